Background: an optimization exercise with open tools, aiming at small area, a short achievable clock period and few clock cycles. Do not read the settings as production practice.
The RTL was checked by simulation tests, not by an equivalence proof against the original design.
The runs stand in the order in which they began. Some may have run side by side, so a run need not build on the results above it, and the first need not be the original design.
Some runs may be left out. An edit can pass the tests and still lose a function that they never use.
No activity file was given, so power comes from the tool's default toggle rates.

### flow/design.v
package mult_types;
    typedef struct packed {
        logic reset_n;
        logic start;
        logic [31:0] multiplicand;
		  logic [31:0] multiplier;
    } multi_inputs_t;
    typedef enum bit[1:0] {
        NONE=2'b0,
		  ADD_SHIFT=2'b01,
		  DONE=2'b10
    } op_e;
    typedef struct packed {
        logic ready;
        logic done;
        int iteration;
        op_e op;
        logic[31:0] M;
        logic C;
        logic[31:0] A;
        logic[31:0] Q;
    } mstate_s;
endpackage : mult_types
package div_types;
    parameter int div_width_p = 32;
    typedef bit [div_width_p-1:0] dividend_t;
    typedef bit [div_width_p-1:0] divisor_t;
    typedef bit [div_width_p-1:0] quotient_t;
	 typedef bit [div_width_p*2:0] remainder_t;
endpackage : div_types
module register #(parameter width = 32)
(
    input clk,
    input load,
    input [width-1:0] in,
    output logic [width-1:0] out
);
logic [width-1:0] data;
always_ff @(posedge clk)
begin
    if (load)
    begin
        data <= in;
    end
end
always_comb
begin
    out = data;
end
endmodule
module multiplier
(
    input logic clk_i,
    input logic rst_i,
	 input logic signed1,
	 input logic signed2,
    input logic [31:0] multiplicand_i,
    input logic [31:0] multiplier_i,
    input logic start_i,
    output logic ready_o,
    output logic [63:0] product_o,
    output logic done_o
);
mult_types::mstate_s ms;
mult_types::mstate_s ms_init;
mult_types::mstate_s ms_add_shift;
mult_types::mstate_s inter;
logic update_state;
logic [63:0] unsigned_prod;
assign unsigned_prod = {ms.A, ms.Q};
logic multiplicand_positive;
assign multiplicand_positive = ~multiplicand_i[31];
logic multiplier_positive;
assign multiplier_positive = ~multiplier_i[31];
logic final_sign;
assign final_sign = (signed1 & ~multiplicand_positive) ^ (signed2 & ~multiplier_positive);
assign ready_o = ms.ready;
assign done_o = ms.done;
assign product_o = (final_sign && (signed1 || signed2)) ? (~unsigned_prod + 1'b1) : unsigned_prod;
always_comb begin : init
    ms_init.ready = 1'b0;
    ms_init.done = 1'b0;
    ms_init.iteration = 0;
    ms_init.op = mult_types::ADD_SHIFT;
    ms_init.M = (signed1) ? ((multiplicand_positive) ? multiplicand_i : (~multiplicand_i + 1)) : multiplicand_i; 
    ms_init.C = 1'b0;
    ms_init.A = 0;
    ms_init.Q = (signed2) ? ((multiplier_positive) ? multiplier_i : (~multiplier_i + 1)) : multiplier_i; 
end
always_comb begin : add_shift
		inter = ms;
	   if (ms.Q[0])
	   	  {inter.C, inter.A} = ms.A + ms.M;
	   else
	   	  inter.C = 1'b0;
      ms_add_shift = inter;
      ms_add_shift.op = mult_types::ADD_SHIFT;
      {ms_add_shift.A, ms_add_shift.Q} = {inter.C, inter.A, inter.Q[31:1]};
      ms_add_shift.iteration = inter.iteration + 1;
      if (ms_add_shift.iteration == 32) begin
            ms_add_shift.op = mult_types::DONE;
            ms_add_shift.done = 1'b1;
            ms_add_shift.ready = 1'b1;
      end
end
always_comb begin
    update_state = 1'b0;
    if ((start_i) | (ms.op == mult_types::ADD_SHIFT))
        update_state = 1'b1;
end
always_ff @(posedge clk_i) begin
    if (rst_i) begin
        ms <= '0;
        ms.ready <= 1'b1;
    end
	 else if (update_state) begin
        if (start_i & ready_o) begin
            ms <= ms_init;
        end
        else begin
            case (ms.op)
					 mult_types::ADD_SHIFT: ms <= ms_add_shift;
                default: ms <= ms_init;
            endcase
        end
    end
end
endmodule
module divider_control
(
    input clk,
    input rst,
    input start_i,
	 input div_types::dividend_t dividend,
	 input div_types::divisor_t divisor,
	 input div_types::remainder_t remainder_in,
    input inputs_signed,
	 output logic init,
    output logic load_remainder,
	 output div_types::remainder_t remainder_out,
	 output logic div_zero,
	 output logic sign_overflow,
	 output logic ready,
    output logic done
);
logic [6:0] counter;
logic [6:0] counter_new;
logic reset_counter;
assign div_zero = (divisor == 32'b0);
assign sign_overflow = (inputs_signed && (dividend == 32'h80000000) && (divisor == 32'h1));
function void set_defaults();
	done = 1'b0;
	ready = 1'b0;
	init = 1'b0;
	load_remainder = 1'b0;
	reset_counter = 1'b0;
	remainder_out = remainder_in;
	counter_new = counter;
endfunction
enum int unsigned {
	load,
	start,
	subtract,
	test,
	finish
} state, next_state;
always_ff @(posedge clk) begin
	state <= rst ? load : next_state;
	counter <= reset_counter ? 6'd32 : counter_new;
end
always_comb begin
	unique case(state)
		load: next_state = start_i ? start : load;
		start: next_state = (div_zero || sign_overflow) ? finish : subtract;
		subtract: next_state = test;
		test: if(counter == 6'd1)
					next_state = finish;
				else
					next_state = subtract;
		finish: next_state = load;
		default: next_state = load;
	endcase
end
always_comb begin
	set_defaults();
	unique case(state)
		load: if (start_i) begin
					reset_counter = 1'b1;
					init = 1'b1;
					load_remainder = 1'b1;
				end
				else
					ready = 1'b1;
		start: begin
					 if (~(div_zero || sign_overflow)) begin
						remainder_out = remainder_in << 1;
						load_remainder = 1'b1;
					 end
				 end
		subtract: begin
						 remainder_out = {(remainder_in [64:32] - {1'b0, divisor}), remainder_in[31:0]};
						 load_remainder = 1'b1;
					 end
		test: begin
					counter_new = counter - 1'b1;
					load_remainder = 1'b1;
					if (remainder_in[64]) begin
						remainder_out = {(remainder_in [64:32] + {1'b0, divisor}), remainder_in[31:0]} << 1;
					end
					else begin
						remainder_out = (remainder_in << 1) + 1'b1;
					end
				end
		finish: 	begin
						done = 1'b1;
						ready = 1'b1;
						load_remainder = 1'b1;
						if (~(div_zero || sign_overflow)) begin
							remainder_out = {(remainder_in [64:32] >> 1), remainder_in[31:0]};	
						end
						else begin
							remainder_out = div_zero ? {1'b0, remainder_in[31:0], 32'hFFFFFFFF} : {33'b0, dividend};
						end
					end
	endcase
end
endmodule
module divider
(
    input clk,
    input rst,
	 input start_i,
	 input div_types::dividend_t dividend,
    input div_types::divisor_t divisor,
	 input inputs_signed,
	 output div_types::quotient_t quotient,
    output div_types::quotient_t remainder,
	 output logic ready,
	 output logic done
);
logic load_remainder;
logic dividend_pos;
logic divisor_pos;
div_types::dividend_t dividend_in;
div_types::divisor_t divisor_in;
div_types::dividend_t dividend_out;
div_types::divisor_t divisor_out;
div_types::remainder_t remainder_in;
div_types::remainder_t remainder_mux_out;
div_types::remainder_t remainder_out;
div_types::quotient_t quotient_out;
logic quotient_sign;
logic div_zero;
logic sign_overflow;
logic init;
logic ready_out;
logic done_out;
div_types::dividend_t dividend_og;
assign remainder_mux_out = init ? {33'b0, dividend_og} : remainder_in;
assign dividend_pos = inputs_signed ? ~dividend_out[31] : 1'b1;
assign divisor_pos = inputs_signed ? ~divisor_out[31] : 1'b1;
assign quotient_sign = dividend_pos ^ divisor_pos;
assign quotient_out = remainder_out[31:0];
assign quotient = (quotient_sign && ~(div_zero || sign_overflow)) ? ~quotient_out + 1'b1 : quotient_out;
assign remainder = dividend_pos ? remainder_out[63:32] : ~remainder_out[63:32] + 1'b1;
assign dividend_in = dividend_pos ? dividend_out : (~dividend_out) + 1'b1;
assign divisor_in = divisor_pos ? divisor_out : (~divisor_out) + 1'b1;
assign dividend_og = (inputs_signed && dividend[31]) ? (~dividend) + 1'b1 : dividend;
register #(65) remainder_reg (
    .clk(clk),
    .load(load_remainder),
    .in(remainder_mux_out),
    .out(remainder_out)
);
register #(32) dividend_reg (
    .clk(clk),
    .load(start_i),
    .in(dividend),
    .out(dividend_out)
);
register #(32) divisor_reg (
    .clk(clk),
    .load(start_i),
    .in(divisor),
    .out(divisor_out)
);
divider_control  control (
    .clk (clk),
    .rst (rst),
    .start_i (start_i),
    .dividend (dividend_in),
    .divisor (divisor_in),
	 .remainder_in(remainder_out),
	 .inputs_signed (inputs_signed),
	 .init (init),
    .load_remainder (load_remainder),
	 .remainder_out (remainder_in),
	 .div_zero (div_zero),
	 .sign_overflow (sign_overflow),
	 .ready (ready_out),
    .done (done_out)
);
always_ff @(posedge clk) begin
	if (rst) begin
		done <= 1'b0;
		ready <= 1'b0;
	end
	else begin
		done <= done_out;
		ready <= ready_out;
	end
end
endmodule
module muldiv
(
    input  logic        clk,
    input  logic        rst,
    input  logic        start,
    input  logic [2:0]  funct3,
    input  logic [31:0] rs1,
    input  logic [31:0] rs2,
    output logic        ready,
    output logic        done,
    output logic [31:0] result
);
logic signed1;
logic signed2;
logic half_sel;
logic is_div;
logic mul_rdy;
logic mul_done;
logic [63:0] mul_out;
logic div_rdy;
logic div_done;
logic [31:0] quotient;
logic [31:0] remainder;
assign is_div = funct3[2];
always_comb begin
    unique case (funct3)
        3'b000: {signed1, signed2, half_sel} = 3'b000;  
        3'b001: {signed1, signed2, half_sel} = 3'b111;  
        3'b010: {signed1, signed2, half_sel} = 3'b101;  
        3'b011: {signed1, signed2, half_sel} = 3'b001;  
        3'b100: {signed1, signed2, half_sel} = 3'b110;  
        3'b101: {signed1, signed2, half_sel} = 3'b000;  
        3'b110: {signed1, signed2, half_sel} = 3'b110;  
        3'b111: {signed1, signed2, half_sel} = 3'b000;  
        default: {signed1, signed2, half_sel} = 3'b000;
    endcase
end
assign ready = mul_rdy & div_rdy;
assign done = is_div ? div_done : mul_done;
always_comb begin
    if (is_div)
        result = funct3[1] ? remainder : quotient;
    else
        result = half_sel ? mul_out[63:32] : mul_out[31:0];
end
multiplier MUL(
    .clk_i(clk),
    .rst_i(rst),
    .signed1(signed1),
    .signed2(signed2),
    .multiplicand_i(rs1),
    .multiplier_i(rs2),
    .start_i(start & ready & ~is_div),
    .ready_o(mul_rdy),
    .product_o(mul_out),
    .done_o(mul_done)
);
divider DIV(
    .clk(clk),
    .rst(rst),
    .start_i(start & ready & is_div),
    .dividend(rs1),
    .divisor(rs2),
    .inputs_signed(signed1 || signed2),
    .quotient(quotient),
    .remainder(remainder),
    .ready(div_rdy),
    .done(div_done)
);
endmodule
### flow/run.sh
#!/bin/bash
# synth_recipe.tcl (not shown) runs the flow's synth.tcl, then flattens the netlist and writes it again
# the make line also repeats each setting of config.mk as NAME=value (left out here)
make -C /OpenROAD-flow-scripts/flow DESIGN_CONFIG=/design/flow/config.mk WORK_HOME=/design/flow/orfs CLKGATE_MAP_FILE= SYNTH_SCRIPT=/design/flow/synth_recipe.tcl finish
### flow/config.mk
export PLATFORM = sky130hd
export DESIGN_NAME = muldiv
export DESIGN_NICKNAME = muldiv
export VERILOG_FILES = /design/flow/design.v
export SDC_FILE = /design/flow/constraint.sdc
export NUM_CORES = 4
export LEC_CHECK = 0
export CAP_MARGIN = 20
export CORE_MARGIN = 2
export CORE_UTILIZATION = 40
export SLEW_MARGIN = 20
### flow/constraint.sdc
create_clock -name core_clock -period 9.0 [get_ports {clk}]
set_input_delay 1.8000 -clock core_clock [delete_from_list [all_inputs] [get_ports {clk}]]
set_output_delay 1.8000 -clock core_clock [all_outputs]
set_load 0.01 [all_outputs]
==> results of run 1 <==
-- layout make-up --
type | instances | share of cell area (%)
multi-input cells | 2366 | 59.47
flip-flops and latches | 273 | 25.83
repair buffers | 142 | 5.059
clock inverters | 11 | 0.3682
inverters | 101 | 1.449
clock buffers | 51 | 4.165
well taps | 765 | 3.658
-- registers in the layout, indices dropped and copies added, names as in the netlist --
signal and cells:
DIV.remainder_reg.data 65, DIV.divisor_reg.data 32, DIV.ready 1, DIV.done 1, DIV.control.counter 7, MUL.ms 132, DIV.dividend_reg.data 32, DIV.control.state 3
-- cell families after synthesis --
| logic type | after synthesis | synth area share, % |
|---|---|---|
| AO/OA/AOI/OAI | 843 | 24.16 |
| XOR/XNOR | 343 | 12.91 |
| adder cells (fa/ha/maj) | 121 | 6.585 |
| buffers and inverters | 280 | 4.708 |
| flip-flops | 273 | 28.96 |
| multiplexers | 24 | 1.056 |
| AND/OR/NAND/NOR | 1035 | 21.63 |
-- path summary, 6_finish.rpt --
check / startpoint / to / slack [ns] / cells past startpoint
max: funct3[1] / result[9] / 0.26 / 17
min reg2reg: MUL.ms[65]$_SDFFE_PP0P_ / MUL.ms[65]$_SDFFE_PP0P_ / 0.49 / 2
max reg2reg: DIV.divisor_reg.data[0]$_DFFE_PP_ / DIV.remainder_reg.data[63]$_SDFFCE_PP0P_ / 2.97 / 16
min: MUL.ms[65]$_SDFFE_PP0P_ / MUL.ms[65]$_SDFFE_PP0P_ / 0.49 / 2
-- Yosys cell counts (25+ instances only) --
cell type    n
nor2_1     297
nand2_1    295
a21oi_1    217
xnor2_1    179
xor2_1     163
clkbuf_1   155
o21ai_0    154
dfxtp_1    144
edfxtp_1   129
ha_1       118
inv_1      100
nor3_1      86
a211oi_1    81
or3_1       57
a311oi_1    51
nand3_1     50
o31ai_1     49
a31oi_1     36
nor4_1      36
nand4_1     33
a21o_1      32
or4_1       32
nand2b_1    25
-- where the power goes --
part	total, W	switching (W)	leakage [nW]	internal (W)
sequential	0.00157	0.000164	2.36	0.00140
combinational	0.00141	0.000867	6.48	0.000543
clock	0.00147	0.000593	0.584	0.000874
-- routing by layer --
metal / vias up / track usage (%) / part of all wire [%]
met4: 0 / 12.78 / 4.7
li1: 10750 / - / -
met2: 1103 / 46.36 / 46
met3: 183 / 3.962 / 8.0
met5: - / 0 / 0
met1: 11180 / 38.00 / 42
-- through the flow --
step	cells	area [sq um]	setup WS, ns	power, W	util (%)
final	3709	26170	0.2599	0.004446	45.35
after global routing	3709	26170	0.01312	0.004615	45.35
after CTS	3708	26150	0.2528	0.004421	45.32
after detailed placement	3646	24960	0.2921	0.002952	43.26
after global placement	3646	24960	0.3298	0.002945	43.26
after floorplan	2919	23330	0.1647	0.002444	-
-- worst max-delay path, delay by kind of cell --
kind	cells	cell delay, ns
buf+inv	6	2.01
simple gates	5	1.01
fa+ha+maj	1	0.36
compound gates	4	1.47
xor+xnor	1	0.26
==> key figures, run 1 <==
Floorplan
  – Die W: 245.5 microns
  – Placeable core region: 57700 sq um
  – Starting Density: 40.44%
  – Total number of placement rows: 88
  – Vertical die dimension: 245.5 microns
  – Total die area: 60280 sq um
  – Top Ports: 104

Clock network
  – Clock tree root driver cell: clkbuf_16
  – Num CTS Buffers: 35
  – Post-CTS Setup Bufs: 0
  – CTS sink count: 273
  – Worst skew pair latency: 0.56 ns
  – Hold Buf Count CTS: 0
  – Clock-pin slew on the worst setup and hold paths: 0.07 ns
  – Clock tree from TritonCTS: done
  – Post-cts repair resize count: 0
  – Deepest level of the CTS H-tree: 2
  – Clk buf depth: 3

Final layout
  – Storage cell area: 6758 sq um
  – Filler Cell Count: 5707
  – # nets final: 3110
  – Commonest non-fill, non-tap cell in the layout: nor2_1
  – Antenna fix cells: 0
  – Area of the multi-input gates: 15560 sq um
  – Most frequent cells in the layout: 295 x nor2_1, 294 x nand2_1, 214 x a21oi_1
  – Area growth syn-to-layout: 12.14%
  – Layout cells sized above 1: 5.537%

Synth
  – Fraction of registers with async set or reset after synthesis: 0%
  – Proportion of synthesized chip area in sequential cells: 28.96%
  – EDFF count, synth: 129
  – Net count after synthesis: 3110
  – Synth warn: 6
  – Ys flop type: dfxtp_1
  – Leading area contributor after synthesis: edfxtp_1
  – Number of instances in the synthesized netlist: 2919
  – Top cells by area, synth: edfxtp_1 17%, dfxtp_1 12%, xnor2_1 6.7%, ha_1 6.3%, xor2_1 6.1%
  – Post-synthesis cell type count: 88
  – Mapped cell area: 23330 sq um
  – Post-synth top area share: 16.60%
  – Yosys reg bits: 273
  – Post-synthesis average cell area: 7.993 sq um

Worst setup path
  – CP max stage cell: clkdlybuf4s50_1
  – Stage delay of the slowest cell on the critical path: 0.66 ns
  – Crit-path max FO: 16
  – Type of element capturing the critical path: output port
  – Data arrival, critical path: 6.94 ns
  – Data required time at the worst endpoint: 7.20 ns
  – Startpoint class of the critical path: input port
  – Type of the worst setup path: in2out
  – Cell chain of the critical path: clkdlybuf4s50_1 -> inv_1 -> ha_1 -> nor3_1 -> nor2_2 -> buf_4 -> buf_4 -> o41ai_1 -> xor2_1 -> nand4_1 -> a211oi_1 -> a311oi_4 -> buf_12 -> and3b_1 -> o311ai_1 -> nand2_1 -> clkdlybuf4s50_1

STA
  – Setup clock skew after layout: 0.02870 ns
  – Count of endpoints failing setup in the final report: 0
  – Min Hold Slack: 0.4859 ns
  – Hold Fails Final Rpt: 0
  – Least-Margin Pin Slew: 1.162 ns
  – Setup repair after global routing missed its margin: false
  – Pins Over Slew Limit: 0
  – Relative slew slack: 22.32%
  – Sum of negative setup slack: 0 ns
  – Highest achievable clock rate: 114.4 MHz
  – Ratio of final minimum period to clock period: 97.11%
  – Shortest period the worst path allows: 8.740 ns

Global routing
  – Leftover overflow at the end of global routing: 0
  – Number of antenna violations at the first check in global routing: 0
  – Via count of the first global-routing pass: 21470
  – GRT Resource Usage Total: 28.68%
  – First-pass GRT wire length: 133000 microns
  – Largest net degree at the start of global routing: 99

Routing
  – Drc violations: 0
  – Initial DRC Count: 2566
  – Number of vias per cell: 6.257
  – Routed Wire Length: 89590 microns
  – Routed len/inst: 24.15 microns
  – Via Count: 23210
  – Final antenna-violating net count: 0
  – DRT Pass-1 Iters: 7

Power and ir drop
  – Power Dens Cells: 169.9 nW/um^2
  – Max VDD drop: 0.0001350 V
  – Leak Pwr: 9.425 nW

Run
  – Max-cap violations: 0

Run status
  – Status: complete, no violations

Placed design
  – PortBufs: 103
  – Routability Congestion: 0.9801
  – Half-perimeter wire length after detailed placement: 67160 microns

Worst hold path
  – Worst min-delay path category: reg2reg
Testbench counts, summed over its fixed seeds: cycles 158,424.
==> inputs of run 2 (changes only) <==
==> flow/design.v (replaced) <==
module muldiv
(
    input  logic        clk,
    input  logic        rst,
    input  logic        start,
    input  logic [2:0]  funct3,
    input  logic [31:0] rs1,
    input  logic [31:0] rs2,
    output logic        ready,
    output logic        done,
    output logic [31:0] result
);
logic st_idle, st_mul, st_dneg, st_norm, st_div, st_fix, st_done;
logic [64:0] X;
logic [32:0] Y;        
logic        dneg;     
logic        bprev;
logic [4:0]  cnt;
logic        o_hi;     
logic        o_corr;   
logic        o_rem;    
logic        o_neg;    
logic        f_ah, f_by, f_bh, f_bl, f_inv, f_cin;
wire        p_sgn  = ~funct3[0];                           
wire        p_dneg = funct3[2] & p_sgn & rs2[31];
always_ff @(posedge clk) begin
    if (funct3[2])
        Y <= {1'b0, rs2 ^ {32{p_dneg}}};
    else
        Y <= {((funct3 == 3'b001) | (funct3 == 3'b010)) & rs1[31], rs1};
    dneg <= p_dneg;
end
wire b_one = X[0] ^ bprev;
wire b_two = (X[1] & ~X[0] & ~bprev) | (~X[1] & X[0] & bprev);
wire b_neg = X[1] & ~(X[0] & bprev);
wire sel_ah = st_mul | st_norm | (st_fix & f_ah);
wire sel_ar = st_div;
wire sel_y1 = (st_mul & b_one) | st_div | st_norm | (st_fix & f_by);
wire sel_y2 = st_mul & b_two;
wire sel_bh = st_dneg | (st_fix & f_bh);
wire sel_bl = st_fix & f_bl;
wire inv    = (st_mul & b_neg) | st_div | st_norm | st_dneg | (st_fix & f_inv);
wire cin    = (st_mul & b_neg) | ((st_div | st_norm) & ~dneg) | st_dneg | (st_fix & f_cin);
wire [34:0] ysx = {{2{Y[32]}}, Y};
wire [34:0] aop = ({35{sel_ah}} & {{2{X[64]}}, X[64:32]})
                | ({35{sel_ar}} & {2'b00, X[63:31]});
wire [34:0] bop = ({35{sel_y1}} & ysx)
                | ({35{sel_y2}} & {ysx[33:0], 1'b0})
                | ({35{sel_bh}} & {3'b000, X[63:32]})
                | ({35{sel_bl}} & {3'b000, X[31:0]});
wire [35:0] S36 = {aop, 1'b1} + {bop ^ {35{inv}}, cin};
wire [34:0] S   = S36[35:1];
wire        tneg = S[34];
function automatic logic [2:0] bytelen(input logic [31:0] x);
    if (x[31:24] != 8'd0)      bytelen = 3'd4;
    else if (x[23:16] != 8'd0) bytelen = 3'd3;
    else if (x[15:8] != 8'd0)  bytelen = 3'd2;
    else if (x[7:0] != 8'd0)   bytelen = 3'd1;
    else                       bytelen = 3'd0;
endfunction
wire       dz    = (Y[31:0] == 32'd0) & ~dneg;
wire       early = tneg | dz;                  
wire [2:0] ba    = bytelen(X[63:32]);
wire [2:0] bd    = bytelen(Y[31:0]);
logic [1:0] nbm1;
always_comb begin
    if (early || ba >= bd + 3'd3) nbm1 = 2'd3;
    else if (ba <= bd)            nbm1 = 2'd0;
    else                          nbm1 = 2'(ba - bd);
end
logic [63:0] xn;      
always_comb begin
    case (nbm1)
        2'd0:    xn = {8'd0,  X[63:32], 24'd0};
        2'd1:    xn = {16'd0, X[63:32], 16'd0};
        2'd2:    xn = {24'd0, X[63:32], 8'd0};
        default: xn = {32'd0, X[63:32]};
    endcase
end
always_ff @(posedge clk) begin
    if (st_idle) begin
        X <= {1'b0, rs1 & {32{funct3[2]}}, rs2};
    end else if (st_mul) begin
        X <= {S[34:2], S[1:0], X[31:2]};
    end else if (st_norm) begin
        X <= {1'b0, xn};
    end else if (st_fix) begin
        X[31:0] <= S[31:0];
    end else begin  
        X <= {1'b0, (tneg & ~st_dneg) ? X[62:31] : S[31:0], X[30:0], ~tneg};
    end
    bprev <= st_mul & X[1];
    cnt   <= st_norm ? {nbm1, 3'b111} : (st_idle ? 5'd15 : cnt - 5'd1);
    if (st_idle) begin
        o_hi   <= (funct3 != 3'b000);
        o_corr <= funct3[1] & rs2[31];
        o_rem  <= funct3[1];
        o_neg  <= funct3[1] ? (p_sgn & rs1[31]) : (p_sgn & (rs1[31] ^ rs2[31]));
    end
    if (st_mul) begin
        f_ah <= 1'b1; f_by <= o_corr; f_bh <= 1'b0; f_bl <= 1'b0; f_inv <= 1'b0; f_cin <= 1'b0;
    end else if (st_norm) begin
        f_ah <= 1'b0; f_by <= 1'b0; f_bh <= 1'b0; f_bl <= o_rem;
        f_inv <= o_rem ? o_neg : dz;
        f_cin <= o_rem & o_neg;
    end else begin
        f_ah <= 1'b0; f_by <= 1'b0; f_bh <= o_rem; f_bl <= ~o_rem; f_inv <= o_neg; f_cin <= o_neg;
    end
    if (rst) begin
        {st_idle, st_mul, st_dneg, st_norm, st_div, st_fix, st_done} <= 7'b1000000;
    end else begin
        st_idle <= (st_idle & ~start) | st_done;
        st_mul  <= (st_idle & start & ~funct3[2]) | (st_mul & (cnt != 5'd0));
        st_dneg <= st_idle & start & funct3[2] & p_sgn & rs1[31];
        st_norm <= (st_idle & start & funct3[2] & ~(p_sgn & rs1[31])) | st_dneg;
        st_div  <= (st_norm & ~early) | (st_div & (cnt != 5'd0));
        st_fix  <= (st_mul & (cnt == 5'd0) & o_hi)
                 | (st_norm & early)
                 | (st_div & (cnt == 5'd0) & (o_rem | o_neg));
        st_done <= (st_mul & (cnt == 5'd0) & ~o_hi)
                 | (st_div & (cnt == 5'd0) & ~(o_rem | o_neg))
                 | st_fix;
    end
end
assign ready  = st_idle;
assign done   = st_done;
assign result = X[31:0];
endmodule
--- a/flow/config.mk
+++ b/flow/config.mk
@@ -7,2 +7,3 @@
 export LEC_CHECK = 0
+export ABC_CLOCK_PERIOD_IN_PS = 4000
 export CAP_MARGIN = 20
@@ -10,2 +11,3 @@
 export CORE_UTILIZATION = 40
+export SETUP_SLACK_MARGIN = 4.0
 export SLEW_MARGIN = 20
==> key figures, run 2 <==
Run status
  – Status: complete, no violations

Global routing
  – Via count of the first global-routing pass: 11580 (-46%)
  – GRT Resource Usage Total: 32.88% (+4.2 points)
  – Largest net degree at the start of global routing: 83 (-16%)
  – First-pass GRT wire length: 72160 microns (-46%)
  – Number of antenna violations at the first check in global routing: 0 (unchanged)
  – Leftover overflow at the end of global routing: 0 (unchanged)

Power and ir drop
  – Net Sw Frac: 43.02% (+6.5 points)
  – Power Total: 0.002615 W (-41%)
  – Part of the power in combinational logic: 42.9% (+11 points)
  – Total internal power: 0.001490 W (-47%)
  – Switching power of the nets: 0.001125 W (-31%)
  – Reg power frac: 31.1% (-4.2 points)
  – Max VDD drop: 0.0001308 V (-3.1%)
  – Leak Pwr: 5.318 nW (-44%)
  – Power Dens Cells: 192.6 nW/um^2 (+13%)
  – Clock share of power: 26.1% (-6.9 points)

Clock network
  – Worst skew pair latency: 0.44 ns (-0.12 ns)
  – Deepest level of the CTS H-tree: 4 (+2)
  – CTS sink count: 122 (-55%)
  – Clock-pin slew on the worst setup and hold paths: 0.07 ns (about the same)
  – Clock tree root driver cell: clkbuf_16
  – Num CTS Buffers: 17 (-51%)
  – Clock tree from TritonCTS: done
  – Clk buf depth: 2 (-1)

Synth
  – Most used standard cells in the synthesized netlist: 224 x nand2_1, 131 x a21oi_1, 103 x clkbuf_1
  – Post-synthesis average cell area: 7.589 sq um (-5.1%)
  – Proportion of synthesized chip area in sequential cells: 25.24% (-3.7 points)
  – Number of instances in the synthesized netlist: 1463 (-50%)
  – Mapped cell area: 11100 sq um (-52%)
  – Most frequently used cell type in the post-synthesis netlist: nand2_1
  – Post-synthesis cell type count: 80 (-9.1%)
  – Post-synth top area share: 15.51% (-1.1 points)
  – Top cells by area, synth: dfxtp_1 16%, edfxtp_1 9.7%, nand2_1 7.6%, a21oi_1 5.9%, ha_1 5.0%
  – Synth warn: 1 (-5)
  – Net count after synthesis: 1578 (-49%)
  – Yosys reg bits: 122 (-55%)
  – Leading area contributor after synthesis: dfxtp_1
  – Ys flop type: dfxtp_1
  – Fraction of registers with async set or reset after synthesis: 0% (unchanged)
  – EDFF count, synth: 36 (-72%)

Final layout
  – Antenna fix cells: 0 (unchanged)
  – Post-layout utilization of the core: 50.11% (+4.8 points)
  – Register ranked first by flip-flop count: X
  – Commonest non-fill, non-tap cell in the layout: nand2_1
  – # nets final: 1622 (-48%)
  – Area growth syn-to-layout: 22.30%
  – Most frequent cells in the layout: 221 x nand2_1, 125 x a21oi_1, 102 x clkdlybuf4s50_1
  – Flip-flop count of the largest register, all copies and words added: 65 (-51%)
  – Filler Cell Count: 2653 (-54%)
  – Layout cells sized above 1: 13.55% (+8.0 points)
  – Top flop regs: X (65), Y (33), cnt (5)

STA
  – Hold Fails Final Rpt: 0 (unchanged)
  – Fin worst setup slack: 4.081 ns (+3.821 ns)
  – Setup repair after global routing missed its margin: true
  – Shortest period the worst path allows: 4.919 ns (-3.821 ns)
  – Relative slew slack: 41.30% (+19 points)
  – Sum of negative setup slack: 0 ns (unchanged)
  – Min Hold Slack: 0.4061 ns (-0.07979 ns)
  – Setup clock skew after layout: 0.01130 ns (-0.01740 ns)
  – Highest achievable clock rate: 203.3 MHz (+78%)
  – Count of endpoints failing setup in the final report: 0 (unchanged)
  – Ratio of final minimum period to clock period: 54.66% (-42 points)
  – Pins Over Slew Limit: 0 (unchanged)
  – Least-Margin Pin Slew: 0.8738 ns (-0.2885 ns)

Worst setup path
  – Data required time at the worst endpoint: 9.28 ns (+2.08 ns)
  – Cell chain of the critical path: buf_12 -> a22oi_2 -> buf_6 -> nand2_8 -> clkbuf_16 -> a222oi_1 -> nand2_1 -> xnor2_2 -> ha_4 -> and3_4 -> and4_4 -> o2111ai_4 -> a2111oi_4 -> buf_4 -> o21ai_4 -> buf_6 -> a21oi_4 -> buf_6 -> a32oi_2 -> or3_1 -> a32oi_1
  – Stage delay of the slowest cell on the critical path: 0.42 ns (-0.24 ns)
  – Buffers and inverters on the worst path: 6 (unchanged)
  – Critical path's top delay family: compound AO/OA/AOI/OAI gates
  – Most used cell along the critical path: buf_6
  – Type of the worst setup path: reg2reg
  – CP max stage cell: dfxtp_4
  – Startpoint class of the critical path: register
  – Crit-path max FO: 24 (+8)
  – Data arrival, critical path: 5.20 ns (-1.74 ns)
  – Type of element capturing the critical path: register
  – Worst Setup SP: st_fix$_SDFF_PP0_
  – Source of the worst register-to-register timing path: st_fix$_SDFF_PP0_

Routing
  – Number of vias per cell: 6.652 (+6.3%)
  – Routed Wire Length: 49590 microns (-45%)
  – Routed len/inst: 26.21 microns (+8.5%)
  – Via Count: 12590 (-46%)
  – Drc violations: 0 (unchanged)
  – Final antenna-violating net count: 0 (unchanged)
  – DRT Pass-1 Iters: 8 (+1)
  – Initial DRC Count: 1892 (-26%)

Floorplan
  – Starting Density: 40.97% (+0.53 points)
  – Die W: 170.6 microns (-31%)
  – Total die area: 29110 sq um (-52%)
  – Total number of placement rows: 60 (-32%)
  – Placeable core region: 27100 sq um (-53%)
  – Top Ports: 104 (unchanged)
  – Vertical die dimension: 170.6 microns (-31%)

Run
  – Max-cap violations: 0 (unchanged)

Placed design
  – Worst slack after detailed placement: 2.435 ns (+2.143 ns)
  – Routability Congestion: 0.9511 (-3.0%)
  – PortBufs: 103 (unchanged)
  – Half-perimeter wire length after detailed placement: 32490 microns (-52%)

Worst hold path
  – Start point of the worst min-delay path: cnt[0]$_SDFF_PP1_
  – Worst min-delay path category: reg2reg
## run 2: cell count changes after synthesis, sizes merged, moves of 85 or more
cell / previous run / this run
xnor2: 179 / 60
xor2: 164 / 41
edfxtp: 129 / 36
a21oi: 218 / 133
o21ai: 160 / 61
nor2: 298 / 96
## run 2: repair_timing
item,CTS,global route
resized for setup,36,56
gates cloned,2,4
pin swaps,9,47
endpoints found under the setup margin,68,64
setup buffers,16,43
hold buffers,0,0
## run 2: cell type report
cell class | count | area [sq um] | share of cell area (%)
tap | 372 | 465.4 | 3.428
clock inverter | 15 | 125.1 | 0.9214
sequential | 122 | 2816 | 20.74
clock buffer | 17 | 425.4 | 3.133
timing repair buffer | 189 | 1822 | 13.42
multi-input combinational | 1145 | 7805 | 57.48
inverter | 32 | 120.1 | 0.8845
## run 2: worst reg2reg max path, delay by kind of cell (launching register included)
family	cells	cell delay [ns]
XOR/XNOR	1	0.17
adder cells (fa/ha/maj)	1	0.29
AND/OR/NAND/NOR	5	1.12
AO/OA/AOI/OAI	8	1.66
buffers and inverters	6	1.10
flip-flops	1	0.42
## run 2: power by group through the flow
stage / clock [W] / sequential, W / combinational, W
2_1_floorplan: 0 / 0.000679 / 0.000729
3_3_place_gp: 0 / 0.000811 / 0.000905
3_5_place_dp: 0 / 0.000811 / 0.000906
4_1_cts: 0.000680 / 0.000799 / 0.000958
5_1_grt: 0.000707 / 0.000812 / 0.00119
6_report: 0.000682 / 0.000812 / 0.00112
## run 2: path summary, 6_finish.rpt
check,to,slack [ns],depth (start not counted)
min,cnt[0]$_SDFF_PP1_,0.41,1
max reg2reg,X[39]$_DFFE_PP_,4.08,21
min reg2reg,cnt[0]$_SDFF_PP1_,0.41,1
max,X[39]$_DFFE_PP_,4.08,21
## run 2: per-layer routing
layer	global-route usage [%]	wire length [microns]	vias up
met5	0	0	-
met4	15.05	2532	0
met3	7.194	6046	189
met2	50.17	21390	957
met1	44.26	19620	5933
li1	-	-	5507
## run 2: cell families (layout without fill, tap and decap cells)
kind of cell,Yosys count,in the layout,synth area share (%)
flops,122,122,25.24
compound gates,473,473,30.28
mux,29,29,2.716
buf+inv,199,253,8.170
fa+ha+maj,45,45,5.139
simple gates,494,497,20.49
xor+xnor,101,101,7.967
## run 2: metrics by stage
stage               instance area, sq um  instances
floorplan                          11100       1463
global placement                   12000       1795
detailed placement                 12000       1795
CTS                                12860       1845
finish                             13580       1892
global route                       13580       1892
Testbench counts for the RTL of run 2, summed over its fixed seeds: cycles 47,758.
==> inputs of run 3 (changes only) <==
--- a/flow/design.v
+++ b/flow/design.v
@@ -35,2 +35,5 @@
 wire b_neg = X[1] & ~(X[0] & bprev);
+wire c_one = X[2] ^ X[1];
+wire c_two = (X[3] & ~X[2] & ~X[1]) | (~X[3] & X[2] & X[1]);
+wire c_neg = X[3] & ~(X[2] & X[1]);
 wire sel_ah = st_mul | st_norm | (st_fix & f_ah);
@@ -43,12 +46,19 @@
 wire cin    = (st_mul & b_neg) | ((st_div | st_norm) & ~dneg) | st_dneg | (st_fix & f_cin);
-wire [34:0] ysx = {{2{Y[32]}}, Y};
-wire [34:0] aop = ({35{sel_ah}} & {{2{X[64]}}, X[64:32]})
-                | ({35{sel_ar}} & {2'b00, X[63:31]});
-wire [34:0] bop = ({35{sel_y1}} & ysx)
-                | ({35{sel_y2}} & {ysx[33:0], 1'b0})
-                | ({35{sel_bh}} & {3'b000, X[63:32]})
-                | ({35{sel_bl}} & {3'b000, X[31:0]});
-wire [35:0] S36 = {aop, 1'b1} + {bop ^ {35{inv}}, cin};
-wire [34:0] S   = S36[35:1];
-wire        tneg = S[34];
+wire [36:0] ysx = {{4{Y[32]}}, Y};
+wire [36:0] aop = ({37{sel_ah}} & {{4{X[64]}}, X[64:32]})
+                | ({37{sel_ar}} & {4'b0000, X[63:31]});
+wire [36:0] bop = ({37{sel_y1}} & ysx)
+                | ({37{sel_y2}} & {ysx[35:0], 1'b0})
+                | ({37{sel_bh}} & {5'b00000, X[63:32]})
+                | ({37{sel_bl}} & {5'b00000, X[31:0]});
+wire        cneg  = st_mul & c_neg;
+wire [34:0] cm    = ({35{st_mul & c_one}} & ysx[34:0])
+                  | ({35{st_mul & c_two}} & {ysx[33:0], 1'b0});
+wire [36:0] cop   = {cm ^ {35{cneg}}, {2{cneg}}};
+wire [36:0] bx    = bop ^ {37{inv}};
+wire [36:0] csum  = aop ^ bx ^ cop;
+wire [36:0] ccar  = {(aop[35:0] & bx[35:0]) | (aop[35:0] & cop[35:0]) | (bx[35:0] & cop[35:0]), cneg};
+wire [37:0] S38   = {csum, 1'b1} + {ccar, cin};
+wire [36:0] S     = S38[37:1];
+wire        tneg  = S[36];
 function automatic logic [2:0] bytelen(input logic [31:0] x);
@@ -80,15 +90,22 @@
 always_ff @(posedge clk) begin
-    if (st_idle) begin
-        X <= {1'b0, rs1 & {32{funct3[2]}}, rs2};
-    end else if (st_mul) begin
-        X <= {S[34:2], S[1:0], X[31:2]};
-    end else if (st_norm) begin
-        X <= {1'b0, xn};
-    end else if (st_fix) begin
+    if (st_idle)
+        X[64:32] <= {1'b0, rs1 & {32{funct3[2]}}};
+    else if (st_mul)
+        X[64:32] <= S[36:4];
+    else if (st_norm)
+        X[64:32] <= {1'b0, xn[63:32]};
+    else  
+        X[64:32] <= {1'b0, (tneg & ~st_dneg) ? X[62:31] : S[31:0]};
+    if (st_idle)
+        X[31:0] <= rs2;
+    else if (st_mul)
+        X[31:0] <= {S[3:0], X[31:4]};
+    else if (st_norm)
+        X[31:0] <= xn[31:0];
+    else if (st_fix | st_dneg)
         X[31:0] <= S[31:0];
-    end else begin  
-        X <= {1'b0, (tneg & ~st_dneg) ? X[62:31] : S[31:0], X[30:0], ~tneg};
-    end
-    bprev <= st_mul & X[1];
-    cnt   <= st_norm ? {nbm1, 3'b111} : (st_idle ? 5'd15 : cnt - 5'd1);
+    else  
+        X[31:0] <= {X[30:0], ~tneg};
+    bprev <= st_mul & X[3];
+    cnt   <= st_norm ? {nbm1, 3'b111} : (st_idle ? 5'd7 : cnt - 5'd1);
     if (st_idle) begin
==> key figures, run 3 <==
STA
  – Least-Margin Pin Slew: 1.170 ns (+0.2959 ns)
  – Pins Over Slew Limit: 0 (unchanged)
  – Shortest period the worst path allows: 5.241 ns (+0.3219 ns)
  – Sum of negative setup slack: 0 ns (unchanged)
  – Count of endpoints failing setup in the final report: 0 (unchanged)
  – Ratio of final minimum period to clock period: 58.24% (+3.6 points)
  – Setup clock skew after layout: 0.01486 ns (+0.003557 ns)
  – Highest achievable clock rate: 190.8 MHz (-6.1%)
  – Relative slew slack: 21.73% (-20 points)
  – Hold Fails Final Rpt: 0 (unchanged)
  – Setup repair after global routing missed its margin: true

Worst setup path
  – Startpoint class of the critical path: register
  – Crit-path max FO: 5 (-79%)
  – Stage delay of the slowest cell on the critical path: 0.56 ns (+0.14 ns)
  – Data required time at the worst endpoint: 9.32 ns (+0.04 ns)
  – Type of element capturing the critical path: register
  – Cell chain of the critical path: ha_4 -> a22oi_2 -> nand2_2 -> buf_12 -> buf_16 -> a222oi_1 -> nand2_1 -> xor2_2 -> fa_1 -> inv_2 -> ha_4 -> a21oi_4 -> o211ai_1 -> o311a_4 -> nand2b_4 -> o311ai_4 -> a21boi_4 -> a21oi_4 -> a221o_1 -> o32a_1
  – Data arrival, critical path: 5.56 ns (+0.36 ns)
  – Type of the worst setup path: reg2reg
  – Reg-to-reg setup timing slack: 3.76 ns (-0.32 ns)
  – CP max stage cell: fa_1

Clock network
  – Num CTS Buffers: 17 (unchanged)
  – Clock tree from TritonCTS: done
  – CTS sink count: 122 (unchanged)
  – Clock-pin slew on the worst setup and hold paths: 0.06 ns (about the same)
  – Clk buf depth: 2 (unchanged)
  – Worst skew pair latency: 0.44 ns (about the same)
  – Clock tree root driver cell: clkbuf_16
  – Hold Buf Count CTS: 0 (unchanged)
  – Deepest level of the CTS H-tree: 4 (unchanged)

Synth
  – EDFF count, synth: 4 (-89%)
  – Top cells by area, synth: dfxtp_1 19%, nand2_1 6.0%, fa_1 5.8%, a21oi_1 5.3%, xor2_1 5.0%
  – Post-synth top area share: 18.97% (+3.5 points)
  – Most used standard cells in the synthesized netlist: 198 x nand2_1, 131 x a21oi_1, 118 x dfxtp_1
  – Post-synthesis average cell area: 7.639 sq um (+0.66%)
  – Net count after synthesis: 1784 (+13%)
  – Ys flop type: dfxtp_1
  – Mapped cell area: 12450 sq um (+12%)
  – Yosys reg bits: 122 (unchanged)
  – Number of instances in the synthesized netlist: 1630 (+11%)
  – Fraction of registers with async set or reset after synthesis: 0% (unchanged)
  – Most frequently used cell type in the post-synthesis netlist: nand2_1
  – Leading area contributor after synthesis: dfxtp_1
  – Proportion of synthesized chip area in sequential cells: 19.94% (-5.3 points)
  – Synth warn: 1 (unchanged)
  – Post-synthesis cell type count: 82 (+2.5%)

Routing
  – Routed Wire Length: 57250 microns (+15%)
  – Final antenna-violating net count: 0 (unchanged)
  – Via Count: 13920 (+11%)
  – Initial DRC Count: 2394 (+27%)
  – Drc violations: 0 (unchanged)
  – Routed len/inst: 27.34 microns (+4.3%)
  – Number of vias per cell: 6.646 (about the same)
  – DRT Pass-1 Iters: 13 (+5)

Run
  – Max-cap violations: 0 (unchanged)

Floorplan
  – Top Ports: 104 (unchanged)
  – Starting Density: 40.71% (-0.26 points)
  – Total number of placement rows: 64 (+6.7%)
  – Placeable core region: 30590 sq um (+13%)
  – Vertical die dimension: 180.4 microns (+5.8%)
  – Total die area: 32560 sq um (+12%)
  – Die W: 180.4 microns (+5.8%)

Final layout
  – Flip-flop count of the largest register, all copies and words added: 65 (unchanged)
  – Area of the multi-input gates: 10040 sq um (+29%)
  – Post-route standard cell area excluding fillers: 15960 sq um (+18%)
  – Register ranked first by flip-flop count: X
  – Commonest non-fill, non-tap cell in the layout: nand2_1
  – Layout cells sized above 1: 18.67% (+5.1 points)
  – Antenna fix cells: 0 (unchanged)
  – Most frequent cells in the layout: 190 x nand2_1, 110 x dfxtp_1, 108 x a21oi_1
  – Filler Cell Count: 2944 (+11%)
  – # nets final: 1839 (+13%)
  – Top flop regs: X (65), Y (33), cnt (5)
  – Area growth syn-to-layout: 28.17%
  – Storage cell area: 2500 sq um (-11%)

Global routing
  – Number of antenna violations at the first check in global routing: 0 (unchanged)
  – GRT Resource Usage Total: 33.38% (+0.50 points)
  – First-pass GRT wire length: 83150 microns (+15%)
  – Leftover overflow at the end of global routing: 0 (unchanged)
  – Via count of the first global-routing pass: 13150 (+14%)
  – Largest net degree at the start of global routing: 76 (-8.4%)

Power and ir drop
  – Power Dens Cells: 223.6 nW/um^2 (+16%)
  – Max VDD drop: 0.0001120 V (-14%)
  – Leak Pwr: 6.296 nW (+18%)
  – Power Total: 0.003569 W (+36%)

Placed design
  – Routability Congestion: 1.016 (+6.9%)
  – PortBufs: 103 (unchanged)
  – Area post-placement: 13430 sq um (+12%)
  – Half-perimeter wire length after detailed placement: 40860 microns (+26%)

Worst hold path
  – Worst min-delay path category: reg2reg

Run status
  – Status: complete, no violations
[run 3: changes by cell type in the layout (fill, tap and decap cells not counted), sizes merged, moves of 10 or more]
cell | previous run | this run
inv | 43 | 84
fa | 1 | 36
xor2 | 41 | 71
xnor2 | 60 | 70
edfxtp | 36 | 4
nand3 | 34 | 21
nand2 | 227 | 198
dfxtp | 86 | 118
o21ai | 61 | 73
nor2 | 96 | 107
a22o | 34 | 14
a22oi | 19 | 78
[run 3: kinds of logic (layout without fill, tap and decap cells)]
family          Yosys count  count (layout)  share of synthesized area [%]
compound gates          530             532                          30.22
xor+xnor                141             141                          9.918
fa+ha+maj                84              84                          10.61
buf+inv                 248             314                          8.641
flops                   122             122                          19.94
mux                      37              37                          3.055
simple gates            468             468                          17.62
[run 3: final timing paths]
check,endpoint,startpoint,cells past startpoint
min,cnt[0]$_SDFF_PP1_,cnt[0]$_SDFF_PP1_,1
max reg2reg,X[21]$_DFF_P_,bprev$_DFF_P_,20
min reg2reg,cnt[0]$_SDFF_PP1_,cnt[0]$_SDFF_PP1_,1
max,X[21]$_DFF_P_,bprev$_DFF_P_,20
[run 3: area by class of cell]
type	instances	area share, %
Multi-Input combinational cell	1262	62.90
Clock inverter	13	0.7526
Inverter	83	1.999
Tap cell	396	3.105
Clock buffer	19	2.775
Timing Repair Buffer	199	12.80
Sequential cell	122	15.66
[run 3: metrics by stage]
stage | hold slack (ns) | util [%] | std cells | setup WS, ns
2_1_floorplan | 0.3258 | - | 1630 | 4.018
3_3_place_gp | 0.3845 | 43.89 | 1987 | 3.276
3_5_place_dp | 0.3910 | 43.89 | 1987 | 3.171
4_1_cts | 0.4060 | 49.00 | 2062 | 3.958
5_1_grt | 0.4350 | 52.17 | 2094 | 3.654
6_report | 0.4011 | 52.17 | 2094 | 3.759
[run 3: worst max-delay path, delay by kind of cell (launching register included)]
family,cells,cell delay (ns)
compound gates,10,2.65
fa+ha+maj,3,1.10
simple gates,3,0.47
buf+inv,3,0.35
flops,1,0.35
xor+xnor,1,0.19
[run 3: power by group]
part	total (W)	leakage (nW)	switching (W)	internal (W)
sequential	0.000894	1.03	0.000270	0.000624
combinational	0.00201	5.00	0.00120	0.000804
clock	0.000668	0.270	0.000279	0.000388
[run 3: repair_timing]
action	CTS	global route
gates cloned	4	4
gates resized for setup	132	129
setup endpoints to repair	68	66
pin swaps	33	59
setup buffers	39	28
[run 3: routing by layer]
metal | vias to the layer above | GRT usage (%) | part of all wire, %
met1 | 6548 | 45.08 | 40
met2 | 1065 | 48.12 | 41
met3 | 266 | 10.79 | 13
li1 | 6037 | - | -
met5 | - | 0 | 0
met4 | 0 | 15.39 | 5.8
Testbench counts for the RTL of run 3, summed over its fixed seeds: cycles 35,054.
==> inputs of run 4 (changes only) <==
--- a/flow/design.v
+++ b/flow/design.v
@@ -16,3 +16,2 @@
 logic        dneg;     
-logic        bprev;
 logic [4:0]  cnt;
@@ -32,16 +31,4 @@
 end
-wire b_one = X[0] ^ bprev;
-wire b_two = (X[1] & ~X[0] & ~bprev) | (~X[1] & X[0] & bprev);
-wire b_neg = X[1] & ~(X[0] & bprev);
-wire c_one = X[2] ^ X[1];
-wire c_two = (X[3] & ~X[2] & ~X[1]) | (~X[3] & X[2] & X[1]);
-wire c_neg = X[3] & ~(X[2] & X[1]);
-wire sel_ah = st_mul | st_norm | (st_fix & f_ah);
-wire sel_ar = st_div;
-wire sel_y1 = (st_mul & b_one) | st_div | st_norm | (st_fix & f_by);
-wire sel_y2 = st_mul & b_two;
-wire sel_bh = st_dneg | (st_fix & f_bh);
-wire sel_bl = st_fix & f_bl;
-wire inv    = (st_mul & b_neg) | st_div | st_norm | st_dneg | (st_fix & f_inv);
-wire cin    = (st_mul & b_neg) | ((st_div | st_norm) & ~dneg) | st_dneg | (st_fix & f_cin);
+logic sel_ah, sel_ar, sel_y1, sel_y2, sel_bh, sel_bl, inv, cin;
+logic sel_c1, sel_c2, cneg;
 wire [36:0] ysx = {{4{Y[32]}}, Y};
@@ -53,5 +40,4 @@
                 | ({37{sel_bl}} & {5'b00000, X[31:0]});
-wire        cneg  = st_mul & c_neg;
-wire [34:0] cm    = ({35{st_mul & c_one}} & ysx[34:0])
-                  | ({35{st_mul & c_two}} & {ysx[33:0], 1'b0});
+wire [34:0] cm    = ({35{sel_c1}} & ysx[34:0])
+                  | ({35{sel_c2}} & {ysx[33:0], 1'b0});
 wire [36:0] cop   = {cm ^ {35{cneg}}, {2{cneg}}};
@@ -89,2 +75,34 @@
 end
+wire n_idle = (st_idle & ~start) | st_done;
+wire n_mul  = (st_idle & start & ~funct3[2]) | (st_mul & (cnt != 5'd0));
+wire n_dneg = st_idle & start & funct3[2] & p_sgn & rs1[31];
+wire n_norm = (st_idle & start & funct3[2] & ~(p_sgn & rs1[31])) | st_dneg;
+wire n_div  = (st_norm & ~early) | (st_div & (cnt != 5'd0));
+wire n_fix  = (st_mul & (cnt == 5'd0) & o_hi)
+            | (st_norm & early)
+            | (st_div & (cnt == 5'd0) & (o_rem | o_neg));
+wire n_done = (st_mul & (cnt == 5'd0) & ~o_hi)
+            | (st_div & (cnt == 5'd0) & ~(o_rem | o_neg))
+            | st_fix;
+wire n_dnegv = st_idle ? p_dneg : dneg;
+logic nf_ah, nf_by, nf_bh, nf_bl, nf_inv, nf_cin;
+always_comb begin
+    if (st_mul) begin
+        nf_ah = 1'b1; nf_by = o_corr; nf_bh = 1'b0; nf_bl = 1'b0; nf_inv = 1'b0; nf_cin = 1'b0;
+    end else if (st_norm) begin
+        nf_ah = 1'b0; nf_by = 1'b0; nf_bh = 1'b0; nf_bl = o_rem;
+        nf_inv = o_rem ? o_neg : dz;
+        nf_cin = o_rem & o_neg;
+    end else begin
+        nf_ah = 1'b0; nf_by = 1'b0; nf_bh = o_rem; nf_bl = ~o_rem; nf_inv = o_neg; nf_cin = o_neg;
+    end
+end
+wire [3:0] nx  = st_idle ? rs2[3:0] : X[7:4];
+wire       npv = st_idle ? 1'b0 : X[3];
+wire nb_one = nx[0] ^ npv;
+wire nb_two = (nx[1] & ~nx[0] & ~npv) | (~nx[1] & nx[0] & npv);
+wire nb_neg = nx[1] & ~(nx[0] & npv);
+wire nc_one = nx[2] ^ nx[1];
+wire nc_two = (nx[3] & ~nx[2] & ~nx[1]) | (~nx[3] & nx[2] & nx[1]);
+wire nc_neg = nx[3] & ~(nx[2] & nx[1]);
 always_ff @(posedge clk) begin
@@ -108,3 +126,2 @@
         X[31:0] <= {X[30:0], ~tneg};
-    bprev <= st_mul & X[3];
     cnt   <= st_norm ? {nbm1, 3'b111} : (st_idle ? 5'd7 : cnt - 5'd1);
@@ -116,11 +133,14 @@
     end
-    if (st_mul) begin
-        f_ah <= 1'b1; f_by <= o_corr; f_bh <= 1'b0; f_bl <= 1'b0; f_inv <= 1'b0; f_cin <= 1'b0;
-    end else if (st_norm) begin
-        f_ah <= 1'b0; f_by <= 1'b0; f_bh <= 1'b0; f_bl <= o_rem;
-        f_inv <= o_rem ? o_neg : dz;
-        f_cin <= o_rem & o_neg;
-    end else begin
-        f_ah <= 1'b0; f_by <= 1'b0; f_bh <= o_rem; f_bl <= ~o_rem; f_inv <= o_neg; f_cin <= o_neg;
-    end
+    {f_ah, f_by, f_bh, f_bl, f_inv, f_cin} <= {nf_ah, nf_by, nf_bh, nf_bl, nf_inv, nf_cin};
+    sel_ah <= n_mul | n_norm | (n_fix & nf_ah);
+    sel_ar <= n_div;
+    sel_y1 <= (n_mul & nb_one) | n_div | n_norm | (n_fix & nf_by);
+    sel_y2 <= n_mul & nb_two;
+    sel_bh <= n_dneg | (n_fix & nf_bh);
+    sel_bl <= n_fix & nf_bl;
+    inv    <= (n_mul & nb_neg) | n_div | n_norm | n_dneg | (n_fix & nf_inv);
+    cin    <= (n_mul & nb_neg) | ((n_div | n_norm) & ~n_dnegv) | n_dneg | (n_fix & nf_cin);
+    sel_c1 <= n_mul & nc_one;
+    sel_c2 <= n_mul & nc_two;
+    cneg   <= n_mul & nc_neg;
     if (rst) begin
@@ -128,13 +148,4 @@
     end else begin
-        st_idle <= (st_idle & ~start) | st_done;
-        st_mul  <= (st_idle & start & ~funct3[2]) | (st_mul & (cnt != 5'd0));
-        st_dneg <= st_idle & start & funct3[2] & p_sgn & rs1[31];
-        st_norm <= (st_idle & start & funct3[2] & ~(p_sgn & rs1[31])) | st_dneg;
-        st_div  <= (st_norm & ~early) | (st_div & (cnt != 5'd0));
-        st_fix  <= (st_mul & (cnt == 5'd0) & o_hi)
-                 | (st_norm & early)
-                 | (st_div & (cnt == 5'd0) & (o_rem | o_neg));
-        st_done <= (st_mul & (cnt == 5'd0) & ~o_hi)
-                 | (st_div & (cnt == 5'd0) & ~(o_rem | o_neg))
-                 | st_fix;
+        {st_idle, st_mul, st_dneg, st_norm, st_div, st_fix, st_done}
+            <= {n_idle, n_mul, n_dneg, n_norm, n_div, n_fix, n_done};
     end
==> key figures, run 4 <==
Routing
  – DRT Pass-1 Iters: 6 (-7)
  – Drc violations: 0 (unchanged)
  – Routed len/inst: 25.24 microns (-7.7%)
  – Final antenna-violating net count: 0 (unchanged)
  – Initial DRC Count: 1616 (-32%)
  – Via Count: 12950 (-6.9%)
  – Number of vias per cell: 6.425 (-3.3%)
  – Routed Wire Length: 50880 microns (-11%)

Placed design
  – PortBufs: 103 (unchanged)
  – Worst slack after detailed placement: 3.503 ns (+0.3320 ns)
  – Half-perimeter wire length after detailed placement: 36290 microns (-11%)
  – Routability Congestion: 0.9745 (-4.1%)

Worst setup path
  – CP max stage cell: fa_1
  – Data arrival, critical path: 5.22 ns (-0.34 ns)
  – Cell chain of the critical path: buf_6 -> a22o_1 -> a221oi_1 -> xor2_1 -> fa_1 -> inv_1 -> ha_2 -> and4_2 -> nor4b_2 -> a22oi_2 -> o211ai_1 -> nor2_2 -> o21ba_2 -> mux2i_2 -> buf_12 -> or2_4 -> a211oi_1 -> a21oi_1
  – Type of the worst setup path: reg2reg
  – Stage delay of the slowest cell on the critical path: 0.55 ns (about the same)
  – Data required time at the worst endpoint: 9.30 ns (-0.02 ns)
  – Type of element capturing the critical path: register
  – Startpoint class of the critical path: register
  – Crit-path max FO: 32 (+27)

STA
  – Setup repair after global routing missed its margin: true
  – Count of endpoints failing setup in the final report: 0 (unchanged)
  – Fin worst setup slack: 4.089 ns (+0.3302 ns)
  – Relative slew slack: 33.30% (+12 points)
  – Shortest period the worst path allows: 4.911 ns (-0.3302 ns)
  – Hold Fails Final Rpt: 0 (unchanged)
  – Min Hold Slack: 0.4040 ns (+0.002914 ns)
  – Sum of negative setup slack: 0 ns (unchanged)
  – Highest achievable clock rate: 203.6 MHz (+6.7%)
  – Least-Margin Pin Slew: 1.000 ns (-0.1693 ns)
  – Setup clock skew after layout: 0.01363 ns (-0.001232 ns)
  – Pins Over Slew Limit: 0 (unchanged)
  – Ratio of final minimum period to clock period: 54.57% (-3.7 points)

Floorplan
  – Vertical die dimension: 180.0 microns (-0.23%)
  – Die W: 180.0 microns (-0.23%)
  – Total die area: 32410 sq um (-0.46%)
  – Top Ports: 104 (unchanged)
  – Total number of placement rows: 64 (unchanged)
  – Placeable core region: 30590 sq um (unchanged)
  – Starting Density: 40.51% (-0.19 points)

Final layout
  – # nets final: 1762 (-4.2%)
  – Storage cell area: 2575 sq um (+3.0%)
  – Top flop regs: X (65), Y (33), cnt (5)
  – Antenna fix cells: 0 (unchanged)
  – Most frequent cells in the layout: 194 x nand2_1, 130 x a21oi_1, 117 x nor2_1
  – Area growth syn-to-layout: 14.47%
  – Flip-flop count of the largest register, all copies and words added: 65 (unchanged)
  – Filler Cell Count: 3118 (+5.9%)
  – Commonest non-fill, non-tap cell in the layout: nand2_1
  – Register ranked first by flip-flop count: X
  – Area of the multi-input gates: 8865 sq um (-12%)
  – Layout cells sized above 1: 8.395% (-10 points)

Worst hold path
  – Worst min-delay path category: reg2reg

Clock network
  – CTS sink count: 126 (+3.3%)
  – Clk buf depth: 2 (unchanged)
  – Clock tree from TritonCTS: done
  – Clock tree root driver cell: clkbuf_16
  – Worst skew pair latency: 0.45 ns (about the same)
  – Num CTS Buffers: 17 (unchanged)
  – Deepest level of the CTS H-tree: 4 (unchanged)
  – Hold Buf Count CTS: 0 (unchanged)
  – Clock-pin slew on the worst setup and hold paths: 0.07 ns (about the same)

Synth
  – Ys flop type: dfxtp_1
  – Synth warn: 1 (unchanged)
  – Mapped cell area: 12390 sq um (-0.47%)
  – Yosys reg bits: 126 (+3.3%)
  – Leading area contributor after synthesis: dfxtp_1
  – Net count after synthesis: 1786 (+0.11%)
  – Top cells by area, synth: dfxtp_1 20%, xor2_1 6.5%, nand2_1 5.9%, fa_1 5.8%, a21oi_1 5.4%
  – Most frequently used cell type in the post-synthesis netlist: nand2_1
  – Number of instances in the synthesized netlist: 1631 (+0.061%)
  – Most used standard cells in the synthesized netlist: 194 x nand2_1, 133 x a21oi_1, 122 x dfxtp_1, 122 x nor2_1, 115 x clkbuf_1
  – Post-synthesis cell type count: 82 (unchanged)
  – Proportion of synthesized chip area in sequential cells: 20.68% (+0.74 points)
  – Post-synthesis average cell area: 7.598 sq um (-0.53%)
  – Post-synth top area share: 19.71% (+0.74 points)
  – EDFF count, synth: 4 (unchanged)
  – Fraction of registers with async set or reset after synthesis: 0% (unchanged)

Global routing
  – First-pass GRT wire length: 75770 microns (-8.9%)
  – Leftover overflow at the end of global routing: 0 (unchanged)
  – Number of antenna violations at the first check in global routing: 0 (unchanged)
  – Via count of the first global-routing pass: 12210 (-7.2%)
  – GRT Resource Usage Total: 30.34% (-3.0 points)
  – Largest net degree at the start of global routing: 56 (-26%)

Power and ir drop
  – Power Dens Cells: 353.4 nW/um^2 (+58%)
  – Leak Pwr: 5.706 nW (-9.4%)
  – Max VDD drop: 0.0001339 V (+20%)

Run
  – Max-cap violations: 0 (unchanged)

Run status
  – Status: complete, no violations
## run 4: cell types whose count changed after synthesis, sizes merged, moves of 13 or more
cell and change:
a221oi +37, a222oi -40, a22o +25, a31oi -13, nor2 +16, o21ai -17
xnor2 -24, xor2 +21
## run 4: worst paths after layout
kind                            cells after the start  slack, ns              start           endpoint
worst min-delay path                                1       0.40  cnt[0]$_SDFF_PP1_  cnt[0]$_SDFF_PP1_
worst max-delay path                               18       4.09     sel_bh$_DFF_P_      X[19]$_DFF_P_
worst min register to register                      1       0.40  cnt[0]$_SDFF_PP1_  cnt[0]$_SDFF_PP1_
worst max register to register                     18       4.09     sel_bh$_DFF_P_      X[19]$_DFF_P_
## run 4: report_power, final
part           leakage, nW  total (W)  internal (W)  switching, W
registers             1.06   0.000976      0.000665      0.000311
clock network        0.302   0.000739      0.000401      0.000338
logic                 4.34    0.00330       0.00124       0.00206
total                 5.71    0.00501       0.00231       0.00271
## run 4: critical path, delay by kind of cell (launching register included)
kind	cells	cell delay, ns
adder cells (fa/ha/maj)	2	0.94
AND/OR/NAND/NOR	4	0.91
multiplexers	1	0.18
AO/OA/AOI/OAI	7	1.81
XOR/XNOR	1	0.14
flip-flops	1	0.31
buffers and inverters	3	0.43
## run 4: cells by family (layout without fill, tap and decap cells)
family                     after synthesis  count (layout)  synth area share (%)
buffers and inverters                  266             254                 9.359
AOI/OAI and AO/OA                      529             529                 30.27
xor gates and xnor gates               138             138                 9.753
DFF                                    126             126                 20.68
and+or+nand+nor                        455             456                 16.48
muxes                                   32              32                 2.706
adders and majority gates               85              85                 10.76
## run 4: what timing repair did
action / 4_1_cts / 5_1_grt
pin swaps: 1 / 8
endpoints found under the setup margin: 65 / 70
setup buffers: 3 / 3
resized for setup: 14 / 44
cloned: 0 / 1
## run 4: cell type report
| type | count | share of cell area (%) |
|---|---|---|
| Clock inverter | 15 | 1.358 |
| Multi-Input combinational cell | 1240 | 62.49 |
| Tap cell | 396 | 3.493 |
| Clock buffer | 17 | 2.999 |
| Timing Repair Buffer | 134 | 9.182 |
| Inverter | 88 | 2.328 |
| Sequential cell | 126 | 18.15 |
## run 4: metrics by stage
| stage | cells | utilization (%) | instance area (sq um) | total power (W) |
|---|---|---|---|---|
| floorplan | 1631 | - | 12390 | 0.003090 |
| global placement | 1977 | 43.44 | 13290 | 0.003981 |
| detailed placement | 1977 | 43.44 | 13290 | 0.003985 |
| CTS | 2012 | 45.71 | 13980 | 0.004784 |
| global route | 2016 | 46.38 | 14190 | 0.005294 |
| finish | 2016 | 46.38 | 14190 | 0.005013 |
## run 4: routing by layer
layer	routed length [microns]	GRT usage, %
met5	0	0
met4	2015	11.42
met3	5119	7.336
met2	22410	46.54
met1	21340	41.26
Testbench counts for the RTL of run 4, summed over its fixed seeds: cycles 35,054.
==> inputs of run 5 (changes only) <==
==> flow/design.v (replaced) <==
module muldiv
(
    input  logic        clk,
    input  logic        rst,
    input  logic        start,
    input  logic [2:0]  funct3,
    input  logic [31:0] rs1,
    input  logic [31:0] rs2,
    output logic        ready,
    output logic        done,
    output logic [31:0] result
);
logic st_idle, st_mul, st_dneg, st_norm, st_div, st_corr, st_fix, st_done;
logic [64:0] X;
logic [32:0] Y;        
logic        dneg;     
logic [4:0]  cnt;
logic        o_hi;     
logic        o_corr;   
logic        o_rem;    
logic        o_neg;    
wire        p_sgn  = ~funct3[0];                           
wire        p_dneg = funct3[2] & p_sgn & rs2[31];
always_ff @(posedge clk) begin
    if (funct3[2])
        Y <= {1'b0, rs2 ^ {32{p_dneg}}};
    else
        Y <= {((funct3 == 3'b001) | (funct3 == 3'b010)) & rs1[31], rs1};
    dneg <= p_dneg;
end
logic sel_ah, sel_ar, sel_y1, sel_y2, sel_bh, sel_bl, sel_bm, inv, cin;
logic sel_c1, sel_c2, cneg;
wire [36:0] ysx = {{4{Y[32]}}, Y};
wire [36:0] aop = ({37{sel_ah}} & {{4{X[64]}}, X[64:32]})
                | ({37{sel_ar}} & {{3{X[64]}}, X[64:31]});
wire [36:0] bop = ({37{sel_y1}} & ysx)
                | ({37{sel_y2}} & {ysx[35:0], 1'b0})
                | ({37{sel_bh}} & {5'b00000, X[63:32]})
                | ({37{sel_bl}} & {5'b00000, X[31:0]})
                | ({37{sel_bm}} & {5'b00000, X[59:28]});
wire [34:0] cm    = ({35{sel_c1}} & ysx[34:0])
                  | ({35{sel_c2}} & {ysx[33:0], 1'b0});
wire [36:0] cop   = {cm ^ {35{cneg}}, {2{cneg}}};
wire [36:0] bx    = bop ^ {37{inv}};
wire [36:0] csum  = aop ^ bx ^ cop;
wire [36:0] ccar  = {(aop[35:0] & bx[35:0]) | (aop[35:0] & cop[35:0]) | (bx[35:0] & cop[35:0]), cneg};
wire [37:0] S38   = {csum, 1'b1} + {ccar, cin};
wire [36:0] S     = S38[37:1];
wire        sneg  = S[36];
function automatic logic [3:0] niblen(input logic [31:0] x);
    niblen = 4'd0;
    for (int i = 0; i < 8; i++)
        if (x[4*i +: 4] != 4'd0) niblen = 4'(i + 1);
endfunction
wire       dz    = (Y[31:0] == 32'd0) & ~dneg;
wire       early = sneg | dz;                  
wire [3:0] na    = niblen(X[63:32]);
wire [3:0] nd    = niblen(Y[31:0]);
logic [2:0] nnm1;
always_comb begin
    if (dz || na <= nd)      nnm1 = 3'd0;
    else if (na >= nd + 4'd7) nnm1 = 3'd7;
    else                     nnm1 = 3'(na - nd);
end
wire [63:0] xn = {32'd0, X[63:32]} << {~nnm1, 2'b00};    
wire last   = (cnt == 5'd0);
wire n_idle = (st_idle & ~start) | st_done;
wire n_mul  = (st_idle & start & ~funct3[2]) | (st_mul & ~last);
wire n_dneg = st_idle & start & funct3[2] & p_sgn & rs1[31];
wire n_norm = (st_idle & start & funct3[2] & ~(p_sgn & rs1[31])) | st_dneg;
wire n_div  = (st_norm & ~early) | (st_div & ~last);
wire n_corr = st_div & last & o_rem & sneg;
wire n_fix  = (st_mul & last & o_hi)
            | (st_norm & early)
            | (st_div & last & (o_rem ? ~sneg : o_neg))
            | st_corr;
wire n_done = (st_mul & last & ~o_hi)
            | (st_div & last & ~o_rem & ~o_neg)
            | st_fix;
wire n_sub  = st_norm | ~sneg;
logic nf_ah, nf_by, nf_bh, nf_bl, nf_bm, nf_inv, nf_cin;
always_comb begin
    if (st_mul) begin
        nf_ah = 1'b1; nf_by = o_corr; nf_bh = 1'b0; nf_bl = 1'b0; nf_bm = 1'b0; nf_inv = 1'b0; nf_cin = 1'b0;
    end else if (st_norm) begin
        nf_ah = 1'b0; nf_by = 1'b0; nf_bh = 1'b0; nf_bl = 1'b0; nf_bm = o_rem;
        nf_inv = o_rem ? o_neg : dz;
        nf_cin = o_rem & o_neg;
    end else begin
        nf_ah = 1'b0; nf_by = 1'b0; nf_bh = o_rem; nf_bl = ~o_rem; nf_bm = 1'b0; nf_inv = o_neg; nf_cin = o_neg;
    end
end
wire [3:0] nx  = st_idle ? rs2[3:0] : X[7:4];
wire       npv = st_idle ? 1'b0 : X[3];
wire nb_one = nx[0] ^ npv;
wire nb_two = (nx[1] & ~nx[0] & ~npv) | (~nx[1] & nx[0] & npv);
wire nb_neg = nx[1] & ~(nx[0] & npv);
wire nc_one = nx[2] ^ nx[1];
wire nc_two = (nx[3] & ~nx[2] & ~nx[1]) | (~nx[3] & nx[2] & nx[1]);
wire nc_neg = nx[3] & ~(nx[2] & nx[1]);
always_ff @(posedge clk) begin
    if (st_idle)
        X[64:32] <= {1'b0, rs1 & {32{funct3[2]}}};
    else if (st_mul)
        X[64:32] <= S[36:4];
    else if (st_norm)
        X[64:32] <= {1'b0, xn[63:32]};
    else  
        X[64:32] <= {S[32] & ~st_dneg, S[31:0]};
    if (st_idle)
        X[31:0] <= rs2;
    else if (st_mul)
        X[31:0] <= {S[3:0], X[31:4]};
    else if (st_norm)
        X[31:0] <= xn[31:0];
    else if (st_fix | st_dneg)
        X[31:0] <= S[31:0];
    else  
        X[31:0] <= {X[30:0], ~sneg};
    cnt <= st_norm ? {nnm1, 2'b11} : (st_idle ? 5'd7 : cnt - 5'd1);
    if (st_idle) begin
        o_hi   <= (funct3 != 3'b000);
        o_corr <= funct3[1] & rs2[31];
        o_rem  <= funct3[1];
        o_neg  <= funct3[1] ? (p_sgn & rs1[31]) : (p_sgn & (rs1[31] ^ rs2[31]));
    end
    sel_ah <= n_mul | n_norm | n_corr | (n_fix & nf_ah);
    sel_ar <= n_div;
    sel_y1 <= (n_mul & nb_one) | n_div | n_norm | n_corr | (n_fix & nf_by);
    sel_y2 <= n_mul & nb_two;
    sel_bh <= n_dneg | (n_fix & nf_bh);
    sel_bl <= n_fix & nf_bl;
    sel_bm <= n_fix & nf_bm;
    inv    <= (n_mul & nb_neg) | (n_div & n_sub) | n_norm | n_dneg | (n_fix & nf_inv);
    cin    <= (n_mul & nb_neg) | (n_div & (n_sub ^ p_dneg)) | (n_norm & ~p_dneg)
            | (n_corr & p_dneg) | n_dneg | (n_fix & nf_cin);
    sel_c1 <= n_mul & nc_one;
    sel_c2 <= n_mul & nc_two;
    cneg   <= n_mul & nc_neg;
    if (rst) begin
        {st_idle, st_mul, st_dneg, st_norm, st_div, st_corr, st_fix, st_done} <= 8'b10000000;
    end else begin
        {st_idle, st_mul, st_dneg, st_norm, st_div, st_corr, st_fix, st_done}
            <= {n_idle, n_mul, n_dneg, n_norm, n_div, n_corr, n_fix, n_done};
    end
end
assign ready  = st_idle;
assign done   = st_done;
assign result = X[31:0];
endmodule
==> key figures, run 5 <==
Run status
  – Status: complete, no violations

Global routing
  – First-pass GRT wire length: 89870 microns (+19%)
  – GRT Resource Usage Total: 35.21% (+4.9 points)
  – Via count of the first global-routing pass: 13780 (+13%)
  – Leftover overflow at the end of global routing: 0 (unchanged)
  – Largest net degree at the start of global routing: 53 (-5.4%)
  – Number of antenna violations at the first check in global routing: 2 (+2)

Final layout
  – Top flop regs: X (65), Y (33), cnt (5)
  – Flip-flop count of the largest register, all copies and words added: 65 (unchanged)
  – Area of the multi-input gates: 9693 sq um (+9.3%)
  – Register ranked first by flip-flop count: X
  – Storage cell area: 2611 sq um (+1.4%)
  – Commonest non-fill, non-tap cell in the layout: nand2_1
  – Filler Cell Count: 3285 (+5.4%)
  – Antenna fix cells: 0 (unchanged)
  – Area growth syn-to-layout: 14.23%
  – Layout cells sized above 1: 8.668% (+0.27 points)
  – # nets final: 1863 (+5.7%)
  – Most frequent cells in the layout: 161 x nand2_1, 136 x a21oi_1, 117 x dfxtp_1

STA
  – Setup repair after global routing missed its margin: true
  – Count of endpoints failing setup in the final report: 0 (unchanged)
  – Relative slew slack: 24.45% (-8.9 points)
  – Ratio of final minimum period to clock period: 55.13% (+0.57 points)
  – Shortest period the worst path allows: 4.962 ns (+0.05098 ns)
  – Pins Over Slew Limit: 0 (unchanged)
  – Hold Fails Final Rpt: 0 (unchanged)
  – Fin worst setup slack: 4.038 ns (-0.05098 ns)
  – Least-Margin Pin Slew: 1.132 ns (+0.1316 ns)
  – Setup clock skew after layout: 0.01382 ns (+0.0001870 ns)
  – Highest achievable clock rate: 201.5 MHz (-1.0%)
  – Sum of negative setup slack: 0 ns (unchanged)

Run
  – Max-cap violations: 0 (unchanged)

Clock network
  – Clock-pin slew on the worst setup and hold paths: 0.07 ns (about the same)
  – Deepest level of the CTS H-tree: 4 (unchanged)
  – Clk buf depth: 2 (unchanged)
  – Clock tree from TritonCTS: done
  – CTS sink count: 128 (+1.6%)
  – Clock tree root driver cell: clkbuf_16
  – Num CTS Buffers: 17 (unchanged)
  – Hold Buf Count CTS: 0 (unchanged)
  – Worst skew pair latency: 0.46 ns (about the same)

Routing
  – Routed Wire Length: 61100 microns (+20%)
  – Via Count: 14740 (+14%)
  – Routed len/inst: 28.27 microns (+12%)
  – Initial DRC Count: 2665 (+65%)
  – Drc violations: 0 (unchanged)
  – Number of vias per cell: 6.821 (+6.2%)
  – Final antenna-violating net count: 0 (unchanged)
  – DRT Pass-1 Iters: 10 (+4)

Worst setup path
  – Source of the worst register-to-register timing path: sel_bm$_DFF_P_
  – Worst Setup SP: sel_bm$_DFF_P_
  – Reg-to-reg setup timing slack: 4.04 ns (-0.05 ns)
  – Type of the worst setup path: reg2reg
  – Data required time at the worst endpoint: 9.34 ns (+0.04 ns)
  – CP max stage cell: a21o_1
  – Most used cell along the critical path: a21o_1
  – Startpoint class of the critical path: register
  – Data arrival, critical path: 5.30 ns (+0.08 ns)
  – Depth of the worst register-to-register path: 14 (-4)
  – Cell chain of the critical path: buf_4 -> a22o_1 -> a221oi_1 -> xnor2_1 -> fa_1 -> ha_1 -> a21o_1 -> a21oi_1 -> a21o_1 -> a311oi_1 -> or3_1 -> and2_2 -> a221o_1 -> a311o_1
  – Buffers and inverters on the worst path: 1 (-2)
  – Critical path's top delay family: compound AO/OA/AOI/OAI gates
  – Type of element capturing the critical path: register
  – Stage delay of the slowest cell on the critical path: 0.46 ns (-0.09 ns)
  – Terminus of the critical flop-to-flop path: sel_y1$_DFF_P_
  – Crit-path max FO: 32 (unchanged)

Placed design
  – Routability Congestion: 1.041 (+6.8%)
  – Worst slack after detailed placement: 3.642 ns (+0.1383 ns)
  – Half-perimeter wire length after detailed placement: 44090 microns (+22%)
  – PortBufs: 103 (unchanged)

Floorplan
  – Top Ports: 104 (unchanged)
  – Die W: 186.1 microns (+3.4%)
  – Starting Density: 40.66% (+0.15 points)
  – Placeable core region: 32620 sq um (+6.6%)
  – Vertical die dimension: 186.1 microns (+3.4%)
  – Total die area: 34630 sq um (+6.9%)
  – Total number of placement rows: 66 (+3.1%)

Power and ir drop
  – Power Dens Cells: 401.2 nW/um^2 (+14%)
  – Leak Pwr: 6.118 nW (+7.2%)
  – Max VDD drop: 0.0001752 V (+31%)

Synth
  – Most used standard cells in the synthesized netlist: 161 x nand2_1, 137 x a21oi_1, 124 x dfxtp_1
  – Most frequently used cell type in the post-synthesis netlist: nand2_1
  – EDFF count, synth: 4 (unchanged)
  – Synth warn: 1 (unchanged)
  – Yosys reg bits: 128 (+1.6%)
  – Post-synthesis average cell area: 7.698 sq um (+1.3%)
  – Ys flop type: dfxtp_1
  – Leading area contributor after synthesis: dfxtp_1
  – Top cells by area, synth: dfxtp_1 19%, a22oi_1 6.0%, fa_1 5.6%, a21oi_1 5.2%, xnor2_1 5.1%
  – Post-synthesis cell type count: 83 (+1.2%)
  – Post-synth top area share: 18.72% (-0.99 points)
  – Mapped cell area: 13260 sq um (+7.0%)
  – Net count after synthesis: 1880 (+5.3%)
  – Number of instances in the synthesized netlist: 1723 (+5.6%)
  – Fraction of registers with async set or reset after synthesis: 0% (unchanged)
  – Proportion of synthesized chip area in sequential cells: 19.62% (-1.1 points)

Worst hold path
  – Endpoint of the worst hold-timing path: cnt[0]$_SDFF_PP1_
  – Worst min-delay path category: reg2reg
  – Start point of the worst min-delay path: cnt[0]$_SDFF_PP1_
  – Worst Hold Path Cells: 1 (unchanged)
[run 5: logic make-up after synthesis]
family | count (synthesis) | share of synthesized area, %
xor gates and xnor gates | 133 | 8.782
and+or+nand+nor | 433 | 15.73
adders and majority gates | 87 | 10.30
muxes | 51 | 4.018
buffers and inverters | 268 | 8.858
AOI/OAI and AO/OA | 623 | 32.70
DFF | 128 | 19.62
[run 5: layer usage]
layer / wire length, microns / up-vias / track usage (%)
met1: 24240 / 7093 / 47.24
met2: 26560 / 1090 / 54.07
li1: - / 6326 / -
met3: 7170 / 231 / 7.376
met4: 3131 / 0 / 16.41
met5: 0 / - / 0
[run 5: worst max-delay path by stage]
stage,endpoint,slack (ns),cells past startpoint
finish,sel_y1$_DFF_P_,4.04,14
detailed placement,sel_ah$_DFF_P_,3.64,14
global route,sel_y1$_DFF_P_,3.90,15
floorplan,sel_y1$_DFF_P_,4.57,16
CTS,sel_y1$_DFF_P_,4.01,15
global placement,sel_ah$_DFF_P_,3.75,15
[run 5: layout make-up]
cell class | instances | share of cell area (%)
clock buffers | 19 | 3.064
repair buffers | 143 | 8.754
inverters | 88 | 2.180
clock inverters | 13 | 1.140
multi-input cells | 1328 | 63.98
well taps | 442 | 3.650
flip-flops and latches | 128 | 17.24
[run 5: worst reg2reg max path, cell delays in order, from the launching register on]
cell,delay [ns]
dfxtp_1,0.30
buf_4,0.26
a22o_1,0.29
a221oi_1,0.36
xnor2_1,0.19
fa_1,0.44
ha_1,0.37
a21o_1,0.22
a21oi_1,0.37
a21o_1,0.47
a311oi_1,0.22
or3_1,0.38
and2_2,0.31
a221o_1,0.35
a311o_1,0.35
[run 5: report_power, final]
part           switching, W  leakage, nW  internal (W)
Clock              0.000314        0.310      0.000464
Combinational       0.00278         4.73       0.00150
Sequential         0.000331         1.08      0.000688
[run 5: stage by stage]
step | instances | hold slack, ns | total power (W) | cell area, sq um | utilization (%)
2_1_floorplan | 1723 | 0.3711 | 0.003709 | 13260 | -
3_3_place_gp | 2127 | 0.3847 | 0.004993 | 14340 | 43.96
3_5_place_dp | 2127 | 0.3879 | 0.004984 | 14340 | 43.96
4_1_cts | 2160 | 0.4034 | 0.005790 | 15020 | 46.05
5_1_grt | 2161 | 0.4348 | 0.006381 | 15150 | 46.45
6_report | 2161 | 0.4035 | 0.006079 | 15150 | 46.45
[run 5: repair_timing]
| item | CTS | global route |
|---|---|---|
| pin swaps | 1 | 1 |
| endpoints found under the setup margin | 18 | 45 |
| gates resized for setup | 9 | 23 |
| buffers inserted | 1 | 0 |
| gates cloned | 0 | 1 |
Testbench counts for the RTL of run 5, summed over its fixed seeds: cycles 33,109.
==> inputs of run 6 (changes only) <==
--- a/flow/design.v
+++ b/flow/design.v
@@ -55,3 +55,2 @@
 wire       dz    = (Y[31:0] == 32'd0) & ~dneg;
-wire       early = sneg | dz;                  
 wire [3:0] na    = niblen(X[63:32]);
@@ -65,29 +64,7 @@
 wire [63:0] xn = {32'd0, X[63:32]} << {~nnm1, 2'b00};    
-wire last   = (cnt == 5'd0);
-wire n_idle = (st_idle & ~start) | st_done;
-wire n_mul  = (st_idle & start & ~funct3[2]) | (st_mul & ~last);
-wire n_dneg = st_idle & start & funct3[2] & p_sgn & rs1[31];
-wire n_norm = (st_idle & start & funct3[2] & ~(p_sgn & rs1[31])) | st_dneg;
-wire n_div  = (st_norm & ~early) | (st_div & ~last);
-wire n_corr = st_div & last & o_rem & sneg;
-wire n_fix  = (st_mul & last & o_hi)
-            | (st_norm & early)
-            | (st_div & last & (o_rem ? ~sneg : o_neg))
-            | st_corr;
-wire n_done = (st_mul & last & ~o_hi)
-            | (st_div & last & ~o_rem & ~o_neg)
-            | st_fix;
-wire n_sub  = st_norm | ~sneg;
-logic nf_ah, nf_by, nf_bh, nf_bl, nf_bm, nf_inv, nf_cin;
-always_comb begin
-    if (st_mul) begin
-        nf_ah = 1'b1; nf_by = o_corr; nf_bh = 1'b0; nf_bl = 1'b0; nf_bm = 1'b0; nf_inv = 1'b0; nf_cin = 1'b0;
-    end else if (st_norm) begin
-        nf_ah = 1'b0; nf_by = 1'b0; nf_bh = 1'b0; nf_bl = 1'b0; nf_bm = o_rem;
-        nf_inv = o_rem ? o_neg : dz;
-        nf_cin = o_rem & o_neg;
-    end else begin
-        nf_ah = 1'b0; nf_by = 1'b0; nf_bh = o_rem; nf_bl = ~o_rem; nf_bm = 1'b0; nf_inv = o_neg; nf_cin = o_neg;
-    end
-end
+wire last = (cnt == 5'd0);
+wire [19:0] nxt0, nxt1;
+muldiv_next nx0 (.sg(1'b0), .nxt(nxt0), .*);
+muldiv_next nx1 (.sg(1'b1), .nxt(nxt1), .*);
+wire [19:0] nxt = sneg ? nxt1 : nxt0;
 wire [3:0] nx  = st_idle ? rs2[3:0] : X[7:4];
@@ -126,15 +103,3 @@
     end
-    sel_ah <= n_mul | n_norm | n_corr | (n_fix & nf_ah);
-    sel_ar <= n_div;
-    sel_y1 <= (n_mul & nb_one) | n_div | n_norm | n_corr | (n_fix & nf_by);
-    sel_y2 <= n_mul & nb_two;
-    sel_bh <= n_dneg | (n_fix & nf_bh);
-    sel_bl <= n_fix & nf_bl;
-    sel_bm <= n_fix & nf_bm;
-    inv    <= (n_mul & nb_neg) | (n_div & n_sub) | n_norm | n_dneg | (n_fix & nf_inv);
-    cin    <= (n_mul & nb_neg) | (n_div & (n_sub ^ p_dneg)) | (n_norm & ~p_dneg)
-            | (n_corr & p_dneg) | n_dneg | (n_fix & nf_cin);
-    sel_c1 <= n_mul & nc_one;
-    sel_c2 <= n_mul & nc_two;
-    cneg   <= n_mul & nc_neg;
+    {sel_ah, sel_ar, sel_y1, sel_y2, sel_bh, sel_bl, sel_bm, inv, cin, sel_c1, sel_c2, cneg} <= nxt[19:8];
     if (rst) begin
@@ -143,3 +108,3 @@
         {st_idle, st_mul, st_dneg, st_norm, st_div, st_corr, st_fix, st_done}
-            <= {n_idle, n_mul, n_dneg, n_norm, n_div, n_corr, n_fix, n_done};
+            <= nxt[7:0];
     end
@@ -150 +115,55 @@
 endmodule
+module muldiv_next
+(
+    input  logic        sg,
+    input  logic        st_idle, st_mul, st_dneg, st_norm, st_div, st_corr, st_fix, st_done,
+    input  logic        start,
+    input  logic [2:0]  funct3,
+    input  logic [31:0] rs1,
+    input  logic        p_sgn, p_dneg,
+    input  logic        last, dz,
+    input  logic        o_hi, o_corr, o_rem, o_neg,
+    input  logic        nb_one, nb_two, nb_neg, nc_one, nc_two, nc_neg,
+    output logic [19:0] nxt
+);
+wire early  = sg | dz;                  
+wire n_idle = (st_idle & ~start) | st_done;
+wire n_mul  = (st_idle & start & ~funct3[2]) | (st_mul & ~last);
+wire n_dneg = st_idle & start & funct3[2] & p_sgn & rs1[31];
+wire n_norm = (st_idle & start & funct3[2] & ~(p_sgn & rs1[31])) | st_dneg;
+wire n_div  = (st_norm & ~early) | (st_div & ~last);
+wire n_corr = st_div & last & o_rem & sg;
+wire n_fix  = (st_mul & last & o_hi)
+            | (st_norm & early)
+            | (st_div & last & (o_rem ? ~sg : o_neg))
+            | st_corr;
+wire n_done = (st_mul & last & ~o_hi)
+            | (st_div & last & ~o_rem & ~o_neg);
+wire n_sub  = st_norm | ~sg;
+logic nf_ah, nf_by, nf_bh, nf_bl, nf_bm, nf_inv, nf_cin;
+always_comb begin
+    if (st_mul) begin
+        nf_ah = 1'b1; nf_by = o_corr; nf_bh = 1'b0; nf_bl = 1'b0; nf_bm = 1'b0; nf_inv = 1'b0; nf_cin = 1'b0;
+    end else if (st_norm) begin
+        nf_ah = 1'b0; nf_by = 1'b0; nf_bh = 1'b0; nf_bl = 1'b0; nf_bm = o_rem;
+        nf_inv = o_rem ? o_neg : dz;
+        nf_cin = o_rem & o_neg;
+    end else begin
+        nf_ah = 1'b0; nf_by = 1'b0; nf_bh = o_rem; nf_bl = ~o_rem; nf_bm = 1'b0; nf_inv = o_neg; nf_cin = o_neg;
+    end
+end
+assign nxt[19] = n_mul | n_norm | n_corr | (n_fix & nf_ah);                           
+assign nxt[18] = n_div;                                                               
+assign nxt[17] = (n_mul & nb_one) | n_div | n_norm | n_corr | (n_fix & nf_by);        
+assign nxt[16] = n_mul & nb_two;                                                      
+assign nxt[15] = n_dneg | (n_fix & nf_bh);                                            
+assign nxt[14] = n_fix & nf_bl;                                                       
+assign nxt[13] = n_fix & nf_bm;                                                       
+assign nxt[12] = (n_mul & nb_neg) | (n_div & n_sub) | n_norm | n_dneg | (n_fix & nf_inv);  
+assign nxt[11] = (n_mul & nb_neg) | (n_div & (n_sub ^ p_dneg)) | (n_norm & ~p_dneg)
+               | (n_corr & p_dneg) | n_dneg | (n_fix & nf_cin);                       
+assign nxt[10]  = n_mul & nc_one;                                                      
+assign nxt[9]  = n_mul & nc_two;                                                      
+assign nxt[8]  = n_mul & nc_neg;                                                      
+assign nxt[7:0] = {n_idle, n_mul, n_dneg, n_norm, n_div, n_corr, n_fix, n_done | st_fix};
+endmodule
==> key figures, run 6 <==
Synth
  – Fraction of registers with async set or reset after synthesis: 0% (unchanged)
  – Yosys reg bits: 128 (unchanged)
  – Ys flop type: dfxtp_1
  – EDFF count, synth: 4 (unchanged)
  – Leading area contributor after synthesis: dfxtp_1
  – Post-synth top area share: 19.89% (+1.2 points)
  – Post-synthesis average cell area: 7.742 sq um (+0.56%)
  – Proportion of synthesized chip area in sequential cells: 20.85% (+1.2 points)
  – Top cells by area, synth: dfxtp_1 20%, xnor2_1 8.1%, a22oi_1 6.3%, fa_1 5.9%, a21oi_1 5.1%
  – Most used standard cells in the synthesized netlist: 166 x nand2_1, 128 x a21oi_1, 124 x dfxtp_1
  – Post-synthesis cell type count: 77 (-7.2%)
  – Most frequently used cell type in the post-synthesis netlist: nand2_1
  – Net count after synthesis: 1769 (-5.9%)
  – Number of instances in the synthesized netlist: 1612 (-6.4%)
  – Mapped cell area: 12480 sq um (-5.9%)
  – Synth warn: 2 (+1)

Worst setup path
  – Crit-path max FO: 43 (+34%)
  – Startpoint class of the critical path: register
  – Stage delay of the slowest cell on the critical path: 0.68 ns (+0.22 ns)
  – Type of the worst setup path: reg2reg
  – Cell chain of the critical path: nor4_2 -> nand2_1 -> a21boi_0 -> nand2b_1 -> nand2_1 -> ha_1 -> ha_1 -> a21oi_1 -> o21ai_0 -> o211ai_4 -> clkbuf_8 -> mux2i_1 -> o21ai_0 -> a21oi_1 -> nor2_1 -> a221o_1
  – Data arrival, critical path: 5.20 ns (-0.10 ns)
  – Type of element capturing the critical path: register
  – Data required time at the worst endpoint: 9.34 ns (about the same)
  – CP max stage cell: nor4_2

Clock network
  – Num CTS Buffers: 17 (unchanged)
  – Worst skew pair latency: 0.45 ns (about the same)
  – Clock tree from TritonCTS: done
  – Clk buf depth: 2 (unchanged)
  – Clock tree root driver cell: clkbuf_16
  – CTS sink count: 128 (unchanged)
  – Clock-pin slew on the worst setup and hold paths: 0.06 ns (about the same)
  – Deepest level of the CTS H-tree: 4 (unchanged)

Final layout
  – Flip-flop count of the largest register, all copies and words added: 65 (unchanged)
  – Commonest non-fill, non-tap cell in the layout: nand2_1
  – Layout cells sized above 1: 8.002% (-0.67 points)
  – Register ranked first by flip-flop count: X
  – Area growth syn-to-layout: 14.82%
  – Most frequent cells in the layout: 163 x nand2_1, 123 x a21oi_1, 118 x dfxtp_1
  – Post-route standard cell area excluding fillers: 14330 sq um (-5.4%)
  – Antenna fix cells: 0 (unchanged)
  – Top flop regs: X (65), Y (33), cnt (5)
  – # nets final: 1756 (-5.7%)
  – Filler Cell Count: 3051 (-7.1%)

Global routing
  – Largest net degree at the start of global routing: 77 (+45%)
  – GRT Resource Usage Total: 31.80% (-3.4 points)
  – First-pass GRT wire length: 79340 microns (-12%)
  – Number of antenna violations at the first check in global routing: 0 (-2)
  – Leftover overflow at the end of global routing: 0 (unchanged)
  – Via count of the first global-routing pass: 12320 (-11%)

Placed design
  – Routability Congestion: 1.005 (-3.4%)
  – Area post-placement: 13430 sq um (-6.3%)
  – Half-perimeter wire length after detailed placement: 38170 microns (-13%)
  – PortBufs: 103 (unchanged)

STA
  – Least-Margin Pin Slew: 1.191 ns (+0.05870 ns)
  – Highest achievable clock rate: 205.8 MHz (+2.1%)
  – Ratio of final minimum period to clock period: 53.99% (-1.1 points)
  – Setup clock skew after layout: 0.01443 ns (+0.0006140 ns)
  – Count of endpoints failing setup in the final report: 0 (unchanged)
  – Hold Fails Final Rpt: 0 (unchanged)
  – Setup repair after global routing missed its margin: true
  – Pins Over Slew Limit: 0 (unchanged)
  – Shortest period the worst path allows: 4.859 ns (-0.1033 ns)
  – Sum of negative setup slack: 0 ns (unchanged)
  – Relative slew slack: 20.32% (-4.1 points)

Routing
  – Final antenna-violating net count: 0 (unchanged)
  – Drc violations: 0 (unchanged)
  – Number of vias per cell: 6.541 (-4.1%)
  – Via Count: 13130 (-11%)
  – Routed Wire Length: 53550 microns (-12%)
  – Routed len/inst: 26.67 microns (-5.7%)
  – Initial DRC Count: 2037 (-24%)
  – DRT Pass-1 Iters: 10 (unchanged)

Run
  – Max-cap violations: 0 (unchanged)

Floorplan
  – Starting Density: 40.69% (about the same)
  – Total number of placement rows: 64 (-3.0%)
  – Top Ports: 104 (unchanged)
  – Die W: 180.6 microns (-2.9%)
  – Placeable core region: 30670 sq um (-6.0%)
  – Vertical die dimension: 180.6 microns (-2.9%)
  – Total die area: 32630 sq um (-5.8%)

Run status
  – Status: complete, no violations

Worst hold path
  – Worst min-delay path category: reg2reg
run 6: changes by cell type after synthesis, moves of 8 or more:
cell      before  now
xor2_1        56   24
a21o_1        36   28
nor3_1        32   18
xnor2_1       77  115
a31oi_1       16    8
a211oi_1      17    9
o21ai_0       83   99
nand4_1       16    8
nor2_1        95  104
a21oi_1      137  128
nand3_1       32   20
run 6: timing repair:
action | 4_1_cts | 5_1_grt
hold buffers | 0 | 0
setup buffers | 0 | 3
pin swaps | 1 | 7
gates resized for setup | 29 | 35
setup endpoints to repair | 59 | 52
run 6: layout make-up:
class                           instances  area (sq um)  share of cell area (%)
Sequential cell                       128          2615                   18.25
Multi-Input combinational cell       1228          9012                   62.90
Inverter                               92         345.3                   2.410
Timing Repair Buffer                  132          1265                   8.828
Tap cell                              396         495.5                   3.458
Clock buffer                           19         432.9                   3.021
Clock inverter                         13         162.7                   1.135
run 6: layer usage:
metal,vias to the layer above,share of wire (%),global-route usage [%]
met1,6280,43,44.42
met4,0,4.0,12.90
met2,859,44,48.55
met3,144,9.8,5.376
met5,-,0,0
li1,5851,-,-
run 6: path summary, 6_finish.rpt:
kind / start / end / slack, ns / cells after the start
worst max-delay path: Y[15]$_DFF_P_ / X[47]$_DFF_P_ / 4.14 / 16
worst min-delay path: cnt[0]$_SDFF_PP1_ / cnt[0]$_SDFF_PP1_ / 0.41 / 1
worst max register to register: Y[15]$_DFF_P_ / X[47]$_DFF_P_ / 4.14 / 16
worst min register to register: cnt[0]$_SDFF_PP1_ / cnt[0]$_SDFF_PP1_ / 0.41 / 1
run 6: cells by family after synthesis:
family          after synthesis  synth area share, %
simple gates                385                13.78
buf+inv                     256                9.043
flops                       128                20.85
mux                          49                4.000
fa+ha+maj                    87                10.95
xor+xnor                    141                10.11
compound gates              566                31.27
run 6: stage by stage:
step	setup slack, ns	std cells	hold WS [ns]	utilization, %
5_1_grt	3.985	2008	0.4379	46.72
3_3_place_gp	3.486	1973	0.3836	43.79
2_1_floorplan	4.386	1612	0.3711	-
6_report	4.141	2008	0.4052	46.72
3_5_place_dp	3.417	1973	0.3918	43.79
4_1_cts	3.985	2005	0.4055	46.19
run 6: critical path: cells and delay by family, from the launching register on:
kind                     cells  cell delay, ns
buffers and inverters        1            0.40
adder cells (fa/ha/maj)      2            0.65
multiplexers                 1            0.60
AND/OR/NAND/NOR              5            1.09
flip-flops                   1            0.36
AO/OA/AOI/OAI                7            1.59
Testbench counts for the RTL of run 6, summed over its fixed seeds: cycles 33,109.
Power of run 6 is not shown: the default activity estimate is doubtful for this run.
==> inputs of run 7 (changes only) <==
--- a/flow/config.mk
+++ b/flow/config.mk
@@ -11,3 +11,3 @@
 export CORE_UTILIZATION = 40
-export SETUP_SLACK_MARGIN = 4.0
+export SETUP_SLACK_MARGIN = 4.5
 export SLEW_MARGIN = 20
==> key figures, run 7 <==
Placed design
  – PortBufs: 103 (unchanged)
  – Half-perimeter wire length after detailed placement: 39370 microns (+3.2%)
  – Routability Congestion: 0.9923 (-1.3%)

Floorplan
  – Vertical die dimension: 180.6 microns (unchanged)
  – Starting Density: 40.69% (unchanged)
  – Placeable core region: 30670 sq um (unchanged)
  – Total number of placement rows: 64 (unchanged)
  – Die W: 180.6 microns (unchanged)
  – Top Ports: 104 (unchanged)
  – Total die area: 32630 sq um (unchanged)

Run
  – Max-cap violations: 0 (unchanged)

Clock network
  – Worst skew pair latency: 0.45 ns (about the same)
  – Num CTS Buffers: 17 (unchanged)
  – Clock tree from TritonCTS: done
  – Clock tree root driver cell: clkbuf_16
  – Deepest level of the CTS H-tree: 4 (unchanged)
  – Clk buf depth: 2 (unchanged)
  – CTS sink count: 128 (unchanged)
  – Clock-pin slew on the worst setup and hold paths: 0.06 ns (about the same)

Synth
  – Yosys reg bits: 128 (unchanged)
  – Number of instances in the synthesized netlist: 1612 (unchanged)
  – Synth warn: 2 (unchanged)
  – Mapped cell area: 12480 sq um (unchanged)
  – Leading area contributor after synthesis: dfxtp_1
  – Fraction of registers with async set or reset after synthesis: 0% (unchanged)
  – Net count after synthesis: 1769 (unchanged)
  – Most used standard cells in the synthesized netlist: 166 x nand2_1, 128 x a21oi_1, 124 x dfxtp_1
  – Most frequently used cell type in the post-synthesis netlist: nand2_1
  – Proportion of synthesized chip area in sequential cells: 20.85% (unchanged)
  – Ys flop type: dfxtp_1
  – EDFF count, synth: 4 (unchanged)
  – Post-synthesis cell type count: 77 (unchanged)
  – Post-synth top area share: 19.89% (unchanged)
  – Post-synthesis average cell area: 7.742 sq um (unchanged)
  – Top cells by area, synth: dfxtp_1 20%, xnor2_1 8.1%, a22oi_1 6.3%, fa_1 5.9%, a21oi_1 5.1%

STA
  – Setup repair after global routing missed its margin: true
  – Count of endpoints failing setup in the final report: 0 (unchanged)
  – Pins Over Slew Limit: 0 (unchanged)
  – Least-Margin Pin Slew: 1.409 ns (+0.2187 ns)
  – Relative slew slack: 5.694% (-15 points)
  – Ratio of final minimum period to clock period: 51.09% (-2.9 points)
  – Sum of negative setup slack: 0 ns (unchanged)
  – Highest achievable clock rate: 217.5 MHz (+5.7%)
  – Setup clock skew after layout: 0.01683 ns (+0.002402 ns)
  – Shortest period the worst path allows: 4.598 ns (-0.2608 ns)
  – Hold Fails Final Rpt: 0 (unchanged)

Routing
  – Initial DRC Count: 2181 (+7.1%)
  – DRT Pass-1 Iters: 9 (-1)
  – Via Count: 13740 (+4.6%)
  – Drc violations: 0 (unchanged)
  – Final antenna-violating net count: 0 (unchanged)
  – Routed Wire Length: 56460 microns (+5.4%)
  – Number of vias per cell: 6.682 (+2.2%)
  – Routed len/inst: 27.46 microns (+3.0%)

Global routing
  – Number of antenna violations at the first check in global routing: 0 (unchanged)
  – GRT Resource Usage Total: 33.15% (+1.3 points)
  – Via count of the first global-routing pass: 12810 (+4.0%)
  – First-pass GRT wire length: 82430 microns (+3.9%)
  – Largest net degree at the start of global routing: 77 (unchanged)
  – Leftover overflow at the end of global routing: 0 (unchanged)

Final layout
  – Commonest non-fill, non-tap cell in the layout: nand2_1
  – Antenna fix cells: 0 (unchanged)
  – Register ranked first by flip-flop count: X
  – Layout cells sized above 1: 15.42% (+7.4 points)
  – Most frequent cells in the layout: 160 x nand2_1, 119 x a21oi_1, 111 x dfxtp_1
  – Flip-flop count of the largest register, all copies and words added: 65 (unchanged)
  – Top flop regs: X (65), Y (33), cnt (5)
  – Area growth syn-to-layout: 24.33%
  – # nets final: 1804 (+2.7%)

Worst setup path
  – Data arrival, critical path: 4.88 ns (-0.32 ns)
  – Type of the worst setup path: reg2reg
  – Startpoint class of the critical path: register
  – Type of element capturing the critical path: register
  – Depth of the worst register-to-register path: 21 (+5)
  – Crit-path max FO: 8 (-81%)
  – Data required time at the worst endpoint: 9.28 ns (-0.06 ns)

Worst hold path
  – Worst Hold Path Cells: 1 (unchanged)
  – Worst min-delay path category: reg2reg

Run status
  – Status: complete, no violations
-- run 7: cell counts after synthesis --
Identical to the previous run, type by type.
-- run 7: logic make-up (layout without fill, tap and decap cells) --
| kind of cell | count (synthesis) | in the layout | synth area share (%) |
|---|---|---|---|
| AO/OA/AOI/OAI | 566 | 566 | 31.27 |
| XOR/XNOR | 141 | 141 | 10.11 |
| adder cells (fa/ha/maj) | 87 | 87 | 10.95 |
| buffers and inverters | 256 | 303 | 9.043 |
| flip-flops | 128 | 128 | 20.85 |
| multiplexers | 49 | 49 | 4.000 |
| AND/OR/NAND/NOR | 385 | 386 | 13.78 |
-- run 7: final cells by class --
| type | instances | area [sq um] |
|---|---|---|
| Inverter | 92 | 345.3 |
| Sequential cell | 128 | 2631 |
| Fill cell | 2978 | 15150 |
| Multi-Input combinational cell | 1229 | 9691 |
| Clock buffer | 20 | 456.7 |
| Clock inverter | 12 | 157.7 |
| Tap cell | 396 | 495.5 |
| Timing Repair Buffer | 179 | 1739 |
-- run 7: worst paths after layout --
check | startpoint | endpoint | slack [ns]
hold reg to reg | cnt[0]$_SDFF_PP1_ | cnt[0]$_SDFF_PP1_ | 0.40
setup / recovery | sel_y1$_DFF_P_ | X[30]$_DFF_P_ | 4.40
setup reg to reg | sel_y1$_DFF_P_ | X[30]$_DFF_P_ | 4.40
hold / removal | cnt[0]$_SDFF_PP1_ | cnt[0]$_SDFF_PP1_ | 0.40
-- run 7: timing repair --
action	CTS	global route
hold buffers	0	0
pin swaps	20	42
resized for setup	90	113
setup buffers	19	26
endpoints found under the setup margin	77	73
cloned	2	3
-- run 7: metrics by stage --
stage	setup WS, ns	hold WS [ns]	instance area, sq um	cells	util [%]
floorplan	4.510	0.3711	12510	1612	-
global placement	3.312	0.3853	13460	1974	43.89
finish	4.402	0.4018	15520	2056	50.59
CTS	4.470	0.4070	14710	2027	47.95
detailed placement	3.258	0.3940	13460	1974	43.89
global route	4.249	0.4439	15520	2056	50.59
-- run 7: routing by layer --
metal	GRT usage, %	share of wire, %
met1	45.57	41
met2	51.30	44
met3	6.973	11
met4	11.65	4.4
met5	0	0
-- run 7: critical path: stages, from the launching register on --
cell and delay (ns):
dfxtp_4 0.39, buf_12 0.16, a222oi_1 0.33, nand2_1 0.15
xnor2_2 0.17, fa_1 0.54, inv_2 0.05, ha_4 0.21
a211o_1 0.31, a41o_4 0.28, o211ai_4 0.24, a211oi_4 0.09
buf_6 0.15, a21oi_4 0.19, buf_4 0.16, buf_6 0.08
buf_6 0.08, nor4_4 0.04, nor4_4 0.25, xnor2_2 0.18
a221oi_2 0.33, a221oi_2 0.06
Power of run 7 is not shown: the default activity estimate is doubtful for this run.
==> inputs of run 8 (changes only) <==
==> flow/flow/run.sh (new file) <==
#!/bin/bash
# The standard layout (standard.sh), with each port buffered by a
# sky130_fd_sc_hd__buf_1 instead of the larger cell buffer_ports picks.
# standard.sh's output goes to standard.log in this folder.
export BUFFER_PORTS_ARGS="-buffer_cell sky130_fd_sc_hd__buf_1"
bash standard.sh > standard.log 2>&1
==> flow/standard.sh (new file) <==
#!/bin/bash
# synth_recipe.tcl (not shown) runs the flow's synth.tcl, then flattens the netlist and writes it again
# the make line also repeats each setting of config.mk as NAME=value (left out here)
make -C /OpenROAD-flow-scripts/flow DESIGN_CONFIG=/design/flow/config.mk WORK_HOME=/design/flow/orfs CLKGATE_MAP_FILE= SYNTH_SCRIPT=/design/flow/synth_recipe.tcl "${@:-finish}"
removed: flow/run.sh
==> key figures, run 8 <==
Clock network
  – Num CTS Buffers: 17 (unchanged)
  – Clock tree from TritonCTS: done
  – Deepest level of the CTS H-tree: 4 (unchanged)
  – Hold Buf Count CTS: 0 (unchanged)
  – Clk buf depth: 2 (unchanged)
  – Worst skew pair latency: 0.46 ns (about the same)
  – Clock-pin slew on the worst setup and hold paths: 0.07 ns (about the same)
  – Clock tree root driver cell: clkbuf_16
  – CTS sink count: 128 (unchanged)

Final layout
  – Non-Filler Instances: 2031 (-1.2%)
  – Top flop regs: X (65), Y (33), cnt (5)
  – Most frequent cells in the layout: 161 x nand2_1, 120 x a21oi_1, 111 x xnor2_1
  – Post-layout utilization of the core: 46.99% (-3.6 points)
  – Filler Cell Count: 3079 (+3.4%)
  – Flip-flop count of the largest register, all copies and words added: 65 (unchanged)
  – Layout cells sized above 1: 12.73% (-2.7 points)
  – Commonest non-fill, non-tap cell in the layout: nand2_1
  – Area growth syn-to-layout: 15.48%
  – Register ranked first by flip-flop count: X
  – # nets final: 1778 (-1.4%)

Worst setup path
  – Crit-path max FO: 15 (+7)
  – Cell chain of the critical path: buf_12 -> a222oi_1 -> nand2_1 -> xnor2_2 -> fa_1 -> inv_1 -> ha_4 -> nand4_1 -> nor3_2 -> o211ai_2 -> a211oi_4 -> a21oi_4 -> o41a_1 -> o21ai_4 -> xor2_4 -> mux2i_4 -> o2111ai_1
  – CP max stage cell: fa_1
  – Type of the worst setup path: reg2reg
  – Startpoint class of the critical path: register
  – Type of element capturing the critical path: register
  – Reg-to-reg setup timing slack: 4.42 ns (+0.02 ns)
  – Stage delay of the slowest cell on the critical path: 0.51 ns (-0.03 ns)
  – Data arrival, critical path: 4.87 ns (about the same)
  – Critical path's top delay family: compound AO/OA/AOI/OAI gates
  – Data required time at the worst endpoint: 9.30 ns (+0.02 ns)
  – Buffers and inverters on the worst path: 2 (-4)

Synth
  – Leading area contributor after synthesis: dfxtp_1
  – Fraction of registers with async set or reset after synthesis: 0% (unchanged)
  – Most used standard cells in the synthesized netlist: 166 x nand2_1, 128 x a21oi_1, 124 x dfxtp_1
  – Proportion of synthesized chip area in sequential cells: 20.85% (unchanged)
  – Yosys reg bits: 128 (unchanged)
  – Ys flop type: dfxtp_1
  – Mapped cell area: 12480 sq um (unchanged)
  – Top cells by area, synth: dfxtp_1 20%, xnor2_1 8.1%, a22oi_1 6.3%, fa_1 5.9%, a21oi_1 5.1%
  – Most frequently used cell type in the post-synthesis netlist: nand2_1
  – Net count after synthesis: 1769 (unchanged)
  – Post-synthesis cell type count: 77 (unchanged)
  – Number of instances in the synthesized netlist: 1612 (unchanged)
  – EDFF count, synth: 4 (unchanged)
  – Synth warn: 2 (unchanged)
  – Post-synth top area share: 19.89% (unchanged)
  – Post-synthesis average cell area: 7.742 sq um (unchanged)

Routing
  – Via Count: 13560 (-1.3%)
  – DRT Pass-1 Iters: 10 (+1)
  – Routed len/inst: 27.67 microns (+0.76%)
  – Initial DRC Count: 1868 (-14%)
  – Drc violations: 0 (unchanged)
  – Number of vias per cell: 6.677 (about the same)
  – Routed Wire Length: 56200 microns (-0.47%)
  – Final antenna-violating net count: 0 (unchanged)

STA
  – Highest achievable clock rate: 218.4 MHz (+0.43%)
  – Ratio of final minimum period to clock period: 50.87% (-0.22 points)
  – Setup repair after global routing missed its margin: true
  – Least-Margin Pin Slew: 1.098 ns (-0.3117 ns)
  – Fin worst setup slack: 4.422 ns (+0.01989 ns)
  – Hold Fails Final Rpt: 0 (unchanged)
  – Count of endpoints failing setup in the final report: 0 (unchanged)
  – Shortest period the worst path allows: 4.578 ns (-0.01989 ns)
  – Sum of negative setup slack: 0 ns (unchanged)
  – Pins Over Slew Limit: 0 (unchanged)
  – Relative slew slack: 26.55% (+21 points)
  – Setup clock skew after layout: 0.01254 ns (-0.004290 ns)

Floorplan
  – Vertical die dimension: 180.6 microns (unchanged)
  – Total number of placement rows: 64 (unchanged)
  – Placeable core region: 30670 sq um (unchanged)
  – Top Ports: 104 (unchanged)
  – Die W: 180.6 microns (unchanged)
  – Total die area: 32630 sq um (unchanged)
  – Starting Density: 40.69% (unchanged)

Placed design
  – Worst slack after detailed placement: 2.820 ns (-0.4382 ns)
  – Routability Congestion: 1.010 (+1.8%)
  – PortBufs: 103 (unchanged)
  – Cell total after placement: 1972 (-0.10%)
  – Half-perimeter wire length after detailed placement: 39140 microns (-0.59%)

Global routing
  – Leftover overflow at the end of global routing: 0 (unchanged)
  – First-pass GRT wire length: 81700 microns (-0.89%)
  – Via count of the first global-routing pass: 12500 (-2.4%)
  – GRT Resource Usage Total: 32.99% (-0.16 points)
  – Number of antenna violations at the first check in global routing: 0 (unchanged)
  – Largest net degree at the start of global routing: 77 (unchanged)

Run status
  – Status: complete, no violations

Run
  – Max-cap violations: 0 (unchanged)

Worst hold path
  – Worst min-delay path category: reg2reg
-- run 8: cell counts after synthesis --
Identical to the previous run, type by type.
-- run 8: worst paths after layout --
path	startpoint	endpoint	cells after the start
min	cnt[0]$_SDFF_PP1_	cnt[0]$_SDFF_PP1_	1
max reg2reg	sel_y1$_DFF_P_	sel_ah$_DFF_P_	17
min reg2reg	cnt[0]$_SDFF_PP1_	cnt[0]$_SDFF_PP1_	1
max	sel_y1$_DFF_P_	sel_ah$_DFF_P_	17
-- run 8: routing by layer --
| layer | vias up | share of wire, % | GRT usage [%] | wire length, microns |
|---|---|---|---|---|
| met3 | 178 | 11 | 6.669 | 6052 |
| met1 | 6586 | 41 | 45.09 | 22890 |
| met5 | - | 0 | 0 | 0 |
| met4 | 0 | 4.1 | 12.77 | 2285 |
| met2 | 908 | 44 | 51.00 | 24970 |
| li1 | 5888 | - | - | - |
-- run 8: layout make-up --
class                           instances  area, sq um  area share, %
Clock buffer                           17        425.4          2.952
Antenna cell                            1        2.502        0.01736
Inverter                               92        357.8          2.483
Timing Repair Buffer                  154        923.4          6.407
Multi-Input combinational cell       1228         9437          65.48
Tap cell                              396        495.5          3.438
Clock inverter                         15        137.6         0.9550
Sequential cell                       128         2633          18.27
-- run 8: kinds of logic (layout without fill, tap and decap cells) --
family	after synthesis	in the layout	synth area share, %
AO/OA/AOI/OAI	566	566	31.27
XOR/XNOR	141	141	10.11
adder cells (fa/ha/maj)	87	87	10.95
buffers and inverters	256	278	9.043
flip-flops	128	128	20.85
multiplexers	49	49	4.000
other	0	1	0
AND/OR/NAND/NOR	385	385	13.78
-- run 8: what timing repair did --
item / 4_1_cts / 5_1_grt
cloned: 1 / 3
pin swaps: 13 / 13
setup buffers: 6 / 16
setup endpoints to repair: 77 / 71
gates resized for setup: 80 / 78
-- run 8: per-stage QoR --
step	instance area [sq um]	hold slack, ns
final	14410	0.4096
after global routing	14410	0.4436
after CTS	13860	0.4145
after detailed placement	12820	0.3994
after global placement	12820	0.3813
after floorplan	12510	0.3711
-- run 8: worst register-to-register path, stage by stage (launching register included) --
cell and delay [ns]:
dfxtp_4 0.35, buf_12 0.15, a222oi_1 0.40, nand2_1 0.17, xnor2_2 0.18, fa_1 0.51
inv_1 0.06, ha_4 0.29, nand4_1 0.12, nor3_2 0.15, o211ai_2 0.15, a211oi_4 0.36
a21oi_4 0.14, o41a_1 0.42, o21ai_4 0.25, xor2_4 0.23, mux2i_4 0.33, o2111ai_1 0.14
Power of run 8 is not shown: the default activity estimate is doubtful for this run.
==> inputs of run 9 (changes only) <==
==> flow/run.sh (new file) <==
#!/bin/bash
# synth_recipe.tcl (not shown) runs the flow's synth.tcl, then flattens the netlist and writes it again
# the make line also repeats each setting of config.mk as NAME=value (left out here)
make -C /OpenROAD-flow-scripts/flow DESIGN_CONFIG=/design/flow/config.mk WORK_HOME=/design/flow/orfs CLKGATE_MAP_FILE= SYNTH_SCRIPT=/design/flow/synth_recipe.tcl finish
--- a/flow/config.mk
+++ b/flow/config.mk
@@ -10,4 +10,4 @@
 export CORE_MARGIN = 2
-export CORE_UTILIZATION = 40
-export SETUP_SLACK_MARGIN = 4.5
+export CORE_UTILIZATION = 60
+export SETUP_SLACK_MARGIN = 4.0
 export SLEW_MARGIN = 20
removed: flow/flow/run.sh
removed: flow/standard.sh
==> key figures, run 9 <==
Floorplan
  – Vertical die dimension: 148.2 microns (-18%)
  – Total number of placement rows: 52 (-19%)
  – Top Ports: 104 (unchanged)
  – Total die area: 21970 sq um (-33%)
  – Die W: 148.2 microns (-18%)
  – Starting Density: 61.48% (+21 points)
  – Placeable core region: 20300 sq um (-34%)

Clock network
  – Deepest level of the CTS H-tree: 4 (unchanged)
  – Clock tree root driver cell: clkbuf_16
  – Num CTS Buffers: 17 (unchanged)
  – Worst skew pair latency: 0.44 ns (-0.02 ns)
  – Hold Buf Count CTS: 0 (unchanged)
  – CTS sink count: 128 (unchanged)
  – Clk buf depth: 2 (unchanged)
  – Clock tree from TritonCTS: done
  – Clock-pin slew on the worst setup and hold paths: 0.07 ns (about the same)

Final layout
  – Area growth syn-to-layout: 13.23%
  – Storage cell area: 2613 sq um (-0.76%)
  – Register ranked first by flip-flop count: X
  – Antenna fix cells: 0 (-1)
  – Filler Cell Count: 1715 (-44%)
  – Flip-flop count of the largest register, all copies and words added: 65 (unchanged)
  – Area of the multi-input gates: 8962 sq um (-5.0%)
  – Most frequent cells in the layout: 163 x nand2_1, 125 x a21oi_1, 118 x dfxtp_1
  – Commonest non-fill, non-tap cell in the layout: nand2_1
  – Top flop regs: X (65), Y (33), cnt (5)
  – # nets final: 1755 (-1.3%)
  – Layout cells sized above 1: 7.511% (-5.2 points)

Worst hold path
  – Worst min-delay path category: reg2reg

Worst setup path
  – CP max stage cell: fa_1
  – Crit-path max FO: 34 (+19)
  – Data required time at the worst endpoint: 9.28 ns (-0.02 ns)
  – Stage delay of the slowest cell on the critical path: 0.56 ns (+0.05 ns)
  – Startpoint class of the critical path: register
  – Critical path's top delay family: compound AO/OA/AOI/OAI gates
  – Type of element capturing the critical path: register
  – Buffers and inverters on the worst path: 2 (unchanged)
  – Cell chain of the critical path: buf_4 -> a22oi_1 -> xnor2_1 -> fa_1 -> inv_1 -> ha_2 -> nand2_1 -> nor3_2 -> o211ai_2 -> a211oi_4 -> a21oi_4 -> o41a_1 -> o21ai_4 -> xor2_4 -> mux2i_4 -> o2111ai_1
  – Data arrival, critical path: 5.17 ns (+0.30 ns)
  – Type of the worst setup path: reg2reg

Synth
  – Ys flop type: dfxtp_1
  – Yosys reg bits: 128 (unchanged)
  – Proportion of synthesized chip area in sequential cells: 20.85% (unchanged)
  – Fraction of registers with async set or reset after synthesis: 0% (unchanged)
  – Most frequently used cell type in the post-synthesis netlist: nand2_1
  – Post-synth top area share: 19.89% (unchanged)
  – EDFF count, synth: 4 (unchanged)
  – Leading area contributor after synthesis: dfxtp_1
  – Number of instances in the synthesized netlist: 1612 (unchanged)
  – Most used standard cells in the synthesized netlist: 166 x nand2_1, 128 x a21oi_1, 124 x dfxtp_1
  – Net count after synthesis: 1769 (unchanged)
  – Synth warn: 2 (unchanged)
  – Post-synthesis average cell area: 7.742 sq um (unchanged)
  – Post-synthesis cell type count: 77 (unchanged)
  – Top cells by area, synth: dfxtp_1 20%, xnor2_1 8.1%, a22oi_1 6.3%, fa_1 5.9%, a21oi_1 5.1%
  – Mapped cell area: 12480 sq um (unchanged)

Global routing
  – First-pass GRT wire length: 77020 microns (-5.7%)
  – Number of antenna violations at the first check in global routing: 0 (unchanged)
  – Via count of the first global-routing pass: 12710 (+1.7%)
  – Leftover overflow at the end of global routing: 0 (unchanged)
  – GRT Resource Usage Total: 45.89% (+13 points)
  – Largest net degree at the start of global routing: 77 (unchanged)

STA
  – Sum of negative setup slack: 0 ns (unchanged)
  – Relative slew slack: 30.67% (+4.1 points)
  – Count of endpoints failing setup in the final report: 0 (unchanged)
  – Hold Fails Final Rpt: 0 (unchanged)
  – Setup clock skew after layout: 0.01189 ns (-0.0006522 ns)
  – Least-Margin Pin Slew: 1.036 ns (-0.06150 ns)
  – Setup repair after global routing missed its margin: true
  – Pins Over Slew Limit: 0 (unchanged)
  – Shortest period the worst path allows: 4.886 ns (+0.3082 ns)
  – Ratio of final minimum period to clock period: 54.29% (+3.4 points)
  – Highest achievable clock rate: 204.7 MHz (-6.3%)

Routing
  – Routed len/inst: 27.32 microns (-1.2%)
  – Drc violations: 0 (unchanged)
  – Number of vias per cell: 7.283 (+9.1%)
  – DRT Pass-1 Iters: 8 (-2)
  – Final antenna-violating net count: 0 (unchanged)
  – Routed Wire Length: 51400 microns (-8.5%)
  – Initial DRC Count: 2395 (+28%)
  – Via Count: 13700 (+1.0%)

Run status
  – Status: complete, no violations

Run
  – Max-cap violations: 0 (unchanged)

Placed design
  – Routability Congestion: 1.098 (+8.6%)
  – PortBufs: 103 (unchanged)
  – Half-perimeter wire length after detailed placement: 35850 microns (-8.4%)
-- run 9: cell counts after synthesis --
Identical to the previous run, type by type.
-- run 9: area by class of cell --
type                       count  share of cell area, %
inverter                      92                  2.453
multi-input combinational   1228                  63.42
clock buffer                  17                  3.010
clock inverter                15                  1.319
tap                          270                  2.391
sequential                   128                  18.49
timing repair buffer         131                  8.916
-- run 9: worst paths after layout --
kind,end,slack (ns),start,cells past startpoint
setup / recovery,sel_ah$_DFF_P_,4.11,sel_c1$_DFF_P_,16
hold / removal,cnt[0]$_SDFF_PP1_,0.40,cnt[0]$_SDFF_PP1_,1
setup reg to reg,sel_ah$_DFF_P_,4.11,sel_c1$_DFF_P_,16
hold reg to reg,cnt[0]$_SDFF_PP1_,0.40,cnt[0]$_SDFF_PP1_,1
-- run 9: what timing repair did --
item | in CTS | in global routing
endpoints found under the setup margin | 31 | 54
buffers inserted | 0 | 4
gates resized for setup | 13 | 39
pin swaps | 1 | 9
-- run 9: kinds of logic after synthesis --
family	share of synthesized area, %
xor+xnor	10.11
simple gates	13.78
mux	4.000
fa+ha+maj	10.95
compound gates	31.27
buf+inv	9.043
flops	20.85
-- run 9: metrics by stage --
| step | instance area, sq um | hold slack, ns | cells | worst slack [ns] | util, % |
|---|---|---|---|---|---|
| after floorplan | 12480 | 0.3711 | 1612 | 4.386 | - |
| after global placement | 13260 | 0.3807 | 1845 | 3.606 | 65.31 |
| after detailed placement | 13260 | 0.3925 | 1845 | 3.499 | 65.34 |
| after CTS | 13930 | 0.4081 | 1877 | 3.969 | 68.64 |
| after global routing | 14130 | 0.4381 | 1881 | 3.970 | 69.61 |
| final | 14130 | 0.4046 | 1881 | 4.114 | 69.61 |
-- run 9: worst reg2reg max path, cell delays in order, from the launching register on --
cell	delay, ns
dfxtp_1	0.31
buf_4	0.43
a22oi_1	0.23
xnor2_1	0.20
fa_1	0.56
inv_1	0.04
ha_2	0.44
nand2_1	0.09
nor3_2	0.20
o211ai_2	0.16
a211oi_4	0.46
a21oi_4	0.14
o41a_1	0.46
o21ai_4	0.26
xor2_4	0.27
mux2i_4	0.34
o2111ai_1	0.13
-- run 9: metal layers --
| metal | vias up | track usage, % | part of all wire [%] |
|---|---|---|---|
| met4 | 0 | 23.57 | 6.6 |
| met2 | 1243 | 68.89 | 42 |
| li1 | 5851 | - | - |
| met1 | 6330 | 60.18 | 36 |
| met3 | 275 | 13.16 | 15 |
| met5 | - | 0 | 0 |
Power of run 9 is not shown: the default activity estimate is doubtful for this run.
==> inputs of run 10 (changes only) <==
==> flow/flow/run.sh (new file) <==
#!/bin/bash
# The standard layout (standard.sh), with each port buffered by a
# sky130_fd_sc_hd__buf_1 instead of the larger cell buffer_ports picks.
# standard.sh's output goes to standard.log in this folder.
export BUFFER_PORTS_ARGS="-buffer_cell sky130_fd_sc_hd__buf_1"
bash standard.sh > standard.log 2>&1
==> flow/standard.sh (new file) <==
#!/bin/bash
# synth_recipe.tcl (not shown) runs the flow's synth.tcl, then flattens the netlist and writes it again
# the make line also repeats each setting of config.mk as NAME=value (left out here)
make -C /OpenROAD-flow-scripts/flow DESIGN_CONFIG=/design/flow/config.mk WORK_HOME=/design/flow/orfs CLKGATE_MAP_FILE= SYNTH_SCRIPT=/design/flow/synth_recipe.tcl "${@:-finish}"
removed: flow/run.sh
==> key figures, run 10 <==
Global routing
  – GRT Resource Usage Total: 45.89% (about the same)
  – Largest net degree at the start of global routing: 81 (+5.2%)
  – Leftover overflow at the end of global routing: 0 (unchanged)
  – First-pass GRT wire length: 76500 microns (-0.68%)
  – Via count of the first global-routing pass: 12560 (-1.1%)
  – Number of antenna violations at the first check in global routing: 0 (unchanged)

STA
  – Sum of negative setup slack: 0 ns (unchanged)
  – Setup clock skew after layout: 0.02054 ns (+0.008655 ns)
  – Highest achievable clock rate: 204.2 MHz (-0.21%)
  – Count of endpoints failing setup in the final report: 0 (unchanged)
  – Ratio of final minimum period to clock period: 54.41% (+0.12 points)
  – Least-Margin Pin Slew: 1.133 ns (+0.09644 ns)
  – Hold Fails Final Rpt: 0 (unchanged)
  – Setup repair after global routing missed its margin: false
  – Relative slew slack: 24.21% (-6.5 points)
  – Pins Over Slew Limit: 0 (unchanged)
  – Shortest period the worst path allows: 4.897 ns (+0.01047 ns)

Routing
  – Via Count: 13530 (-1.2%)
  – Number of vias per cell: 7.181 (-1.4%)
  – Drc violations: 0 (unchanged)
  – Initial DRC Count: 2523 (+5.3%)
  – Final antenna-violating net count: 0 (unchanged)
  – Routed len/inst: 27.35 microns (about the same)
  – DRT Pass-1 Iters: 10 (+2)
  – Routed Wire Length: 51530 microns (+0.25%)

Floorplan
  – Die W: 148.2 microns (unchanged)
  – Total die area: 21970 sq um (unchanged)
  – Starting Density: 61.48% (unchanged)
  – Top Ports: 104 (unchanged)
  – Total number of placement rows: 52 (unchanged)
  – Vertical die dimension: 148.2 microns (unchanged)
  – Placeable core region: 20300 sq um (unchanged)

Worst setup path
  – Startpoint class of the critical path: register
  – Data arrival, critical path: 5.17 ns (about the same)
  – Type of the worst setup path: reg2reg
  – Crit-path max FO: 34 (unchanged)
  – Type of element capturing the critical path: register
  – Data required time at the worst endpoint: 9.27 ns (about the same)
  – Depth of the worst register-to-register path: 16 (unchanged)

Synth
  – Ys flop type: dfxtp_1
  – Synth warn: 2 (unchanged)
  – Post-synth top area share: 19.89% (unchanged)
  – Net count after synthesis: 1769 (unchanged)
  – Leading area contributor after synthesis: dfxtp_1
  – Proportion of synthesized chip area in sequential cells: 20.85% (unchanged)
  – Mapped cell area: 12480 sq um (unchanged)
  – Most frequently used cell type in the post-synthesis netlist: nand2_1
  – EDFF count, synth: 4 (unchanged)
  – Post-synthesis cell type count: 77 (unchanged)
  – Top cells by area, synth: dfxtp_1 20%, xnor2_1 8.1%, a22oi_1 6.3%, fa_1 5.9%, a21oi_1 5.1%
  – Number of instances in the synthesized netlist: 1612 (unchanged)
  – Most used standard cells in the synthesized netlist: 166 x nand2_1, 128 x a21oi_1, 124 x dfxtp_1
  – Post-synthesis average cell area: 7.742 sq um (unchanged)
  – Yosys reg bits: 128 (unchanged)
  – Fraction of registers with async set or reset after synthesis: 0% (unchanged)

Final layout
  – Area growth syn-to-layout: 8.091%
  – Register ranked first by flip-flop count: X
  – # nets final: 1757 (+0.11%)
  – Layout cells sized above 1: 7.440% (-0.071 points)
  – Commonest non-fill, non-tap cell in the layout: nand2_1
  – Most frequent cells in the layout: 164 x nand2_1, 125 x a21oi_1, 118 x dfxtp_1
  – Flip-flop count of the largest register, all copies and words added: 65 (unchanged)
  – Top flop regs: X (65), Y (33), cnt (5)

Placed design
  – PortBufs: 103 (unchanged)
  – Half-perimeter wire length after detailed placement: 35850 microns (about the same)
  – Routability Congestion: 1.050 (-4.3%)

Clock network
  – Num CTS Buffers: 17 (unchanged)
  – Deepest level of the CTS H-tree: 4 (unchanged)
  – Clk buf depth: 2 (unchanged)
  – Worst skew pair latency: 0.45 ns (about the same)
  – Clock-pin slew on the worst setup and hold paths: 0.07 ns (about the same)
  – Clock tree root driver cell: clkbuf_16
  – Hold Buf Count CTS: 0 (unchanged)
  – Clock tree from TritonCTS: done
  – CTS sink count: 128 (unchanged)

Worst hold path
  – Worst min-delay path category: reg2reg
  – Worst Hold Path Cells: 1 (unchanged)

Run status
  – Status: complete, no violations

Run
  – Max-cap violations: 0 (unchanged)
[run 10: cell counts after synthesis]
Identical to the previous run, type by type.
[run 10: kinds of logic after synthesis]
family,after synthesis,synth area share (%)
AOI/OAI and AO/OA,566,31.27
xor gates and xnor gates,141,10.11
adders and majority gates,87,10.95
buffers and inverters,256,9.043
DFF,128,20.85
muxes,49,4.000
and+or+nand+nor,385,13.78
[run 10: final timing paths]
| kind | start | end | slack (ns) |
|---|---|---|---|
| setup / recovery | sel_c1$_DFF_P_ | sel_ah$_DFF_P_ | 4.10 |
| setup reg to reg | sel_c1$_DFF_P_ | sel_ah$_DFF_P_ | 4.10 |
| hold / removal | cnt[0]$_SDFF_PP1_ | cnt[0]$_SDFF_PP1_ | 0.40 |
| hold reg to reg | cnt[0]$_SDFF_PP1_ | cnt[0]$_SDFF_PP1_ | 0.40 |
[run 10: repair_timing]
item,4_1_cts,5_1_grt
buffers inserted,0,3
endpoints found under the hold margin,0,0
resized for setup,21,32
cloned,0,1
setup endpoints to repair,66,47
pin swaps,1,8
[run 10: final cells by class]
class,count,area (sq um)
antenna,1,2.502
clock buffer,19,442.9
clock inverter,13,138.9
fill,1780,6810
inverter,92,351.6
multi-input combinational,1229,8970
sequential,128,2613
tap,270,337.8
timing repair buffer,132,633.1
[run 10: worst max-delay path, cell delays in order, from the launching register on]
cell	delay, ns
dfxtp_1	0.31
buf_4	0.41
a22oi_1	0.23
xnor2_1	0.19
fa_1	0.54
inv_1	0.04
ha_1	0.38
nand2_1	0.17
nor3_2	0.22
o211ai_2	0.16
a211oi_4	0.38
a21oi_4	0.13
o41a_1	0.52
o21ai_4	0.27
xor2_4	0.27
mux2i_4	0.35
o2111ai_1	0.13
[run 10: through the flow]
stage                     setup slack, ns  hold WS, ns  instance area (sq um)  util, %  instances
after floorplan                     4.386       0.3711                  12480        -       1612
after global placement              3.120       0.3812                  12630    62.24       1847
after detailed placement            2.874       0.3893                  12640    62.27       1847
after CTS                           4.005       0.4049                  13320    65.63       1879
after global routing                3.991       0.4155                  13490    66.44       1883
final                               4.103       0.4034                  13490    66.45       1884
[run 10: routing by layer]
metal | global-route usage, % | vias to the layer above | wire [microns]
met2 | 69.26 | 1143 | 21590
met3 | 13.74 | 264 | 7301
met1 | 60.51 | 6273 | 19610
met5 | 0.9091 | - | 0
met4 | 20.86 | 0 | 3023
li1 | - | 5849 | -
Power of run 10 is not shown: the default activity estimate is doubtful for this run.
==> inputs of run 11 (changes only) <==
--- a/flow/design.v
+++ b/flow/design.v
@@ -92,3 +92,3 @@
         X[31:0] <= xn[31:0];
-    else if (st_fix | st_dneg)
+    else if (st_fix | st_dneg | st_corr | (st_div & last & o_rem))    
         X[31:0] <= S[31:0];
@@ -137,6 +137,7 @@
             | (st_norm & early)
-            | (st_div & last & (o_rem ? ~sg : o_neg))
-            | st_corr;
+            | (st_div & last & o_neg & ~(o_rem & sg))
+            | (st_corr & o_neg);
 wire n_done = (st_mul & last & ~o_hi)
-            | (st_div & last & ~o_rem & ~o_neg);
+            | (st_div & last & ~o_neg & ~(o_rem & sg))
+            | (st_corr & ~o_neg);
 wire n_sub  = st_norm | ~sg;
--- a/flow/config.mk
+++ b/flow/config.mk
@@ -10,4 +10,4 @@
 export CORE_MARGIN = 2
-export CORE_UTILIZATION = 60
-export SETUP_SLACK_MARGIN = 4.0
+export CORE_UTILIZATION = 40
+export SETUP_SLACK_MARGIN = 4.5
 export SLEW_MARGIN = 20
==> key figures, run 11 <==
Synth
  – Number of instances in the synthesized netlist: 1628 (+0.99%)
  – Ys flop type: dfxtp_1
  – Net count after synthesis: 1784 (+0.85%)
  – Yosys reg bits: 128 (unchanged)
  – Post-synthesis cell type count: 82 (+6.5%)
  – Post-synth top area share: 19.52% (-0.38 points)
  – Most frequently used cell type in the post-synthesis netlist: nand2_1
  – EDFF count, synth: 4 (unchanged)
  – Synth warn: 2 (unchanged)
  – Leading area contributor after synthesis: dfxtp_1
  – Most used standard cells in the synthesized netlist: 164 x nand2_1, 130 x a21oi_1, 124 x dfxtp_1
  – Mapped cell area: 12720 sq um (+1.9%)
  – Top cells by area, synth: dfxtp_1 20%, xnor2_1 8.3%, a22oi_1 6.1%, fa_1 5.8%, a21oi_1 5.1%
  – Post-synthesis average cell area: 7.813 sq um (+0.92%)
  – Fraction of registers with async set or reset after synthesis: 0% (unchanged)
  – Proportion of synthesized chip area in sequential cells: 20.46% (-0.39 points)

Routing
  – WL met1: 24790 microns (+26%)
  – Drc violations: 0 (unchanged)
  – Final antenna-violating net count: 0 (unchanged)
  – Number of vias per cell: 6.769 (-5.7%)
  – Via Count: 14250 (+5.3%)
  – Initial DRC Count: 2310 (-8.4%)
  – Total length of routed met2 wires: 26540 microns (+23%)
  – Routed len/inst: 29.90 microns (+9.3%)
  – DRT Pass-1 Iters: 8 (-2)
  – DR WL met3: 7690 microns (+5.3%)
  – Highest layer used for signal routing: met4
  – Routed Wire Length: 62940 microns (+22%)

Worst setup path
  – Startpoint class of the critical path: register
  – Cell chain of the critical path: or4_1 -> o21bai_1 -> a21oi_1 -> nor2_1 -> o21bai_2 -> ha_4 -> nand2b_1 -> a21o_1 -> a21o_1 -> a211oi_4 -> nor2_4 -> buf_12 -> buf_12 -> buf_16 -> mux2i_2 -> mux2_2 -> o221a_2 -> o21bai_1 -> o21ai_1
  – Stage delay of the slowest cell on the critical path: 0.60 ns (+0.06 ns)
  – Type of the worst setup path: reg2reg
  – Data arrival, critical path: 5.04 ns (-0.13 ns)
  – CP max stage cell: or4_1
  – Type of element capturing the critical path: register
  – Crit-path max FO: 8 (-76%)
  – Data required time at the worst endpoint: 9.39 ns (+0.12 ns)

Final layout
  – Most frequent cells in the layout: 160 x nand2_1, 114 x a21oi_1, 106 x xnor2_1
  – # nets final: 1845 (+5.0%)
  – Register ranked first by flip-flop count: X
  – Flip-flop count of the largest register, all copies and words added: 65 (unchanged)
  – Commonest non-fill, non-tap cell in the layout: nand2_1
  – Area growth syn-to-layout: 24.25%
  – Layout cells sized above 1: 21.50% (+14 points)
  – Top flop regs: X (65), Y (33), cnt (5)
  – Filler Cell Count: 3013 (+69%)

Clock network
  – Clock tree root driver cell: clkbuf_16
  – Clock tree from TritonCTS: done
  – Worst skew pair latency: 0.47 ns (+0.02 ns)
  – Num CTS Buffers: 17 (unchanged)
  – Clk buf depth: 2 (unchanged)
  – CTS sink count: 128 (unchanged)
  – Deepest level of the CTS H-tree: 4 (unchanged)
  – Clock-pin slew on the worst setup and hold paths: 0.07 ns (about the same)
  – Hold Buf Count CTS: 0 (unchanged)

STA
  – Count of endpoints failing setup in the final report: 0 (unchanged)
  – Setup clock skew after layout: 0.01292 ns (-0.007623 ns)
  – Sum of negative setup slack: 0 ns (unchanged)
  – Hold Fails Final Rpt: 0 (unchanged)
  – Highest achievable clock rate: 215.4 MHz (+5.5%)
  – Relative slew slack: 24.98% (+0.77 points)
  – Setup repair after global routing missed its margin: true
  – Shortest period the worst path allows: 4.644 ns (-0.2531 ns)
  – Ratio of final minimum period to clock period: 51.60% (-2.8 points)
  – Least-Margin Pin Slew: 1.123 ns (-0.01008 ns)
  – Pins Over Slew Limit: 0 (unchanged)

Worst hold path
  – Worst min-delay path category: reg2reg

Floorplan
  – Top Ports: 104 (unchanged)
  – Placeable core region: 31470 sq um (+55%)
  – Total number of placement rows: 65 (+25%)
  – Total die area: 33240 sq um (+51%)
  – Vertical die dimension: 182.3 microns (+23%)
  – Starting Density: 40.41% (-21 points)
  – Die W: 182.3 microns (+23%)

Global routing
  – GRT Resource Usage Total: 36.96% (-8.9 points)
  – Number of antenna violations at the first check in global routing: 2 (+2)
  – Largest net degree at the start of global routing: 73 (-9.9%)
  – Via count of the first global-routing pass: 13420 (+6.8%)
  – Leftover overflow at the end of global routing: 0 (unchanged)
  – First-pass GRT wire length: 90740 microns (+19%)

Run
  – Max-cap violations: 0 (unchanged)

Placed design
  – PortBufs: 103 (unchanged)
  – Half-perimeter wire length after detailed placement: 41110 microns (+15%)
  – Routability Congestion: 1.020 (-2.8%)

Run status
  – Status: complete, no violations
## run 11: final cells by class
type | instances | area (sq um) | area share [%]
multi-input combinational | 1242 | 10180 | 64.42
sequential | 128 | 2651 | 16.78
timing repair buffer | 206 | 1528 | 9.667
tap | 402 | 503.0 | 3.183
clock buffer | 19 | 442.9 | 2.803
inverter | 94 | 356.6 | 2.256
clock inverter | 13 | 138.9 | 0.8788
antenna | 1 | 2.502 | 0.01583
## run 11: timing repair
action	4_1_cts	5_1_grt
cloned	3	1
setup endpoints to repair	77	74
buffers inserted	31	40
pin swaps	28	59
gates resized for setup	134	147
## run 11: worst paths after layout
check / cells past startpoint / from / slack (ns) / endpoint
hold / removal: 1 / cnt[0]$_SDFF_PP1_ / 0.41 / cnt[0]$_SDFF_PP1_
setup / recovery: 19 / X[43]$_DFF_P_ / 4.36 / X[13]$_DFF_P_
setup reg to reg: 19 / X[43]$_DFF_P_ / 4.36 / X[13]$_DFF_P_
hold reg to reg: 1 / cnt[0]$_SDFF_PP1_ / 0.41 / cnt[0]$_SDFF_PP1_
## run 11: per-stage QoR
stage	instance area, sq um	hold WS, ns	setup slack (ns)	std cells	utilization, %
finish	15800	0.4089	4.356	2105	50.21
global route	15800	0.4231	4.207	2104	50.20
CTS	14730	0.4096	4.440	2063	46.79
detailed placement	13070	0.3945	3.238	1997	41.53
global placement	13070	0.3869	3.349	1997	41.53
floorplan	12720	0.3711	4.505	1628	-
## run 11: metal layers
layer  global-route usage [%]  vias to the layer above
li1                         -                     6063
met1                    49.21                     6847
met2                    55.11                     1076
met3                    9.639                      263
met4                    18.84                        0
met5                        0                        -
## run 11: logic make-up (layout without fill, tap and decap cells)
family | after synthesis | count (layout) | share of synthesized area (%)
DFF | 128 | 128 | 20.46
xor gates and xnor gates | 140 | 140 | 9.640
adders and majority gates | 86 | 86 | 10.64
and+or+nand+nor | 393 | 393 | 14.72
buffers and inverters | 258 | 332 | 8.853
muxes | 53 | 53 | 4.190
other | 0 | 1 | 0
AOI/OAI and AO/OA | 570 | 570 | 31.50
## run 11: critical path: cells and delay by family, from the launching register on
kind | cells | cell delay (ns)
and+or+nand+nor | 4 | 0.94
AOI/OAI and AO/OA | 9 | 2.00
adders and majority gates | 1 | 0.27
buffers and inverters | 3 | 0.41
muxes | 2 | 0.52
DFF | 1 | 0.42
Testbench counts for the RTL of run 11, summed over its fixed seeds: cycles 32,841.
Power of run 11 is not shown: the default activity estimate is doubtful for this run.
==> inputs of run 12 (changes only) <==
--- a/flow/config.mk
+++ b/flow/config.mk
@@ -10,4 +10,4 @@
 export CORE_MARGIN = 2
-export CORE_UTILIZATION = 40
-export SETUP_SLACK_MARGIN = 4.5
+export CORE_UTILIZATION = 50
+export SETUP_SLACK_MARGIN = 4.0
 export SLEW_MARGIN = 20
==> key figures, run 12 <==
Synth
  – Leading area contributor after synthesis: dfxtp_1
  – EDFF count, synth: 4 (unchanged)
  – Ys flop type: dfxtp_1
  – Top cells by area, synth: dfxtp_1 20%, xnor2_1 8.3%, a22oi_1 6.1%, fa_1 5.8%, a21oi_1 5.1%
  – Post-synthesis cell type count: 82 (unchanged)
  – Number of instances in the synthesized netlist: 1628 (unchanged)
  – Most used standard cells in the synthesized netlist: 164 x nand2_1, 130 x a21oi_1, 124 x dfxtp_1
  – Post-synthesis average cell area: 7.813 sq um (unchanged)
  – Mapped cell area: 12720 sq um (unchanged)
  – Fraction of registers with async set or reset after synthesis: 0% (unchanged)
  – Net count after synthesis: 1784 (unchanged)
  – Most frequently used cell type in the post-synthesis netlist: nand2_1
  – Yosys reg bits: 128 (unchanged)
  – Post-synth top area share: 19.52% (unchanged)
  – Synth warn: 2 (unchanged)
  – Proportion of synthesized chip area in sequential cells: 20.46% (unchanged)

Global routing
  – Number of antenna violations at the first check in global routing: 0 (-2)
  – GRT Resource Usage Total: 42.66% (+5.7 points)
  – Leftover overflow at the end of global routing: 0 (unchanged)
  – Via count of the first global-routing pass: 12690 (-5.4%)
  – First-pass GRT wire length: 83970 microns (-7.5%)
  – Largest net degree at the start of global routing: 73 (unchanged)

Run status
  – Status: complete, no violations

Worst setup path
  – CP max stage cell: nor4_2
  – Crit-path max FO: 30 (+22)
  – Type of the worst setup path: reg2reg
  – Stage delay of the slowest cell on the critical path: 0.70 ns (+0.10 ns)
  – Type of element capturing the critical path: register
  – Startpoint class of the critical path: register
  – Data arrival, critical path: 5.25 ns (+0.21 ns)
  – Cell chain of the critical path: nor4_2 -> nand2_1 -> o21ai_0 -> ha_1 -> ha_1 -> a21o_1 -> a21o_1 -> a211oi_1 -> or2_4 -> buf_6 -> mux2i_1 -> a221oi_1 -> o21ai_0 -> a22o_1
  – Data required time at the worst endpoint: 9.33 ns (-0.06 ns)

Clock network
  – Deepest level of the CTS H-tree: 4 (unchanged)
  – Worst skew pair latency: 0.45 ns (-0.02 ns)
  – Clk buf depth: 2 (unchanged)
  – CTS sink count: 128 (unchanged)
  – Hold Buf Count CTS: 0 (unchanged)
  – Clock-pin slew on the worst setup and hold paths: 0.07 ns (about the same)
  – Clock tree from TritonCTS: done
  – Num CTS Buffers: 17 (unchanged)
  – Clock tree root driver cell: clkbuf_16

Routing
  – Final antenna-violating net count: 0 (unchanged)
  – Via Count: 13820 (-3.0%)
  – Drc violations: 0 (unchanged)
  – Initial DRC Count: 1976 (-14%)
  – Routed Wire Length: 59670 microns (-5.2%)
  – Routed len/inst: 30.44 microns (+1.8%)
  – DRT Pass-1 Iters: 10 (+2)
  – Number of vias per cell: 7.053 (+4.2%)

STA
  – Relative slew slack: 25.18% (+0.20 points)
  – Hold Fails Final Rpt: 0 (unchanged)
  – Pins Over Slew Limit: 0 (unchanged)
  – Setup repair after global routing missed its margin: true
  – Least-Margin Pin Slew: 1.120 ns (-0.002949 ns)
  – Shortest period the worst path allows: 4.919 ns (+0.2753 ns)
  – Setup clock skew after layout: 0.01554 ns (+0.002619 ns)
  – Count of endpoints failing setup in the final report: 0 (unchanged)
  – Sum of negative setup slack: 0 ns (unchanged)
  – Highest achievable clock rate: 203.3 MHz (-5.6%)
  – Min Hold Slack: 0.4047 ns (-0.004216 ns)
  – Ratio of final minimum period to clock period: 54.65% (+3.1 points)

Final layout
  – Flip-flop count of the largest register, all copies and words added: 65 (unchanged)
  – Antenna fix cells: 0 (-1)
  – Commonest non-fill, non-tap cell in the layout: nand2_1
  – Register ranked first by flip-flop count: X
  – Most frequent cells in the layout: 164 x nand2_1, 129 x a21oi_1, 118 x xnor2_1
  – # nets final: 1773 (-3.9%)
  – Area growth syn-to-layout: 9.542%
  – Filler Cell Count: 2462 (-18%)
  – Post-route standard cell area excluding fillers: 13930 sq um (-12%)
  – Layout cells sized above 1: 8.773% (-13 points)
  – Top flop regs: X (65), Y (33), cnt (5)

Placed design
  – Half-perimeter wire length after detailed placement: 41010 microns (-0.24%)
  – Area post-placement: 12940 sq um (-1.0%)
  – PortBufs: 103 (unchanged)
  – Routability Congestion: 1.094 (+7.2%)

Floorplan
  – Top Ports: 104 (unchanged)
  – Die W: 163.5 microns (-10%)
  – Vertical die dimension: 163.5 microns (-10%)
  – Starting Density: 50.66% (+10 points)
  – Placeable core region: 25110 sq um (-20%)
  – Total number of placement rows: 58 (-11%)
  – Total die area: 26730 sq um (-20%)

Worst hold path
  – Worst min-delay path category: reg2reg

Run
  – Max-cap violations: 0 (unchanged)
run 12: cell counts after synthesis:
No cell type changed its count.
run 12: worst max-delay path: cells and delay by family, from the launching register on:
| kind | cells | cell delay (ns) |
|---|---|---|
| adders and majority gates | 2 | 0.63 |
| muxes | 1 | 0.23 |
| buffers and inverters | 1 | 0.34 |
| AOI/OAI and AO/OA | 7 | 2.05 |
| and+or+nand+nor | 3 | 1.14 |
| DFF | 1 | 0.38 |
run 12: cells by family after synthesis:
group	synth area share, %
AO/OA/AOI/OAI	31.50
XOR/XNOR	9.640
adder cells (fa/ha/maj)	10.64
buffers and inverters	8.853
flip-flops	20.46
multiplexers	4.190
AND/OR/NAND/NOR	14.72
run 12: cell type report:
| type | instances | area, sq um | area share, % |
|---|---|---|---|
| Multi-Input combinational cell | 1242 | 9231 | 66.25 |
| Tap cell | 330 | 412.9 | 2.963 |
| Clock buffer | 20 | 446.7 | 3.206 |
| Timing Repair Buffer | 134 | 718.2 | 5.154 |
| Clock inverter | 12 | 133.9 | 0.9608 |
| Inverter | 94 | 352.8 | 2.532 |
| Sequential cell | 128 | 2638 | 18.93 |
run 12: worst paths after layout:
check                          from           endpoint  slack, ns  cells past startpoint
setup / recovery      Y[23]$_DFF_P_      X[38]$_DFF_P_       4.08                     14
hold / removal    cnt[0]$_SDFF_PP1_  cnt[0]$_SDFF_PP1_       0.40                      1
setup reg to reg      Y[23]$_DFF_P_      X[38]$_DFF_P_       4.08                     14
hold reg to reg   cnt[0]$_SDFF_PP1_  cnt[0]$_SDFF_PP1_       0.40                      1
run 12: what timing repair did:
| action | in CTS | in global routing |
|---|---|---|
| setup endpoints to repair | 50 | 49 |
| pin swaps | 1 | 6 |
| resized for setup | 19 | 41 |
| buffers inserted | 0 | 9 |
run 12: layer usage:
| metal | GRT usage, % | wire length (microns) | up-vias | share of wire (%) |
|---|---|---|---|---|
| met3 | 9.599 | 7481 | 232 | 13 |
| met1 | 57.16 | 23520 | 6583 | 39 |
| met4 | 18.38 | 3197 | 4 | 5.4 |
| met5 | 2.462 | 85 | - | 0.14 |
| li1 | - | - | 5929 | - |
| met2 | 65.61 | 25390 | 1075 | 43 |
run 12: metrics by stage:
stage / utilization [%] / instances / worst slack (ns)
global placement: 51.54 / 1919 / 3.528
CTS: 54.16 / 1951 / 3.932
global route: 55.49 / 1960 / 3.956
floorplan: - / 1628 / 4.406
finish: 55.49 / 1960 / 4.081
detailed placement: 51.54 / 1919 / 3.504
Power of run 12 is not shown: the default activity estimate is doubtful for this run.
==> inputs of run 13 (changes only) <==
--- a/flow/config.mk
+++ b/flow/config.mk
@@ -11,2 +11,3 @@
 export CORE_UTILIZATION = 50
+export CTS_BUF_LIST = sky130_fd_sc_hd__clkbuf_4 sky130_fd_sc_hd__clkbuf_8
 export SETUP_SLACK_MARGIN = 4.0
==> key figures, run 13 <==
Clock network
  – Clock-pin slew on the worst setup and hold paths: 0.10 ns (+0.03 ns)
  – Hold Buf Count CTS: 0 (unchanged)
  – Clock tree root driver cell: clkbuf_8
  – CTS sink count: 128 (unchanged)
  – Num CTS Buffers: 17 (unchanged)
  – Clock tree from TritonCTS: done
  – Worst skew pair latency: 0.47 ns (+0.02 ns)
  – Deepest level of the CTS H-tree: 4 (unchanged)
  – Clk buf depth: 2 (unchanged)

Final layout
  – Layout cells sized above 1: 9.430% (+0.66 points)
  – Filler Cell Count: 2487 (+1.0%)
  – Non-Filler Instances: 1963 (+0.15%)
  – Antenna fix cells: 0 (unchanged)
  – Area growth syn-to-layout: 8.518%
  – Register ranked first by flip-flop count: X
  – Post-route standard cell area excluding fillers: 13800 sq um (-0.93%)
  – Top flop regs: X (65), Y (33), cnt (5)
  – Most frequent cells in the layout: 163 x nand2_1, 127 x a21oi_1, 118 x xnor2_1
  – Commonest non-fill, non-tap cell in the layout: nand2_1
  – # nets final: 1776 (+0.17%)
  – Flip-flop count of the largest register, all copies and words added: 65 (unchanged)

STA
  – Relative slew slack: 23.50% (-1.7 points)
  – Least-Margin Pin Slew: 1.143 ns (+0.02375 ns)
  – Sum of negative setup slack: 0 ns (unchanged)
  – Setup clock skew after layout: 0.02034 ns (+0.004801 ns)
  – Shortest period the worst path allows: 5.007 ns (+0.08797 ns)
  – Ratio of final minimum period to clock period: 55.63% (+0.98 points)
  – Count of endpoints failing setup in the final report: 0 (unchanged)
  – Highest achievable clock rate: 199.7 MHz (-1.8%)
  – Pins Over Slew Limit: 0 (unchanged)
  – Hold Fails Final Rpt: 0 (unchanged)
  – Setup repair after global routing missed its margin: false

Floorplan
  – Die W: 163.5 microns (unchanged)
  – Top Ports: 104 (unchanged)
  – Starting Density: 50.66% (unchanged)
  – Total die area: 26730 sq um (unchanged)
  – Total number of placement rows: 58 (unchanged)
  – Vertical die dimension: 163.5 microns (unchanged)
  – Placeable core region: 25110 sq um (unchanged)

Placed design
  – Routability Congestion: 1.094 (unchanged)
  – Area post-placement: 12940 sq um (unchanged)
  – PortBufs: 103 (unchanged)
  – Half-perimeter wire length after detailed placement: 41010 microns (unchanged)
  – Cell total after placement: 1919 (unchanged)

Synth
  – EDFF count, synth: 4 (unchanged)
  – Most frequently used cell type in the post-synthesis netlist: nand2_1
  – Top cells by area, synth: dfxtp_1 20%, xnor2_1 8.3%, a22oi_1 6.1%, fa_1 5.8%, a21oi_1 5.1%
  – Proportion of synthesized chip area in sequential cells: 20.46% (unchanged)
  – Post-synthesis cell type count: 82 (unchanged)
  – Mapped cell area: 12720 sq um (unchanged)
  – Yosys reg bits: 128 (unchanged)
  – Leading area contributor after synthesis: dfxtp_1
  – Post-synthesis average cell area: 7.813 sq um (unchanged)
  – Fraction of registers with async set or reset after synthesis: 0% (unchanged)
  – Ys flop type: dfxtp_1
  – Net count after synthesis: 1784 (unchanged)
  – Synth warn: 2 (unchanged)
  – Post-synth top area share: 19.52% (unchanged)
  – Most used standard cells in the synthesized netlist: 164 x nand2_1, 130 x a21oi_1, 124 x dfxtp_1
  – Number of instances in the synthesized netlist: 1628 (unchanged)

Worst setup path
  – Data required time at the worst endpoint: 9.36 ns (+0.03 ns)
  – Crit-path max FO: 30 (unchanged)
  – Worst Setup SP: Y[23]$_DFF_P_
  – Stage delay of the slowest cell on the critical path: 0.73 ns (+0.03 ns)
  – Data arrival, critical path: 5.37 ns (+0.12 ns)
  – Buffers and inverters on the worst path: 1 (unchanged)
  – Type of the worst setup path: reg2reg
  – Startpoint class of the critical path: register
  – Critical path's top delay family: compound AO/OA/AOI/OAI gates
  – CP max stage cell: nor4_2
  – Cell chain of the critical path: nor4_2 -> nand2_1 -> o21ai_0 -> ha_1 -> ha_1 -> a21o_1 -> a21o_1 -> a211oi_1 -> or2_4 -> buf_6 -> mux2i_1 -> a221oi_1 -> o21ai_0 -> a22o_1
  – Type of element capturing the critical path: register
  – Source of the worst register-to-register timing path: Y[23]$_DFF_P_

Worst hold path
  – Start point of the worst min-delay path: cnt[0]$_SDFF_PP1_
  – Worst min-delay path category: reg2reg

Routing
  – Initial DRC Count: 1937 (-2.0%)
  – Drc violations: 0 (unchanged)
  – DRT Pass-1 Iters: 9 (-1)
  – Routed len/inst: 30.55 microns (+0.35%)
  – Final antenna-violating net count: 0 (unchanged)
  – Routed Wire Length: 59970 microns (+0.51%)
  – Number of vias per cell: 7.007 (-0.64%)
  – Via Count: 13760 (-0.49%)

Global routing
  – GRT Resource Usage Total: 42.48% (-0.18 points)
  – Via count of the first global-routing pass: 12680 (-0.016%)
  – Leftover overflow at the end of global routing: 0 (unchanged)
  – Number of antenna violations at the first check in global routing: 0 (unchanged)
  – Largest net degree at the start of global routing: 73 (unchanged)
  – First-pass GRT wire length: 83750 microns (-0.27%)

Run status
  – Status: complete, no violations

Run
  – Max-cap violations: 0 (unchanged)
run 13: cell counts after synthesis:
No cell type changed its count.
run 13: worst paths after layout:
kind,endpoint,slack [ns],cells after the start
worst min register to register,cnt[0]$_SDFF_PP1_,0.41,1
worst max register to register,X[38]$_DFF_P_,3.99,14
worst max-delay path,X[38]$_DFF_P_,3.99,14
worst min-delay path,cnt[0]$_SDFF_PP1_,0.41,1
run 13: cell families (layout without fill, tap and decap cells):
| family | after synthesis | in the layout | share of synthesized area, % |
|---|---|---|---|
| compound gates | 570 | 570 | 31.50 |
| simple gates | 393 | 393 | 14.72 |
| flops | 128 | 128 | 20.46 |
| mux | 53 | 53 | 4.190 |
| xor+xnor | 140 | 140 | 9.640 |
| buf+inv | 258 | 263 | 8.853 |
| fa+ha+maj | 86 | 86 | 10.64 |
run 13: final cells by class:
cell class | instances | area (sq um) | share of cell area (%)
Timing Repair Buffer | 137 | 750.7 | 5.439
Inverter | 94 | 352.8 | 2.556
Multi-Input combinational cell | 1242 | 9253 | 67.03
Tap cell | 330 | 412.9 | 2.991
Clock buffer | 20 | 262.8 | 1.904
Clock inverter | 12 | 133.9 | 0.9699
Sequential cell | 128 | 2638 | 19.11
run 13: stage by stage:
step,setup slack (ns),hold WS [ns],utilization [%]
after detailed placement,3.504,0.3944,51.54
after CTS,3.931,0.4178,53.44
final,3.993,0.4109,54.97
after global placement,3.528,0.3842,51.54
after global routing,3.965,0.4323,54.97
after floorplan,4.406,0.3711,-
run 13: repair_timing:
item,4_1_cts,5_1_grt
pin swaps,1,9
endpoints found under the setup margin,50,49
resized for setup,20,46
buffers inserted,0,12
run 13: routing by layer:
| metal | track usage (%) | part of all wire, % | vias to the layer above |
|---|---|---|---|
| met4 | 17.62 | 5.7 | 4 |
| met5 | 2.462 | 0.14 | - |
| li1 | - | - | 5919 |
| met3 | 9.751 | 12 | 236 |
| met1 | 56.70 | 40 | 6544 |
| met2 | 65.77 | 42 | 1052 |
Power of run 13 is not shown: the default activity estimate is doubtful for this run.
==> inputs of run 14 (changes only) <==
--- a/flow/config.mk
+++ b/flow/config.mk
@@ -12,3 +12,3 @@
 export CTS_BUF_LIST = sky130_fd_sc_hd__clkbuf_4 sky130_fd_sc_hd__clkbuf_8
-export SETUP_SLACK_MARGIN = 4.0
+export SETUP_SLACK_MARGIN = 4.3
 export SLEW_MARGIN = 20
==> key figures, run 14 <==
Run status
  – Status: complete, no violations

Final layout
  – # nets final: 1810 (+1.9%)
  – Area growth syn-to-layout: 16.10%
  – Top flop regs: X (65), Y (33), cnt (5)
  – Post-route standard cell area excluding fillers: 14770 sq um (+7.0%)
  – Most frequent cells in the layout: 162 x nand2_1, 122 x a21oi_1, 110 x dfxtp_1, 110 x xnor2_1, 104 x a22oi_1
  – Non-Filler Instances: 1997 (+1.7%)
  – Commonest non-fill, non-tap cell in the layout: nand2_1
  – Flip-flop count of the largest register, all copies and words added: 65 (unchanged)
  – Register ranked first by flip-flop count: X
  – Layout cells sized above 1: 15.96% (+6.5 points)
  – Antenna fix cells: 0 (unchanged)

Worst setup path
  – Stage delay of the slowest cell on the critical path: 0.57 ns (-0.16 ns)
  – Depth of the worst register-to-register path: 17 (+3)
  – Cell chain of the critical path: nor4_4 -> a21boi_2 -> o21ai_1 -> nand2_1 -> buf_4 -> ha_1 -> ha_1 -> a21o_1 -> a21o_1 -> a211oi_4 -> nor2_4 -> buf_16 -> a22oi_1 -> o21ai_1 -> a221oi_1 -> o21bai_1 -> o21ai_1
  – Reg-to-reg setup timing slack: 4.29 ns (+0.30 ns)
  – Data required time at the worst endpoint: 9.33 ns (-0.03 ns)
  – Terminus of the critical flop-to-flop path: X[10]$_DFF_P_
  – Startpoint class of the critical path: register
  – Source of the worst register-to-register timing path: Y[15]$_DFF_P_
  – Crit-path max FO: 19 (-37%)
  – Most used cell along the critical path: o21ai_1
  – CP max stage cell: nor4_4
  – Data arrival, critical path: 5.03 ns (-0.34 ns)
  – Type of element capturing the critical path: register
  – Type of the worst setup path: reg2reg

Synth
  – Most frequently used cell type in the post-synthesis netlist: nand2_1
  – Fraction of registers with async set or reset after synthesis: 0% (unchanged)
  – Post-synthesis average cell area: 7.813 sq um (unchanged)
  – Post-synth top area share: 19.52% (unchanged)
  – EDFF count, synth: 4 (unchanged)
  – Mapped cell area: 12720 sq um (unchanged)
  – Net count after synthesis: 1784 (unchanged)
  – Top cells by area, synth: dfxtp_1 20%, xnor2_1 8.3%, a22oi_1 6.1%, fa_1 5.8%, a21oi_1 5.1%
  – Post-synthesis cell type count: 82 (unchanged)
  – Ys flop type: dfxtp_1
  – Proportion of synthesized chip area in sequential cells: 20.46% (unchanged)
  – Leading area contributor after synthesis: dfxtp_1
  – Most used standard cells in the synthesized netlist: 164 x nand2_1, 130 x a21oi_1, 124 x dfxtp_1
  – Yosys reg bits: 128 (unchanged)
  – Synth warn: 2 (unchanged)
  – Number of instances in the synthesized netlist: 1628 (unchanged)

Run
  – Max-cap violations: 0 (unchanged)

STA
  – Shortest period the worst path allows: 4.705 ns (-0.3015 ns)
  – Setup repair after global routing missed its margin: true
  – Sum of negative setup slack: 0 ns (unchanged)
  – Pins Over Slew Limit: 0 (unchanged)
  – Highest achievable clock rate: 212.5 MHz (+6.4%)
  – Hold Fails Final Rpt: 0 (unchanged)
  – Fin worst setup slack: 4.295 ns (+0.3015 ns)
  – Ratio of final minimum period to clock period: 52.28% (-3.4 points)
  – Count of endpoints failing setup in the final report: 0 (unchanged)
  – Setup clock skew after layout: 0.02004 ns (-0.0003058 ns)
  – Relative slew slack: 24.77% (+1.3 points)
  – Least-Margin Pin Slew: 1.126 ns (-0.01765 ns)

Worst hold path
  – Start point of the worst min-delay path: cnt[0]$_SDFF_PP1_
  – Worst Hold Path Cells: 1 (unchanged)
  – Endpoint of the worst hold-timing path: cnt[0]$_SDFF_PP1_
  – Worst min-delay path category: reg2reg

Floorplan
  – Placeable core region: 25110 sq um (unchanged)
  – Total die area: 26730 sq um (unchanged)
  – Vertical die dimension: 163.5 microns (unchanged)
  – Total number of placement rows: 58 (unchanged)
  – Die W: 163.5 microns (unchanged)
  – Starting Density: 50.66% (unchanged)
  – Top Ports: 104 (unchanged)

Clock network
  – CTS sink count: 128 (unchanged)
  – Hold Buf Count CTS: 0 (unchanged)
  – Clk buf depth: 2 (unchanged)
  – Deepest level of the CTS H-tree: 4 (unchanged)
  – Num CTS Buffers: 17 (unchanged)
  – Clock-pin slew on the worst setup and hold paths: 0.10 ns (about the same)
  – Worst skew pair latency: 0.48 ns (about the same)
  – Clock tree root driver cell: clkbuf_8
  – Clock tree from TritonCTS: done

Global routing
  – GRT Resource Usage Total: 44.29% (+1.8 points)
  – Number of antenna violations at the first check in global routing: 0 (unchanged)
  – Largest net degree at the start of global routing: 73 (unchanged)
  – Leftover overflow at the end of global routing: 0 (unchanged)
  – Via count of the first global-routing pass: 12940 (+2.0%)
  – First-pass GRT wire length: 86680 microns (+3.5%)

Routing
  – Via Count: 14050 (+2.2%)
  – Initial DRC Count: 2128 (+9.9%)
  – Routed Wire Length: 61520 microns (+2.6%)
  – Drc violations: 0 (unchanged)
  – Final antenna-violating net count: 0 (unchanged)
  – DRT Pass-1 Iters: 9 (unchanged)
  – Routed len/inst: 30.81 microns (+0.83%)
  – Number of vias per cell: 7.037 (+0.43%)

Placed design
  – Worst slack after detailed placement: 3.504 ns (unchanged)
  – Routability Congestion: 1.094 (unchanged)
  – Cell total after placement: 1919 (unchanged)
  – Area post-placement: 12940 sq um (unchanged)
  – Half-perimeter wire length after detailed placement: 41010 microns (unchanged)
  – PortBufs: 103 (unchanged)
==> run 14: cell counts after synthesis <==
Identical to the previous run, type by type.
==> run 14: worst max path at each step <==
stage | end | cells past startpoint | from | slack, ns
floorplan | sel_bh$_DFF_P_ | 18 | cneg$_DFF_P_ | 4.41
global placement | sel_bh$_DFF_P_ | 16 | cneg$_DFF_P_ | 3.53
detailed placement | sel_bh$_DFF_P_ | 16 | cneg$_DFF_P_ | 3.50
CTS | sel_y1$_DFF_P_ | 18 | sel_y1$_DFF_P_ | 4.28
global route | sel_ah$_DFF_P_ | 17 | sel_y1$_DFF_P_ | 4.24
finish | X[10]$_DFF_P_ | 17 | Y[15]$_DFF_P_ | 4.29
==> run 14: repair_timing <==
action,in CTS,in global routing
pin swaps,8,58
endpoints found under the hold margin,0,0
gates resized for setup,65,122
gates cloned,1,4
endpoints found under the setup margin,75,65
setup buffers,12,29
==> run 14: routing by layer <==
layer | up-vias | wire length, microns | global-route usage [%] | part of all wire [%]
li1 | 6001 | - | - | -
met1 | 6775 | 24070 | 58.89 | 39
met2 | 1071 | 26710 | 67.55 | 43
met3 | 206 | 7596 | 10.64 | 12
met4 | 0 | 3145 | 20.65 | 5.1
met5 | - | 0 | 1.136 | 0
==> run 14: logic make-up after synthesis <==
kind of cell | share of synthesized area, %
flip-flops | 20.46
adder cells (fa/ha/maj) | 10.64
AND/OR/NAND/NOR | 14.72
buffers and inverters | 8.853
multiplexers | 4.190
XOR/XNOR | 9.640
AO/OA/AOI/OAI | 31.50
==> run 14: per-stage QoR <==
stage | hold WS [ns] | utilization [%]
after detailed placement | 0.3944 | 51.54
final | 0.4133 | 58.82
after floorplan | 0.3711 | -
after global routing | 0.4324 | 58.82
after global placement | 0.3842 | 51.54
after CTS | 0.4178 | 55.08
==> run 14: final cells by class <==
cell class	instances	area (sq um)
clock buffer	20	262.8
sequential	128	2643
fill	2397	10340
multi-input combinational	1242	9818
tap	330	412.9
timing repair buffer	171	1145
inverter	94	352.8
clock inverter	12	133.9
==> run 14: worst max-delay path, delay by kind of cell, from the launching register on <==
family,cells,cell delay [ns]
adders and majority gates,2,0.57
DFF,1,0.40
AOI/OAI and AO/OA,10,2.33
and+or+nand+nor,3,0.87
buffers and inverters,2,0.39
Power of run 14 is not shown: the default activity estimate is doubtful for this run.
==> inputs of run 15 (changes only) <==
--- a/flow/config.mk
+++ b/flow/config.mk
@@ -7,3 +7,3 @@
 export LEC_CHECK = 0
-export ABC_CLOCK_PERIOD_IN_PS = 4000
+export ABC_CLOCK_PERIOD_IN_PS = 3000
 export CAP_MARGIN = 20
@@ -12,3 +12,3 @@
 export CTS_BUF_LIST = sky130_fd_sc_hd__clkbuf_4 sky130_fd_sc_hd__clkbuf_8
-export SETUP_SLACK_MARGIN = 4.3
+export SETUP_SLACK_MARGIN = 4.0
 export SLEW_MARGIN = 20
==> key figures, run 15 <==
Synth
  – Yosys reg bits: 128 (unchanged)
  – Mapped cell area: 12720 sq um (unchanged)
  – Number of instances in the synthesized netlist: 1628 (unchanged)
  – Post-synth top area share: 19.52% (unchanged)
  – Proportion of synthesized chip area in sequential cells: 20.46% (unchanged)
  – Ys flop type: dfxtp_1
  – Net count after synthesis: 1784 (unchanged)
  – EDFF count, synth: 4 (unchanged)
  – Leading area contributor after synthesis: dfxtp_1
  – Most frequently used cell type in the post-synthesis netlist: nand2_1
  – Most used standard cells in the synthesized netlist: 164 x nand2_1, 130 x a21oi_1, 124 x dfxtp_1
  – Post-synthesis cell type count: 82 (unchanged)
  – Fraction of registers with async set or reset after synthesis: 0% (unchanged)
  – Post-synthesis average cell area: 7.813 sq um (unchanged)
  – Synth warn: 2 (unchanged)
  – Top cells by area, synth: dfxtp_1 20%, xnor2_1 8.3%, a22oi_1 6.1%, fa_1 5.8%, a21oi_1 5.1%

Placed design
  – Half-perimeter wire length after detailed placement: 41010 microns (unchanged)
  – PortBufs: 103 (unchanged)
  – Routability Congestion: 1.094 (unchanged)

Worst setup path
  – Type of the worst setup path: reg2reg
  – Stage delay of the slowest cell on the critical path: 0.73 ns (+0.16 ns)
  – Crit-path max FO: 30 (+11)
  – Critical path's top delay family: compound AO/OA/AOI/OAI gates
  – Source of the worst register-to-register timing path: Y[23]$_DFF_P_
  – Buffers and inverters on the worst path: 1 (-1)
  – Data arrival, critical path: 5.37 ns (+0.34 ns)
  – CP max stage cell: nor4_2
  – Cell chain of the critical path: nor4_2 -> nand2_1 -> o21ai_0 -> ha_1 -> ha_1 -> a21o_1 -> a21o_1 -> a211oi_1 -> or2_4 -> buf_6 -> mux2i_1 -> a221oi_1 -> o21ai_0 -> a22o_1
  – Data required time at the worst endpoint: 9.36 ns (+0.03 ns)
  – Startpoint class of the critical path: register
  – Worst Setup SP: Y[23]$_DFF_P_
  – Type of element capturing the critical path: register

Routing
  – Drc violations: 0 (unchanged)
  – Number of vias per cell: 7.007 (-0.43%)
  – DRT Pass-1 Iters: 9 (unchanged)
  – Via Count: 13760 (-2.1%)
  – Routed Wire Length: 59970 microns (-2.5%)
  – Initial DRC Count: 1937 (-9.0%)
  – Routed len/inst: 30.55 microns (-0.83%)
  – Final antenna-violating net count: 0 (unchanged)

Final layout
  – # nets final: 1776 (-1.9%)
  – Layout cells sized above 1: 9.430% (-6.5 points)
  – Antenna fix cells: 0 (unchanged)
  – Most frequent cells in the layout: 163 x nand2_1, 127 x a21oi_1, 118 x xnor2_1
  – Flip-flop count of the largest register, all copies and words added: 65 (unchanged)
  – Top flop regs: X (65), Y (33), cnt (5)
  – Register ranked first by flip-flop count: X
  – Area growth syn-to-layout: 8.518%
  – Commonest non-fill, non-tap cell in the layout: nand2_1
  – Filler Cell Count: 2487 (+3.8%)

STA
  – Highest achievable clock rate: 199.7 MHz (-6.0%)
  – Least-Margin Pin Slew: 1.143 ns (+0.01765 ns)
  – Count of endpoints failing setup in the final report: 0 (unchanged)
  – Shortest period the worst path allows: 5.007 ns (+0.3015 ns)
  – Ratio of final minimum period to clock period: 55.63% (+3.4 points)
  – Hold Fails Final Rpt: 0 (unchanged)
  – Relative slew slack: 23.50% (-1.3 points)
  – Pins Over Slew Limit: 0 (unchanged)
  – Sum of negative setup slack: 0 ns (unchanged)
  – Setup repair after global routing missed its margin: false
  – Setup clock skew after layout: 0.02034 ns (+0.0003058 ns)

Floorplan
  – Top Ports: 104 (unchanged)
  – Total die area: 26730 sq um (unchanged)
  – Die W: 163.5 microns (unchanged)
  – Vertical die dimension: 163.5 microns (unchanged)
  – Total number of placement rows: 58 (unchanged)
  – Starting Density: 50.66% (unchanged)
  – Placeable core region: 25110 sq um (unchanged)

Run
  – Max-cap violations: 0 (unchanged)

Clock network
  – Worst skew pair latency: 0.47 ns (about the same)
  – Clock-pin slew on the worst setup and hold paths: 0.10 ns (about the same)
  – Clk buf depth: 2 (unchanged)
  – Clock tree root driver cell: clkbuf_8
  – Num CTS Buffers: 17 (unchanged)
  – Deepest level of the CTS H-tree: 4 (unchanged)
  – Hold Buf Count CTS: 0 (unchanged)
  – CTS sink count: 128 (unchanged)
  – Clock tree from TritonCTS: done

Global routing
  – Leftover overflow at the end of global routing: 0 (unchanged)
  – First-pass GRT wire length: 83750 microns (-3.4%)
  – Largest net degree at the start of global routing: 73 (unchanged)
  – Number of antenna violations at the first check in global routing: 0 (unchanged)
  – Via count of the first global-routing pass: 12680 (-2.0%)
  – GRT Resource Usage Total: 42.48% (-1.8 points)

Worst hold path
  – Worst min-delay path category: reg2reg
  – Start point of the worst min-delay path: cnt[0]$_SDFF_PP1_

Run status
  – Status: complete, no violations
run 15: logic make-up (layout without fill, tap and decap cells):
| kind of cell | Yosys count | in the layout | share of synthesized area, % |
|---|---|---|---|
| buffers and inverters | 258 | 263 | 8.853 |
| adders and majority gates | 86 | 86 | 10.64 |
| muxes | 53 | 53 | 4.190 |
| and+or+nand+nor | 393 | 393 | 14.72 |
| AOI/OAI and AO/OA | 570 | 570 | 31.50 |
| DFF | 128 | 128 | 20.46 |
| xor gates and xnor gates | 140 | 140 | 9.640 |
run 15: worst register-to-register path, stage by stage (launching register included):
cell      delay [ns]
dfxtp_1         0.41
nor4_2          0.73
nand2_1         0.11
o21ai_0         0.48
ha_1            0.34
ha_1            0.29
a21o_1          0.16
a21o_1          0.22
a211oi_1        0.39
or2_4           0.34
buf_6           0.35
mux2i_1         0.25
a221oi_1        0.37
o21ai_0         0.23
a22o_1          0.24
run 15: layout make-up:
type                    instances  area (sq um)  share of cell area, %
flip-flops and latches        128          2638                  19.11
multi-input cells            1242          9253                  67.03
clock inverters                12         133.9                 0.9699
repair buffers                137         750.7                  5.439
well taps                     330         412.9                  2.991
clock buffers                  20         262.8                  1.904
inverters                      94         352.8                  2.556
run 15: stage by stage:
stage | worst slack (ns) | std cells | hold WS [ns] | utilization [%] | instance area (sq um)
after CTS | 3.931 | 1951 | 0.4178 | 53.44 | 13420
after detailed placement | 3.504 | 1919 | 0.3944 | 51.54 | 12940
after floorplan | 4.406 | 1628 | 0.3711 | - | 12720
after global placement | 3.528 | 1919 | 0.3842 | 51.54 | 12940
final | 3.993 | 1963 | 0.4109 | 54.97 | 13800
after global routing | 3.965 | 1963 | 0.4323 | 54.97 | 13800
run 15: repair_timing:
action | CTS | global route
pin swaps | 1 | 9
buffers inserted | 0 | 12
endpoints found under the setup margin | 50 | 49
gates resized for setup | 20 | 46
run 15: metal layers:
layer  track usage (%)  part of all wire (%)
met1             56.70                    40
met2             65.77                    42
met3             9.751                    12
met4             17.62                   5.7
met5             2.462                  0.14
run 15: worst paths after layout:
check / slack [ns] / to / cells past startpoint
worst max register to register: 3.99 / X[38]$_DFF_P_ / 14
worst max-delay path: 3.99 / X[38]$_DFF_P_ / 14
worst min register to register: 0.41 / cnt[0]$_SDFF_PP1_ / 1
worst min-delay path: 0.41 / cnt[0]$_SDFF_PP1_ / 1
Power of run 15 is not shown: the default activity estimate is doubtful for this run.
==> inputs of run 16 (changes only) <==
--- a/flow/design.v
+++ b/flow/design.v
@@ -46,4 +46,4 @@
 wire [36:0] ccar  = {(aop[35:0] & bx[35:0]) | (aop[35:0] & cop[35:0]) | (bx[35:0] & cop[35:0]), cneg};
-wire [37:0] S38   = {csum, 1'b1} + {ccar, cin};
-wire [36:0] S     = S38[37:1];
+wire [36:0] S;
+muldiv_add37 add (.a(csum), .b(ccar), .cin(cin), .s(S));
 wire        sneg  = S[36];
@@ -170 +170,30 @@
 endmodule
+module muldiv_add37
+(
+    input  logic [36:0] a,
+    input  logic [36:0] b,
+    input  logic        cin,
+    output logic [36:0] s
+);
+wire [36:0] g = a & b;
+wire [36:0] p = a ^ b;
+wire [37*7-1:0] G, P;
+assign G[36:0] = {g[36:1], g[0] | (p[0] & cin)};
+assign P[36:0] = p;
+genvar l, i;
+generate
+    for (l = 0; l < 6; l++) begin : lvl
+        for (i = 0; i < 37; i++) begin : bit_
+            if (((i >> l) & 1) == 1) begin : op
+                localparam int J = ((i >> l) << l) - 1;
+                assign G[37*(l+1) + i] = G[37*l + i] | (P[37*l + i] & G[37*l + J]);
+                assign P[37*(l+1) + i] = P[37*l + i] & P[37*l + J];
+            end else begin : pass
+                assign G[37*(l+1) + i] = G[37*l + i];
+                assign P[37*(l+1) + i] = P[37*l + i];
+            end
+        end
+    end
+endgenerate
+assign s = p ^ {G[37*6 +: 36], cin};
+endmodule
--- a/flow/config.mk
+++ b/flow/config.mk
@@ -7,3 +7,3 @@
 export LEC_CHECK = 0
-export ABC_CLOCK_PERIOD_IN_PS = 3000
+export ABC_CLOCK_PERIOD_IN_PS = 4000
 export CAP_MARGIN = 20
==> key figures, run 16 <==
Run status
  – Status: complete, no violations

STA
  – Hold Fails Final Rpt: 0 (unchanged)
  – Least-Margin Pin Slew: 1.190 ns (+0.04717 ns)
  – Ratio of final minimum period to clock period: 54.30% (-1.3 points)
  – Setup repair after global routing missed its margin: true
  – Count of endpoints failing setup in the final report: 0 (unchanged)
  – Setup clock skew after layout: 0.01983 ns (-0.0005164 ns)
  – Relative slew slack: 20.34% (-3.2 points)
  – Shortest period the worst path allows: 4.887 ns (-0.1201 ns)
  – Min Hold Slack: 0.4098 ns (-0.001111 ns)
  – Pins Over Slew Limit: 0 (unchanged)
  – Fin worst setup slack: 4.113 ns (+0.1201 ns)
  – Sum of negative setup slack: 0 ns (unchanged)
  – Highest achievable clock rate: 204.6 MHz (+2.5%)

Final layout
  – Antenna fix cells: 0 (unchanged)
  – Register ranked first by flip-flop count: X
  – Commonest non-fill, non-tap cell in the layout: nand2_1
  – Post-route standard cell area excluding fillers: 13210 sq um (-4.3%)
  – Top flop regs: X (65), Y (33), cnt (5)
  – Flip-flop count of the largest register, all copies and words added: 65 (unchanged)
  – Area growth syn-to-layout: 6.678%
  – # nets final: 1690 (-4.8%)
  – Layout cells sized above 1: 8.360% (-1.1 points)
  – Most frequent cells in the layout: 143 x nand2_1, 121 x dfxtp_1, 106 x a22oi_1, 106 x a21oi_1, 102 x buf_1

Routing
  – Routed len/inst: 28.04 microns (-8.2%)
  – Via Count: 12840 (-6.7%)
  – Final antenna-violating net count: 0 (unchanged)
  – Initial DRC Count: 2021 (+4.3%)
  – Routed Wire Length: 52350 microns (-13%)
  – Number of vias per cell: 6.875 (-1.9%)
  – DRT Pass-1 Iters: 9 (unchanged)
  – Drc violations: 0 (unchanged)

Worst setup path
  – Critical path's top delay family: compound AO/OA/AOI/OAI gates
  – Cell chain of the critical path: buf_4 -> a222oi_1 -> nand2_1 -> xnor2_1 -> fa_1 -> inv_1 -> ha_1 -> a21o_1 -> a31oi_2 -> o211ai_1 -> a221o_1 -> or2_2 -> fa_1 -> inv_1 -> o32a_1 -> nor2_1
  – Stage delay of the slowest cell on the critical path: 0.58 ns (-0.15 ns)
  – Source of the worst register-to-register timing path: sel_y2$_DFF_P_
  – Crit-path max FO: 33 (+10%)
  – Depth of the worst register-to-register path: 16 (+2)
  – Type of element capturing the critical path: register
  – Data required time at the worst endpoint: 9.43 ns (+0.07 ns)
  – Data arrival, critical path: 5.31 ns (-0.06 ns)
  – Terminus of the critical flop-to-flop path: X[64]$_SDFF_PP0_
  – Startpoint class of the critical path: register
  – Buffers and inverters on the worst path: 3 (+2)
  – Reg-to-reg setup timing slack: 4.11 ns (+0.12 ns)
  – CP max stage cell: fa_1
  – Type of the worst setup path: reg2reg

Global routing
  – GRT Resource Usage Total: 39.64% (-2.8 points)
  – Number of antenna violations at the first check in global routing: 1 (+1)
  – Leftover overflow at the end of global routing: 0 (unchanged)
  – Via count of the first global-routing pass: 12330 (-2.8%)
  – Largest net degree at the start of global routing: 44 (-40%)
  – First-pass GRT wire length: 77530 microns (-7.4%)

Clock network
  – Clk buf depth: 2 (unchanged)
  – Clock tree from TritonCTS: done
  – CTS sink count: 128 (unchanged)
  – Hold Buf Count CTS: 0 (unchanged)
  – Worst skew pair latency: 0.49 ns (+0.02 ns)
  – Clock tree root driver cell: clkbuf_8
  – Deepest level of the CTS H-tree: 4 (unchanged)
  – Num CTS Buffers: 17 (unchanged)
  – Clock-pin slew on the worst setup and hold paths: 0.10 ns (about the same)

Synth
  – Fraction of registers with async set or reset after synthesis: 0% (unchanged)
  – Number of instances in the synthesized netlist: 1535 (-5.7%)
  – Leading area contributor after synthesis: dfxtp_1
  – Post-synth top area share: 20.04% (+0.53 points)
  – Post-synthesis average cell area: 8.069 sq um (+3.3%)
  – Most frequently used cell type in the post-synthesis netlist: nand2_1
  – Synth warn: 2 (unchanged)
  – Yosys reg bits: 128 (unchanged)
  – Post-synthesis cell type count: 86 (+4.9%)
  – Top cells by area, synth: dfxtp_1 20%, fa_1 7.0%, a22oi_1 6.4%, xnor2_1 5.5%, ha_1 4.7%
  – Proportion of synthesized chip area in sequential cells: 21.01% (+0.55 points)
  – Net count after synthesis: 1695 (-5.0%)
  – Mapped cell area: 12390 sq um (-2.6%)
  – Ys flop type: dfxtp_1
  – Most used standard cells in the synthesized netlist: 144 x nand2_1, 124 x dfxtp_1, 106 x a21oi_1, 106 x a22oi_1, 104 x clkbuf_1
  – EDFF count, synth: 4 (unchanged)

Power and ir drop
  – Total internal power: 0.002309 W
  – Net Sw Frac: 56.53%
  – Part of the power in combinational logic: 70.1%
  – Power Dens Cells: 402.0 nW/um^2
  – Max VDD drop: 0.0001825 V
  – Power Total: 0.005312 W
  – Leak Pwr: 5.382 nW
  – Reg power frac: 19.1%
  – Switching power of the nets: 0.003003 W
  – Clock share of power: 10.8%

Floorplan
  – Placeable core region: 24320 sq um (-3.1%)
  – Starting Density: 50.93% (+0.27 points)
  – Total die area: 26050 sq um (-2.6%)
  – Total number of placement rows: 57 (-1.7%)
  – Vertical die dimension: 161.4 microns (-1.3%)
  – Top Ports: 104 (unchanged)
  – Die W: 161.4 microns (-1.3%)

Placed design
  – Worst slack after detailed placement: 3.607 ns (+0.1027 ns)
  – Routability Congestion: 1.009 (-7.7%)
  – Half-perimeter wire length after detailed placement: 36360 microns (-11%)
  – Area post-placement: 12630 sq um (-2.4%)
  – PortBufs: 103 (unchanged)

Worst hold path
  – Worst Hold Path Cells: 1 (unchanged)
  – Worst min-delay path category: reg2reg
  – Start point of the worst min-delay path: cnt[0]$_SDFF_PP1_
  – Endpoint of the worst hold-timing path: cnt[0]$_SDFF_PP1_

Run
  – Max-cap violations: 0 (unchanged)
==> run 16: worst max-delay path by stage <==
stage | slack (ns) | startpoint | cells past startpoint | to
after floorplan | 4.41 | inv$_DFF_P_ | 17 | X[17]$_DFF_P_
after global placement | 3.65 | sel_bm$_DFF_P_ | 18 | X[17]$_DFF_P_
after detailed placement | 3.61 | sel_bm$_DFF_P_ | 18 | X[17]$_DFF_P_
after CTS | 4.01 | Y[7]$_DFF_P_ | 16 | X[27]$_DFF_P_
after global routing | 3.98 | sel_y2$_DFF_P_ | 16 | X[64]$_SDFF_PP0_
final | 4.11 | sel_y2$_DFF_P_ | 16 | X[64]$_SDFF_PP0_
==> run 16: power groups by stage <==
| stage | combinational, W | clock [W] | sequential [W] |
|---|---|---|---|
| 2_1_floorplan | 0.00267 | 0 | 0.000780 |
| 3_3_place_gp | 0.00345 | 0 | 0.00100 |
| 3_5_place_dp | 0.00346 | 0 | 0.00100 |
| 4_1_cts | 0.00351 | 0.000578 | 0.000989 |
| 5_1_grt | 0.00398 | 0.000600 | 0.00101 |
| 6_report | 0.00372 | 0.000576 | 0.00101 |
==> run 16: area by class of cell <==
cell class / count / area [sq um]
fillers: 2410 / 11110
well taps: 324 / 405.4
flip-flops and latches: 128 / 2606
multi-input cells: 1168 / 8836
clock inverters: 15 / 190.2
inverters: 78 / 294.0
clock buffers: 17 / 234.0
repair buffers: 137 / 646.9
==> run 16: kinds of logic (layout without fill, tap and decap cells) <==
kind of cell | Yosys count | in the layout | share of synthesized area, %
simple gates | 366 | 367 | 14.19
xor+xnor | 124 | 124 | 8.769
compound gates | 521 | 521 | 30.10
mux | 66 | 66 | 5.485
buf+inv | 240 | 247 | 8.738
flops | 128 | 128 | 21.01
fa+ha+maj | 90 | 90 | 11.70
==> run 16: routing by layer <==
metal	global-route usage [%]	up-vias	share of wire (%)
met4	15.91	0	4.3
met3	9.296	169	12
met2	62.37	891	44
met5	0	-	0
met1	52.56	6151	39
li1	-	5624	-
==> run 16: worst reg2reg max path: stages (launching register included) <==
cell      delay, ns
dfxtp_1        0.31
buf_4          0.26
a222oi_1       0.41
nand2_1        0.12
xnor2_1        0.18
fa_1           0.56
inv_1          0.05
ha_1           0.37
a21o_1         0.24
a31oi_2        0.32
o211ai_1       0.20
a221o_1        0.43
or2_2          0.35
fa_1           0.58
inv_1          0.05
o32a_1         0.33
nor2_1         0.08
==> run 16: repair_timing <==
item / 4_1_cts / 5_1_grt
pin swaps: 2 / 2
endpoints found under the setup margin: 25 / 69
resized for setup: 1 / 18
hold endpoints to repair: 0 / 0
setup buffers: 5 / 0
cloned: 0 / 1
==> run 16: through the flow <==
stage | util (%) | cells
2_1_floorplan | - | 1535
3_3_place_gp | 51.93 | 1829
3_5_place_dp | 51.93 | 1829
4_1_cts | 53.88 | 1866
5_1_grt | 54.33 | 1867
6_report | 54.33 | 1867
Testbench counts for the RTL of run 16, summed over its fixed seeds: cycles 32,841.
==> inputs of run 17 (changes only) <==
--- a/flow/config.mk
+++ b/flow/config.mk
@@ -12,3 +12,3 @@
 export CTS_BUF_LIST = sky130_fd_sc_hd__clkbuf_4 sky130_fd_sc_hd__clkbuf_8
-export SETUP_SLACK_MARGIN = 4.0
+export SETUP_SLACK_MARGIN = 4.5
 export SLEW_MARGIN = 20
==> key figures, run 17 <==
Run status
  – Status: complete, no violations

Floorplan
  – Top Ports: 104 (unchanged)
  – Vertical die dimension: 161.4 microns (unchanged)
  – Placeable core region: 24320 sq um (unchanged)
  – Total number of placement rows: 57 (unchanged)
  – Die W: 161.4 microns (unchanged)
  – Starting Density: 50.93% (unchanged)
  – Total die area: 26050 sq um (unchanged)

Worst setup path
  – Buffers and inverters on the worst path: 5 (+2)
  – Stage delay of the slowest cell on the critical path: 0.56 ns (-0.02 ns)
  – Reg-to-reg setup timing slack: 4.43 ns (+0.32 ns)
  – Data required time at the worst endpoint: 9.43 ns (about the same)
  – Worst Setup SP: sel_y1$_DFF_P_
  – Levels on crit path: 18 (+2)
  – CP max stage cell: fa_1
  – Type of element capturing the critical path: register
  – Cell chain of the critical path: clkbuf_16 -> a222oi_1 -> nand2_1 -> xnor2_1 -> fa_1 -> inv_1 -> ha_1 -> a211oi_4 -> nor3_4 -> o2111ai_4 -> buf_12 -> a2111oi_4 -> buf_4 -> or2_4 -> fa_1 -> inv_1 -> o32a_1 -> nor2_1
  – Source of the worst register-to-register timing path: sel_y1$_DFF_P_
  – Crit-path max FO: 9 (-73%)
  – Type of the worst setup path: reg2reg
  – Critical path's top delay family: adder cells
  – Startpoint class of the critical path: register
  – Data arrival, critical path: 4.99 ns (-0.32 ns)
  – Depth of the worst register-to-register path: 18 (+2)
  – Terminus of the critical flop-to-flop path: X[64]$_SDFF_PP0_

Synth
  – Synth warn: 2 (unchanged)
  – Post-synthesis cell type count: 86 (unchanged)
  – Post-synthesis average cell area: 8.069 sq um (unchanged)
  – EDFF count, synth: 4 (unchanged)
  – Mapped cell area: 12390 sq um (unchanged)
  – Proportion of synthesized chip area in sequential cells: 21.01% (unchanged)
  – Number of instances in the synthesized netlist: 1535 (unchanged)
  – Top cells by area, synth: dfxtp_1 20%, fa_1 7.0%, a22oi_1 6.4%, xnor2_1 5.5%, ha_1 4.7%
  – Ys flop type: dfxtp_1
  – Post-synth top area share: 20.04% (unchanged)
  – Most frequently used cell type in the post-synthesis netlist: nand2_1
  – Most used standard cells in the synthesized netlist: 144 x nand2_1, 124 x dfxtp_1, 106 x a21oi_1, 106 x a22oi_1, 104 x clkbuf_1
  – Yosys reg bits: 128 (unchanged)
  – Net count after synthesis: 1695 (unchanged)
  – Fraction of registers with async set or reset after synthesis: 0% (unchanged)
  – Leading area contributor after synthesis: dfxtp_1

Run
  – Max-cap violations: 0 (unchanged)

Clock network
  – Num CTS Buffers: 17 (unchanged)
  – CTS sink count: 128 (unchanged)
  – Clk buf depth: 2 (unchanged)
  – Clock tree from TritonCTS: done
  – Deepest level of the CTS H-tree: 4 (unchanged)
  – Worst skew pair latency: 0.50 ns (about the same)
  – Clock-pin slew on the worst setup and hold paths: 0.11 ns (about the same)
  – Hold Buf Count CTS: 0 (unchanged)
  – Clock tree root driver cell: clkbuf_8

Global routing
  – Largest net degree at the start of global routing: 44 (unchanged)
  – Leftover overflow at the end of global routing: 0 (unchanged)
  – First-pass GRT wire length: 77890 microns (+0.46%)
  – Via count of the first global-routing pass: 12380 (+0.40%)
  – Number of antenna violations at the first check in global routing: 0 (-1)
  – GRT Resource Usage Total: 39.80% (+0.16 points)

STA
  – Min Hold Slack: 0.4143 ns (+0.004564 ns)
  – Count of endpoints failing setup in the final report: 0 (unchanged)
  – Ratio of final minimum period to clock period: 50.74% (-3.6 points)
  – Hold Fails Final Rpt: 0 (unchanged)
  – Shortest period the worst path allows: 4.567 ns (-0.3202 ns)
  – Sum of negative setup slack: 0 ns (unchanged)
  – Relative slew slack: 21.37% (+1.0 points)
  – Least-Margin Pin Slew: 1.177 ns (-0.01382 ns)
  – Setup clock skew after layout: 0.02222 ns (+0.002391 ns)
  – Highest achievable clock rate: 219.0 MHz (+7.0%)
  – Setup repair after global routing missed its margin: true
  – Pins Over Slew Limit: 0 (unchanged)

Power and ir drop
  – Net Sw Frac: 55.40% (-1.1 points)
  – Total internal power: 0.002558 W (+11%)
  – Part of the power in combinational logic: 72.5% (+2.4 points)
  – Switching power of the nets: 0.003178 W (+5.8%)
  – Max VDD drop: 0.0001820 V (-0.25%)
  – Leak Pwr: 5.643 nW (+4.9%)
  – Power Dens Cells: 408.4 nW/um^2 (+1.6%)
  – Power Total: 0.005736 W (+8.0%)
  – Clock share of power: 9.4% (-1.4 points)
  – Reg power frac: 18.1% (-1.0 points)

Routing
  – Routed Wire Length: 53750 microns (+2.7%)
  – DRT Pass-1 Iters: 10 (+1)
  – Drc violations: 0 (unchanged)
  – Final antenna-violating net count: 0 (unchanged)
  – Via Count: 13230 (+3.1%)
  – Routed len/inst: 28.30 microns (+0.94%)
  – Number of vias per cell: 6.968 (+1.4%)
  – Initial DRC Count: 1927 (-4.7%)

Final layout
  – Register ranked first by flip-flop count: X
  – Area growth syn-to-layout: 13.39%
  – Commonest non-fill, non-tap cell in the layout: nand2_1
  – # nets final: 1721 (+1.8%)
  – Top flop regs: X (65), Y (33), cnt (5)
  – Post-route standard cell area excluding fillers: 14040 sq um (+6.3%)
  – Most frequent cells in the layout: 143 x nand2_1, 110 x dfxtp_1, 105 x a22oi_1
  – Flip-flop count of the largest register, all copies and words added: 65 (unchanged)
  – Layout cells sized above 1: 13.98% (+5.6 points)

Worst hold path
  – Worst Hold Path Cells: 1 (unchanged)
  – Worst min-delay path category: reg2reg
  – Endpoint of the worst hold-timing path: cnt[0]$_SDFF_PP1_
  – Start point of the worst min-delay path: cnt[0]$_SDFF_PP1_

Placed design
  – Area post-placement: 12650 sq um (+0.20%)
  – Half-perimeter wire length after detailed placement: 36140 microns (-0.60%)
  – PortBufs: 103 (unchanged)
  – Routability Congestion: 1.024 (+1.4%)
==> run 17: changes by cell type in the layout (fill, tap and decap cells not counted), moves of 7 or more <==
cell     before  now
buf_4        33   46
dfxtp_1     121  110
buf_12        0    8
ha_1         47   39
xnor2_1      78   70
xnor2_2       0    8
dfxtp_2       3   10
==> run 17: logic make-up after synthesis <==
| logic type | Yosys count | synth area share (%) |
|---|---|---|
| fa+ha+maj | 90 | 11.70 |
| flops | 128 | 21.01 |
| xor+xnor | 124 | 8.769 |
| simple gates | 366 | 14.19 |
| mux | 66 | 5.485 |
| compound gates | 521 | 30.10 |
| buf+inv | 240 | 8.738 |
==> run 17: how the worst max path moves through the flow <==
stage | endpoint | slack [ns]
2_1_floorplan | X[17]$_DFF_P_ | 4.56
3_3_place_gp | X[17]$_DFF_P_ | 3.68
3_5_place_dp | X[17]$_DFF_P_ | 3.64
4_1_cts | X[43]$_DFF_P_ | 4.43
5_1_grt | X[30]$_DFF_P_ | 4.30
6_report | X[64]$_SDFF_PP0_ | 4.43
==> run 17: per-stage QoR <==
stage               setup WS [ns]  instances  utilization, %
detailed placement          3.640       1831           52.03
CTS                         4.435       1873           55.24
global placement            3.680       1831           52.00
floorplan                   4.563       1535               -
finish                      4.433       1899           57.75
global route                4.296       1898           57.74
==> run 17: power by group through the flow <==
stage | combinational (W) | sequential, W | clock (W)
after floorplan | 0.00267 | 0.000780 | 0
after CTS | 0.00371 | 0.00100 | 0.000537
after global placement | 0.00343 | 0.00102 | 0
after global routing | 0.00441 | 0.00104 | 0.000560
final | 0.00416 | 0.00104 | 0.000541
after detailed placement | 0.00345 | 0.00101 | 0
==> run 17: final cells by class <==
cell class              instances  area (sq um)
flip-flops and latches        128          2630
fillers                      2290         10280
multi-input cells            1168          9253
repair buffers                168          1062
well taps                     324         405.4
inverters                      78         294.0
diodes                          1         2.502
clock buffers                  17         234.0
clock inverters                15         162.7
==> run 17: what timing repair did <==
item	CTS	global route
resized for setup	56	75
pin swaps	16	44
gates cloned	1	3
setup endpoints to repair	73	71
setup buffers	9	22
==> run 17: routing by layer <==
metal  vias to the layer above  routed length (microns)  GRT usage (%)
met4                         0                     3168          18.95
met2                       955                    23300          61.09
li1                       5700                        -              -
met1                      6335                    21260          53.69
met3                       243                     6013          7.987
met5                         -                        0              0
==> inputs of run 18 (changes only) <==
--- a/flow/design.v
+++ b/flow/design.v
@@ -77,21 +77,15 @@
 wire nc_neg = nx[3] & ~(nx[2] & nx[1]);
+wire x_hs = ~(st_idle | st_mul | st_norm);
+wire x_ls = st_fix | st_dneg | st_corr | (st_div & last & o_rem);    
+wire x_ld = ~(st_idle | st_mul | st_norm | x_ls);
 always_ff @(posedge clk) begin
-    if (st_idle)
-        X[64:32] <= {1'b0, rs1 & {32{funct3[2]}}};
-    else if (st_mul)
-        X[64:32] <= S[36:4];
-    else if (st_norm)
-        X[64:32] <= {1'b0, xn[63:32]};
-    else  
-        X[64:32] <= {S[32] & ~st_dneg, S[31:0]};
-    if (st_idle)
-        X[31:0] <= rs2;
-    else if (st_mul)
-        X[31:0] <= {S[3:0], X[31:4]};
-    else if (st_norm)
-        X[31:0] <= xn[31:0];
-    else if (st_fix | st_dneg | st_corr | (st_div & last & o_rem))    
-        X[31:0] <= S[31:0];
-    else  
-        X[31:0] <= {X[30:0], ~sneg};
+    X[64:32] <= ({33{st_idle}} & {1'b0, rs1 & {32{funct3[2]}}})
+              | ({33{st_mul}}  & S[36:4])
+              | ({33{st_norm}} & {1'b0, xn[63:32]})
+              | ({33{x_hs}}    & {S[32] & ~st_dneg, S[31:0]});    
+    X[31:0]  <= ({32{st_idle}} & rs2)
+              | ({32{st_mul}}  & {S[3:0], X[31:4]})
+              | ({32{st_norm}} & xn[31:0])
+              | ({32{x_ls}}    & S[31:0])                         
+              | ({32{x_ld}}    & {X[30:0], ~sneg});               
     cnt <= st_norm ? {nnm1, 2'b11} : (st_idle ? 5'd7 : cnt - 5'd1);
--- a/flow/config.mk
+++ b/flow/config.mk
@@ -12,3 +12,3 @@
 export CTS_BUF_LIST = sky130_fd_sc_hd__clkbuf_4 sky130_fd_sc_hd__clkbuf_8
-export SETUP_SLACK_MARGIN = 4.5
+export SETUP_SLACK_MARGIN = 4.0
 export SLEW_MARGIN = 20
==> key figures, run 18 <==
STA
  – Relative slew slack: 37.00% (+16 points)
  – Setup repair after global routing missed its margin: true
  – Ratio of final minimum period to clock period: 53.48% (+2.7 points)
  – Shortest period the worst path allows: 4.814 ns (+0.2469 ns)
  – Setup clock skew after layout: 0.02020 ns (-0.002013 ns)
  – Pins Over Slew Limit: 0 (unchanged)
  – Highest achievable clock rate: 207.7 MHz (-5.1%)
  – Fin worst setup slack: 4.186 ns (-0.2469 ns)
  – Hold Fails Final Rpt: 0 (unchanged)
  – Sum of negative setup slack: 0 ns (unchanged)
  – Count of endpoints failing setup in the final report: 0 (unchanged)
  – Least-Margin Pin Slew: 0.9318 ns (-0.2449 ns)

Final layout
  – Most frequent cells in the layout: 139 x nand2_1, 125 x a22oi_1, 117 x dfxtp_1
  – Filler Cell Count: 2207 (-3.6%)
  – # nets final: 1596 (-7.3%)
  – Top flop regs: X (65), Y (33), cnt (5)
  – Layout cells sized above 1: 7.459% (-6.5 points)
  – Register ranked first by flip-flop count: X
  – Commonest non-fill, non-tap cell in the layout: nand2_1
  – Area growth syn-to-layout: 7.583%
  – Flip-flop count of the largest register, all copies and words added: 65 (unchanged)

Synth
  – Proportion of synthesized chip area in sequential cells: 22.50% (+1.5 points)
  – Post-synthesis average cell area: 8.145 sq um (+0.95%)
  – Net count after synthesis: 1581 (-6.7%)
  – Post-synth top area share: 21.46% (+1.4 points)
  – Ys flop type: dfxtp_1
  – Most frequently used cell type in the post-synthesis netlist: nand2_1
  – EDFF count, synth: 4 (unchanged)
  – Mapped cell area: 11570 sq um (-6.6%)
  – Fraction of registers with async set or reset after synthesis: 0% (unchanged)
  – Leading area contributor after synthesis: dfxtp_1
  – Synth warn: 2 (unchanged)
  – Number of instances in the synthesized netlist: 1420 (-7.5%)
  – Most used standard cells in the synthesized netlist: 139 x nand2_1, 125 x a22oi_1, 124 x dfxtp_1
  – Post-synthesis cell type count: 72 (-16%)
  – Top cells by area, synth: dfxtp_1 21%, a22oi_1 8.1%, fa_1 7.4%, xnor2_1 6.4%, ha_1 5.2%
  – Yosys reg bits: 128 (unchanged)

Run
  – Max-cap violations: 0 (unchanged)

Worst setup path
  – Startpoint class of the critical path: register
  – Type of element capturing the critical path: register
  – Critical path's top delay family: compound AO/OA/AOI/OAI gates
  – Type of the worst setup path: reg2reg
  – Stage delay of the slowest cell on the critical path: 0.60 ns (+0.04 ns)
  – Reg-to-reg setup timing slack: 4.19 ns (-0.25 ns)
  – Buffers and inverters on the worst path: 1 (-4)
  – Data arrival, critical path: 5.19 ns (+0.20 ns)
  – Terminus of the critical flop-to-flop path: X[46]$_DFF_P_
  – Source of the worst register-to-register timing path: X[43]$_DFF_P_
  – Worst Setup SP: X[43]$_DFF_P_
  – Cell chain of the critical path: or4_1 -> o21bai_1 -> a21oi_1 -> nor2_1 -> o21bai_1 -> ha_1 -> nand2b_1 -> a2111oi_2 -> nor2_1 -> o211ai_1 -> buf_4 -> mux2i_1 -> nand2_1 -> a32o_1 -> a221o_1
  – Data required time at the worst endpoint: 9.37 ns (-0.06 ns)
  – Depth of the worst register-to-register path: 15 (-3)
  – Levels on crit path: 15 (-3)
  – Endpoint of the most critical setup path: X[46]$_DFF_P_
  – CP max stage cell: or4_1
  – Crit-path max FO: 10 (+1)

Global routing
  – Gr busiest metal: met2
  – Met1 capacity usage during global routing: 54.31% (+0.62 points)
  – Number of antenna violations at the first check in global routing: 0 (unchanged)
  – M3 GR Usage: 8.778% (+0.79 points)
  – Leftover overflow at the end of global routing: 0 (unchanged)
  – First-pass GRT wire length: 71240 microns (-8.5%)
  – Grt met2 use: 58.55% (-2.5 points)
  – Largest net degree at the start of global routing: 69 (+57%)
  – Via count of the first global-routing pass: 11440 (-7.6%)
  – GRT Resource Usage Total: 38.96% (-0.84 points)

Floorplan
  – Vertical die dimension: 156.1 microns (-3.3%)
  – Starting Density: 51.09% (+0.16 points)
  – Die W: 156.1 microns (-3.3%)
  – Placeable core region: 22640 sq um (-6.9%)
  – Total die area: 24360 sq um (-6.5%)
  – Top Ports: 104 (unchanged)
  – Total number of placement rows: 55 (-3.5%)

Placed design
  – Half-perimeter wire length after detailed placement: 33570 microns (-7.1%)
  – Worst slack after detailed placement: 3.207 ns (-0.4338 ns)
  – Routability Congestion: 0.9911 (-3.2%)
  – PortBufs: 103 (unchanged)

Routing
  – Initial DRC Count: 1881 (-2.4%)
  – Number of vias per cell: 6.937 (-0.46%)
  – Drc violations: 0 (unchanged)
  – Routed Wire Length: 47420 microns (-12%)
  – Via Count: 12030 (-9.1%)
  – DRT Pass-1 Iters: 9 (-1)
  – Final antenna-violating net count: 0 (unchanged)
  – Routed len/inst: 27.35 microns (-3.4%)

Worst hold path
  – Worst min-delay path category: reg2reg

Clock network
  – Num CTS Buffers: 17 (unchanged)
  – CTS sink count: 128 (unchanged)
  – Clock tree root driver cell: clkbuf_8
  – Hold Buf Count CTS: 0 (unchanged)
  – Deepest level of the CTS H-tree: 4 (unchanged)
  – Clock-pin slew on the worst setup and hold paths: 0.09 ns (-0.02 ns)
  – Clock tree from TritonCTS: done
  – Worst skew pair latency: 0.47 ns (-0.03 ns)
  – Clk buf depth: 2 (unchanged)

Run status
  – Status: complete, no violations
## run 18: cell count changes after synthesis, sizes merged, moves of 14 or more
cell    change
a221oi     -16
inv        +16
o21ai      -22
a222oi     +22
mux2i      -15
a22oi      +19
o21a       -14
a21oi      -30
## run 18: how the worst min path moves through the flow
stage / slack (ns) / cells past startpoint / from / to
2_1_floorplan: 0.37 / 1 / cnt[0]$_SDFF_PP1_ / cnt[0]$_SDFF_PP1_
3_3_place_gp: 0.39 / 1 / cnt[0]$_SDFF_PP1_ / cnt[0]$_SDFF_PP1_
3_5_place_dp: 0.39 / 1 / cnt[0]$_SDFF_PP1_ / cnt[0]$_SDFF_PP1_
4_1_cts: 0.42 / 1 / cnt[0]$_SDFF_PP1_ / cnt[0]$_SDFF_PP1_
5_1_grt: 0.44 / 1 / cnt[0]$_SDFF_PP1_ / cnt[0]$_SDFF_PP1_
6_report: 0.42 / 1 / cnt[0]$_SDFF_PP1_ / cnt[0]$_SDFF_PP1_
## run 18: layout make-up
cell class	count	area, sq um	share of cell area [%]
clock inverter	14	133.9	1.076
clock buffer	18	241.5	1.941
timing repair buffer	138	688.2	5.530
antenna	1	2.502	0.02011
tap	285	356.6	2.866
sequential	128	2614	21.01
multi-input combinational	1055	8050	64.70
inverter	95	356.6	2.866
## run 18: worst register-to-register path, delay by kind of cell, from the launching register on
family,cells,cell delay [ns]
compound gates,7,1.99
simple gates,5,1.11
mux,1,0.54
flops,1,0.47
fa+ha+maj,1,0.35
buf+inv,1,0.26
## run 18: cell families (layout without fill, tap and decap cells)
family	after synthesis	count (layout)	synth area share [%]
AOI/OAI and AO/OA	446	446	28.15
and+or+nand+nor	341	341	13.76
buffers and inverters	237	265	8.989
xor gates and xnor gates	133	133	10.07
DFF	128	128	22.50
adders and majority gates	91	91	12.64
muxes	44	44	3.894
other	0	1	0
## run 18: per-layer routing
| metal | vias to the layer above | routed length, microns |
|---|---|---|
| li1 | 5231 | - |
| met5 | - | 0 |
| met3 | 126 | 5831 |
| met2 | 900 | 20500 |
| met1 | 5771 | 19310 |
| met4 | 0 | 1775 |
## run 18: what timing repair did
item                                    in CTS  in global routing
pin swaps                                    1                  8
resized for setup                           10                 19
buffers inserted                             5                  3
endpoints found under the setup margin      58                 62
## run 18: through the flow
| step | cell area (sq um) | std cells | hold slack [ns] | utilization (%) |
|---|---|---|---|---|
| floorplan | 11570 | 1420 | 0.3711 | - |
| global placement | 11850 | 1692 | 0.3886 | 52.32 |
| detailed placement | 11850 | 1692 | 0.3909 | 52.32 |
| CTS | 12320 | 1729 | 0.4182 | 54.41 |
| global route | 12440 | 1733 | 0.4385 | 54.95 |
| finish | 12440 | 1734 | 0.4170 | 54.96 |
Testbench counts for the RTL of run 18, summed over its fixed seeds: cycles 32,841.
Power of run 18 is not shown: the default activity estimate is doubtful for this run.
==> inputs of run 19 (changes only) <==
--- a/flow/config.mk
+++ b/flow/config.mk
@@ -12,3 +12,3 @@
 export CTS_BUF_LIST = sky130_fd_sc_hd__clkbuf_4 sky130_fd_sc_hd__clkbuf_8
-export SETUP_SLACK_MARGIN = 4.0
+export SETUP_SLACK_MARGIN = 4.5
 export SLEW_MARGIN = 20
==> key figures, run 19 <==
Clock network
  – Clock tree from TritonCTS: done
  – Clock-pin slew on the worst setup and hold paths: 0.09 ns (about the same)
  – CTS sink count: 128 (unchanged)
  – Clock tree root driver cell: clkbuf_8
  – Hold Buf Count CTS: 0 (unchanged)
  – Worst skew pair latency: 0.48 ns (about the same)
  – Deepest level of the CTS H-tree: 4 (unchanged)
  – Num CTS Buffers: 17 (unchanged)
  – Clk buf depth: 2 (unchanged)

Synth
  – Proportion of synthesized chip area in sequential cells: 22.50% (unchanged)
  – Ys flop type: dfxtp_1
  – Post-synthesis average cell area: 8.145 sq um (unchanged)
  – Most used standard cells in the synthesized netlist: 139 x nand2_1, 125 x a22oi_1, 124 x dfxtp_1
  – Net count after synthesis: 1581 (unchanged)
  – Yosys reg bits: 128 (unchanged)
  – Leading area contributor after synthesis: dfxtp_1
  – EDFF count, synth: 4 (unchanged)
  – Post-synth top area share: 21.46% (unchanged)
  – Top cells by area, synth: dfxtp_1 21%, a22oi_1 8.1%, fa_1 7.4%, xnor2_1 6.4%, ha_1 5.2%
  – Fraction of registers with async set or reset after synthesis: 0% (unchanged)
  – Synth warn: 2 (unchanged)
  – Mapped cell area: 11570 sq um (unchanged)
  – Most frequently used cell type in the post-synthesis netlist: nand2_1
  – Post-synthesis cell type count: 72 (unchanged)
  – Number of instances in the synthesized netlist: 1420 (unchanged)

STA
  – Setup clock skew after layout: 0.01973 ns (-0.0004683 ns)
  – Sum of negative setup slack: 0 ns (unchanged)
  – Least-Margin Pin Slew: 1.104 ns (+0.1721 ns)
  – Setup repair after global routing missed its margin: true
  – Hold Fails Final Rpt: 0 (unchanged)
  – Pins Over Slew Limit: 0 (unchanged)
  – Highest achievable clock rate: 217.7 MHz (+4.8%)
  – Shortest period the worst path allows: 4.594 ns (-0.2195 ns)
  – Ratio of final minimum period to clock period: 51.04% (-2.4 points)
  – Relative slew slack: 25.73% (-11 points)
  – Count of endpoints failing setup in the final report: 0 (unchanged)

Routing
  – DRT Pass-1 Iters: 10 (+1)
  – Via Count: 12480 (+3.8%)
  – Initial DRC Count: 2092 (+11%)
  – Drc violations: 0 (unchanged)
  – Routed Wire Length: 49210 microns (+3.8%)
  – Routed len/inst: 27.80 microns (+1.7%)
  – Number of vias per cell: 7.053 (+1.7%)
  – Final antenna-violating net count: 0 (unchanged)

Worst hold path
  – Start point of the worst min-delay path: cnt[0]$_SDFF_PP1_
  – Worst min-delay path category: reg2reg

Floorplan
  – Starting Density: 51.09% (unchanged)
  – Die W: 156.1 microns (unchanged)
  – Total number of placement rows: 55 (unchanged)
  – Placeable core region: 22640 sq um (unchanged)
  – Vertical die dimension: 156.1 microns (unchanged)
  – Total die area: 24360 sq um (unchanged)
  – Top Ports: 104 (unchanged)

Worst setup path
  – Worst Setup SP: sel_y1$_DFF_P_
  – Startpoint class of the critical path: register
  – Data arrival, critical path: 4.97 ns (-0.22 ns)
  – Type of element capturing the critical path: register
  – Source of the worst register-to-register timing path: sel_y1$_DFF_P_
  – Data required time at the worst endpoint: 9.37 ns (about the same)
  – Type of the worst setup path: reg2reg
  – Crit-path max FO: 11 (+1)

Final layout
  – Filler Cell Count: 2154 (-2.4%)
  – Most frequent cells in the layout: 136 x nand2_1, 123 x a22oi_1, 111 x dfxtp_1
  – Commonest non-fill, non-tap cell in the layout: nand2_1
  – Flip-flop count of the largest register, all copies and words added: 65 (unchanged)
  – Storage cell area: 2629 sq um (+0.57%)
  – Register ranked first by flip-flop count: X
  – Layout cells sized above 1: 13.34% (+5.9 points)
  – Non-Filler Instances: 1770 (+2.1%)
  – # nets final: 1632 (+2.3%)
  – Top flop regs: X (65), Y (33), cnt (5)
  – Area growth syn-to-layout: 13.92%
  – Area of the multi-input gates: 8412 sq um (+4.5%)

Run status
  – Status: complete, no violations

Run
  – Max-cap violations: 0 (unchanged)

Global routing
  – GRT Resource Usage Total: 39.60% (+0.64 points)
  – First-pass GRT wire length: 72420 microns (+1.7%)
  – Leftover overflow at the end of global routing: 0 (unchanged)
  – Number of antenna violations at the first check in global routing: 0 (unchanged)
  – Via count of the first global-routing pass: 11570 (+1.2%)
  – Largest net degree at the start of global routing: 69 (unchanged)

Placed design
  – Half-perimeter wire length after detailed placement: 33570 microns (unchanged)
  – Routability Congestion: 0.9911 (unchanged)
  – PortBufs: 103 (unchanged)
  – Cell total after placement: 1692 (unchanged)
-- run 19: changes by cell type in the layout (fill, tap and decap cells not counted), moves of 4 or more --
cell / before / now
a21oi_2: 0 / 7
a21oi_1: 78 / 71
o21ai_0: 51 / 47
buf_4: 32 / 54
ha_4: 0 / 7
buf_6: 0 / 7
mux2i_1: 37 / 31
dfxtp_1: 117 / 111
nor2_2: 3 / 7
ha_1: 48 / 40
nor2_1: 83 / 79
-- run 19: worst max-delay path, cell delays in order, from the launching register on --
cell	delay (ns)
dfxtp_4	0.36
buf_12	0.15
a222oi_1	0.34
nand2_1	0.10
xor2_1	0.17
fa_1	0.53
inv_1	0.06
fa_2	0.38
nand2b_4	0.18
a211oi_4	0.37
o21ai_4	0.12
a2111oi_4	0.36
buf_4	0.22
o21ai_4	0.07
and2_4	0.18
fa_2	0.59
nor2_1	0.05
a221o_1	0.26
-- run 19: area by class of cell --
class                      instances  share of cell area, %
inverter                          95                  2.706
clock inverter                    14                  1.016
sequential                       128                  19.95
timing repair buffer             172                  7.929
multi-input combinational       1057                  63.84
clock buffer                      18                  1.833
antenna                            1                0.01899
tap                              285                  2.706
-- run 19: repair_timing --
item / 4_1_cts / 5_1_grt
gates cloned: 2 / 2
buffers inserted: 12 / 28
resized for setup: 45 / 71
endpoints found under the setup margin: 77 / 71
endpoints found under the hold margin: 0 / 0
pin swaps: 15 / 36
-- run 19: layer usage --
layer | vias to the layer above | global-route usage [%] | share of wire (%)
li1 | 5316 | - | -
met1 | 6003 | 55.17 | 39
met2 | 990 | 59.92 | 43
met3 | 174 | 8.278 | 13
met4 | 0 | 15.68 | 4.5
met5 | - | 0 | 0
-- run 19: logic make-up after synthesis --
logic type | after synthesis | synth area share (%)
buf+inv | 237 | 8.989
xor+xnor | 133 | 10.07
flops | 128 | 22.50
mux | 44 | 3.894
fa+ha+maj | 91 | 12.64
simple gates | 341 | 13.76
compound gates | 446 | 28.15
-- run 19: path summary, 6_finish.rpt --
kind	endpoint	slack, ns	cells past startpoint
setup / recovery	X[60]$_DFF_P_	4.41	17
hold / removal	cnt[0]$_SDFF_PP1_	0.42	1
setup reg to reg	X[60]$_DFF_P_	4.41	17
hold reg to reg	cnt[0]$_SDFF_PP1_	0.42	1
-- run 19: through the flow --
| stage | setup WS, ns | instance area (sq um) | utilization (%) | hold WS [ns] |
|---|---|---|---|---|
| floorplan | 4.528 | 11570 | - | 0.3711 |
| global placement | 3.199 | 11850 | 52.32 | 0.3886 |
| detailed placement | 3.207 | 11850 | 52.32 | 0.3909 |
| CTS | 4.506 | 12570 | 55.54 | 0.4181 |
| global route | 4.332 | 13170 | 58.19 | 0.4381 |
| finish | 4.406 | 13180 | 58.20 | 0.4167 |
Power of run 19 is not shown: the default activity estimate is doubtful for this run.
==> inputs of run 20 (changes only) <==
--- a/flow/design.v
+++ b/flow/design.v
@@ -25,3 +25,3 @@
     if (funct3[2])
-        Y <= {1'b0, rs2 ^ {32{p_dneg}}};
+        Y <= {p_dneg, rs2};
     else
@@ -49,10 +49,10 @@
 wire        sneg  = S[36];
-function automatic logic [3:0] niblen(input logic [31:0] x);
+function automatic logic [3:0] niblen(input logic [31:0] x, input logic s);
     niblen = 4'd0;
     for (int i = 0; i < 8; i++)
-        if (x[4*i +: 4] != 4'd0) niblen = 4'(i + 1);
+        if (x[4*i +: 4] != {4{s}}) niblen = 4'(i + 1);
 endfunction
-wire       dz    = (Y[31:0] == 32'd0) & ~dneg;
-wire [3:0] na    = niblen(X[63:32]);
-wire [3:0] nd    = niblen(Y[31:0]);
+wire       dz    = (Y[31:0] == 32'd0);
+wire [3:0] na    = niblen(X[63:32], 1'b0);
+wire [3:0] nd    = niblen(Y[31:0], dneg);    
 logic [2:0] nnm1;
@@ -156,3 +156,4 @@
 assign nxt[13] = n_fix & nf_bm;                                                       
-assign nxt[12] = (n_mul & nb_neg) | (n_div & n_sub) | n_norm | n_dneg | (n_fix & nf_inv);  
+assign nxt[12] = (n_mul & nb_neg) | (n_div & (n_sub ^ p_dneg)) | (n_norm & ~p_dneg)
+               | (n_corr & p_dneg) | n_dneg | (n_fix & nf_inv);                       
 assign nxt[11] = (n_mul & nb_neg) | (n_div & (n_sub ^ p_dneg)) | (n_norm & ~p_dneg)
--- a/flow/config.mk
+++ b/flow/config.mk
@@ -12,3 +12,3 @@
 export CTS_BUF_LIST = sky130_fd_sc_hd__clkbuf_4 sky130_fd_sc_hd__clkbuf_8
-export SETUP_SLACK_MARGIN = 4.5
+export SETUP_SLACK_MARGIN = 4.0
 export SLEW_MARGIN = 20
==> key figures, run 20 <==
Run status
  – Status: complete, no violations

Worst setup path
  – Data arrival, critical path: 5.22 ns (+0.25 ns)
  – Type of element capturing the critical path: register
  – Data required time at the worst endpoint: 9.35 ns (-0.02 ns)
  – Stage delay of the slowest cell on the critical path: 0.72 ns (+0.13 ns)
  – Buffers and inverters on the worst path: 0 (-3)
  – Startpoint class of the critical path: register
  – Type of the worst setup path: reg2reg
  – CP max stage cell: mux2i_1
  – Crit-path max FO: 13 (+2)
  – Critical path's top delay family: compound AO/OA/AOI/OAI gates
  – Cell chain of the critical path: or4_1 -> o22ai_1 -> o221ai_1 -> nand2_1 -> a21boi_0 -> o21ai_0 -> nand2_1 -> ha_1 -> ha_1 -> a21oi_1 -> o211ai_1 -> nand3_4 -> mux2i_1 -> mux4_2 -> o221ai_1

Placed design
  – Area post-placement: 11790 sq um (-0.48%)
  – Half-perimeter wire length after detailed placement: 34180 microns (+1.8%)
  – Routability Congestion: 1.017 (+2.6%)
  – PortBufs: 103 (unchanged)

Synth
  – Multiplexer share of the synthesized area: 8.019% (+4.1 points)
  – Yosys reg bits: 128 (unchanged)
  – Post-synthesis average cell area: 8.458 sq um (+3.8%)
  – Proportion of synthesized chip area in sequential cells: 22.69% (+0.19 points)
  – EDFF count, synth: 4 (unchanged)
  – Synth warn: 2 (unchanged)
  – Most used standard cells in the synthesized netlist: 140 x nand2_1, 124 x dfxtp_1, 118 x a22oi_1
  – Leading area contributor after synthesis: dfxtp_1
  – Net count after synthesis: 1517 (-4.0%)
  – Post-synthesis share of cell area spent on full adders, half adders and majority gates: 12.74% (+0.11 points)
  – Ys flop type: dfxtp_1
  – Most frequently used cell type in the post-synthesis netlist: nand2_1
  – Post-synthesis xor/xnor area fraction: 7.866% (-2.2 points)
  – Mapped cell area: 11470 sq um (-0.84%)
  – Post-synthesis cell type count: 66 (-8.3%)
  – Main combinational cell family by area after synthesis: compound AO/OA/AOI/OAI gates
  – Post-Synth Simple-Gate Area: 12.85% (-0.91 points)
  – Fraction of registers with async set or reset after synthesis: 0% (unchanged)
  – Post-synth top area share: 21.65% (+0.18 points)
  – Number of instances in the synthesized netlist: 1356 (-4.5%)
  – Post-synthesis compound-gate area fraction: 26.81% (-1.3 points)
  – Top cells by area, synth: dfxtp_1 22%, a22oi_1 7.7%, fa_1 7.5%, a222oi_1 5.6%, ha_1 5.2%

Routing
  – Final antenna-violating net count: 0 (unchanged)
  – Via Count: 11850 (-5.1%)
  – Initial DRC Count: 2149 (+2.7%)
  – DRT Pass-1 Iters: 10 (unchanged)
  – Routed len/inst: 28.77 microns (+3.5%)
  – Drc violations: 0 (unchanged)
  – Number of vias per cell: 7.059 (about the same)
  – Routed Wire Length: 48310 microns (-1.8%)

STA
  – Sum of negative setup slack: 0 ns (unchanged)
  – Setup repair after global routing missed its margin: false
  – Hold Fails Final Rpt: 0 (unchanged)
  – Shortest period the worst path allows: 4.872 ns (+0.2783 ns)
  – Ratio of final minimum period to clock period: 54.14% (+3.1 points)
  – Relative slew slack: 38.75% (+13 points)
  – Least-Margin Pin Slew: 0.9104 ns (-0.1936 ns)
  – Highest achievable clock rate: 205.2 MHz (-5.7%)
  – Count of endpoints failing setup in the final report: 0 (unchanged)
  – Pins Over Slew Limit: 0 (unchanged)
  – Setup clock skew after layout: 0.01927 ns (-0.0004666 ns)

Run
  – Max-cap violations: 0 (unchanged)

Clock network
  – Clock-pin slew on the worst setup and hold paths: 0.10 ns (about the same)
  – Clk buf depth: 2 (unchanged)
  – Deepest level of the CTS H-tree: 4 (unchanged)
  – Num CTS Buffers: 17 (unchanged)
  – Clock tree root driver cell: clkbuf_8
  – CTS sink count: 128 (unchanged)
  – Clock tree from TritonCTS: done
  – Worst skew pair latency: 0.49 ns (about the same)
  – Hold Buf Count CTS: 0 (unchanged)

Floorplan
  – Total number of placement rows: 55 (unchanged)
  – Vertical die dimension: 155.5 microns (-0.41%)
  – Die W: 155.5 microns (-0.41%)
  – Top Ports: 104 (unchanged)
  – Placeable core region: 22570 sq um (-0.30%)
  – Starting Density: 50.81% (-0.28 points)
  – Total die area: 24160 sq um (-0.82%)

Final layout
  – Commonest non-fill, non-tap cell in the layout: nand2_1
  – Layout cells sized above 1: 10.55% (-2.8 points)
  – Flip-flop count of the largest register, all copies and words added: 65 (unchanged)
  – Post-route standard cell area excluding fillers: 12440 sq um (-5.6%)
  – # nets final: 1541 (-5.6%)
  – Register ranked first by flip-flop count: X
  – Filler Cell Count: 2211 (+2.6%)
  – Top flop regs: X (65), Y (33), cnt (5)
  – Area growth syn-to-layout: 8.466%
  – Most frequent cells in the layout: 139 x nand2_1, 120 x dfxtp_1, 117 x a22oi_1

Worst hold path
  – Worst min-delay path category: reg2reg

Global routing
  – Number of antenna violations at the first check in global routing: 1 (+1)
  – GRT Resource Usage Total: 40.12% (+0.51 points)
  – Largest net degree at the start of global routing: 61 (-12%)
  – First-pass GRT wire length: 72840 microns (+0.58%)
  – Leftover overflow at the end of global routing: 0 (unchanged)
  – Via count of the first global-routing pass: 11450 (-1.1%)
## run 20: cell type report
cell class              instances  area [sq um]  share of cell area (%)
multi-input cells             992          8025                   64.51
flip-flops and latches        128          2608                   20.96
repair buffers                141         680.7                   5.472
inverters                     100         375.4                   3.018
well taps                     285         356.6                   2.867
clock buffers                  17         234.0                   1.881
clock inverters                15         157.7                   1.267
diodes                          1         2.502                 0.02012
## run 20: worst paths after layout
| check | start | endpoint | slack [ns] | depth (start not counted) |
|---|---|---|---|---|
| setup / recovery | Y[4]$_DFF_P_ | X[30]$_DFF_P_ | 4.13 | 15 |
| hold / removal | cnt[0]$_SDFF_PP1_ | cnt[0]$_SDFF_PP1_ | 0.41 | 1 |
| setup reg to reg | Y[4]$_DFF_P_ | X[30]$_DFF_P_ | 4.13 | 15 |
| hold reg to reg | cnt[0]$_SDFF_PP1_ | cnt[0]$_SDFF_PP1_ | 0.41 | 1 |
## run 20: metal layers
layer	vias to the layer above	routed length, microns	part of all wire, %	GRT usage (%)
met4	0	2284	4.7	18.13
met5	-	0	0	0
met2	910	21380	44	62.07
met1	5681	19130	40	53.57
li1	5093	-	-	-
met3	168	5517	11	8.969
## run 20: metrics by stage
step	hold slack (ns)	utilization [%]	setup WS (ns)	instances
floorplan	0.3711	-	4.526	1356
global placement	0.3867	52.23	3.589	1636
detailed placement	0.3877	52.23	3.481	1636
CTS	0.4104	54.22	4.020	1668
global route	0.4309	55.10	3.997	1678
finish	0.4084	55.11	4.128	1679
## run 20: cells by family (layout without fill, tap and decap cells)
logic type,Yosys count,after routing
and+or+nand+nor,308,308
muxes,86,86
adders and majority gates,91,91
other,0,1
xor gates and xnor gates,103,103
buffers and inverters,236,273
AOI/OAI and AO/OA,404,404
DFF,128,128
## run 20: timing repair
| action | 4_1_cts | 5_1_grt |
|---|---|---|
| hold endpoints to repair | 0 | 0 |
| setup buffers | 0 | 10 |
| gates resized for setup | 12 | 22 |
| pin swaps | 0 | 6 |
| endpoints found under the setup margin | 67 | 70 |
Testbench counts for the RTL of run 20, summed over its fixed seeds: cycles 32,841.
Power of run 20 is not shown: the default activity estimate is doubtful for this run.
==> inputs of run 21 (changes only) <==
--- a/flow/design.v
+++ b/flow/design.v
@@ -12,3 +12,3 @@
 );
-logic st_idle, st_mul, st_dneg, st_norm, st_div, st_corr, st_fix, st_done;
+logic st_idle, st_mul, st_align, st_dneg, st_norm, st_div, st_corr, st_fix, st_done;
 logic [64:0] X;
@@ -18,2 +18,3 @@
 logic        o_hi;     
+logic        o_short;  
 logic        o_corr;   
@@ -23,2 +24,4 @@
 wire        p_dneg = funct3[2] & p_sgn & rs2[31];
+wire        p_short = funct3[1] ? (rs2[31:15] == 17'd0)
+                                : ((rs2[31:15] == 17'd0) | (rs2[31:15] == 17'h1ffff));
 always_ff @(posedge clk) begin
@@ -65,6 +68,6 @@
 wire last = (cnt == 5'd0);
-wire [19:0] nxt0, nxt1;
+wire [20:0] nxt0, nxt1;
 muldiv_next nx0 (.sg(1'b0), .nxt(nxt0), .*);
 muldiv_next nx1 (.sg(1'b1), .nxt(nxt1), .*);
-wire [19:0] nxt = sneg ? nxt1 : nxt0;
+wire [20:0] nxt = sneg ? nxt1 : nxt0;
 wire [3:0] nx  = st_idle ? rs2[3:0] : X[7:4];
@@ -77,5 +80,5 @@
 wire nc_neg = nx[3] & ~(nx[2] & nx[1]);
-wire x_hs = ~(st_idle | st_mul | st_norm);
+wire x_hs = ~(st_idle | st_mul | st_align | st_norm);
 wire x_ls = st_fix | st_dneg | st_corr | (st_div & last & o_rem);    
-wire x_ld = ~(st_idle | st_mul | st_norm | x_ls);
+wire x_ld = ~(st_idle | st_mul | st_align | st_norm | x_ls);
 always_ff @(posedge clk) begin
@@ -83,2 +86,3 @@
               | ({33{st_mul}}  & S[36:4])
+              | ({33{st_align}} & {{16{X[64]}}, X[64:48]})
               | ({33{st_norm}} & {1'b0, xn[63:32]})
@@ -87,2 +91,3 @@
               | ({32{st_mul}}  & {S[3:0], X[31:4]})
+              | ({32{st_align}} & X[47:16])
               | ({32{st_norm}} & xn[31:0])
@@ -90,3 +95,3 @@
               | ({32{x_ld}}    & {X[30:0], ~sneg});               
-    cnt <= st_norm ? {nnm1, 2'b11} : (st_idle ? 5'd7 : cnt - 5'd1);
+    cnt <= st_norm ? {nnm1, 2'b11} : (st_idle ? {2'b00, ~p_short, 2'b11} : cnt - 5'd1);
     if (st_idle) begin
@@ -94,2 +99,3 @@
         o_corr <= funct3[1] & rs2[31];
+        o_short <= p_short;
         o_rem  <= funct3[1];
@@ -97,8 +103,8 @@
     end
-    {sel_ah, sel_ar, sel_y1, sel_y2, sel_bh, sel_bl, sel_bm, inv, cin, sel_c1, sel_c2, cneg} <= nxt[19:8];
+    {sel_ah, sel_ar, sel_y1, sel_y2, sel_bh, sel_bl, sel_bm, inv, cin, sel_c1, sel_c2, cneg} <= nxt[20:9];
     if (rst) begin
-        {st_idle, st_mul, st_dneg, st_norm, st_div, st_corr, st_fix, st_done} <= 8'b10000000;
+        {st_idle, st_mul, st_align, st_dneg, st_norm, st_div, st_corr, st_fix, st_done} <= 9'b100000000;
     end else begin
-        {st_idle, st_mul, st_dneg, st_norm, st_div, st_corr, st_fix, st_done}
-            <= nxt[7:0];
+        {st_idle, st_mul, st_align, st_dneg, st_norm, st_div, st_corr, st_fix, st_done}
+            <= nxt[8:0];
     end
@@ -112,3 +118,3 @@
     input  logic        sg,
-    input  logic        st_idle, st_mul, st_dneg, st_norm, st_div, st_corr, st_fix, st_done,
+    input  logic        st_idle, st_mul, st_align, st_dneg, st_norm, st_div, st_corr, st_fix, st_done,
     input  logic        start,
@@ -118,5 +124,5 @@
     input  logic        last, dz,
-    input  logic        o_hi, o_corr, o_rem, o_neg,
+    input  logic        o_hi, o_corr, o_short, o_rem, o_neg,
     input  logic        nb_one, nb_two, nb_neg, nc_one, nc_two, nc_neg,
-    output logic [19:0] nxt
+    output logic [20:0] nxt
 );
@@ -129,3 +135,5 @@
 wire n_corr = st_div & last & o_rem & sg;
-wire n_fix  = (st_mul & last & o_hi)
+wire n_align = st_mul & last & o_short;
+wire m_end  = (st_mul & last & ~o_short) | st_align;    
+wire n_fix  = (m_end & o_hi)
             | (st_norm & early)
@@ -133,3 +141,3 @@
             | (st_corr & o_neg);
-wire n_done = (st_mul & last & ~o_hi)
+wire n_done = (m_end & ~o_hi)
             | (st_div & last & ~o_neg & ~(o_rem & sg))
@@ -139,3 +147,3 @@
 always_comb begin
-    if (st_mul) begin
+    if (st_mul | st_align) begin
         nf_ah = 1'b1; nf_by = o_corr; nf_bh = 1'b0; nf_bl = 1'b0; nf_bm = 1'b0; nf_inv = 1'b0; nf_cin = 1'b0;
@@ -149,17 +157,17 @@
 end
-assign nxt[19] = n_mul | n_norm | n_corr | (n_fix & nf_ah);                           
-assign nxt[18] = n_div;                                                               
-assign nxt[17] = (n_mul & nb_one) | n_div | n_norm | n_corr | (n_fix & nf_by);        
-assign nxt[16] = n_mul & nb_two;                                                      
-assign nxt[15] = n_dneg | (n_fix & nf_bh);                                            
-assign nxt[14] = n_fix & nf_bl;                                                       
-assign nxt[13] = n_fix & nf_bm;                                                       
+assign nxt[20] = n_mul | n_norm | n_corr | (n_fix & nf_ah);                           
+assign nxt[19] = n_div;                                                               
+assign nxt[18] = (n_mul & nb_one) | n_div | n_norm | n_corr | (n_fix & nf_by);        
+assign nxt[17] = n_mul & nb_two;                                                      
+assign nxt[16] = n_dneg | (n_fix & nf_bh);                                            
+assign nxt[15] = n_fix & nf_bl;                                                       
+assign nxt[14] = n_fix & nf_bm;                                                       
+assign nxt[13] = (n_mul & nb_neg) | (n_div & (n_sub ^ p_dneg)) | (n_norm & ~p_dneg)
+               | (n_corr & p_dneg) | n_dneg | (n_fix & nf_inv);                       
 assign nxt[12] = (n_mul & nb_neg) | (n_div & (n_sub ^ p_dneg)) | (n_norm & ~p_dneg)
-               | (n_corr & p_dneg) | n_dneg | (n_fix & nf_inv);                       
-assign nxt[11] = (n_mul & nb_neg) | (n_div & (n_sub ^ p_dneg)) | (n_norm & ~p_dneg)
                | (n_corr & p_dneg) | n_dneg | (n_fix & nf_cin);                       
-assign nxt[10]  = n_mul & nc_one;                                                      
-assign nxt[9]  = n_mul & nc_two;                                                      
-assign nxt[8]  = n_mul & nc_neg;                                                      
-assign nxt[7:0] = {n_idle, n_mul, n_dneg, n_norm, n_div, n_corr, n_fix, n_done | st_fix};
+assign nxt[11]  = n_mul & nc_one;                                                      
+assign nxt[10]  = n_mul & nc_two;                                                      
+assign nxt[9]  = n_mul & nc_neg;                                                      
+assign nxt[8:0] = {n_idle, n_mul, n_align, n_dneg, n_norm, n_div, n_corr, n_fix, n_done | st_fix};
 endmodule
==> key figures, run 21 <==
Worst setup path
  – CP max stage cell: dfxtp_1
  – Crit-path max FO: 18 (+5)
  – Buffers and inverters on the worst path: 2 (+2)
  – Type of the worst setup path: reg2reg
  – Type of element capturing the critical path: register
  – Most used cell along the critical path: a21o_1
  – Cell chain of the critical path: buf_4 -> a22oi_1 -> fa_1 -> inv_1 -> ha_1 -> a21o_1 -> a21o_1 -> a21oi_2 -> nand3b_1 -> a21oi_1 -> and3b_2 -> nor3_2 -> or3_4 -> a21o_2 -> o31ai_1
  – Startpoint class of the critical path: register
  – Data required time at the worst endpoint: 9.39 ns (+0.04 ns)
  – Stage delay of the slowest cell on the critical path: 0.94 ns (+0.22 ns)
  – Critical path's top delay family: compound AO/OA/AOI/OAI gates
  – Data arrival, critical path: 5.25 ns (+0.03 ns)

Clock network
  – Deepest level of the CTS H-tree: 4 (unchanged)
  – Clk buf depth: 2 (unchanged)
  – Clock tree from TritonCTS: done
  – Num CTS Buffers: 17 (unchanged)
  – Worst skew pair latency: 0.49 ns (about the same)
  – Clock tree root driver cell: clkbuf_8
  – CTS sink count: 130 (+1.6%)
  – Clock-pin slew on the worst setup and hold paths: 0.09 ns (about the same)

STA
  – Highest achievable clock rate: 205.7 MHz (+0.24%)
  – Shortest period the worst path allows: 4.861 ns (-0.01158 ns)
  – Pins Over Slew Limit: 0 (unchanged)
  – Relative slew slack: 22.53% (-16 points)
  – Count of endpoints failing setup in the final report: 0 (unchanged)
  – Setup clock skew after layout: 0.02294 ns (+0.003675 ns)
  – Min Hold Slack: 0.4064 ns (-0.001993 ns)
  – Setup repair after global routing missed its margin: false
  – Ratio of final minimum period to clock period: 54.01% (-0.13 points)
  – Sum of negative setup slack: 0 ns (unchanged)
  – Least-Margin Pin Slew: 1.147 ns (+0.2367 ns)
  – Hold Fails Final Rpt: 0 (unchanged)

Floorplan
  – Vertical die dimension: 157.9 microns (+1.6%)
  – Total die area: 24930 sq um (+3.2%)
  – Starting Density: 50.76% (-0.053 points)
  – Placeable core region: 23330 sq um (+3.4%)
  – Die W: 157.9 microns (+1.6%)
  – Total number of placement rows: 56 (+1.8%)
  – Top Ports: 104 (unchanged)

Synth
  – Ys flop type: dfxtp_1
  – Number of instances in the synthesized netlist: 1423 (+4.9%)
  – Post-synthesis average cell area: 8.322 sq um (-1.6%)
  – Proportion of synthesized chip area in sequential cells: 22.40% (-0.29 points)
  – Yosys reg bits: 130 (+1.6%)
  – Net count after synthesis: 1584 (+4.4%)
  – Most frequently used cell type in the post-synthesis netlist: nand2_1
  – Leading area contributor after synthesis: dfxtp_1
  – Post-synth top area share: 21.13% (-0.51 points)
  – Top cells by area, synth: dfxtp_1 21%, fa_1 7.3%, a22oi_1 6.7%, a222oi_1 5.7%, ha_1 5.1%
  – Synth warn: 2 (unchanged)
  – Fraction of registers with async set or reset after synthesis: 0% (unchanged)
  – Most used standard cells in the synthesized netlist: 158 x nand2_1, 125 x dfxtp_1, 106 x clkbuf_1
  – EDFF count, synth: 5 (+1)
  – Mapped cell area: 11840 sq um (+3.3%)
  – Post-synthesis cell type count: 72 (+9.1%)

Final layout
  – Top flop regs: X (65), Y (33), cnt (5)
  – Commonest non-fill, non-tap cell in the layout: nand2_1
  – # nets final: 1576 (+2.3%)
  – Layout cells sized above 1: 9.734% (-0.82 points)
  – Antenna fix cells: 0 (-1)
  – Most frequent cells in the layout: 158 x nand2_1, 119 x dfxtp_1, 105 x a22oi_1
  – Register ranked first by flip-flop count: X
  – Flip-flop count of the largest register, all copies and words added: 65 (unchanged)
  – Area growth syn-to-layout: 7.470%

Run status
  – Status: complete, no violations

Routing
  – Total length of routed met2 wires: 23650 microns (+11%)
  – Routed len/inst: 31.72 microns (+10%)
  – Routed Wire Length: 55420 microns (+15%)
  – Final antenna-violating net count: 0 (unchanged)
  – Via Count: 12600 (+6.3%)
  – Highest layer used for signal routing: met4
  – Number of vias per cell: 7.210 (+2.1%)
  – Initial DRC Count: 2627 (+22%)
  – Drc violations: 0 (unchanged)
  – DRT Pass-1 Iters: 11 (+1)
  – WL met1: 20780 microns (+8.6%)
  – DR WL met3: 7603 microns (+38%)

Global routing
  – Number of antenna violations at the first check in global routing: 0 (-1)
  – First-pass GRT wire length: 78680 microns (+8.0%)
  – Via count of the first global-routing pass: 11740 (+2.6%)
  – GRT Resource Usage Total: 43.72% (+3.6 points)
  – Largest net degree at the start of global routing: 60 (-1.6%)
  – Leftover overflow at the end of global routing: 0 (unchanged)

Power and ir drop
  – Leak Pwr: 5.105 nW
  – Power Total: 0.005276 W
  – Max VDD drop: 0.0002281 V
  – Power Dens Cells: 414.5 nW/um^2

Placed design
  – Routability Congestion: 1.069 (+5.2%)
  – PortBufs: 103 (unchanged)
  – Half-perimeter wire length after detailed placement: 39010 microns (+14%)

Run
  – Max-cap violations: 0 (unchanged)

Worst hold path
  – Worst min-delay path category: reg2reg
## run 21: cell types whose count changed in the layout (fill, tap and decap cells not counted), sizes merged, moves of 9 or more
| cell | before | now |
|---|---|---|
| a21o | 5 | 19 |
| nand4 | 9 | 18 |
| buf | 140 | 128 |
| o21ai | 40 | 55 |
| nand2 | 140 | 158 |
| inv | 111 | 99 |
| o221ai | 15 | 4 |
| nor2 | 37 | 53 |
| a221o | 14 | 39 |
| a22oi | 118 | 105 |
## run 21: final cells by class
type	count	area (sq um)
Fill cell	2258	10610
Sequential cell	130	2663
Clock inverter	14	191.4
Clock buffer	18	247.7
Inverter	92	345.3
Timing Repair Buffer	130	640.6
Tap cell	319	399.1
Multi-Input combinational cell	1044	8240
## run 21: layer usage
layer,vias to the layer above,track usage [%]
li1,5255,-
met1,6044,56.67
met2,1052,65.69
met3,245,12.76
met4,0,22.86
met5,-,0
## run 21: worst paths after layout
path         cells after the start           endpoint              start  slack (ns)
min                              1  cnt[0]$_SDFF_PP1_  cnt[0]$_SDFF_PP1_        0.41
max                             15     sel_bh$_DFF_P_     sel_ah$_DFF_P_        4.14
min reg2reg                      1  cnt[0]$_SDFF_PP1_  cnt[0]$_SDFF_PP1_        0.41
max reg2reg                     15     sel_bh$_DFF_P_     sel_ah$_DFF_P_        4.14
## run 21: cells by family (layout without fill, tap and decap cells)
logic type | count (synthesis) | after routing | synth area share, %
muxes | 79 | 79 | 7.079
and+or+nand+nor | 352 | 352 | 14.15
buffers and inverters | 249 | 254 | 9.192
adders and majority gates | 91 | 91 | 12.34
DFF | 130 | 130 | 22.40
AOI/OAI and AO/OA | 418 | 418 | 27.15
xor gates and xnor gates | 104 | 104 | 7.692
## run 21: repair_timing
item,4_1_cts,5_1_grt
pin swaps,0,7
resized for setup,11,34
hold buffers,0,0
cloned,0,2
setup buffers,0,2
endpoints found under the setup margin,55,74
## run 21: report_power, final
group	switching (W)	internal, W	total, W
Clock	0.000307	0.000292	0.000599
Sequential	0.000508	0.000726	0.00123
Combinational	0.00219	0.00126	0.00344
## run 21: per-stage QoR
stage | worst slack (ns) | area, sq um | util, % | cells
2_1_floorplan | 4.366 | 11840 | - | 1423
3_3_place_gp | 3.667 | 12080 | 51.76 | 1711
3_5_place_dp | 3.687 | 12080 | 51.76 | 1711
4_1_cts | 4.001 | 12550 | 53.79 | 1743
5_1_grt | 4.012 | 12730 | 54.55 | 1747
6_report | 4.139 | 12730 | 54.55 | 1747
Testbench counts for the RTL of run 21, summed over its fixed seeds: cycles 31,398.
==> inputs of run 22 (changes only) <==
==> flow/design.v: back to that of run 18 <==
--- a/flow/config.mk
+++ b/flow/config.mk
@@ -8,3 +8,3 @@
 export ABC_CLOCK_PERIOD_IN_PS = 4000
-export CAP_MARGIN = 20
+export CAP_MARGIN = 10
 export CORE_MARGIN = 2
@@ -13,2 +13,2 @@
 export SETUP_SLACK_MARGIN = 4.0
-export SLEW_MARGIN = 20
+export SLEW_MARGIN = 10
==> key figures, run 22 <==
Synth
  – Ys flop type: dfxtp_1
  – Top cells by area, synth: dfxtp_1 21%, a22oi_1 8.1%, fa_1 7.4%, xnor2_1 6.4%, ha_1 5.2%
  – Mapped cell area: 11570 sq um (-2.3%)
  – Proportion of synthesized chip area in sequential cells: 22.50% (+0.10 points)
  – Fraction of registers with async set or reset after synthesis: 0% (unchanged)
  – Yosys reg bits: 128 (-1.5%)
  – Most used standard cells in the synthesized netlist: 139 x nand2_1, 125 x a22oi_1, 124 x dfxtp_1
  – Most frequently used cell type in the post-synthesis netlist: nand2_1
  – Number of instances in the synthesized netlist: 1420 (-0.21%)
  – Post-synth top area share: 21.46% (+0.33 points)
  – Post-synthesis cell type count: 72 (unchanged)
  – Post-synthesis average cell area: 8.145 sq um (-2.1%)
  – EDFF count, synth: 4 (-1)
  – Synth warn: 2 (unchanged)
  – Leading area contributor after synthesis: dfxtp_1
  – Net count after synthesis: 1581 (-0.19%)

STA
  – Setup repair after global routing missed its margin: true
  – Hold Fails Final Rpt: 0 (unchanged)
  – Shortest period the worst path allows: 4.827 ns (-0.03326 ns)
  – Relative slew slack: 26.98% (+4.5 points)
  – Least-Margin Pin Slew: 1.094 ns (-0.05344 ns)
  – Pins Over Slew Limit: 0 (unchanged)
  – Count of endpoints failing setup in the final report: 0 (unchanged)
  – Sum of negative setup slack: 0 ns (unchanged)
  – Highest achievable clock rate: 207.1 MHz (+0.69%)
  – Ratio of final minimum period to clock period: 53.64% (-0.37 points)
  – Setup clock skew after layout: 0.02084 ns (-0.002101 ns)
  – Fin worst setup slack: 4.173 ns (+0.03326 ns)

Placed design
  – Routability Congestion: 0.9911 (-7.3%)
  – PortBufs: 103 (unchanged)
  – Worst slack after detailed placement: 3.207 ns (-0.4805 ns)
  – Half-perimeter wire length after detailed placement: 33570 microns (-14%)
  – Area post-placement: 11850 sq um (-1.9%)

Final layout
  – Most frequent cells in the layout: 139 x nand2_1, 125 x a22oi_1, 117 x dfxtp_1
  – Post-route standard cell area excluding fillers: 12420 sq um (-2.4%)
  – # nets final: 1595 (+1.2%)
  – Commonest non-fill, non-tap cell in the layout: nand2_1
  – Top flop regs: X (65), Y (33), cnt (5)
  – Area growth syn-to-layout: 7.411% (about the same)
  – Filler Cell Count: 2208 (-2.2%)
  – Layout cells sized above 1: 7.395% (-2.3 points)
  – Register ranked first by flip-flop count: X
  – Flip-flop count of the largest register, all copies and words added: 65 (unchanged)

Worst setup path
  – Terminus of the critical flop-to-flop path: X[60]$_DFF_P_
  – Startpoint class of the critical path: register
  – Type of the worst setup path: reg2reg
  – Reg-to-reg setup timing slack: 4.17 ns (+0.03 ns)
  – Cell chain of the critical path: buf_4 -> a222oi_1 -> nand2_1 -> xor2_1 -> fa_1 -> inv_1 -> fa_2 -> nand2b_2 -> a211oi_4 -> o21ai_4 -> a2111oi_4 -> buf_4 -> o21ai_1 -> and2_4 -> fa_1 -> nor2_1 -> a221o_1
  – Data arrival, critical path: 5.20 ns (-0.05 ns)
  – CP max stage cell: fa_1
  – Depth of the worst register-to-register path: 17 (+2)
  – Stage delay of the slowest cell on the critical path: 0.58 ns (-0.36 ns)
  – Crit-path max FO: 32 (+14)
  – Type of element capturing the critical path: register
  – Source of the worst register-to-register timing path: sel_bl$_DFF_P_
  – Data required time at the worst endpoint: 9.37 ns (-0.02 ns)

Clock network
  – Clock tree root driver cell: clkbuf_8
  – CTS sink count: 128 (-1.5%)
  – Num CTS Buffers: 17 (unchanged)
  – Worst skew pair latency: 0.47 ns (-0.02 ns)
  – Clk buf depth: 2 (unchanged)
  – Clock-pin slew on the worst setup and hold paths: 0.09 ns (about the same)
  – Deepest level of the CTS H-tree: 4 (unchanged)
  – Clock tree from TritonCTS: done

Routing
  – Number of vias per cell: 6.931 (-3.9%)
  – Via Count: 12010 (-4.6%)
  – Drc violations: 0 (unchanged)
  – Final antenna-violating net count: 0 (unchanged)
  – Initial DRC Count: 1946 (-26%)
  – Routed len/inst: 27.29 microns (-14%)
  – DRT Pass-1 Iters: 8 (-3)
  – Routed Wire Length: 47300 microns (-15%)

Global routing
  – Largest net degree at the start of global routing: 69 (+15%)
  – First-pass GRT wire length: 71240 microns (-9.5%)
  – Number of antenna violations at the first check in global routing: 0 (unchanged)
  – Leftover overflow at the end of global routing: 0 (unchanged)
  – GRT Resource Usage Total: 38.96% (-4.8 points)
  – Via count of the first global-routing pass: 11440 (-2.6%)

Run status
  – Status: complete, no violations

Worst hold path
  – Endpoint of the worst hold-timing path: cnt[0]$_SDFF_PP1_
  – Worst min-delay path category: reg2reg
  – Worst Hold Path Cells: 1 (unchanged)
  – Start point of the worst min-delay path: cnt[0]$_SDFF_PP1_

Floorplan
  – Vertical die dimension: 156.1 microns (-1.1%)
  – Total number of placement rows: 55 (-1.8%)
  – Die W: 156.1 microns (-1.1%)
  – Placeable core region: 22640 sq um (-3.0%)
  – Total die area: 24360 sq um (-2.3%)
  – Top Ports: 104 (unchanged)
  – Starting Density: 51.09% (+0.33 points)

Run
  – Max-cap violations: 0 (unchanged)
[run 22: cell families after synthesis]
group | Yosys count | synth area share, %
AOI/OAI and AO/OA | 446 | 28.15
xor gates and xnor gates | 133 | 10.07
adders and majority gates | 91 | 12.64
buffers and inverters | 237 | 8.989
DFF | 128 | 22.50
muxes | 44 | 3.894
and+or+nand+nor | 341 | 13.76
[run 22: worst max-delay path by stage]
stage                   start            end  cells after the start
6_report       sel_bl$_DFF_P_  X[60]$_DFF_P_                     17
4_1_cts        sel_c2$_DFF_P_  X[60]$_DFF_P_                     15
2_1_floorplan    cneg$_DFF_P_    cin$_DFF_P_                     15
3_3_place_gp   sel_bm$_DFF_P_    inv$_DFF_P_                     15
3_5_place_dp   sel_bm$_DFF_P_    inv$_DFF_P_                     15
5_1_grt         X[39]$_DFF_P_  X[40]$_DFF_P_                     15
[run 22: per-stage QoR]
| stage | instances | hold WS [ns] | utilization, % |
|---|---|---|---|
| floorplan | 1420 | 0.3711 | - |
| global placement | 1692 | 0.3886 | 52.32 |
| detailed placement | 1692 | 0.3909 | 52.32 |
| CTS | 1729 | 0.4182 | 54.41 |
| global route | 1732 | 0.4385 | 54.86 |
| finish | 1733 | 0.4174 | 54.87 |
[run 22: per-layer routing]
metal,wire [microns],part of all wire [%],track usage [%],vias up
met4,1848,3.9,15.16,0
met1,19350,41,54.31,5817
li1,-,-,-,5246
met2,20380,43,58.55,823
met5,0,0,0,-
met3,5729,12,8.778,125
[run 22: area by class of cell]
cell class	instances	area (sq um)	area share, %
diodes	1	2.502	0.02014
inverters	95	356.6	2.870
well taps	285	356.6	2.870
repair buffers	137	668.1	5.378
multi-input cells	1055	8050	64.80
clock inverters	14	133.9	1.078
clock buffers	18	241.5	1.944
flip-flops and latches	128	2614	21.04
[run 22: what timing repair did]
action,in CTS,in global routing
setup endpoints to repair,58,62
resized for setup,10,19
hold buffers,0,0
pin swaps,1,8
setup buffers,5,3
[run 22: critical path, delay by kind of cell, from the launching register on]
kind | cells | cell delay (ns)
AOI/OAI and AO/OA | 6 | 1.56
DFF | 1 | 0.30
xor gates and xnor gates | 1 | 0.17
and+or+nand+nor | 4 | 0.59
adders and majority gates | 3 | 1.57
buffers and inverters | 3 | 0.54
Testbench counts for the RTL of run 22, summed over its fixed seeds: cycles 32,841.
Power of run 22 is not shown: the default activity estimate is doubtful for this run.
==> inputs of run 23 (changes only) <==
==> flow/design.v: back to that of run 21 <==
==> key figures, run 23 <==
Run status
  – Status: complete, no violations

Final layout
  – Storage cell area: 2663 sq um (+1.9%)
  – # nets final: 1576 (-1.2%)
  – Top flop regs: X (65), Y (33), cnt (5)
  – Most frequent cells in the layout: 158 x nand2_1, 119 x dfxtp_1, 105 x a22oi_1
  – Post-layout utilization of the core: 54.55% (-0.32 points)
  – Non-Filler Instances: 1747 (+0.81%)
  – Antenna fix cells: 0 (-1)
  – Filler Cell Count: 2258 (+2.3%)
  – Flip-flop count of the largest register, all copies and words added: 65 (unchanged)
  – Register ranked first by flip-flop count: X
  – Commonest non-fill, non-tap cell in the layout: nand2_1
  – Area of the multi-input gates: 8240 sq um (+2.4%)
  – Layout cells sized above 1: 9.734% (+2.3 points)
  – Area growth syn-to-layout: 7.470% (about the same)

Floorplan
  – Die W: 157.9 microns (+1.2%)
  – Top Ports: 104 (unchanged)
  – Placeable core region: 23330 sq um (+3.1%)
  – Starting Density: 50.76% (-0.33 points)
  – Total number of placement rows: 56 (+1.8%)
  – Vertical die dimension: 157.9 microns (+1.2%)
  – Total die area: 24930 sq um (+2.3%)

Worst setup path
  – Terminus of the critical flop-to-flop path: sel_bh$_DFF_P_
  – Stage delay of the slowest cell on the critical path: 0.94 ns (+0.36 ns)
  – Most used cell along the critical path: a21o_1
  – Type of element capturing the critical path: register
  – Reg-to-reg setup timing slack: 4.14 ns (-0.03 ns)
  – Data required time at the worst endpoint: 9.39 ns (+0.02 ns)
  – Type of the worst setup path: reg2reg
  – CP max stage cell: dfxtp_1
  – Depth of the worst register-to-register path: 15 (-2)
  – Data arrival, critical path: 5.25 ns (+0.05 ns)
  – Source of the worst register-to-register timing path: sel_ah$_DFF_P_
  – Buffers and inverters on the worst path: 2 (-1)
  – Crit-path max FO: 18 (-44%)
  – Startpoint class of the critical path: register
  – Critical path's top delay family: compound AO/OA/AOI/OAI gates
  – Cell chain of the critical path: buf_4 -> a22oi_1 -> fa_1 -> inv_1 -> ha_1 -> a21o_1 -> a21o_1 -> a21oi_2 -> nand3b_1 -> a21oi_1 -> and3b_2 -> nor3_2 -> or3_4 -> a21o_2 -> o31ai_1

Worst hold path
  – Endpoint of the worst hold-timing path: cnt[0]$_SDFF_PP1_
  – Worst Hold Path Cells: 1 (unchanged)
  – Worst min-delay path category: reg2reg
  – Start point of the worst min-delay path: cnt[0]$_SDFF_PP1_

Synth
  – Ys flop type: dfxtp_1
  – Post-synthesis average cell area: 8.322 sq um (+2.2%)
  – EDFF count, synth: 5 (+1)
  – Post-synthesis cell type count: 72 (unchanged)
  – Net count after synthesis: 1584 (+0.19%)
  – Fraction of registers with async set or reset after synthesis: 0% (unchanged)
  – Most frequently used cell type in the post-synthesis netlist: nand2_1
  – Yosys reg bits: 130 (+1.6%)
  – Proportion of synthesized chip area in sequential cells: 22.40% (-0.10 points)
  – Top cells by area, synth: dfxtp_1 21%, fa_1 7.3%, a22oi_1 6.7%, a222oi_1 5.7%, ha_1 5.1%
  – Number of instances in the synthesized netlist: 1423 (+0.21%)
  – Synth warn: 2 (unchanged)
  – Mapped cell area: 11840 sq um (+2.4%)
  – Most used standard cells in the synthesized netlist: 158 x nand2_1, 125 x dfxtp_1, 106 x clkbuf_1
  – Leading area contributor after synthesis: dfxtp_1
  – Post-synth top area share: 21.13% (-0.33 points)

STA
  – Ratio of final minimum period to clock period: 54.01% (+0.37 points)
  – Setup repair after global routing missed its margin: false
  – Min Hold Slack: 0.4064 ns (-0.01095 ns)
  – Count of endpoints failing setup in the final report: 0 (unchanged)
  – Setup clock skew after layout: 0.02294 ns (+0.002101 ns)
  – Sum of negative setup slack: 0 ns (unchanged)
  – Relative slew slack: 22.53% (-4.5 points)
  – Hold Fails Final Rpt: 0 (unchanged)
  – Least-Margin Pin Slew: 1.147 ns (+0.05344 ns)
  – Highest achievable clock rate: 205.7 MHz (-0.68%)
  – Shortest period the worst path allows: 4.861 ns (+0.03326 ns)
  – Pins Over Slew Limit: 0 (unchanged)

Run
  – Max-cap violations: 0 (unchanged)

Global routing
  – Grt met2 use: 65.69% (+7.1 points)
  – Largest net degree at the start of global routing: 60 (-13%)
  – GRT Resource Usage Total: 43.72% (+4.8 points)
  – Number of antenna violations at the first check in global routing: 0 (unchanged)
  – M3 GR Usage: 12.76% (+4.0 points)
  – First-pass GRT wire length: 78680 microns (+10%)
  – Met1 capacity usage during global routing: 56.67% (+2.4 points)
  – Gr busiest metal: met2
  – Via count of the first global-routing pass: 11740 (+2.7%)
  – Leftover overflow at the end of global routing: 0 (unchanged)

Clock network
  – Clk buf depth: 2 (unchanged)
  – Clock tree from TritonCTS: done
  – Num CTS Buffers: 17 (unchanged)
  – CTS sink count: 130 (+1.6%)
  – Clock-pin slew on the worst setup and hold paths: 0.09 ns (about the same)
  – Worst skew pair latency: 0.49 ns (+0.02 ns)
  – Deepest level of the CTS H-tree: 4 (unchanged)
  – Hold Buf Count CTS: 0 (unchanged)
  – Clock tree root driver cell: clkbuf_8

Placed design
  – PortBufs: 103 (unchanged)
  – Half-perimeter wire length after detailed placement: 39010 microns (+16%)
  – Routability Congestion: 1.069 (+7.9%)
  – Cell total after placement: 1711 (+1.1%)

Power and ir drop
  – Power Dens Cells: 414.5 nW/um^2
  – Leak Pwr: 5.105 nW
  – Max VDD drop: 0.0002281 V

Routing
  – Final antenna-violating net count: 0 (unchanged)
  – Initial DRC Count: 2627 (+35%)
  – Routed Wire Length: 55420 microns (+17%)
  – Number of vias per cell: 7.210 (+4.0%)
  – Routed len/inst: 31.72 microns (+16%)
  – DRT Pass-1 Iters: 11 (+3)
  – Via Count: 12600 (+4.9%)
  – Drc violations: 0 (unchanged)
-- run 23: timing repair --
action	CTS	global route
pin swaps	0	7
gates cloned	0	2
resized for setup	11	34
endpoints found under the setup margin	55	74
buffers inserted	0	2
-- run 23: worst max-delay path by stage --
stage	start	to	slack, ns	depth (start not counted)
after floorplan	cneg$_DFF_P_	X[49]$_DFF_P_	4.37	14
after detailed placement	sel_y1$_DFF_P_	st_done$_SDFF_PP0_	3.69	17
final	sel_ah$_DFF_P_	sel_bh$_DFF_P_	4.14	15
after CTS	sel_y2$_DFF_P_	X[58]$_DFF_P_	4.00	17
after global placement	sel_y1$_DFF_P_	st_done$_SDFF_PP0_	3.67	17
after global routing	sel_y2$_DFF_P_	sel_bh$_DFF_P_	4.01	17
-- run 23: power by group --
part	switching, W	internal [W]	leakage (nW)
Clock	0.000307	0.000292	0.217
Sequential	0.000508	0.000726	1.10
Combinational	0.00219	0.00126	3.79
Total	0.00300	0.00227	5.11
-- run 23: cell families after synthesis --
| group | count (synthesis) | share of synthesized area (%) |
|---|---|---|
| AOI/OAI and AO/OA | 418 | 27.15 |
| and+or+nand+nor | 352 | 14.15 |
| buffers and inverters | 249 | 9.192 |
| DFF | 130 | 22.40 |
| xor gates and xnor gates | 104 | 7.692 |
| adders and majority gates | 91 | 12.34 |
| muxes | 79 | 7.079 |
-- run 23: worst register-to-register path, delay by kind of cell, from the launching register on --
| family | cells | cell delay [ns] |
|---|---|---|
| buffers and inverters | 2 | 0.49 |
| DFF | 1 | 0.94 |
| adders and majority gates | 2 | 0.86 |
| AOI/OAI and AO/OA | 7 | 1.34 |
| and+or+nand+nor | 4 | 1.15 |
-- run 23: layout make-up --
| class | count | area share, % |
|---|---|---|
| well taps | 319 | 3.136 |
| flip-flops and latches | 130 | 20.92 |
| clock inverters | 14 | 1.504 |
| clock buffers | 18 | 1.947 |
| multi-input cells | 1044 | 64.75 |
| repair buffers | 130 | 5.033 |
| inverters | 92 | 2.713 |
-- run 23: through the flow --
step                      power (W)  worst slack, ns  area [sq um]
after detailed placement   0.004354            3.687         12080
after CTS                  0.004968            4.001         12550
final                      0.005276            4.139         12730
after floorplan            0.003271            4.366         11840
after global placement     0.004374            3.667         12080
after global routing       0.005477            4.012         12730
-- run 23: layer usage --
metal,share of wire [%],wire [microns],up-vias
li1,-,-,5255
met2,43,23650,1052
met1,37,20780,6044
met3,14,7603,245
met4,6.1,3383,0
met5,0,0,-
Testbench counts for the RTL of run 23, summed over its fixed seeds: cycles 31,398.
==> inputs of run 24 (changes only) <==
--- a/flow/design.v
+++ b/flow/design.v
@@ -15,9 +15,3 @@
 logic [32:0] Y;        
-logic        dneg;     
 logic [4:0]  cnt;
-logic        o_hi;     
-logic        o_short;  
-logic        o_corr;   
-logic        o_rem;    
-logic        o_neg;    
 wire        p_sgn  = ~funct3[0];                           
@@ -31,4 +25,10 @@
         Y <= {((funct3 == 3'b001) | (funct3 == 3'b010)) & rs1[31], rs1};
-    dneg <= p_dneg;
 end
+wire        dneg   = Y[32];                                
+wire        o_hi    = (funct3 != 3'b000);                  
+wire        o_short = p_short;                             
+wire        o_corr  = funct3[1] & rs2[31];                 
+wire        o_rem   = funct3[1];                           
+wire        o_neg   = funct3[1] ? (p_sgn & rs1[31])        
+                                : (p_sgn & (rs1[31] ^ rs2[31]));
 logic sel_ah, sel_ar, sel_y1, sel_y2, sel_bh, sel_bl, sel_bm, inv, cin;
@@ -96,9 +96,2 @@
     cnt <= st_norm ? {nnm1, 2'b11} : (st_idle ? {2'b00, ~p_short, 2'b11} : cnt - 5'd1);
-    if (st_idle) begin
-        o_hi   <= (funct3 != 3'b000);
-        o_corr <= funct3[1] & rs2[31];
-        o_short <= p_short;
-        o_rem  <= funct3[1];
-        o_neg  <= funct3[1] ? (p_sgn & rs1[31]) : (p_sgn & (rs1[31] ^ rs2[31]));
-    end
     {sel_ah, sel_ar, sel_y1, sel_y2, sel_bh, sel_bl, sel_bm, inv, cin, sel_c1, sel_c2, cneg} <= nxt[20:9];
--- a/flow/config.mk
+++ b/flow/config.mk
@@ -8,3 +8,3 @@
 export ABC_CLOCK_PERIOD_IN_PS = 4000
-export CAP_MARGIN = 10
+export CAP_MARGIN = 20
 export CORE_MARGIN = 2
@@ -13,2 +13,2 @@
 export SETUP_SLACK_MARGIN = 4.0
-export SLEW_MARGIN = 10
+export SLEW_MARGIN = 20
==> key figures, run 24 <==
Floorplan
  – Vertical die dimension: 156.8 microns (-0.68%)
  – Total die area: 24590 sq um (-1.4%)
  – Starting Density: 51.27% (+0.51 points)
  – Total number of placement rows: 55 (-1.8%)
  – Top Ports: 104 (unchanged)
  – Die W: 156.8 microns (-0.68%)
  – Placeable core region: 22780 sq um (-2.4%)

Routing
  – WL met1: 20410 microns (-1.8%)
  – Routed Wire Length: 53790 microns (-2.9%)
  – DR WL met3: 6984 microns (-8.1%)
  – Final antenna-violating net count: 0 (unchanged)
  – Total length of routed met2 wires: 22990 microns (-2.8%)
  – Drc violations: 0 (unchanged)
  – DRT Pass-1 Iters: 10 (-1)
  – Via Count: 12360 (-1.9%)
  – Initial DRC Count: 2585 (-1.6%)
  – Highest layer used for signal routing: met4
  – Routed len/inst: 31.09 microns (-2.0%)
  – Number of vias per cell: 7.143 (-0.93%)

Worst setup path
  – Data required time at the worst endpoint: 9.37 ns (-0.02 ns)
  – CP max stage cell: fa_1
  – Type of element capturing the critical path: register
  – Startpoint class of the critical path: register
  – Cell chain of the critical path: buf_4 -> a22oi_1 -> xor2_1 -> fa_1 -> inv_1 -> ha_1 -> a21o_1 -> or3_1 -> o21ai_4 -> o32ai_4 -> nor2_4 -> nor2_1 -> o41ai_4 -> buf_4 -> o21ai_1 -> xor2_1 -> a221o_1
  – Terminus of the critical flop-to-flop path: X[63]$_DFF_P_
  – Reg-to-reg setup timing slack: 4.14 ns (about the same)
  – Critical path's top delay family: compound AO/OA/AOI/OAI gates
  – Buffers and inverters on the worst path: 3 (+1)
  – Data arrival, critical path: 5.23 ns (-0.02 ns)
  – Depth of the worst register-to-register path: 17 (+2)
  – Stage delay of the slowest cell on the critical path: 0.57 ns (-0.37 ns)
  – Crit-path max FO: 34 (+16)
  – Source of the worst register-to-register timing path: sel_c1$_DFF_P_
  – Type of the worst setup path: reg2reg

Placed design
  – PortBufs: 103 (unchanged)
  – Routability Congestion: 1.051 (-1.7%)
  – Half-perimeter wire length after detailed placement: 38230 microns (-2.0%)
  – Worst slack after detailed placement: 3.197 ns (-0.4902 ns)
  – Cell total after placement: 1690 (-1.2%)
  – Area post-placement: 11910 sq um (-1.4%)

Synth
  – Number of instances in the synthesized netlist: 1407 (-1.1%)
  – Synth warn: 2 (unchanged)
  – Ys flop type: dfxtp_1
  – Most used standard cells in the synthesized netlist: 136 x nand2_1, 124 x dfxtp_1, 110 x a22oi_1
  – Net count after synthesis: 1568 (-1.0%)
  – Main combinational cell family by area after synthesis: compound AO/OA/AOI/OAI gates
  – Multiplexer share of the synthesized area: 7.425% (+0.35 points)
  – Mapped cell area: 11680 sq um (-1.4%)
  – Post-synthesis share of cell area spent on full adders, half adders and majority gates: 12.51% (+0.17 points)
  – Yosys reg bits: 124 (-4.6%)
  – Leading area contributor after synthesis: dfxtp_1
  – Post-synthesis average cell area: 8.300 sq um (-0.27%)
  – Post-synthesis compound-gate area fraction: 28.34% (+1.2 points)
  – Fraction of registers with async set or reset after synthesis: 0% (unchanged)
  – Top cells by area, synth: dfxtp_1 21%, fa_1 7.4%, a22oi_1 7.1%, a222oi_1 6.1%, ha_1 5.1%
  – Post-synthesis xor/xnor area fraction: 7.875% (+0.18 points)
  – Proportion of synthesized chip area in sequential cells: 21.26% (-1.1 points)
  – Post-synthesis cell type count: 72 (unchanged)
  – Most frequently used cell type in the post-synthesis netlist: nand2_1
  – Post-Synth Simple-Gate Area: 13.29% (-0.86 points)
  – EDFF count, synth: 0 (-5)
  – Post-synth top area share: 21.26% (+0.13 points)

STA
  – Fin worst setup slack: 4.137 ns (-0.002490 ns)
  – Ratio of final minimum period to clock period: 54.04% (about the same)
  – Shortest period the worst path allows: 4.863 ns (+0.002490 ns)
  – Pins Over Slew Limit: 0 (unchanged)
  – Least-Margin Pin Slew: 1.096 ns (-0.05092 ns)
  – Count of endpoints failing setup in the final report: 0 (unchanged)
  – Hold Fails Final Rpt: 0 (unchanged)
  – Setup clock skew after layout: 0.02430 ns (+0.001357 ns)
  – Relative slew slack: 26.92% (+4.4 points)
  – Setup repair after global routing missed its margin: true
  – Highest achievable clock rate: 205.6 MHz (about the same)
  – Sum of negative setup slack: 0 ns (unchanged)

Final layout
  – Area growth syn-to-layout: 7.597%
  – Top flop regs: X (65), Y (33), cnt (5)
  – Register ranked first by flip-flop count: X
  – Most frequent cells in the layout: 136 x nand2_1, 114 x dfxtp_1, 110 x a22oi_1
  – Non-Filler Instances: 1730 (-0.97%)
  – Commonest non-fill, non-tap cell in the layout: nand2_1
  – Antenna fix cells: 0 (unchanged)
  – Post-route standard cell area excluding fillers: 12560 sq um (-1.3%)
  – Flip-flop count of the largest register, all copies and words added: 65 (unchanged)
  – Layout cells sized above 1: 10.73% (+0.99 points)
  – # nets final: 1565 (-0.70%)

Clock network
  – Clk buf depth: 2 (unchanged)
  – Worst skew pair latency: 0.48 ns (about the same)
  – Deepest level of the CTS H-tree: 4 (unchanged)
  – Num CTS Buffers: 17 (unchanged)
  – Clock-pin slew on the worst setup and hold paths: 0.09 ns (about the same)
  – Hold Buf Count CTS: 0 (unchanged)
  – Clock tree from TritonCTS: done
  – Clock tree root driver cell: clkbuf_8
  – CTS sink count: 124 (-4.6%)

Global routing
  – Leftover overflow at the end of global routing: 0 (unchanged)
  – Number of antenna violations at the first check in global routing: 0 (unchanged)
  – GRT Resource Usage Total: 43.39% (-0.33 points)
  – First-pass GRT wire length: 77880 microns (-1.0%)
  – Via count of the first global-routing pass: 11640 (-0.89%)
  – Largest net degree at the start of global routing: 61 (+1.7%)

Worst hold path
  – Endpoint of the worst hold-timing path: cnt[0]$_SDFF_PP1_
  – Worst Hold Path Cells: 1 (unchanged)
  – Start point of the worst min-delay path: cnt[0]$_SDFF_PP1_
  – Worst min-delay path category: reg2reg

Run status
  – Status: complete, no violations

Run
  – Max-cap violations: 0 (unchanged)
-- run 24: metal layers --
metal  track usage [%]  vias up
li1                  -     5232
met2             64.31     1016
met3             12.41      235
met5                 0        -
met1             56.21     5874
met4             24.90        0
-- run 24: cell families after synthesis --
family	count (synthesis)
AND/OR/NAND/NOR	323
multiplexers	82
AO/OA/AOI/OAI	435
XOR/XNOR	105
buffers and inverters	247
adder cells (fa/ha/maj)	91
flip-flops	124
-- run 24: worst max-delay path by stage --
stage,cells past startpoint,start,slack (ns),end
6_report,17,sel_c1$_DFF_P_,4.14,X[63]$_DFF_P_
5_1_grt,17,sel_y2$_DFF_P_,3.96,cin$_DFF_P_
4_1_cts,17,sel_y2$_DFF_P_,4.02,X[62]$_DFF_P_
3_5_place_dp,19,Y[0]$_DFF_P_,3.20,X[41]$_DFF_P_
3_3_place_gp,19,Y[0]$_DFF_P_,3.22,X[41]$_DFF_P_
2_1_floorplan,16,cneg$_DFF_P_,4.54,X[58]$_DFF_P_
-- run 24: metrics by stage --
step / util [%] / hold WS (ns)
2_1_floorplan: - / 0.3711
3_3_place_gp: 52.27 / 0.3859
3_5_place_dp: 52.27 / 0.3850
4_1_cts: 54.52 / 0.4077
5_1_grt: 55.16 / 0.4250
6_report: 55.16 / 0.4076
-- run 24: final cells by class --
class | instances | area (sq um)
clock buffers | 17 | 234.0
clock inverters | 15 | 176.4
fillers | 2194 | 10210
inverters | 89 | 334.1
multi-input cells | 1036 | 8268
flip-flops and latches | 124 | 2497
well taps | 313 | 391.6
repair buffers | 136 | 663.1
-- run 24: what timing repair did --
| action | in CTS | in global routing |
|---|---|---|
| setup buffers | 4 | 4 |
| pin swaps | 1 | 5 |
| resized for setup | 17 | 30 |
| setup endpoints to repair | 69 | 72 |
Testbench counts for the RTL of run 24, summed over its fixed seeds: cycles 31,398.
Power of run 24 is not shown: the default activity estimate is doubtful for this run.
==> inputs of run 25 (changes only) <==
--- a/flow/config.mk
+++ b/flow/config.mk
@@ -12,3 +12,3 @@
 export CTS_BUF_LIST = sky130_fd_sc_hd__clkbuf_4 sky130_fd_sc_hd__clkbuf_8
-export SETUP_SLACK_MARGIN = 4.0
+export SETUP_SLACK_MARGIN = 4.5
 export SLEW_MARGIN = 20
==> key figures, run 25 <==
Clock network
  – Clock-pin slew on the worst setup and hold paths: 0.09 ns (about the same)
  – Clock tree root driver cell: clkbuf_8
  – Worst skew pair latency: 0.48 ns (about the same)
  – Hold Buf Count CTS: 0 (unchanged)
  – Clock tree from TritonCTS: done
  – Num CTS Buffers: 17 (unchanged)
  – Deepest level of the CTS H-tree: 4 (unchanged)
  – CTS sink count: 124 (unchanged)
  – Clk buf depth: 2 (unchanged)

Global routing
  – Number of antenna violations at the first check in global routing: 0 (unchanged)
  – GRT Resource Usage Total: 44.87% (+1.5 points)
  – Leftover overflow at the end of global routing: 0 (unchanged)
  – Largest net degree at the start of global routing: 61 (unchanged)
  – First-pass GRT wire length: 80340 microns (+3.2%)
  – Via count of the first global-routing pass: 12000 (+3.1%)

STA
  – Hold Fails Final Rpt: 0 (unchanged)
  – Setup clock skew after layout: 0.02410 ns (-0.0001982 ns)
  – Fin worst setup slack: 4.270 ns (+0.1333 ns)
  – Relative slew slack: 28.57% (+1.7 points)
  – Shortest period the worst path allows: 4.730 ns (-0.1333 ns)
  – Ratio of final minimum period to clock period: 52.56% (-1.5 points)
  – Pins Over Slew Limit: 0 (unchanged)
  – Least-Margin Pin Slew: 1.071 ns (-0.02481 ns)
  – Setup repair after global routing missed its margin: true
  – Min Hold Slack: 0.4079 ns (+0.0002800 ns)
  – Highest achievable clock rate: 211.4 MHz (+2.8%)
  – Count of endpoints failing setup in the final report: 0 (unchanged)
  – Sum of negative setup slack: 0 ns (unchanged)

Synth
  – Post-synthesis share of cell area spent on full adders, half adders and majority gates: 12.51% (unchanged)
  – Multiplexer share of the synthesized area: 7.425% (unchanged)
  – Yosys reg bits: 124 (unchanged)
  – Post-synthesis cell type count: 72 (unchanged)
  – Post-synthesis average cell area: 8.300 sq um (unchanged)
  – Leading area contributor after synthesis: dfxtp_1
  – Ys flop type: dfxtp_1
  – Most frequently used cell type in the post-synthesis netlist: nand2_1
  – EDFF count, synth: 0 (unchanged)
  – Post-synth top area share: 21.26% (unchanged)
  – Top cells by area, synth: dfxtp_1 21%, fa_1 7.4%, a22oi_1 7.1%, a222oi_1 6.1%, ha_1 5.1%
  – Proportion of synthesized chip area in sequential cells: 21.26% (unchanged)
  – Post-synthesis xor/xnor area fraction: 7.875% (unchanged)
  – Post-Synth Simple-Gate Area: 13.29% (unchanged)
  – Most used standard cells in the synthesized netlist: 136 x nand2_1, 124 x dfxtp_1, 110 x a22oi_1
  – Number of instances in the synthesized netlist: 1407 (unchanged)
  – Main combinational cell family by area after synthesis: compound AO/OA/AOI/OAI gates
  – Post-synthesis compound-gate area fraction: 28.34% (unchanged)
  – Mapped cell area: 11680 sq um (unchanged)
  – Fraction of registers with async set or reset after synthesis: 0% (unchanged)
  – Net count after synthesis: 1568 (unchanged)
  – Synth warn: 2 (unchanged)

Final layout
  – Top flop regs: X (65), Y (33), cnt (5)
  – Antenna fix cells: 0 (unchanged)
  – Register ranked first by flip-flop count: X
  – Commonest non-fill, non-tap cell in the layout: nand2_1
  – # nets final: 1612 (+3.0%)
  – Most frequent cells in the layout: 131 x nand2_1, 109 x dfxtp_1, 109 x a22oi_1
  – Post-route standard cell area excluding fillers: 13760 sq um (+9.5%)
  – Area growth syn-to-layout: 17.80%
  – Filler Cell Count: 2050 (-6.6%)
  – Layout cells sized above 1: 19.54% (+8.8 points)
  – Flip-flop count of the largest register, all copies and words added: 65 (unchanged)

Worst setup path
  – Data arrival, critical path: 5.06 ns (-0.17 ns)
  – Startpoint class of the critical path: register
  – Data required time at the worst endpoint: 9.33 ns (-0.04 ns)
  – Type of the worst setup path: reg2reg
  – Type of element capturing the critical path: register
  – Crit-path max FO: 7 (-79%)

Floorplan
  – Total number of placement rows: 55 (unchanged)
  – Vertical die dimension: 156.8 microns (unchanged)
  – Placeable core region: 22780 sq um (unchanged)
  – Total die area: 24590 sq um (unchanged)
  – Die W: 156.8 microns (unchanged)
  – Top Ports: 104 (unchanged)
  – Starting Density: 51.27% (unchanged)

Placed design
  – Worst slack after detailed placement: 3.197 ns (unchanged)
  – Half-perimeter wire length after detailed placement: 38230 microns (unchanged)
  – PortBufs: 103 (unchanged)
  – Area post-placement: 11910 sq um (unchanged)
  – Routability Congestion: 1.051 (unchanged)

Worst hold path
  – Worst min-delay path category: reg2reg

Routing
  – Routed len/inst: 31.96 microns (+2.8%)
  – Via Count: 12870 (+4.1%)
  – Final antenna-violating net count: 0 (unchanged)
  – Routed Wire Length: 56790 microns (+5.6%)
  – Initial DRC Count: 2619 (+1.3%)
  – Number of vias per cell: 7.242 (+1.4%)
  – DRT Pass-1 Iters: 14 (+4)
  – Drc violations: 0 (unchanged)

Run status
  – Status: complete, no violations

Run
  – Max-cap violations: 0 (unchanged)
[run 25: cell count changes in the layout (fill, tap and decap cells not counted), sizes merged]
cell and change:
buf +45, clkbuf +1, bufbuf +1
[run 25: path summary, 6_finish.rpt]
| kind | to | startpoint | slack [ns] | depth (start not counted) |
|---|---|---|---|---|
| worst max-delay path | sel_ah$_DFF_P_ | sel_bl$_DFF_P_ | 4.27 | 20 |
| worst max register to register | sel_ah$_DFF_P_ | sel_bl$_DFF_P_ | 4.27 | 20 |
| worst min register to register | cnt[0]$_SDFF_PP1_ | cnt[0]$_SDFF_PP1_ | 0.41 | 1 |
| worst min-delay path | cnt[0]$_SDFF_PP1_ | cnt[0]$_SDFF_PP1_ | 0.41 | 1 |
[run 25: repair_timing]
action	4_1_cts	5_1_grt
endpoints found under the hold margin	0	0
endpoints found under the setup margin	78	76
resized for setup	104	82
gates cloned	2	2
pin swaps	43	48
buffers inserted	26	25
[run 25: worst max-delay path, stage by stage, from the launching register on]
cell and delay [ns]:
dfxtp_4 0.37, buf_12 0.16, buf_12 0.15, a222oi_1 0.36, nand2_1 0.12, xor2_1 0.16
fa_1 0.52, inv_2 0.04, fa_2 0.37, nand2b_4 0.17, a21oi_4 0.24, o21ai_4 0.13
o32ai_4 0.31, nor2_4 0.12, buf_6 0.14, o311ai_4 0.37, buf_4 0.18, o211a_4 0.22
or2_0 0.17, and2_1 0.17, o211ai_1 0.09
[run 25: layout make-up]
cell class / count / area (sq um) / area share [%]
Tap cell: 313 / 391.6 / 2.847
Timing Repair Buffer: 183 / 1227 / 8.923
Inverter: 89 / 334.1 / 2.429
Clock inverter: 15 / 176.4 / 1.283
Sequential cell: 124 / 2509 / 18.24
Clock buffer: 17 / 234.0 / 1.701
Multi-Input combinational cell: 1036 / 8884 / 64.58
[run 25: per-stage QoR]
stage,cells,util (%)
2_1_floorplan,1407,-
3_3_place_gp,1690,52.27
3_5_place_dp,1690,52.27
4_1_cts,1750,57.35
5_1_grt,1777,60.39
6_report,1777,60.39
[run 25: logic make-up (layout without fill, tap and decap cells)]
kind of cell	after synthesis	count (layout)
AO/OA/AOI/OAI	435	435
flip-flops	124	124
buffers and inverters	247	304
multiplexers	82	82
XOR/XNOR	105	105
adder cells (fa/ha/maj)	91	91
AND/OR/NAND/NOR	323	323
[run 25: metal layers]
layer | global-route usage, % | up-vias | routed length [microns]
met1 | 56.79 | 6120 | 20550
met5 | 0 | - | 0
met2 | 65.71 | 1124 | 23740
li1 | - | 5331 | -
met3 | 14.51 | 294 | 8290
met4 | 28.22 | 0 | 4211
Power of run 25 is not shown: the default activity estimate is doubtful for this run.

## static timing again, ports no longer ideal
The results above use ideal ports. As a check the final layouts listed here were re-extracted and re-timed, cells and wires unchanged.
Step 1 assumes that a clkbuf_16 drives the clock port and a buf_2 every other input.
Step 2, shift: input delay + t, output delay - t, t = (earliest + latest rising clock arrival at the registers) / 2. This alone moves slack from input paths to output paths.
a / b / c = ideal / step 1 / step 2; a / b = the first two.
run	t, ns	setup WS [ns]	hold slack, ns	latest minus earliest clock arrival (ns)
run 1	0.608	0.260 / 0.237 / 0.237	0.486 / 0.486 / 0.486	0.034 / 0.034
run 2	0.485	4.081 / 4.081 / 4.081	0.406 / 0.406 / 0.406	0.011 / 0.012
run 3	0.479	3.759 / 3.759 / 3.759	0.401 / 0.401 / 0.401	0.015 / 0.015
run 4	0.495	4.089 / 4.089 / 4.089	0.404 / 0.404 / 0.404	0.013 / 0.014
run 5	0.504	4.038 / 4.038 / 4.038	0.404 / 0.404 / 0.404	0.014 / 0.014
run 6	0.496	4.141 / 4.141 / 4.141	0.405 / 0.405 / 0.405	0.014 / 0.014
run 7	0.493	4.402 / 4.402 / 4.248	0.402 / 0.402 / 0.402	0.016 / 0.017
run 8	0.505	4.422 / 4.422 / 4.197	0.410 / 0.410 / 0.410	0.013 / 0.012
run 9	0.485	4.114 / 4.114 / 4.114	0.405 / 0.405 / 0.405	0.012 / 0.012
run 10	0.485	4.103 / 4.103 / 4.103	0.403 / 0.403 / 0.403	0.021 / 0.021
run 11	0.508	4.356 / 4.356 / 4.347	0.409 / 0.409 / 0.409	0.013 / 0.013
run 12	0.489	4.081 / 4.081 / 4.081	0.405 / 0.405 / 0.405	0.016 / 0.015
run 13	0.508	3.993 / 3.993 / 3.993	0.411 / 0.411 / 0.411	0.021 / 0.020
run 14	0.511	4.295 / 4.295 / 4.295	0.413 / 0.413 / 0.413	0.020 / 0.020
run 15	0.508	3.993 / 3.993 / 3.993	0.411 / 0.411 / 0.411	0.021 / 0.020
run 16	0.524	4.113 / 4.113 / 4.113	0.410 / 0.410 / 0.410	0.020 / 0.020
run 17	0.533	4.433 / 4.433 / 4.433	0.414 / 0.414 / 0.414	0.022 / 0.022
run 18	0.505	4.186 / 4.186 / 4.186	0.417 / 0.417 / 0.417	0.020 / 0.020
run 19	0.509	4.406 / 4.406 / 4.406	0.417 / 0.417 / 0.417	0.020 / 0.020
run 20	0.530	4.128 / 4.128 / 4.128	0.408 / 0.408 / 0.408	0.019 / 0.019
run 21	0.524	4.139 / 4.139 / 4.139	0.406 / 0.406 / 0.406	0.023 / 0.023
run 22	0.504	4.173 / 4.173 / 4.173	0.417 / 0.417 / 0.417	0.020 / 0.021
run 23	0.524	4.139 / 4.139 / 4.139	0.406 / 0.406 / 0.406	0.023 / 0.023
run 24	0.510	4.137 / 4.137 / 4.137	0.408 / 0.408 / 0.408	0.024 / 0.025
run 25	0.516	4.270 / 4.270 / 4.270	0.408 / 0.408 / 0.408	0.024 / 0.024
After both steps setup and hold are still met in every run listed. The setup slack of run 8, which loses most, moves by 0.000 ns with the drivers and by -0.225 ns with both steps.
